Source: an optimization exercise on an open RTL-to-GDS flow (aim: small area). Production flows keep margins and buffers that such runs may drop. Function was checked by simulation only, so behaviour that the tests miss may differ from the original. The runs stand in the order in which they began. Some may have run side by side, so a run need not build on the results above it, and the first need not be the original design. The series may have gaps, and a smaller design here may also do less where the tests do not look.

[flow/config.mk]
export PLATFORM = sky130hd
export DESIGN_NAME = hsv_rgb_pwm
export DESIGN_NICKNAME = hsv_rgb_pwm
export VERILOG_FILES = /design/flow/design.v
export SDC_FILE = /design/flow/constraint.sdc
export NUM_CORES = 4
export LEC_CHECK = 0
export CAP_MARGIN = 20
export CORE_MARGIN = 2
export CORE_UTILIZATION = 40
export SLEW_MARGIN = 20
[flow/constraint.sdc]
create_clock -name core_clock -period 70.0 [get_ports {clk}]
set_input_delay 14.0000 -clock core_clock [delete_from_list [all_inputs] [get_ports {clk}]]
set_output_delay 14.0000 -clock core_clock [all_outputs]
set_load 0.01 [all_outputs]
[flow/design.v]
`timescale 1ns / 1ps
module hsv_to_rgb(
    input [8:0] Hue,Saturation ,Value, 
    input clk, reset,
    output reg [7:0] R,G,B
        );
    integer Hi, Vmin,a, Vinc, Vdec, v;
    reg [7:0] sostR, sostG, sostB;
    reg [7:0] nR, nG, nB;                    
    always@(posedge clk) begin
        if (reset==1) begin                      
            Hi <= 0;
            Vmin <= 0;
            a <= 0;   
            Vinc <= 0;
            Vdec <= 0;
            v <= 0;   
            R <= 8'b0;
            G <= 8'b0;
            B <= 8'b0;
            sostR<=0;
            sostG<=0;
            sostB<=0;
        end
        else begin                               
             Hi = (Hue/60)%6;
             Vmin = (100-Saturation)*Value/100;
             a = (Value-Vmin)* (Hue%60)/60;
             Vinc = Vmin + a;
             Vdec = Value - a; 
             Vinc = Vinc + Vinc + Vinc/2;
             Vdec = Vdec + Vdec + Vdec/2;
             Vmin = Vmin + Vmin + Vmin/2;
             v = Value + Value + Value/2;
             sostR = R;
             sostG = G;
             sostB = B;
             nR = R;
             nG = G;
             nB = B;
             case (Hi)
                   0  : begin nR = v; nG = Vinc; nB =Vmin; end
                   1  : begin nR = Vdec; nG = v; nB =Vmin; end
                   2  : begin nR = Vmin; nG = v; nB =Vinc; end
                   3  : begin nR = Vmin; nG = Vdec; nB =v; end
                   4  : begin nR = Vinc; nG = Vmin; nB =v; end
                   5  : begin nR = v; nG = Vmin; nB =Vdec; end
                   default :  begin nR = 0; nG = 0; nB =0; end
             endcase
             if ((sostR>10)&&(nR==0)) nR = 255;
             if ((sostG>10)&&(nG==0)) nG = 255;
             if ((sostB>10)&&(nB==0)) nB = 255;
             R <= nR;
             G <= nG;
             B <= nB;
             end
        end
endmodule
`timescale 1ns / 1ps
module PWM(
    input [7:0] R,G,B,
    input clk, reset,
    output reg [2:0]rgb_led_tri_o
    );
    reg[8:0] counter;
    integer temp1,temp2,temp3;
    reg sostR,sostG,sostB;
    always@(posedge clk)
    begin
        if (reset==1) begin                          
            rgb_led_tri_o <= 0;
            temp1<=0;
            temp2<=0;
            temp3<=0;
            counter <= 0;
        end
        else begin
            if ((temp1!=R)|(temp2!=G)|(temp3!=B)) begin  
                counter = 0;
                temp1 = R;
                temp2 = G;
                temp3 = B;
            end
            if(counter<R)                              
                rgb_led_tri_o[0] <=1'b1;
            else 
                rgb_led_tri_o[0] <=1'b0;
            if(counter<G) 
                rgb_led_tri_o[1] <=1'b1;
            else 
                rgb_led_tri_o[1] <=1'b0;
            if(counter<B) 
                   rgb_led_tri_o[2] <=1'b1;
            else 
                   rgb_led_tri_o[2] <=1'b0;    
            counter<=counter+1;
        end
    end
endmodule
`timescale 1ns / 1ps
module hsv_rgb_pwm(
    input clk,
    input reset,
    input [8:0] Hue,
    input [8:0] Saturation,
    input [8:0] Value,
    output [7:0] R,
    output [7:0] G,
    output [7:0] B,
    output [2:0] rgb_led_tri_o
    );
    hsv_to_rgb hsv_to_rgb_0 (
        .Hue(Hue), .Saturation(Saturation), .Value(Value),
        .clk(clk), .reset(reset),
        .R(R), .G(G), .B(B));
    PWM PWM_0 (
        .R(R), .G(G), .B(B),
        .clk(clk), .reset(reset),
        .rgb_led_tri_o(rgb_led_tri_o));
endmodule
[flow/run.sh]
#!/bin/bash
# synth_recipe.tcl (not shown) runs the flow's synth.tcl, then flattens the netlist and writes it again
# the make line also repeats each setting of config.mk as NAME=value (left out here)
make -C /OpenROAD-flow-scripts/flow DESIGN_CONFIG=/design/flow/config.mk WORK_HOME=/design/flow/orfs CLKGATE_MAP_FILE= SYNTH_SCRIPT=/design/flow/synth_recipe.tcl finish
==> flow_metrics.py, run 1 <==
metrics = {
    "final_layout": {
        "final_cell_count_no_fill": 4885,
        "utilization": 0.4373,
        "fin_nets": 4660,
        "drive_gt1_frac": 0.04658,
        "area_growth_syn_to_layout_pct": 8.255,
        "n_antenna_cell": 0,
    },
    "cts": {
        "clkLatencyLatePin_ns": 0.32,
        "numClockSinks": 60,
        "cts_root_buffer": "clkbuf_16",
        "h-tree-depth": 3,
        "cts_tree": "yes",
        "clock_tree.buffer_depth": 2,
        "cts_hold_buffers": 0,
        "cts.reportedPaths.clkPinSlew_ns": 0.05,
        "cts-buffers-inserted": 9,
    },
    "sta": {
        "maximum_achievable_frequency_ghz": 0.01532,
        "finalClockSkew_ns": 0.006164,
        "final_setup_violations": 0,
        "fin_setup_tns_ns": 0,
        "final.min_clock_period_ns": 65.29,
        "final.setup.worst_slack_ns": 4.708,
        "drv_slew": 0,
        "tightestPinTransition_ns": 0.9951,
        "grt_setup_unrepaired": "false",
        "count_of_endpoints_failing_hold_in_the_final_timing_report": 0,
        "layout_worst_path_cycle_share": 0.9327,
        "slew-limit-headroom": 0.3366,
    },
    "flow_run": {
        "max_cap_violations": 0,
    },
    "worst_setup_path": {
        "timing.setup.critical_path_class": "input pin to flip-flop",
        "flop_to_flop_setup_slack_ns": 66.12,
        "worst_r2r_path_depth": 15,
        "timing.critical_path.slowest_cell_delay_ns": 0.57,
        "crit_required_ns": 70.26,
        "worst_r2r_endpoint": "PWM_0.rgb_led_tri_o[2]$_SDFF_PP0_",
        "critical_path_data_arrival_time_ns": 65.56,
        "endpoint_kind": "flip-flop",
        "startpoint_type": "input pin",
        "cp_slowest_cell": "fa_1",
        "worstReg2RegStart": "hsv_to_rgb_0.G[0]$_SDFF_PP0_",
        "critPathMaxFanout": 13,
    },
    "floorplanning": {
        "fp-row-count": 101,
        "full_die_area_um2": 78810,
        "die_x_um": 280.7,
        "start_util": 0.4040,
        "core_area_um2": 75820,
        "dieHeight_um": 280.7,
        "i_o_pin_cnt": 56,
    },
    "global_routing": {
        "gr-usage-all-layers": 0.2027,
        "overflow": 0,
        "first_pass_grt_wire_length_um": 131600,
        "grt_start_max_net_pins": 63,
        "vias_in_the_first_global_route": 25840,
        "grt_antenna_before_repair": 0,
    },
    "routing": {
        "finalWirelength_um": 78500,
        "drc": 0,
        "vias": 25840,
        "route.antenna.remaining_nets": 0,
        "drt_first_iter_violations": 1777,
        "detail_route.vias_per_cell": 5.290,
        "detail_route.first_pass.iterations": 6,
        "detail_route.wl_per_cell_um": 16.07,
    },
    "logic_synthesis": {
        "synth_edf_count": 0,
        "postSynth.asyncResetShare": 0,
        "post_synthesis_sequential_element_count": 60,
        "netlist.top_cell.by_area": "fa_1",
        "synth_top_area_share": 0.3255,
        "ys_top_cells_by_count": "inv_1 (765), fa_1 (498), nand2_1 (332)",
        "yosysMostFrequentCell": "inv_1",
        "synth_warnings": 2,
        "synth_seq_area_share": 0.03921,
        "synth_cell_types": 127,
        "cells_taking_the_most_area_after_synthesis": "fa_1 (33%), ha_1 (9.4%), inv_1 (9.4%), xnor2_1 (4.6%), nand2_1 (4.1%)",
        "postSynthAreaPerCell_um2": 8.125,
        "ys.flop_type": "dfxtp_1",
        "postSynthCellCount": 3770,
        "synth_area_um2": 30630,
    },
    "place": {
        "placement.io_buffers": 55,
        "detailed_place_hpwl_um": 65640,
        "gp_congestion": 0.9053,
        "dp_worst_setup_slack_ns": 2.933,
        "dp_cells": 4869,
    },
    "min_path": {
        "worst_hold_start": "PWM_0.counter[8]$_SDFF_PP0_",
        "timing.hold.worst_endpoint": "PWM_0.counter[8]$_SDFF_PP0_",
        "min_path_type": "flip-flop to flip-flop",
        "min_delay_path_depth": 2,
    },
    "status": {
        "run_status": "timing/DRC/antenna clean",
    },
}
-- cells in the final DEF, fill, tap and decap left out, drive strengths merged, types with 18 or more instances in the layout --
master and instances:
a21oi 171, a22oi 18, and3 27, inv 766, or2 27, dfxtp 60
buf 37, xor2 76, or3 32, a211oi 37, mux2i 21, xnor2 162
a31oi 23, nor2b 41, nand4 25, o211ai 32, o21a 24, nand3 93
o21bai 24, nor2 253, nor4 20, clkdlybuf4s50 54, fa 498, and2 95
nand2b 54, ha 231, conb 137, a21o 48, nand2 332, o22ai 20
o21ai 134, nor3 54
-- logic make-up (layout without fill, tap and decap cells) --
logic type                 Yosys count  in the layout  synth area share
and+or+nand+nor                   1087           1087            0.1738
buffers and inverters              871            873            0.1078
AOI/OAI and AO/OA                  742            742            0.1758
adders and majority gates          741            741            0.4238
xor gates and xnor gates           239            239           0.06952
DFF                                 60             60           0.03921
muxes                               28             28          0.009803
other                                2            137         0.0002452
-- critical path: cells and delay by family --
family	cells	cell delay, ns
mux	8	2.27
fa+ha+maj	26	10.75
simple gates	56	12.80
xor+xnor	10	2.50
buf+inv	15	1.82
compound gates	80	21.27
-- layer usage --
layer  up-vias  track usage  share of wire
li1      12480            -              -
met1     12680       0.2824           0.47
met2       603       0.3536           0.48
met3        73      0.01139          0.040
met4         0      0.02921          0.013
met5         -            0              0
-- what timing repair did --
item,4_1_cts,5_1_grt
buffers inserted,0,0
endpoints found under the hold margin,0,0
endpoints found under the setup margin,0,24
gates resized for setup,0,8
-- flip-flops by register name (all words and copies together) (netlist names) --
signal               flops
PWM_0.rgb_led_tri_o      3
PWM_0.temp3              8
PWM_0.temp1              8
hsv_to_rgb_0.R           8
hsv_to_rgb_0.G           8
hsv_to_rgb_0.B           8
PWM_0.temp2              8
PWM_0.counter            9
-- worst max path at each step --
stage / from / to / slack (ns) / cells past startpoint
6_report: Saturation[0] / hsv_to_rgb_0.B[4]$_SDFF_PP0_ / 4.71 / 195
5_1_grt: Saturation[0] / hsv_to_rgb_0.B[3]$_SDFF_PP0_ / 0.11 / 193
4_1_cts: Saturation[0] / hsv_to_rgb_0.B[4]$_SDFF_PP0_ / 3.10 / 194
3_5_place_dp: Saturation[0] / hsv_to_rgb_0.B[3]$_SDFF_PP0_ / 2.93 / 194
3_3_place_gp: Saturation[0] / hsv_to_rgb_0.B[6]$_SDFF_PP0_ / 4.01 / 195
2_1_floorplan: Saturation[0] / hsv_to_rgb_0.B[1]$_SDFF_PP0_ / 11.82 / 199
-- area by class of cell --
| cell class | instances | area (µm²) |
|---|---|---|
| Fill cell | 7639 | 42660 |
| Clock buffer | 11 | 242.7 |
| Clock inverter | 5 | 75.07 |
| Tap cell | 978 | 1224 |
| Multi-Input combinational cell | 2974 | 26730 |
| Timing Repair Buffer | 91 | 815.8 |
| Sequential cell | 60 | 1201 |
| Inverter | 766 | 2875 |
-- through the flow --
stage          hold slack [ns]  cell area [µm²]
3_3_place_gp            0.4807            32780
5_1_grt                 0.5284            33160
2_1_floorplan           0.4587            31140
6_report                0.4977            33160
4_1_cts                 0.5019            33110
3_5_place_dp            0.4902            32790
Power of run 1 is left out: the tool's default activity adds up to more than one toggle a clock period on the data nets, which glitch-free logic cannot reach.
==> run 2, diff against run 1 <==
==> flow/design.v (replaced) <==
`timescale 1ns / 1ps
module hsv_to_rgb(
    input [8:0] Hue, Saturation, Value,
    input clk, reset,
    output reg [7:0] R, G, B,
    output restart
    );
    wire [6:0] S = Saturation[6:0];
    wire [6:0] V = Value[6:0];
    reg [2:0] Hi;
    reg [5:0] f;
    always @* begin
        if      (Hue < 9'd60)  begin Hi = 3'd0; f = Hue - 9'd0;   end
        else if (Hue < 9'd120) begin Hi = 3'd1; f = Hue - 9'd60;  end
        else if (Hue < 9'd180) begin Hi = 3'd2; f = Hue - 9'd120; end
        else if (Hue < 9'd240) begin Hi = 3'd3; f = Hue - 9'd180; end
        else if (Hue < 9'd300) begin Hi = 3'd4; f = Hue - 9'd240; end
        else if (Hue < 9'd360) begin Hi = 3'd5; f = Hue - 9'd300; end
        else                   begin Hi = 3'd0; f = 6'd0;         end
    end
    wire odd = Hi[0];
    wire [5:0] fd = odd ? 6'd60 - f : f;
    wire [13:0] sv = S * V;
    wire [6:0] d = (sv + 14'd99) / 14'd100;
    wire [6:0] m = V - d;
    wire [12:0] df = d * fd + (odd ? 13'd59 : 13'd0);
    wire [6:0] t = df / 13'd60;
    wire [6:0] mid = m + t;
    reg [1:0] sr, sg, sb;
    always @* begin
        case (Hi)
            3'd0: begin sr = 2'd0; sg = 2'd2; sb = 2'd1; end
            3'd1: begin sr = 2'd2; sg = 2'd0; sb = 2'd1; end
            3'd2: begin sr = 2'd1; sg = 2'd0; sb = 2'd2; end
            3'd3: begin sr = 2'd1; sg = 2'd2; sb = 2'd0; end
            3'd4: begin sr = 2'd2; sg = 2'd1; sb = 2'd0; end
            default: begin sr = 2'd0; sg = 2'd1; sb = 2'd2; end
        endcase
    end
    function [6:0] pick(input [1:0] s, input [6:0] v0, input [6:0] v1, input [6:0] v2);
        pick = (s == 2'd0) ? v0 : (s == 2'd1) ? v1 : v2;
    endfunction
    wire [6:0] xr = pick(sr, V, m, mid);
    wire [6:0] xg = pick(sg, V, m, mid);
    wire [6:0] xb = pick(sb, V, m, mid);
    function [7:0] level(input [6:0] x, input [7:0] cur);
        level = ({x, 1'b0} + x[6:1]) | {8{x == 7'd0 && (cur[7:4] != 4'd0 || cur[3:2] == 2'b11)}};
    endfunction
    wire [7:0] nR = level(xr, R);
    wire [7:0] nG = level(xg, G);
    wire [7:0] nB = level(xb, B);
    assign restart = reset || nR != R || nG != G || nB != B;
    always @(posedge clk) begin
        if (reset) begin
            R <= 8'd0; G <= 8'd0; B <= 8'd0;
        end else begin
            R <= nR; G <= nG; B <= nB;
        end
    end
endmodule
`timescale 1ns / 1ps
module PWM(
    input [7:0] R, G, B,
    input clk, reset, restart,
    output reg [2:0] rgb_led_tri_o
    );
    reg [8:0] c;
    always @(posedge clk) begin
        if (restart) c <= 9'd0;
        else         c <= c + 9'd1;
        if (reset) rgb_led_tri_o <= 3'b000;
        else rgb_led_tri_o <= {c < B, c < G, c < R};
    end
endmodule
`timescale 1ns / 1ps
module hsv_rgb_pwm(
    input clk,
    input reset,
    input [8:0] Hue,
    input [8:0] Saturation,
    input [8:0] Value,
    output [7:0] R,
    output [7:0] G,
    output [7:0] B,
    output [2:0] rgb_led_tri_o
    );
    wire restart;
    hsv_to_rgb hsv_to_rgb_0 (
        .Hue(Hue), .Saturation(Saturation), .Value(Value),
        .clk(clk), .reset(reset),
        .R(R), .G(G), .B(B), .restart(restart));
    PWM PWM_0 (
        .R(R), .G(G), .B(B),
        .clk(clk), .reset(reset), .restart(restart),
        .rgb_led_tri_o(rgb_led_tri_o));
endmodule
--- a/flow/config.mk
+++ b/flow/config.mk
@@ -7,2 +7,3 @@
 export LEC_CHECK = 0
+export ABC_AREA = 1
 export CAP_MARGIN = 20
==> run 2 against run 1 <==
Still clean on timing, DRC and antenna. Critical path depth is 75 lower. Register-to-register slack gained 0.85 ns. Wire length decreased by 73%. Critical path type unchanged. Flip-flop and latch count fell by 24. Sequential share of layout area rose by 3.5 points. Global-route usage decreased by 1.5 points. Count of clock-buffer cells in the layout shrank 5. Die area shrank 69%. First-iteration DRC count shrank 75%. Setup slack improved by 33 ns. Largest cell class unchanged.
==> flow_metrics.py, run 2 <==
metrics = {
    "floorplanning": {
        "full_die_area_um2": 24080,
        "core_area_um2": 22570,
        "start_util": 0.4050,
        "i_o_pin_cnt": 56,
        "dieHeight_um": 155.2,
        "die_x_um": 155.2,
        "fp-row-count": 55,
    },
    "final_layout": {
        "drive_gt1_frac": 0.06344,
        "layout_commonest_cell": "nand2_1",
        "utilization": 0.4468,
        "fin_nets": 1668,
        "n_antenna_cell": 0,
        "mostFrequentLayoutCells": "nand2_1 (359), inv_1 (292), ha_1 (118), nor2_1 (95), nand3_1 (72)",
        "num-fill-cells": 2405,
        "final_design_area_no_fill_um2": 10080,
        "largest_register": "PWM_0.c",
        "area_growth_syn_to_layout_pct": 10.31,
        "largest_register_ffs": 9,
    },
    "sta": {
        "final_setup_violations": 0,
        "slew-limit-headroom": 0.3770,
        "count_of_endpoints_failing_hold_in_the_final_timing_report": 0,
        "tightestPinTransition_ns": 0.9315,
        "drv_slew": 0,
        "layout_worst_path_cycle_share": 0.4682,
        "maximum_achievable_frequency_ghz": 0.03051,
        "final.min_clock_period_ns": 32.78,
        "fin_setup_tns_ns": 0,
        "finalClockSkew_ns": 0.004631,
        "grt_setup_unrepaired": "false",
    },
    "cts": {
        "post_cts_gate_resize_count": 0,
        "h-tree-depth": 2,
        "post-cts-setup-buffers": 0,
        "clkLatencyLatePin_ns": 0.29,
        "clock_tree.buffer_depth": 2,
        "cts.reportedPaths.clkPinSlew_ns": 0.06,
        "cts-buffers-inserted": 5,
        "numClockSinks": 36,
        "cts_tree": "yes",
        "cts_root_buffer": "clkbuf_16",
        "cts_hold_buffers": 0,
    },
    "logic_synthesis": {
        "synth_compound_gate_area_share": 0.1289,
        "ys.flop_type": "dfxtp_1",
        "synth.mux.area_fraction": 0,
        "synth_xor_area_frac": 0.06419,
        "netlist.top_cell.by_area": "ha_1",
        "synth_edf_count": 0,
        "largest_family_of_logic_cells_by_synthesized_area": "simple AND/OR/NAND/NOR gates",
        "post_synthesis_sequential_element_count": 36,
        "postSynth.asyncResetShare": 0,
        "postSynthCellCount": 1424,
        "synth_simple_gate_area_share": 0.3103,
        "ys_top_cells_by_count": "nand2_1 (359), inv_1 (292), ha_1 (118)",
        "synth_area_um2": 9143,
        "yosysMostFrequentCell": "nand2_1",
        "synthAdderAreaFrac": 0.2841,
        "synth_warnings": 2,
        "postSynthAreaPerCell_um2": 6.420,
        "cells_taking_the_most_area_after_synthesis": "ha_1 (16%), nand2_1 (15%), fa_1 (12%), inv_1 (12%), dfxtp_1 (7.9%)",
        "synth_cell_types": 49,
        "synth_top_area_share": 0.1615,
        "synth_seq_area_share": 0.07883,
    },
    "worst_setup_path": {
        "worstReg2RegStart": "hsv_to_rgb_0.B[3]$_SDFF_PP0_",
        "setup.worst_path.start": "Value[4]",
        "timing.critical_path.slowest_cell_delay_ns": 0.69,
        "crit_required_ns": 70.22,
        "endpoint_kind": "flip-flop",
        "critPathMostFrequentCell": "nand2_1",
        "critPathMaxFanout": 11,
        "startpoint_type": "input pin",
        "timing.setup.critical_path_class": "input pin to flip-flop",
        "critical_path_data_arrival_time_ns": 32.99,
        "cp_slowest_cell": "clkdlybuf4s50_1",
    },
    "status": {
        "run_status": "timing/DRC/antenna clean",
    },
    "global_routing": {
        "vias_in_the_first_global_route": 8275,
        "grt_start_max_net_pins": 25,
        "grt_antenna_before_repair": 0,
        "overflow": 0,
        "first_pass_grt_wire_length_um": 38340,
        "gr-usage-all-layers": 0.1873,
    },
    "routing": {
        "detail_route.vias_per_cell": 4.893,
        "detail_route.wl_per_cell_um": 12.28,
        "route.antenna.remaining_nets": 0,
        "vias": 8567,
        "drc": 0,
        "finalWirelength_um": 21510,
        "drt_first_iter_violations": 453,
        "detail_route.first_pass.iterations": 5,
    },
    "place": {
        "placement.io_buffers": 51,
        "postPlaceCellArea_um2": 9936,
        "gp_congestion": 0.8510,
        "detailed_place_hpwl_um": 18520,
    },
    "min_path": {
        "worst_hold_start": "PWM_0.c[0]$_SDFF_PP0_",
        "min_path_type": "flip-flop to flip-flop",
    },
    "flow_run": {
        "max_cap_violations": 0,
    },
}
==> run 2: layer usage <==
metal  part of all wire  global-route usage  vias to the layer above
li1                   -                   -                     4567
met1               0.48              0.2528                     3857
met2               0.48              0.3344                      126
met3              0.025             0.01114                       17
met4              0.015             0.03320                        0
met5                  0                   0                        -
==> run 2: kinds of logic after synthesis <==
logic type | Yosys count
compound gates | 198
simple gates | 626
flops | 36
fa+ha+maj | 174
xor+xnor | 67
buf+inv | 323
==> run 2: area by class of cell <==
type | instances | area, µm² | area share
Multi-Input combinational cell | 1065 | 7199 | 0.7139
Inverter | 306 | 1149 | 0.1139
Sequential cell | 36 | 720.7 | 0.07146
Timing Repair Buffer | 51 | 510.5 | 0.05062
Tap cell | 285 | 356.6 | 0.03536
Clock buffer | 6 | 138.9 | 0.01377
Clock inverter | 2 | 10.01 | 0.0009926
==> run 2: per-stage QoR <==
step | worst slack (ns) | hold slack [ns] | instances
after floorplan | 40.22 | 0.4297 | 1424
after global placement | 36.95 | 0.4509 | 1743
after detailed placement | 36.83 | 0.4582 | 1743
after CTS | 37.10 | 0.4716 | 1751
after global routing | 35.21 | 0.5100 | 1751
final | 37.22 | 0.4655 | 1751
==> run 2: final timing paths <==
check                                        endpoint  slack (ns)  depth (start not counted)
worst max register to register  PWM_0.c[6]$_SDFF_PP0_       66.97                         15
worst max-delay path            PWM_0.c[6]$_SDFF_PP0_       37.22                        120
worst min-delay path            PWM_0.c[0]$_SDFF_PP0_        0.47                          1
worst min register to register  PWM_0.c[0]$_SDFF_PP0_        0.47                          1
==> run 2: critical path, delay by kind of cell <==
kind / cells / cell delay, ns
buf+inv: 12 / 1.37
xor+xnor: 4 / 0.80
simple gates: 80 / 8.98
compound gates: 10 / 1.64
fa+ha+maj: 14 / 6.11
Power of run 2 is left out for the same reason.
==> run 3, diff against run 2 <==
==> flow/design.v (replaced) <==
`timescale 1ns / 1ps
module hsv_to_rgb(
    input [8:0] Hue, Saturation, Value,
    input clk, reset,
    output reg [7:0] R, G, B,
    output restart
    );
    wire [6:0] S = Saturation[6:0];
    wire [6:0] V = Value[6:0];
    reg [2:0] Hi;
    reg [5:0] K;
    always @* begin
        if      (Hue < 9'd60)  begin Hi = 3'd0; K = 6'd0;  end
        else if (Hue < 9'd120) begin Hi = 3'd1; K = 6'd57; end
        else if (Hue < 9'd180) begin Hi = 3'd2; K = 6'd8;  end
        else if (Hue < 9'd240) begin Hi = 3'd3; K = 6'd49; end
        else if (Hue < 9'd300) begin Hi = 3'd4; K = 6'd16; end
        else if (Hue < 9'd360) begin Hi = 3'd5; K = 6'd41; end
        else                   begin Hi = 3'd0; K = 6'd24; end
    end
    wire odd = Hi[0];
    wire [5:0] fd = (Hue[5:0] ^ {6{odd}}) + K;
wire n0;
wire n1;
wire n2;
wire n3;
wire n4;
wire n5;
wire n6;
wire n7;
wire n8;
wire n9;
wire n10;
wire n11;
wire n12;
wire n13;
wire n14;
wire n15;
wire n16;
wire n17;
wire n18;
wire n19;
wire n20;
wire n21;
wire n22;
wire n23;
wire n24;
wire n25;
wire n26;
wire n27;
wire n28;
wire n29;
wire n30;
wire n31;
wire n32;
wire n33;
wire n34;
wire n35;
wire n36;
wire n37;
wire n38;
wire n39;
wire n40;
wire n41;
wire n42;
wire n43;
wire n44;
wire n45;
wire n46;
wire n47;
wire n48;
wire n49;
wire n50;
wire n51;
wire n52;
wire n53;
wire n54;
wire n55;
wire n56;
wire n57;
wire n58;
wire n59;
wire n60;
wire n61;
wire n62;
wire n63;
wire n64;
wire n65;
wire n66;
wire n67;
wire n68;
wire n69;
wire n70;
wire n71;
wire n72;
wire n73;
wire n74;
wire n75;
wire n76;
wire n77;
wire n78;
wire n79;
wire n80;
wire n81;
wire n82;
wire n83;
wire n84;
wire n85;
wire n86;
wire n87;
wire n88;
wire n89;
wire n90;
wire n91;
wire n92;
wire n93;
wire n94;
wire n95;
wire n96;
wire n97;
wire n98;
wire n99;
wire n100;
wire n101;
wire n102;
wire n103;
wire n104;
wire n105;
wire n106;
wire n107;
wire n108;
wire n109;
wire n110;
wire n111;
wire n112;
wire n113;
wire n114;
wire n115;
wire n116;
wire n117;
wire n118;
wire n119;
wire n120;
wire n121;
wire n122;
wire n123;
wire n124;
wire n125;
wire n126;
wire n127;
wire n128;
wire n129;
wire n130;
wire n131;
wire n132;
wire n133;
wire n134;
wire n135;
wire n136;
wire n137;
wire n138;
wire n139;
wire n140;
wire n141;
wire n142;
wire n143;
wire n144;
wire n145;
wire n146;
wire n147;
wire n148;
wire n149;
wire n150;
wire n151;
wire n152;
wire n153;
wire n154;
wire n155;
wire n156;
wire n157;
wire n158;
wire n159;
wire n160;
wire n161;
wire n162;
wire n163;
wire n164;
wire n165;
wire n166;
wire n167;
wire n168;
wire n169;
wire n170;
wire n171;
wire n172;
wire n173;
wire n174;
wire n175;
wire n176;
wire n177;
wire n178;
wire n179;
wire n180;
wire n181;
wire n182;
wire n183;
wire n184;
wire n185;
wire n186;
wire n187;
wire n188;
wire n189;
wire n190;
wire n191;
wire n192;
wire n193;
wire n194;
wire n195;
wire n196;
wire n197;
wire n198;
wire n199;
wire n200;
wire n201;
wire n202;
wire n203;
wire n204;
wire n205;
wire n206;
wire n207;
wire n208;
wire n209;
wire n210;
wire n211;
wire n212;
wire n213;
wire n214;
wire n215;
wire n216;
wire n217;
wire n218;
wire n219;
wire n220;
wire n221;
wire n222;
wire n223;
wire n224;
wire n225;
wire n226;
wire n227;
wire n228;
wire n229;
wire n230;
wire n231;
wire n232;
wire n233;
wire n234;
wire n235;
wire n236;
wire n237;
wire n238;
wire n239;
wire n240;
wire n241;
wire n242;
wire n243;
wire n244;
wire n245;
wire n246;
wire n247;
wire n248;
wire n249;
wire n250;
wire n251;
wire n252;
wire n253;
wire n254;
wire n255;
wire n256;
wire n257;
wire n258;
wire n259;
wire n260;
wire n261;
wire n262;
wire n263;
wire n264;
wire n265;
wire n266;
wire n267;
wire n268;
wire n269;
wire n270;
wire n271;
wire n272;
wire n273;
wire n274;
wire n275;
wire n276;
wire n277;
wire n278;
wire n279;
wire n280;
wire n281;
wire n282;
wire n283;
wire n284;
wire n285;
wire n286;
wire n287;
wire n288;
wire n289;
wire n290;
wire n291;
wire n292;
wire n293;
wire n294;
wire n295;
wire n296;
wire n297;
wire n298;
wire n299;
wire n300;
wire n301;
wire n302;
wire n303;
wire n304;
wire n305;
wire n306;
wire n307;
wire n308;
wire n309;
wire n310;
wire n311;
wire n312;
wire n313;
wire n314;
wire n315;
wire n316;
wire n317;
wire n318;
wire n319;
wire n320;
wire n321;
wire n322;
wire n323;
wire n324;
wire n325;
wire n326;
wire n327;
wire n328;
wire n329;
wire n330;
wire n331;
wire n332;
wire n333;
wire n334;
wire n335;
wire n336;
wire n337;
wire n338;
wire n339;
wire n340;
wire n341;
wire n342;
wire n343;
wire n344;
wire n345;
wire n346;
wire n347;
wire n348;
wire n349;
wire n350;
wire n351;
wire n352;
wire n353;
wire n354;
wire n355;
wire n356;
wire n357;
wire n358;
wire n359;
wire n360;
wire n361;
wire n362;
wire n363;
wire n364;
wire n365;
wire n366;
wire n367;
wire n368;
wire n369;
wire n370;
wire n371;
wire n372;
wire n373;
wire n374;
wire n375;
wire n376;
wire n377;
wire n378;
wire n379;
wire n380;
wire n381;
wire n382;
wire n383;
wire n384;
wire n385;
wire n386;
wire n387;
wire n388;
wire n389;
wire n390;
wire n391;
wire n392;
wire n393;
wire n394;
wire n395;
wire n396;
wire n397;
wire n398;
wire n399;
wire n400;
wire n401;
wire n402;
wire n403;
wire n404;
wire n405;
wire n406;
wire n407;
wire n408;
wire n409;
wire n410;
wire n411;
wire n412;
wire n413;
wire n414;
wire n415;
wire n416;
wire n417;
wire n418;
wire n419;
wire n420;
wire n421;
wire n422;
wire n423;
wire n424;
wire n425;
wire n426;
wire n427;
wire n428;
wire n429;
wire n430;
wire n431;
wire n432;
wire n433;
wire n434;
wire n435;
wire n436;
wire n437;
wire n438;
wire n439;
wire n440;
wire n441;
wire n442;
wire n443;
wire n444;
wire n445;
wire n446;
wire n447;
wire n448;
wire n449;
wire n450;
wire n451;
wire n452;
wire n453;
wire n454;
wire n455;
wire n456;
wire n457;
wire n458;
wire n459;
wire n460;
wire n461;
wire n462;
wire n463;
wire n464;
assign n0 = ~(S[0] & V[6]) ^ ~(S[1] & V[5]);
assign n1 = ~(~(S[0] & V[6]) | ~(S[1] & V[5]));
assign n2 = ~(S[1] & V[6]) ^ ~(S[2] & V[5]);
assign n3 = ~(~(S[1] & V[6]) | ~(S[2] & V[5]));
assign n4 = ~(S[0] & V[4]) ^ ~(S[1] & V[3]);
assign n5 = ~(~(S[0] & V[4]) | ~(S[1] & V[3]));
assign n6 = ~(S[0] & V[5]) ^ ~(S[1] & V[4]) ^ ~(S[2] & V[3]);
assign n7 = (~(S[0] & V[5]) & ~(S[1] & V[4])) | (~(S[0] & V[5]) & ~(S[2] & V[3])) | (~(S[1] & V[4]) & ~(S[2] & V[3]));
assign n8 = ~(S[3] & V[2]) ^ ~(S[4] & V[1]);
assign n9 = ~(~(S[3] & V[2]) | ~(S[4] & V[1]));
assign n10 = ~(n0);
assign n11 = n10 ^ ~(S[2] & V[4]) ^ ~(S[3] & V[3]);
assign n12 = (n10 & ~(S[2] & V[4])) | (n10 & ~(S[3] & V[3])) | (~(S[2] & V[4]) & ~(S[3] & V[3]));
assign n13 = ~(S[4] & V[2]) ^ ~(S[5] & V[1]) ^ ~(S[6] & V[0]);
assign n14 = (~(S[4] & V[2]) & ~(S[5] & V[1])) | (~(S[4] & V[2]) & ~(S[6] & V[0])) | (~(S[5] & V[1]) & ~(S[6] & V[0]));
assign n15 = ~(n2);
assign n16 = n15 ^ ~(S[3] & V[4]) ^ ~(S[4] & V[3]);
assign n17 = (n15 & ~(S[3] & V[4])) | (n15 & ~(S[4] & V[3])) | (~(S[3] & V[4]) & ~(S[4] & V[3]));
assign n18 = ~(n1);
assign n19 = ~(S[5] & V[2]) ^ ~(S[6] & V[1]) ^ n18;
assign n20 = (~(S[5] & V[2]) & ~(S[6] & V[1])) | (~(S[5] & V[2]) & n18) | (~(S[6] & V[1]) & n18);
assign n21 = ~(S[2] & V[6]) ^ ~(S[3] & V[5]) ^ ~(S[4] & V[4]);
assign n22 = (~(S[2] & V[6]) & ~(S[3] & V[5])) | (~(S[2] & V[6]) & ~(S[4] & V[4])) | (~(S[3] & V[5]) & ~(S[4] & V[4]));
assign n23 = ~(n3);
assign n24 = ~(S[5] & V[3]) ^ ~(S[6] & V[2]) ^ n23;
assign n25 = (~(S[5] & V[3]) & ~(S[6] & V[2])) | (~(S[5] & V[3]) & n23) | (~(S[6] & V[2]) & n23);
assign n26 = ~(S[3] & V[6]) ^ ~(S[4] & V[5]) ^ ~(S[5] & V[4]);
assign n27 = (~(S[3] & V[6]) & ~(S[4] & V[5])) | (~(S[3] & V[6]) & ~(S[5] & V[4])) | (~(S[4] & V[5]) & ~(S[5] & V[4]));
assign n28 = ~(S[0] & V[3]) ^ ~(S[1] & V[2]);
assign n29 = ~(~(S[0] & V[3]) | ~(S[1] & V[2]));
assign n30 = ~(n4);
assign n31 = n30 ^ ~(S[2] & V[2]) ^ ~(S[3] & V[1]);
assign n32 = (n30 & ~(S[2] & V[2])) | (n30 & ~(S[3] & V[1])) | (~(S[2] & V[2]) & ~(S[3] & V[1]));
assign n33 = ~(n8);
assign n34 = n6 ^ n33 ^ ~(S[5] & V[0]);
assign n35 = (n6 & n33) | (n6 & ~(S[5] & V[0])) | (n33 & ~(S[5] & V[0]));
assign n36 = n11 ^ n13 ^ n7;
assign n37 = (n11 & n13) | (n11 & n7) | (n13 & n7);
assign n38 = n16 ^ n19 ^ n12;
assign n39 = (n16 & n19) | (n16 & n12) | (n19 & n12);
assign n40 = n21 ^ n24 ^ n17;
assign n41 = (n21 & n24) | (n21 & n17) | (n24 & n17);
assign n42 = n26 ^ ~(S[6] & V[3]) ^ n22;
assign n43 = (n26 & ~(S[6] & V[3])) | (n26 & n22) | (~(S[6] & V[3]) & n22);
assign n44 = ~(S[4] & V[6]) ^ ~(S[5] & V[5]) ^ ~(S[6] & V[4]);
assign n45 = (~(S[4] & V[6]) & ~(S[5] & V[5])) | (~(S[4] & V[6]) & ~(S[6] & V[4])) | (~(S[5] & V[5]) & ~(S[6] & V[4]));
assign n46 = ~(S[0] & V[2]) ^ ~(S[1] & V[1]);
assign n47 = ~(~(S[0] & V[2]) | ~(S[1] & V[1]));
assign n48 = ~(n28);
assign n49 = n48 ^ ~(S[2] & V[1]) ^ ~(S[3] & V[0]);
assign n50 = (n48 & ~(S[2] & V[1])) | (n48 & ~(S[3] & V[0])) | (~(S[2] & V[1]) & ~(S[3] & V[0]));
assign n51 = ~(n29);
assign n52 = n31 ^ ~(S[4] & V[0]) ^ n51;
assign n53 = (n31 & ~(S[4] & V[0])) | (n31 & n51) | (~(S[4] & V[0]) & n51);
assign n54 = ~(n5);
assign n55 = n34 ^ n54 ^ n32;
assign n56 = (n34 & n54) | (n34 & n32) | (n54 & n32);
assign n57 = ~(n9);
assign n58 = n36 ^ n57 ^ n35;
assign n59 = (n36 & n57) | (n36 & n35) | (n57 & n35);
assign n60 = n38 ^ n14 ^ n37;
assign n61 = (n38 & n14) | (n38 & n37) | (n14 & n37);
assign n62 = n40 ^ n20 ^ n39;
assign n63 = (n40 & n20) | (n40 & n39) | (n20 & n39);
assign n64 = n42 ^ n25 ^ n41;
assign n65 = (n42 & n25) | (n42 & n41) | (n25 & n41);
assign n66 = n44 ^ n27 ^ n43;
assign n67 = (n44 & n27) | (n44 & n43) | (n27 & n43);
assign n68 = ~(S[5] & V[6]) ^ ~(S[6] & V[5]) ^ n45;
assign n69 = (~(S[5] & V[6]) & ~(S[6] & V[5])) | (~(S[5] & V[6]) & n45) | (~(S[6] & V[5]) & n45);
assign n70 = ~(S[0] & V[1]) ^ ~(S[1] & V[0]);
assign n71 = ~(~(S[0] & V[1]) | ~(S[1] & V[0]));
assign n72 = ~(~(S[2] & V[0]));
assign n73 = n46 ^ n72 ^ n71;
assign n74 = (n46 & n72) | (n46 & n71) | (n72 & n71);
assign n75 = ~(n49);
assign n76 = n75 ^ n47 ^ n74;
assign n77 = (n75 & n47) | (n75 & n74) | (n47 & n74);
assign n78 = ~(n77);
assign n79 = n52 ^ n50 ^ n78;
assign n80 = (n52 & n50) | (n52 & n78) | (n50 & n78);
assign n81 = n55 ^ n53 ^ n80;
assign n82 = (n55 & n53) | (n55 & n80) | (n53 & n80);
assign n83 = n58 ^ n56 ^ n82;
assign n84 = (n58 & n56) | (n58 & n82) | (n56 & n82);
assign n85 = n60 ^ n59 ^ n84;
assign n86 = (n60 & n59) | (n60 & n84) | (n59 & n84);
assign n87 = n62 ^ n61 ^ n86;
assign n88 = (n62 & n61) | (n62 & n86) | (n61 & n86);
assign n89 = n64 ^ n63 ^ n88;
assign n90 = (n64 & n63) | (n64 & n88) | (n63 & n88);
assign n91 = n66 ^ n65 ^ n90;
assign n92 = (n66 & n65) | (n66 & n90) | (n65 & n90);
assign n93 = n68 ^ n67 ^ n92;
assign n94 = (n68 & n67) | (n68 & n92) | (n67 & n92);
assign n95 = ~(S[6] & V[6]) ^ n69 ^ n94;
assign n96 = (~(S[6] & V[6]) & n69) | (~(S[6] & V[6]) & n94) | (n69 & n94);
assign n97 = ~(~(S[0] & V[0]));
assign n98 = n70;
assign n99 = n73;
assign n100 = n76;
assign n101 = ~(n79);
assign n102 = ~(n81);
assign n103 = ~(n83);
assign n104 = ~(n85);
assign n105 = ~(n87);
assign n106 = ~(n89);
assign n107 = ~(n91);
assign n108 = ~(n93);
assign n109 = ~(n95);
assign n110 = ~(n96);
assign n111 = n97 ^ n100;
assign n112 = n97 & n100;
assign n113 = n98 ^ n101;
assign n114 = n98 & n101;
assign n115 = n97 ^ n99 ^ n102;
assign n116 = (n97 & n99) | (n97 & n102) | (n99 & n102);
assign n117 = n107 ^ n109;
assign n118 = ~(n107 | n109);
assign n119 = n98 ^ n100 ^ n103;
assign n120 = (n98 & n100) | (n98 & n103) | (n100 & n103);
assign n121 = ~(1'b1);
assign n122 = n108 ^ n110 ^ n121;
assign n123 = (n108 & n110) | (n108 & n121) | (n110 & n121);
assign n124 = n99 ^ n101 ^ n104;
assign n125 = (n99 & n101) | (n99 & n104) | (n101 & n104);
assign n126 = n100 ^ n102 ^ n105;
assign n127 = (n100 & n102) | (n100 & n105) | (n102 & n105);
assign n128 = n111 ^ n105;
assign n129 = n111 & ~n105;
assign n130 = ~(n113);
assign n131 = n130 ^ n106 ^ n108;
assign n132 = (n130 & n106) | (n130 & n108) | (n106 & n108);
assign n133 = n115 ^ n117 ^ 1'b1;
assign n134 = (n115 & n117) | (n115 & 1'b1) | (n117 & 1'b1);
assign n135 = ~(n122);
assign n136 = n119 ^ n135 ^ n116;
assign n137 = (n119 & n135) | (n119 & n116) | (n135 & n116);
assign n138 = ~(n109);
assign n139 = n124 ^ n138 ^ n120;
assign n140 = (n124 & n138) | (n124 & n120) | (n138 & n120);
assign n141 = ~(n110);
assign n142 = n126 ^ n141 ^ 1'b1;
assign n143 = (n126 & n141) | (n126 & 1'b1) | (n141 & 1'b1);
assign n144 = n101 ^ n103 ^ n106;
assign n145 = (n101 & n103) | (n101 & n106) | (n103 & n106);
assign n146 = n102 ^ n104 ^ n107;
assign n147 = (n102 & n104) | (n102 & n107) | (n104 & n107);
assign n148 = n103 ^ n105 ^ n108;
assign n149 = (n103 & n105) | (n103 & n108) | (n105 & n108);
assign n150 = n104 ^ n106;
assign n151 = n104 & n106;
assign n152 = n105 ^ n107;
assign n153 = n105 & n107;
assign n154 = n128 ^ n107;
assign n155 = ~(n128 | n107);
assign n156 = ~(n131);
assign n157 = n156 ^ n112 ^ n129;
assign n158 = (n156 & n112) | (n156 & n129) | (n112 & n129);
assign n159 = ~(n132);
assign n160 = n133 ^ n114 ^ n159;
assign n161 = (n133 & n114) | (n133 & n159) | (n114 & n159);
assign n162 = n136 ^ n118 ^ n134;
assign n163 = (n136 & n118) | (n136 & n134) | (n118 & n134);
assign n164 = ~(n123);
assign n165 = n139 ^ n164 ^ n137;
assign n166 = (n139 & n164) | (n139 & n137) | (n164 & n137);
assign n167 = n142 ^ n125 ^ n140;
assign n168 = (n142 & n125) | (n142 & n140) | (n125 & n140);
assign n169 = n144 ^ n127 ^ n143;
assign n170 = (n144 & n127) | (n144 & n143) | (n127 & n143);
assign n171 = n146 ^ 1'b1 ^ n145;
assign n172 = (n146 & 1'b1) | (n146 & n145) | (1'b1 & n145);
assign n173 = n148 ^ 1'b1 ^ n147;
assign n174 = (n148 & 1'b1) | (n148 & n147) | (1'b1 & n147);
assign n175 = n150 ^ n109 ^ n149;
assign n176 = (n150 & n109) | (n150 & n149) | (n109 & n149);
assign n177 = n152 ^ n110 ^ n151;
assign n178 = (n152 & n110) | (n152 & n151) | (n110 & n151);
assign n179 = n106 ^ n108 ^ n153;
assign n180 = (n106 & n108) | (n106 & n153) | (n108 & n153);
assign n181 = n107 ^ n109;
assign n182 = n107 & n109;
assign n183 = n108 ^ n110;
assign n184 = n108 & n110;
assign n185 = n154 ^ 1'b1;
assign n186 = n154 & 1'b1;
assign n187 = n157 ^ n155 ^ n186;
assign n188 = (n157 & n155) | (n157 & n186) | (n155 & n186);
assign n189 = n160 ^ n158 ^ n188;
assign n190 = (n160 & n158) | (n160 & n188) | (n158 & n188);
assign n191 = n162 ^ n161 ^ n190;
assign n192 = (n162 & n161) | (n162 & n190) | (n161 & n190);
assign n193 = n165 ^ n163 ^ n192;
assign n194 = (n165 & n163) | (n165 & n192) | (n163 & n192);
assign n195 = n167 ^ n166 ^ n194;
assign n196 = (n167 & n166) | (n167 & n194) | (n166 & n194);
assign n197 = n169 ^ n168 ^ n196;
assign n198 = (n169 & n168) | (n169 & n196) | (n168 & n196);
assign n199 = n171 ^ n170 ^ n198;
assign n200 = (n171 & n170) | (n171 & n198) | (n170 & n198);
assign n201 = n173 ^ n172 ^ n200;
assign n202 = (n173 & n172) | (n173 & n200) | (n172 & n200);
assign n203 = n175 ^ n174 ^ n202;
assign n204 = (n175 & n174) | (n175 & n202) | (n174 & n202);
assign n205 = n177 ^ n176 ^ n204;
assign n206 = (n177 & n176) | (n177 & n204) | (n176 & n204);
assign n207 = n179 ^ n178 ^ n206;
assign n208 = (n179 & n178) | (n179 & n206) | (n178 & n206);
assign n209 = n181 ^ n180 ^ n208;
assign n210 = (n181 & n180) | (n181 & n208) | (n180 & n208);
assign n211 = n183 ^ n182 ^ n210;
assign n212 = (n183 & n182) | (n183 & n210) | (n182 & n210);
assign n213 = n109 ^ n184 ^ n212;
assign n214 = (n109 & n184) | (n109 & n212) | (n184 & n212);
assign n215 = n110 ^ n214;
assign n216 = n110 & n214;
assign n217 = n203;
assign n218 = n205;
assign n219 = n207;
assign n220 = n209;
assign n221 = n211;
assign n222 = n213;
assign n223 = n215;
assign n224 = V[0] ^ n217;
assign n225 = V[0] & ~n217;
assign n226 = V[1] ^ n218;
assign n227 = V[1] & ~n218;
assign n228 = V[2] ^ n219;
assign n229 = V[2] & ~n219;
assign n230 = V[3] ^ n220;
assign n231 = V[3] & ~n220;
assign n232 = V[4] ^ n221;
assign n233 = V[4] & ~n221;
assign n234 = V[5] ^ n222;
assign n235 = V[5] & ~n222;
assign n236 = V[6] ^ n223;
assign n237 = V[6] & ~n223;
assign n238 = n224 ^ 1'b1;
assign n239 = 1'b1 & ~n224;
assign n240 = ~(n226);
assign n241 = n240 ^ n225 ^ n239;
assign n242 = (n240 & n225) | (n240 & n239) | (n225 & n239);
assign n243 = ~(n228);
assign n244 = n243 ^ n227 ^ n242;
assign n245 = (n243 & n227) | (n243 & n242) | (n227 & n242);
assign n246 = ~(n230);
assign n247 = n246 ^ n229 ^ n245;
assign n248 = (n246 & n229) | (n246 & n245) | (n229 & n245);
assign n249 = ~(n232);
assign n250 = n249 ^ n231 ^ n248;
assign n251 = (n249 & n231) | (n249 & n248) | (n231 & n248);
assign n252 = ~(n234);
assign n253 = n252 ^ n233 ^ n251;
assign n254 = (n252 & n233) | (n252 & n251) | (n233 & n251);
assign n255 = ~(n236);
assign n256 = n255 ^ n235 ^ n254;
assign n257 = (n255 & n235) | (n255 & n254) | (n235 & n254);
assign n258 = ~(n238);
assign n259 = n241;
assign n260 = n244;
assign n261 = n247;
assign n262 = n250;
assign n263 = n253;
assign n264 = n256;
assign n265 = ~(n217 & fd[4]) ^ ~(n218 & fd[3]);
assign n266 = ~(~(n217 & fd[4]) | ~(n218 & fd[3]));
assign n267 = ~(n217 & fd[5]) ^ ~(n218 & fd[4]) ^ ~(n219 & fd[3]);
assign n268 = (~(n217 & fd[5]) & ~(n218 & fd[4])) | (~(n217 & fd[5]) & ~(n219 & fd[3])) | (~(n218 & fd[4]) & ~(n219 & fd[3]));
assign n269 = ~(n220 & fd[2]) ^ ~(n221 & fd[1]);
assign n270 = ~(~(n220 & fd[2]) | ~(n221 & fd[1]));
assign n271 = ~(n218 & fd[5]) ^ ~(n219 & fd[4]) ^ ~(n220 & fd[3]);
assign n272 = (~(n218 & fd[5]) & ~(n219 & fd[4])) | (~(n218 & fd[5]) & ~(n220 & fd[3])) | (~(n219 & fd[4]) & ~(n220 & fd[3]));
assign n273 = ~(n221 & fd[2]) ^ ~(n222 & fd[1]) ^ ~(n223 & fd[0]);
assign n274 = (~(n221 & fd[2]) & ~(n222 & fd[1])) | (~(n221 & fd[2]) & ~(n223 & fd[0])) | (~(n222 & fd[1]) & ~(n223 & fd[0]));
assign n275 = ~(n219 & fd[5]) ^ ~(n220 & fd[4]) ^ ~(n221 & fd[3]);
assign n276 = (~(n219 & fd[5]) & ~(n220 & fd[4])) | (~(n219 & fd[5]) & ~(n221 & fd[3])) | (~(n220 & fd[4]) & ~(n221 & fd[3]));
assign n277 = ~(n222 & fd[2]) ^ ~(n223 & fd[1]);
assign n278 = ~(~(n222 & fd[2]) | ~(n223 & fd[1]));
assign n279 = ~(n220 & fd[5]) ^ ~(n221 & fd[4]) ^ ~(n222 & fd[3]);
assign n280 = (~(n220 & fd[5]) & ~(n221 & fd[4])) | (~(n220 & fd[5]) & ~(n222 & fd[3])) | (~(n221 & fd[4]) & ~(n222 & fd[3]));
assign n281 = ~(n217 & fd[3]) ^ ~(n218 & fd[2]);
assign n282 = ~(~(n217 & fd[3]) | ~(n218 & fd[2]));
assign n283 = ~(n265);
assign n284 = n283 ^ ~(n219 & fd[2]) ^ ~(n220 & fd[1]);
assign n285 = (n283 & ~(n219 & fd[2])) | (n283 & ~(n220 & fd[1])) | (~(n219 & fd[2]) & ~(n220 & fd[1]));
assign n286 = ~(n269);
assign n287 = n267 ^ n286 ^ ~(n222 & fd[0]);
assign n288 = (n267 & n286) | (n267 & ~(n222 & fd[0])) | (n286 & ~(n222 & fd[0]));
assign n289 = n271 ^ n273 ^ n268;
assign n290 = (n271 & n273) | (n271 & n268) | (n273 & n268);
assign n291 = ~(n277);
assign n292 = n275 ^ n291 ^ n272;
assign n293 = (n275 & n291) | (n275 & n272) | (n291 & n272);
assign n294 = n279 ^ ~(n223 & fd[2]) ^ n276;
assign n295 = (n279 & ~(n223 & fd[2])) | (n279 & n276) | (~(n223 & fd[2]) & n276);
assign n296 = ~(n221 & fd[5]) ^ ~(n222 & fd[4]) ^ ~(n223 & fd[3]);
assign n297 = (~(n221 & fd[5]) & ~(n222 & fd[4])) | (~(n221 & fd[5]) & ~(n223 & fd[3])) | (~(n222 & fd[4]) & ~(n223 & fd[3]));
assign n298 = ~(n217 & fd[2]) ^ ~(n218 & fd[1]);
assign n299 = ~(~(n217 & fd[2]) | ~(n218 & fd[1]));
assign n300 = ~(n281);
assign n301 = n300 ^ ~(n219 & fd[1]) ^ ~(n220 & fd[0]);
assign n302 = (n300 & ~(n219 & fd[1])) | (n300 & ~(n220 & fd[0])) | (~(n219 & fd[1]) & ~(n220 & fd[0]));
assign n303 = ~(n282);
assign n304 = n284 ^ ~(n221 & fd[0]) ^ n303;
assign n305 = (n284 & ~(n221 & fd[0])) | (n284 & n303) | (~(n221 & fd[0]) & n303);
assign n306 = ~(n266);
assign n307 = n287 ^ n306 ^ n285;
assign n308 = (n287 & n306) | (n287 & n285) | (n306 & n285);
assign n309 = ~(n270);
assign n310 = n289 ^ n309 ^ n288;
assign n311 = (n289 & n309) | (n289 & n288) | (n309 & n288);
assign n312 = n292 ^ n274 ^ n290;
assign n313 = (n292 & n274) | (n292 & n290) | (n274 & n290);
assign n314 = ~(n278);
assign n315 = n294 ^ n314 ^ n293;
assign n316 = (n294 & n314) | (n294 & n293) | (n314 & n293);
assign n317 = n296 ^ n280 ^ n295;
assign n318 = (n296 & n280) | (n296 & n295) | (n280 & n295);
assign n319 = ~(n222 & fd[5]) ^ ~(n223 & fd[4]) ^ n297;
assign n320 = (~(n222 & fd[5]) & ~(n223 & fd[4])) | (~(n222 & fd[5]) & n297) | (~(n223 & fd[4]) & n297);
assign n321 = ~(n217 & fd[1]) ^ ~(n218 & fd[0]);
assign n322 = ~(~(n217 & fd[1]) | ~(n218 & fd[0]));
assign n323 = ~(~(n219 & fd[0]));
assign n324 = n298 ^ n323 ^ n322;
assign n325 = (n298 & n323) | (n298 & n322) | (n323 & n322);
assign n326 = ~(n301);
assign n327 = n326 ^ n299 ^ n325;
assign n328 = (n326 & n299) | (n326 & n325) | (n299 & n325);
assign n329 = ~(n328);
assign n330 = n304 ^ n302 ^ n329;
assign n331 = (n304 & n302) | (n304 & n329) | (n302 & n329);
assign n332 = n307 ^ n305 ^ n331;
assign n333 = (n307 & n305) | (n307 & n331) | (n305 & n331);
assign n334 = n310 ^ n308 ^ n333;
assign n335 = (n310 & n308) | (n310 & n333) | (n308 & n333);
assign n336 = n312 ^ n311 ^ n335;
assign n337 = (n312 & n311) | (n312 & n335) | (n311 & n335);
assign n338 = n315 ^ n313 ^ n337;
assign n339 = (n315 & n313) | (n315 & n337) | (n313 & n337);
assign n340 = n317 ^ n316 ^ n339;
assign n341 = (n317 & n316) | (n317 & n339) | (n316 & n339);
assign n342 = n319 ^ n318 ^ n341;
assign n343 = (n319 & n318) | (n319 & n341) | (n318 & n341);
assign n344 = ~(n223 & fd[5]) ^ n320 ^ n343;
assign n345 = (~(n223 & fd[5]) & n320) | (~(n223 & fd[5]) & n343) | (n320 & n343);
assign n346 = ~(~(n217 & fd[0]));
assign n347 = n321;
assign n348 = n324;
assign n349 = n327;
assign n350 = ~(n330);
assign n351 = ~(n332);
assign n352 = ~(n334);
assign n353 = ~(n336);
assign n354 = ~(n338);
assign n355 = ~(n340);
assign n356 = ~(n342);
assign n357 = ~(n344);
assign n358 = ~(n345);
assign n359 = n346 ^ n350;
assign n360 = n346 & n350;
assign n361 = n347 ^ n351;
assign n362 = n347 & n351;
assign n363 = n348 ^ n352;
assign n364 = n348 & n352;
assign n365 = n349 ^ n353;
assign n366 = n349 & n353;
assign n367 = n350 ^ n354;
assign n368 = n350 & n354;
assign n369 = n348 ^ n352;
assign n370 = n348 & n352;
assign n371 = n349 ^ n353 ^ n357;
assign n372 = (n349 & n353) | (n349 & n357) | (n353 & n357);
assign n373 = n359 ^ n354 ^ n358;
assign n374 = (n359 & n354) | (n359 & n358) | (n354 & n358);
assign n375 = n361 ^ n355 ^ odd;
assign n376 = (n361 & n355) | (n361 & odd) | (n355 & odd);
assign n377 = n363 ^ n356 ^ odd;
assign n378 = (n363 & n356) | (n363 & odd) | (n356 & odd);
assign n379 = n365 ^ n357 ^ odd;
assign n380 = (n365 & n357) | (n365 & odd) | (n357 & odd);
assign n381 = n367 ^ n358 ^ odd;
assign n382 = (n367 & n358) | (n367 & odd) | (n358 & odd);
assign n383 = n351 ^ n355 ^ odd;
assign n384 = (n351 & n355) | (n351 & odd) | (n355 & odd);
assign n385 = n369 ^ n356;
assign n386 = n369 & n356;
assign n387 = n371 ^ odd ^ n370;
assign n388 = (n371 & odd) | (n371 & n370) | (odd & n370);
assign n389 = n373 ^ 1'b1 ^ n372;
assign n390 = (n373 & 1'b1) | (n373 & n372) | (1'b1 & n372);
assign n391 = n375 ^ n360 ^ n374;
assign n392 = (n375 & n360) | (n375 & n374) | (n360 & n374);
assign n393 = n377 ^ n362 ^ n376;
assign n394 = (n377 & n362) | (n377 & n376) | (n362 & n376);
assign n395 = n379 ^ n364 ^ n378;
assign n396 = (n379 & n364) | (n379 & n378) | (n364 & n378);
assign n397 = n381 ^ n366 ^ n380;
assign n398 = (n381 & n366) | (n381 & n380) | (n366 & n380);
assign n399 = n383 ^ n368 ^ n382;
assign n400 = (n383 & n368) | (n383 & n382) | (n368 & n382);
assign n401 = n352 ^ n356 ^ n384;
assign n402 = (n352 & n356) | (n352 & n384) | (n356 & n384);
assign n403 = n353 ^ n357;
assign n404 = n353 & n357;
assign n405 = n354 ^ n358;
assign n406 = n354 & n358;
assign n407 = n385 ^ 1'b1;
assign n408 = n385 & 1'b1;
assign n409 = n387 ^ n386 ^ n408;
assign n410 = (n387 & n386) | (n387 & n408) | (n386 & n408);
assign n411 = n389 ^ n388 ^ n410;
assign n412 = (n389 & n388) | (n389 & n410) | (n388 & n410);
assign n413 = n391 ^ n390 ^ n412;
assign n414 = (n391 & n390) | (n391 & n412) | (n390 & n412);
assign n415 = n393 ^ n392 ^ n414;
assign n416 = (n393 & n392) | (n393 & n414) | (n392 & n414);
assign n417 = n395 ^ n394 ^ n416;
assign n418 = (n395 & n394) | (n395 & n416) | (n394 & n416);
assign n419 = n397 ^ n396 ^ n418;
assign n420 = (n397 & n396) | (n397 & n418) | (n396 & n418);
assign n421 = n399 ^ n398 ^ n420;
assign n422 = (n399 & n398) | (n399 & n420) | (n398 & n420);
assign n423 = n401 ^ n400 ^ n422;
assign n424 = (n401 & n400) | (n401 & n422) | (n400 & n422);
assign n425 = n403 ^ n402 ^ n424;
assign n426 = (n403 & n402) | (n403 & n424) | (n402 & n424);
assign n427 = n405 ^ n404 ^ n426;
assign n428 = (n405 & n404) | (n405 & n426) | (n404 & n426);
assign n429 = n355 ^ n406 ^ n428;
assign n430 = (n355 & n406) | (n355 & n428) | (n406 & n428);
assign n431 = n356 ^ n430;
assign n432 = n356 & n430;
assign n433 = n357 ^ n432;
assign n434 = n357 & n432;
assign n435 = n358 ^ n434;
assign n436 = n358 & n434;
assign n437 = n423;
assign n438 = n425;
assign n439 = n427;
assign n440 = n429;
assign n441 = n431;
assign n442 = n433;
assign n443 = n435;
assign n444 = n258 ^ n437;
assign n445 = n258 & n437;
assign n446 = n259 ^ n438 ^ n445;
assign n447 = (n259 & n438) | (n259 & n445) | (n438 & n445);
assign n448 = n260 ^ n439 ^ n447;
assign n449 = (n260 & n439) | (n260 & n447) | (n439 & n447);
assign n450 = n261 ^ n440 ^ n449;
assign n451 = (n261 & n440) | (n261 & n449) | (n440 & n449);
assign n452 = n262 ^ n441 ^ n451;
assign n453 = (n262 & n441) | (n262 & n451) | (n441 & n451);
assign n454 = n263 ^ n442 ^ n453;
assign n455 = (n263 & n442) | (n263 & n453) | (n442 & n453);
assign n456 = n264 ^ n443 ^ n455;
assign n457 = (n264 & n443) | (n264 & n455) | (n443 & n455);
assign n458 = n444;
assign n459 = n446;
assign n460 = n448;
assign n461 = n450;
assign n462 = n452;
assign n463 = n454;
assign n464 = n456;
    wire [6:0] dd = {n223, n222, n221, n220, n219, n218, n217};
    wire [6:0] mm = {n264, n263, n262, n261, n260, n259, n258};
    wire [6:0] md = {n464, n463, n462, n461, n460, n459, n458};
    reg [2:0] sr, sg, sb;    
    always @* begin
        case (Hi)
            3'd0: begin sr = 3'b001; sg = 3'b100; sb = 3'b010; end
            3'd1: begin sr = 3'b100; sg = 3'b001; sb = 3'b010; end
            3'd2: begin sr = 3'b010; sg = 3'b001; sb = 3'b100; end
            3'd3: begin sr = 3'b010; sg = 3'b100; sb = 3'b001; end
            3'd4: begin sr = 3'b100; sg = 3'b010; sb = 3'b001; end
            default: begin sr = 3'b001; sg = 3'b010; sb = 3'b100; end
        endcase
    end
    function [6:0] pick(input [2:0] s, input [6:0] v0, input [6:0] v1, input [6:0] v2);
        pick = ({7{s[0]}} & v0) | ({7{s[1]}} & v1) | ({7{s[2]}} & v2);
    endfunction
    wire [6:0] xr = pick(sr, V, mm, md);
    wire [6:0] xg = pick(sg, V, mm, md);
    wire [6:0] xb = pick(sb, V, mm, md);
    function [7:0] level(input [6:0] x, input [7:0] cur);
        level = ({x, 1'b0} + x[6:1]) | {8{x == 7'd0 && (cur[7:4] != 4'd0 || cur[3:2] == 2'b11)}};
    endfunction
    wire [7:0] nR = level(xr, R);
    wire [7:0] nG = level(xg, G);
    wire [7:0] nB = level(xb, B);
    assign restart = reset || nR != R || nG != G || nB != B;
    always @(posedge clk) begin
        if (reset) begin
            R <= 8'd0; G <= 8'd0; B <= 8'd0;
        end else begin
            R <= nR; G <= nG; B <= nB;
        end
    end
endmodule
`timescale 1ns / 1ps
module PWM(
    input [7:0] R, G, B,
    input clk, reset, restart,
    output reg [2:0] rgb_led_tri_o
    );
    reg [8:0] c;
    always @(posedge clk) begin
        if (restart) c <= 9'd0;
        else         c <= c + 9'd1;
        if (reset) rgb_led_tri_o <= 3'b000;
        else rgb_led_tri_o <= {c < B, c < G, c < R};
    end
endmodule
`timescale 1ns / 1ps
module hsv_rgb_pwm(
    input clk,
    input reset,
    input [8:0] Hue,
    input [8:0] Saturation,
    input [8:0] Value,
    output [7:0] R,
    output [7:0] G,
    output [7:0] B,
    output [2:0] rgb_led_tri_o
    );
    wire restart;
    hsv_to_rgb hsv_to_rgb_0 (
        .Hue(Hue), .Saturation(Saturation), .Value(Value),
        .clk(clk), .reset(reset),
        .R(R), .G(G), .B(B), .restart(restart));
    PWM PWM_0 (
        .R(R), .G(G), .B(B),
        .clk(clk), .reset(reset), .restart(restart),
        .rgb_led_tri_o(rgb_led_tri_o));
endmodule
==> run 3 against run 2 <==
Non-clock buffer count rose by 1. Count of clock-buffer cells in the layout is the same. Critical path depth fell by 36. Largest cell class unchanged. Sequential share of layout area is 0.80 points higher. Utilization is 0.44 points higher. Critical endpoint is now PWM_0.c[8]$_SDFF_PP0_.
==> flow_metrics.py, run 3 <==
metrics = {
    "final_layout": {
        "area_growth_syn_to_layout_pct": 11.59,
        "final-seq-area_um2": 720.7,
        "largest_register": "PWM_0.c",
        "multiInputGateArea_um2": 6192,
        "fin_nets": 1387,
        "n_antenna_cell": 0,
        "num-fill-cells": 2044,
        "largest_register_ffs": 9,
        "final_design_area_no_fill_um2": 9070,
        "layout_commonest_cell": "inv_1",
        "mostFrequentLayoutCells": "inv_1 (295), nand2_1 (264), fa_1 (120), ha_1 (85), nor2_1 (73)",
        "drive_gt1_frac": 0.04853,
    },
    "worst_setup_path": {
        "critPathMostFrequentCell": "fa_1",
        "critical_path_data_arrival_time_ns": 36.07,
        "worstReg2RegStart": "hsv_to_rgb_0.B[6]$_SDFF_PP0_",
        "endpoint_kind": "flip-flop",
        "worst_r2r_path_depth": 14,
        "cp_slowest_cell": "clkdlybuf4s50_1",
        "timing.critical_path.slowest_cell_delay_ns": 0.88,
        "flop_to_flop_setup_slack_ns": 67.52,
        "startpoint_type": "input pin",
        "crit_required_ns": 70.20,
        "timing.setup.critical_path_class": "input pin to flip-flop",
        "critPathMaxFanout": 11,
        "worst_r2r_endpoint": "PWM_0.c[8]$_SDFF_PP0_",
    },
    "cts": {
        "cts.reportedPaths.clkPinSlew_ns": 0.05,
        "h-tree-depth": 2,
        "clock_tree.buffer_depth": 2,
        "numClockSinks": 36,
        "cts_hold_buffers": 0,
        "cts-buffers-inserted": 5,
        "post-cts-setup-buffers": 0,
        "cts_root_buffer": "clkbuf_16",
        "post_cts_gate_resize_count": 0,
        "clkLatencyLatePin_ns": 0.28,
        "cts_tree": "yes",
    },
    "logic_synthesis": {
        "synthAdderAreaFrac": 0.4264,
        "synth.mux.area_fraction": 0,
        "synth_xor_area_frac": 0.03556,
        "postSynthCellCount": 1109,
        "synth_compound_gate_area_share": 0.06389,
        "synth_edf_count": 0,
        "netlist.top_cell.by_area": "fa_1",
        "synth_seq_area_share": 0.08867,
        "synth_top_area_share": 0.2956,
        "largest_family_of_logic_cells_by_synthesized_area": "adder cells",
        "ys.flop_type": "dfxtp_1",
        "cells_taking_the_most_area_after_synthesis": "fa_1 (30%), inv_1 (14%), ha_1 (13%), nand2_1 (12%), dfxtp_1 (8.9%)",
        "post_synthesis_sequential_element_count": 36,
        "synth_simple_gate_area_share": 0.2360,
        "postSynth.asyncResetShare": 0,
        "ys_top_cells_by_count": "inv_1 (295), nand2_1 (264), fa_1 (120)",
        "synth_area_um2": 8128,
        "yosysMostFrequentCell": "inv_1",
        "postSynthAreaPerCell_um2": 7.329,
        "synth_cell_types": 47,
        "synth_warnings": 2,
    },
    "global_routing": {
        "gr-usage-all-layers": 0.1841,
        "overflow": 0,
        "first_pass_grt_wire_length_um": 32420,
        "grt_start_max_net_pins": 29,
        "grt_antenna_before_repair": 0,
        "vias_in_the_first_global_route": 6834,
    },
    "place": {
        "postPlaceCellArea_um2": 8906,
        "placement.io_buffers": 51,
        "gp_congestion": 0.8655,
        "detailed_place_hpwl_um": 15750,
    },
    "floorplanning": {
        "core_area_um2": 20100,
        "full_die_area_um2": 21480,
        "start_util": 0.4043,
        "i_o_pin_cnt": 56,
        "die_x_um": 146.5,
        "dieHeight_um": 146.5,
        "fp-row-count": 52,
    },
    "sta": {
        "tightestPinTransition_ns": 0.7276,
        "slew-limit-headroom": 0.5115,
        "grt_setup_unrepaired": "false",
        "drv_slew": 0,
        "fin_setup_tns_ns": 0,
        "hold_slack_ns": 0.5206,
        "final.min_clock_period_ns": 35.86,
        "final_setup_violations": 0,
        "finalClockSkew_ns": 0.005229,
        "count_of_endpoints_failing_hold_in_the_final_timing_report": 0,
        "layout_worst_path_cycle_share": 0.5123,
        "maximum_achievable_frequency_ghz": 0.02788,
    },
    "min_path": {
        "timing.hold.worst_endpoint": "PWM_0.rgb_led_tri_o[0]$_SDFF_PP0_",
        "min_delay_path_depth": 1,
        "min_path_type": "flip-flop to flip-flop",
        "worst_hold_start": "PWM_0.c[8]$_SDFF_PP0_",
    },
    "routing": {
        "drt_first_iter_violations": 317,
        "drc": 0,
        "finalWirelength_um": 18470,
        "vias": 6664,
        "detail_route.vias_per_cell": 4.680,
        "detail_route.first_pass.iterations": 5,
        "route.antenna.remaining_nets": 0,
        "detail_route.wl_per_cell_um": 12.97,
    },
    "status": {
        "run_status": "timing/DRC/antenna clean",
    },
    "flow_run": {
        "max_cap_violations": 0,
    },
}
==> run 3: per-stage QoR <==
stage               cells  worst slack [ns]  utilization
finish               1424             34.14       0.4511
global route         1424             32.78       0.4511
CTS                  1424             33.98       0.4511
detailed placement   1416             33.74       0.4430
global placement     1416             33.90       0.4430
floorplan            1109             35.96            -
==> run 3: how the worst max path moves through the flow <==
stage / start / endpoint / slack (ns) / cells past startpoint
after global placement: Value[4] / PWM_0.c[2]$_SDFF_PP0_ / 33.90 / 84
after CTS: Value[3] / PWM_0.c[8]$_SDFF_PP0_ / 33.98 / 88
after floorplan: Value[4] / PWM_0.c[0]$_SDFF_PP0_ / 35.96 / 81
after detailed placement: Value[3] / PWM_0.c[8]$_SDFF_PP0_ / 33.74 / 88
after global routing: Value[4] / PWM_0.c[1]$_SDFF_PP0_ / 32.78 / 88
final: Value[3] / PWM_0.c[8]$_SDFF_PP0_ / 34.14 / 84
==> run 3: kinds of logic after synthesis <==
group / Yosys count
AND/OR/NAND/NOR: 431
adder cells (fa/ha/maj): 205
buffers and inverters: 318
XOR/XNOR: 33
AO/OA/AOI/OAI: 86
flip-flops: 36
==> run 3: layout make-up <==
cell class | instances | area share
Tap cell | 270 | 0.03725
Inverter | 303 | 0.1254
Clock buffer | 6 | 0.01421
Timing Repair Buffer | 52 | 0.05711
Sequential cell | 36 | 0.07946
Multi-Input combinational cell | 755 | 0.6827
Clock inverter | 2 | 0.003863
==> run 3: per-layer routing <==
metal  part of all wire  global-route usage  vias to the layer above
met4             0.0041             0.02330                        0
met5                  0                   0                        -
met1               0.49              0.2611                     3145
li1                   -                   -                     3388
met3              0.034             0.01219                        8
met2               0.47              0.3191                      123
==> run 3: critical path: cells and delay by family <==
kind            cells  cell delay [ns]
fa+ha+maj          39            15.92
compound gates     14             2.04
buf+inv            15             1.94
simple gates       14             1.41
xor+xnor            2             0.71
Power of run 3 is left out for the same reason.
==> run 4, diff against run 3 <==
==> flow/flow/run.sh (new file) <==
#!/bin/bash
# Own flow: the standard synthesis, then a cleanup of the adder logic
# (polar.py: full adders used inverted where that saves inverters; resynth.sh:
# the logic between adder cells and flip-flops re-mapped by ABC for area),
# then the standard layout with small port buffers.
# Each tool's output goes to a log file of its own in the work folder.
set -euo pipefail
W=$(pwd)
F=$W/flow
R=$W/orfs/results/${FLOW_PLATFORM:-sky130hd}/hsv_rgb_pwm/base
export LIB=$FLOW_HOME/platforms/sky130hd/lib/sky130_fd_sc_hd__tt_025C_1v80.lib
export CFG=$FLOW_HOME/platforms/sky130hd/config.mk
bash standard.sh synth > $W/log_synth.txt 2>&1
cp $R/1_2_yosys.v $W/netlist_standard.v
python3 $F/polar.py $W/netlist_standard.v $W/netlist_polar.v > $W/log_polar.txt 2>&1
mkdir -p $W/resynth
TMPD=$W/resynth bash $F/resynth.sh $W/netlist_polar.v $W/netlist_resynth.v $F/area.abc > $W/log_resynth.txt 2>&1
cp $W/resynth/rs.log $W/log_resynth_yosys.txt
cp $W/netlist_resynth.v $R/1_2_yosys.v
rm -f $R/1_synth.odb $R/1_synth.sdc
bash standard.sh finish "BUFFER_PORTS_ARGS=-buffer_cell sky130_fd_sc_hd__buf_1" > $W/log_layout.txt 2>&1
==> flow/flow/area.abc (new file) <==
strash
ifraig
dc2
dch -f
amap
topo
==> flow/flow/models.py (new file) <==
#!/usr/bin/env python3
"""Writes Verilog models (for techmap) of the single-output combinational cells of
a liberty file, except the ones named on the command line's keep list.
Usage: models.py lib out.v"""
import re, sys
lib = open(sys.argv[1]).read()
out = []
for cm in re.finditer(r'\n\s*cell\s*\(\s*"?([\w]+)"?\s*\)\s*\{', lib):
    name = cm.group(1)
    # find the cell's text: up to the next top-level cell
    start = cm.end()
    nxt = re.search(r'\n\s*cell\s*\(', lib[start:])
    text = lib[start: start + nxt.start()] if nxt else lib[start:]
    if re.search(r'\b(ff|latch|statetable)\s*\(', text): continue
    pins = re.findall(r'\n\s*pin\s*\(\s*"?(\w+)"?\s*\)\s*\{(.*?)\n\s{8}\}', text, re.S)
    ins, outs = [], []
    for pn, pt in pins:
        d = re.search(r'direction\s*:\s*"?(\w+)"?', pt)
        if not d: continue
        if d.group(1) == 'input': ins.append(pn)
        elif d.group(1) == 'output':
            f = re.search(r'function\s*:\s*"([^"]*)"', pt)
            outs.append((pn, f.group(1) if f else None))
    if len(outs) != 1 or outs[0][1] is None or not ins: continue
    fn = outs[0][1].replace('!', '~').replace('*', '&').replace('+', '|')
    on = outs[0][0]
    out.append(f"module {name}({', '.join(ins + [on])});\n  input {', '.join(ins)};\n  output {on};\n  assign {on} = {fn};\nendmodule\n")
open(sys.argv[2], 'w').write("\n".join(out))
sys.stderr.write(f"models: {len(out)} cells\n")
==> flow/flow/polar.py (new file) <==
#!/usr/bin/env python3
"""Inverter removal around full adders. A full adder is self-dual: inverting its
three inputs inverts both outputs. This chooses, for every fa cell, whether to
use it inverted so that the fewest inverters are needed between cells, then
rewrites the netlist (all inverters rebuilt, at most one per signal).
Usage: polar.py in.v out.v"""
import re, sys, random

src = open(sys.argv[1]).read()
m = re.search(r'^(.*?;\n)(\s*sky130_fd_sc_hd__.*)(endmodule.*)$', src, re.S)
head, body, tail = m.group(1), m.group(2), m.group(3)
# head must hold the port list and wire declarations only
cell_re = re.compile(r'\s*(sky130_fd_sc_hd__\w+)\s+(\S+)\s*\((.*?)\);', re.S)
cells = []
pos = 0
for cm in cell_re.finditer(body):
    assert body[pos:cm.start()].strip() == '', body[pos:cm.start()][:200]
    pos = cm.end()
    pins = [(p, n.strip()) for p, n in re.findall(r'\.(\w+)\(([^()]*)\)', cm.group(3))]
    cells.append([cm.group(1), cm.group(2), pins])
assert body[pos:].strip() == ''
OUTPINS = {'Y', 'X', 'SUM', 'COUT', 'Q', 'Q_N', 'HI', 'LO'}
def is_inv(t): return re.match(r'sky130_fd_sc_hd__(clk)?inv_\d+$', t) is not None
def is_glue(t):
    if re.match(r'sky130_fd_sc_hd__(fa|dfxtp|dfrtp|dfstp|dfxbp|conb)_', t): return False
    if re.match(r'sky130_fd_sc_hd__ha_', t): return HA_GLUE
    return True
HA_GLUE = __import__('os').environ.get('HA_GLUE', '1') == '1'
def is_fa(t): return re.match(r'sky130_fd_sc_hd__fa_\d+$', t) is not None

drv = {}
for i, (t, n, pins) in enumerate(cells):
    for p, net in pins:
        if p in OUTPINS: drv[net] = (i, p)
inv_of = {}  # inverter output net -> input net
for t, n, pins in cells:
    if is_inv(t):
        d = dict(pins); inv_of[d['Y']] = d['A']
def root(net):
    par = 0
    while net in inv_of:
        net = inv_of[net]; par ^= 1
    return net, par

# ports: nets named in the module header as inputs/outputs are roots / rigid loads
port_nets = set()
for mm in re.finditer(r'^\s*(input|output)\s+(\[(\d+):(\d+)\]\s*)?([\\\w.$\[\]]+)\s*;', head, re.M):
    name = mm.group(5)
    if mm.group(2):
        hi, lo = int(mm.group(3)), int(mm.group(4))
        for b in range(min(hi, lo), max(hi, lo) + 1): port_nets.add(f"{name}[{b}]")
    else:
        port_nets.add(name)
out_ports = set()
for mm in re.finditer(r'^\s*output\s+(\[(\d+):(\d+)\]\s*)?([\\\w.$\[\]]+)\s*;', head, re.M):
    name = mm.group(4)
    if mm.group(1):
        hi, lo = int(mm.group(2)), int(mm.group(3))
        for b in range(min(hi, lo), max(hi, lo) + 1): out_ports.add(f"{name}[{b}]")
    else: out_ports.add(name)

fa_idx = [i for i, c in enumerate(cells) if is_fa(c[0])]
fa_pos = {i: k for k, i in enumerate(fa_idx)}
# loads: root -> list of (cell index or None, pin, parity)
loads = {}
for i, (t, n, pins) in enumerate(cells):
    if is_inv(t): continue
    for p, net in pins:
        if p in OUTPINS: continue
        if net.startswith("1'b") or net == '': continue
        r, par = root(net)
        loads.setdefault(r, []).append((i, p, par))
for net in out_ports:
    r, par = root(net)
    if (r, par) != (net, 0):
        loads.setdefault(r, []).append((None, net, par))
# nets that are output ports driven through inverters keep their names

roots = set(loads)
for net, (i, p) in drv.items():
    if not is_inv(cells[i][0]): roots.add(net)

def fa_of_driver(r):
    d = drv.get(r)
    if d and is_fa(cells[d[0]][0]): return fa_pos[d[0]]
    return None

root_list = sorted(roots)
rinfo = []
for r in root_list:
    dfa = fa_of_driver(r)
    ls = []; soft = []
    for (i, p, par) in loads.get(r, []):
        f = fa_pos.get(i) if i is not None else None
        ls.append((f, par)); soft.append(i is not None and is_glue(cells[i][0]))
    d = drv.get(r)
    soft_drv = d is not None and is_glue(cells[d[0]][0])
    rinfo.append((dfa, ls, soft_drv, soft))
# roots touching each fa
touch = [set() for _ in fa_idx]
for k, (dfa, ls, _, _) in enumerate(rinfo):
    if dfa is not None: touch[dfa].add(k)
    for f, par in ls:
        if f is not None: touch[f].add(k)

GLUE_W = float(__import__('os').environ.get('GLUE_W', '0.25'))
def rcost(k, flip):
    dfa, ls, soft_drv, soft = rinfo[k]
    prov = flip[dfa] if dfa is not None else 0
    hard = False; softm = False
    for (f, par), sl in zip(ls, soft):
        if (par ^ (flip[f] if f is not None else 0)) != prov:
            if sl: softm = True
            else: hard = True
    if hard: return GLUE_W if soft_drv else 1.0
    return GLUE_W if softm else 0.0

def total(flip): return sum(rcost(k, flip) for k in range(len(rinfo)))

best = None
rng = random.Random(1)
for trial in range(30):
    flip = [0] * len(fa_idx) if trial == 0 else [rng.randint(0, 1) for _ in fa_idx]
    improved = True
    while improved:
        improved = False
        order = list(range(len(fa_idx))); rng.shuffle(order)
        for f in order:
            before = sum(rcost(k, flip) for k in touch[f])
            flip[f] ^= 1
            after = sum(rcost(k, flip) for k in touch[f])
            if after < before or (after == before and rng.random() < 0.3 and trial > 0):
                improved = improved or after < before
            else:
                flip[f] ^= 1
    c = total(flip)
    if best is None or c < best[0]: best = (c, flip[:])
orig_inv = sum(1 for c in cells if is_inv(c[0]))
cost0 = total([0]*len(fa_idx))
cost, flip = best
sys.stderr.write(f"polar: {len(fa_idx)} fa, inverters {orig_inv}, cost {cost0} -> {cost}, flipped {sum(flip)}\n")

# rebuild
newc = 0
def newnet():
    global newc
    newc += 1
    return f"_pol{newc}_"
# canonical nets: (r, 0) -> r ; (r, 1) -> an existing inverter output with parity 1 if any
canon = {}
for net in inv_of:
    r, par = root(net)
    if par == 1 and (r, 1) not in canon: canon[(r, 1)] = net
for net in out_ports:
    if net in inv_of:
        r, par = root(net)
        if par == 1: canon[(r, 1)] = net
def cname(r, q):
    if q == 0: return r
    if (r, 1) not in canon: canon[(r, 1)] = newnet()
    return canon[(r, 1)]
flipset = {fa_idx[f] for f in range(len(fa_idx)) if flip[f]}
out = []
used = {}
new_wires = set()
for i, (t, n, pins) in enumerate(cells):
    if is_inv(t): continue
    np_ = []
    fl = i in flipset
    for p, net in pins:
        if p in OUTPINS:
            if net == '' : np_.append((p, net)); continue
            q = 1 if fl else 0
            nn = cname(net, q)
            np_.append((p, nn)); used.setdefault(net, set()).add(q)
            new_wires.add(nn)
        elif net.startswith("1'b") or net == '':
            np_.append((p, net))
        else:
            r, par = root(net)
            q = par ^ (1 if fl else 0)
            np_.append((p, cname(r, q))); used.setdefault(r, set()).add(q)
            new_wires.add(cname(r, q))
    out.append((t, n, np_))
for net in out_ports:
    r, par = root(net)
    if (r, par) != (net, 0):
        assert cname(r, par) == net, net
        used.setdefault(r, set()).add(par)
ninv = 0
for r in root_list:
    d = drv.get(r)
    dfl = d is not None and d[0] in flipset
    prov = 1 if dfl else 0
    for q in used.get(r, set()):
        if q != prov:
            ninv += 1
            out.append(("sky130_fd_sc_hd__inv_1", f"_polinv{ninv}_", [("A", cname(r, prov)), ("Y", cname(r, q))]))
sys.stderr.write(f"polar: wrote {ninv} inverters\n")
declared = set(re.findall(r'^\s*wire\s+(?:\[\d+:\d+\]\s*)?(\S+)\s*;', head, re.M))
extra = [w for w in sorted(new_wires) if w.startswith('_pol') and w not in declared]
lines = [head.rstrip('\n')]
for w in extra: lines.append(f"  wire {w};")
for t, n, pins in out:
    lines.append(f"  {t} {n} (")
    lines.append(",\n".join(f"    .{p}({net}{' ' if net.startswith(chr(92)) else ''})" for p, net in pins))
    lines.append("  );")
lines.append(tail)
open(sys.argv[2], 'w').write("\n".join(lines))
==> flow/flow/resynth.sh (new file) <==
#!/bin/bash
# resynth.sh in.v out.v [abc script]: re-map the logic between the adder cells,
# flip-flops and tie cells with ABC for area.
set -e
HERE=$(cd $(dirname $0) && pwd)
LIB=${LIB:-/OpenROAD-flow-scripts/flow/platforms/sky130hd/lib/sky130_fd_sc_hd__tt_025C_1v80.lib}
CFG=${CFG:-/OpenROAD-flow-scripts/flow/platforms/sky130hd/config.mk}
T=${TMPD:-$(mktemp -d)}
python3 $HERE/models.py $LIB $T/models.v 2>/dev/null
if [ "${HA_GLUE:-1}" = 1 ]; then cat >> $T/models.v <<'EOM'
module sky130_fd_sc_hd__ha_1(A, B, COUT, SUM);
  input A, B;
  output COUT, SUM;
  assign SUM = A ^ B;
  assign COUT = A & B;
endmodule
EOM
fi
DU=$(for c in $(grep -o "sky130_fd_sc_hd__\(probe\w*\|lpflow\w*\)" $CFG); do echo -n "-dont_use $c "; done)
SCRIPT=${3:-$HERE/area.abc}
cat > $T/rs.ys <<EOY
read_liberty -lib $LIB
read_verilog $1
hierarchy -top hsv_rgb_pwm
techmap -map $T/models.v
techmap
opt_expr
opt_clean
abc -liberty $LIB $DU -script $SCRIPT
opt_clean -purge
hilomap -singleton -hicell sky130_fd_sc_hd__conb_1 HI -locell sky130_fd_sc_hd__conb_1 LO
insbuf -buf sky130_fd_sc_hd__buf_4 A X
splitnets
opt_clean -purge
check -assert
tee -o $T/stat.txt stat -liberty $LIB
write_verilog -noattr -nohex -nodec $2
EOY
Y=$(command -v yosys || echo $FLOW_HOME/../tools/install/yosys/bin/yosys)
$Y -q -l $T/rs.log -s $T/rs.ys > /dev/null
grep -i "chip area" $T/stat.txt
==> flow/standard.sh (new file) <==
#!/bin/bash
# synth_recipe.tcl (not shown) runs the flow's synth.tcl, then flattens the netlist and writes it again
# the make line also repeats each setting of config.mk as NAME=value (left out here)
make -C /OpenROAD-flow-scripts/flow DESIGN_CONFIG=/design/flow/config.mk WORK_HOME=/design/flow/orfs CLKGATE_MAP_FILE= SYNTH_SCRIPT=/design/flow/synth_recipe.tcl "${@:-finish}"
--- a/flow/config.mk
+++ b/flow/config.mk
@@ -11,2 +11,3 @@
 export CORE_UTILIZATION = 40
+export CTS_BUF_LIST = sky130_fd_sc_hd__clkbuf_4
 export SLEW_MARGIN = 20
removed: flow/run.sh
==> run 4 against run 3 <==
Wire length shrank 15%. Flip-flop and latch count stayed put. First-iteration DRC count increased by 38%. Synthesized area is 24% lower. Synthesized cell count fell by 29%. Count of clock-buffer cells in the layout unchanged. Final area down 26%. Still clean on timing, DRC and antenna.
==> flow_metrics.py, run 4 <==
metrics = {
    "floorplanning": {
        "full_die_area_um2": 16560,
        "fp-row-count": 45,
        "start_util": 0.4090,
        "core_area_um2": 15200,
        "i_o_pin_cnt": 56,
        "die_x_um": 128.7,
        "dieHeight_um": 128.7,
    },
    "final_layout": {
        "drive_gt1_frac": 0.01296,
        "largest_register": "PWM_0.c",
        "utilization": 0.4438,
        "fin_nets": 997,
        "mostFrequentLayoutCells": "nor2_1 (191), fa_1 (120), clkinv_1 (112), nand2_1 (71), a21oi_1 (53)",
        "final_design_area_no_fill_um2": 6746,
        "largest_register_ffs": 9,
        "num-fill-cells": 1578,
        "layout_commonest_cell": "nor2_1",
        "area_growth_syn_to_layout_pct": 8.513,
        "n_antenna_cell": 0,
    },
    "min_path": {
        "min_path_type": "flip-flop to flip-flop",
    },
    "worst_setup_path": {
        "critical_path_data_arrival_time_ns": 38.65,
        "critPathMostFrequentCell": "fa_1",
        "worst_r2r_path_depth": 18,
        "startpoint_type": "input pin",
        "worstReg2RegStart": "hsv_to_rgb_0.B[3]$_SDFF_PP0_",
        "timing.setup.critical_path_class": "input pin to flip-flop",
        "timing.critical_path.slowest_cell_delay_ns": 0.65,
        "critPathMaxFanout": 9,
        "setup.worst_path.start": "Value[3]",
        "cp_slowest_cell": "nor3_1",
        "worst_r2r_endpoint": "PWM_0.c[1]$_SDFF_PP0_",
        "timing.critical_path.to": "PWM_0.c[1]$_SDFF_PP0_",
        "flop_to_flop_setup_slack_ns": 65.77,
        "endpoint_kind": "flip-flop",
        "crit_required_ns": 70.27,
    },
    "status": {
        "run_status": "timing/DRC/antenna clean",
    },
    "routing": {
        "vias": 5669,
        "finalWirelength_um": 15780,
        "drc": 0,
        "detail_route.first_pass.iterations": 8,
        "route.antenna.remaining_nets": 0,
        "drt_first_iter_violations": 437,
        "detail_route.wl_per_cell_um": 15.22,
        "detail_route.vias_per_cell": 5.467,
    },
    "global_routing": {
        "first_pass_grt_wire_length_um": 27770,
        "grt_antenna_before_repair": 0,
        "grt_start_max_net_pins": 27,
        "overflow": 0,
        "gr-usage-all-layers": 0.2073,
        "vias_in_the_first_global_route": 5543,
    },
    "logic_synthesis": {
        "postSynthAreaPerCell_um2": 7.900,
        "synth_area_um2": 6217,
        "synth_warnings": 2,
        "postSynthCellCount": 787,
    },
    "sta": {
        "fin_setup_tns_ns": 0,
        "slew-limit-headroom": 0.3652,
        "count_of_endpoints_failing_hold_in_the_final_timing_report": 0,
        "layout_worst_path_cycle_share": 0.5483,
        "grt_setup_unrepaired": "false",
        "finalClockSkew_ns": 0.01698,
        "drv_slew": 0,
        "hold_slack_ns": 0.4299,
        "tightestPinTransition_ns": 0.9423,
        "final_setup_violations": 0,
        "final.min_clock_period_ns": 38.38,
        "maximum_achievable_frequency_ghz": 0.02606,
    },
    "cts": {
        "cts_hold_buffers": 0,
        "clkLatencyLatePin_ns": 0.36,
        "cts_root_buffer": "clkbuf_4",
        "post-cts-setup-buffers": 0,
        "cts_tree": "yes",
        "cts.reportedPaths.clkPinSlew_ns": 0.11,
        "clock_tree.buffer_depth": 2,
        "post_cts_gate_resize_count": 0,
        "cts-buffers-inserted": 5,
        "numClockSinks": 36,
        "h-tree-depth": 2,
    },
    "place": {
        "postPlaceCellArea_um2": 6666,
        "gp_congestion": 0.8383,
        "detailed_place_hpwl_um": 13560,
        "placement.io_buffers": 51,
    },
    "flow_run": {
        "max_cap_violations": 0,
    },
}
## run 4: worst min path at each step
stage / slack (ns) / startpoint / cells past startpoint / end
after floorplan: 0.40 / PWM_0.c[0]$_SDFF_PP0_ / 1 / PWM_0.c[0]$_SDFF_PP0_
after global placement: 0.41 / PWM_0.c[0]$_SDFF_PP0_ / 1 / PWM_0.c[0]$_SDFF_PP0_
after detailed placement: 0.41 / PWM_0.c[0]$_SDFF_PP0_ / 1 / PWM_0.c[0]$_SDFF_PP0_
after CTS: 0.43 / PWM_0.c[0]$_SDFF_PP0_ / 1 / PWM_0.c[0]$_SDFF_PP0_
after global routing: 0.44 / PWM_0.c[0]$_SDFF_PP0_ / 1 / PWM_0.c[0]$_SDFF_PP0_
final: 0.43 / PWM_0.c[0]$_SDFF_PP0_ / 1 / PWM_0.c[0]$_SDFF_PP0_
## run 4: stage by stage
step	instances	setup WS, ns
after floorplan	787	33.83
after global placement	1029	31.15
after global routing	1037	29.81
final	1037	31.62
after CTS	1037	31.52
after detailed placement	1029	31.13
## run 4: cell type report
class	count	area [µm²]	share of cell area
flip-flops and latches	36	720.7	0.1068
clock buffers	6	45.04	0.006677
clock inverters	2	35.03	0.005193
inverters	112	420.4	0.06231
repair buffers	54	214.0	0.03171
multi-input cells	639	5076	0.7524
well taps	188	235.2	0.03487
## run 4: worst max-delay path, delay by kind of cell
kind | cells | cell delay [ns]
AND/OR/NAND/NOR | 16 | 3.10
AO/OA/AOI/OAI | 24 | 4.56
adder cells (fa/ha/maj) | 37 | 15.76
buffers and inverters | 6 | 1.22
## run 4: metal layers
metal / routed length (µm) / part of all wire / GRT usage
met1: 8003 / 0.51 / 0.3181
met5: 0 / 0 / 0
met3: 577 / 0.037 / 0.01663
met2: 7102 / 0.45 / 0.3312
met4: 96 / 0.0061 / 0.02494
Power of run 4 is left out for the same reason.
==> run 5, diff against run 4 <==
--- a/flow/design.v
+++ b/flow/design.v
@@ -485,4 +485,2 @@
 wire n462;
-wire n463;
-wire n464;
 assign n0 = ~(S[0] & V[6]) ^ ~(S[1] & V[5]);
@@ -856,42 +854,42 @@
 assign n368 = n350 & n354;
-assign n369 = n348 ^ n352;
-assign n370 = n348 & n352;
-assign n371 = n349 ^ n353 ^ n357;
-assign n372 = (n349 & n353) | (n349 & n357) | (n353 & n357);
-assign n373 = n359 ^ n354 ^ n358;
-assign n374 = (n359 & n354) | (n359 & n358) | (n354 & n358);
-assign n375 = n361 ^ n355 ^ odd;
-assign n376 = (n361 & n355) | (n361 & odd) | (n355 & odd);
-assign n377 = n363 ^ n356 ^ odd;
-assign n378 = (n363 & n356) | (n363 & odd) | (n356 & odd);
-assign n379 = n365 ^ n357 ^ odd;
-assign n380 = (n365 & n357) | (n365 & odd) | (n357 & odd);
-assign n381 = n367 ^ n358 ^ odd;
-assign n382 = (n367 & n358) | (n367 & odd) | (n358 & odd);
-assign n383 = n351 ^ n355 ^ odd;
-assign n384 = (n351 & n355) | (n351 & odd) | (n355 & odd);
-assign n385 = n369 ^ n356;
-assign n386 = n369 & n356;
-assign n387 = n371 ^ odd ^ n370;
-assign n388 = (n371 & odd) | (n371 & n370) | (odd & n370);
-assign n389 = n373 ^ 1'b1 ^ n372;
-assign n390 = (n373 & 1'b1) | (n373 & n372) | (1'b1 & n372);
-assign n391 = n375 ^ n360 ^ n374;
-assign n392 = (n375 & n360) | (n375 & n374) | (n360 & n374);
-assign n393 = n377 ^ n362 ^ n376;
-assign n394 = (n377 & n362) | (n377 & n376) | (n362 & n376);
-assign n395 = n379 ^ n364 ^ n378;
-assign n396 = (n379 & n364) | (n379 & n378) | (n364 & n378);
-assign n397 = n381 ^ n366 ^ n380;
-assign n398 = (n381 & n366) | (n381 & n380) | (n366 & n380);
-assign n399 = n383 ^ n368 ^ n382;
-assign n400 = (n383 & n368) | (n383 & n382) | (n368 & n382);
-assign n401 = n352 ^ n356 ^ n384;
-assign n402 = (n352 & n356) | (n352 & n384) | (n356 & n384);
-assign n403 = n353 ^ n357;
-assign n404 = n353 & n357;
-assign n405 = n354 ^ n358;
-assign n406 = n354 & n358;
-assign n407 = n385 ^ 1'b1;
-assign n408 = n385 & 1'b1;
+assign n369 = n349 ^ n353;
+assign n370 = n349 & n353;
+assign n371 = n359 ^ n354 ^ n358;
+assign n372 = (n359 & n354) | (n359 & n358) | (n354 & n358);
+assign n373 = n361 ^ n355 ^ odd;
+assign n374 = (n361 & n355) | (n361 & odd) | (n355 & odd);
+assign n375 = n363 ^ n356 ^ odd;
+assign n376 = (n363 & n356) | (n363 & odd) | (n356 & odd);
+assign n377 = n365 ^ n357 ^ odd;
+assign n378 = (n365 & n357) | (n365 & odd) | (n357 & odd);
+assign n379 = n367 ^ n358 ^ odd;
+assign n380 = (n367 & n358) | (n367 & odd) | (n358 & odd);
+assign n381 = n351 ^ n355 ^ odd;
+assign n382 = (n351 & n355) | (n351 & odd) | (n355 & odd);
+assign n383 = n348 ^ n352;
+assign n384 = n348 & n352;
+assign n385 = n369 ^ n357 ^ odd;
+assign n386 = (n369 & n357) | (n369 & odd) | (n357 & odd);
+assign n387 = n371 ^ 1'b1 ^ n370;
+assign n388 = (n371 & 1'b1) | (n371 & n370) | (1'b1 & n370);
+assign n389 = n373 ^ n360 ^ n372;
+assign n390 = (n373 & n360) | (n373 & n372) | (n360 & n372);
+assign n391 = n375 ^ n362 ^ n374;
+assign n392 = (n375 & n362) | (n375 & n374) | (n362 & n374);
+assign n393 = n377 ^ n364 ^ n376;
+assign n394 = (n377 & n364) | (n377 & n376) | (n364 & n376);
+assign n395 = n379 ^ n366 ^ n378;
+assign n396 = (n379 & n366) | (n379 & n378) | (n366 & n378);
+assign n397 = n381 ^ n368 ^ n380;
+assign n398 = (n381 & n368) | (n381 & n380) | (n368 & n380);
+assign n399 = n352 ^ n356 ^ n382;
+assign n400 = (n352 & n356) | (n352 & n382) | (n356 & n382);
+assign n401 = n353 ^ n357;
+assign n402 = n353 & n357;
+assign n403 = n354 ^ n358;
+assign n404 = n354 & n358;
+assign n405 = n383 ^ n356;
+assign n406 = n383 & n356;
+assign n407 = n385 ^ n384 ^ n406;
+assign n408 = (n385 & n384) | (n385 & n406) | (n384 & n406);
 assign n409 = n387 ^ n386 ^ n408;
@@ -914,43 +912,41 @@
 assign n426 = (n403 & n402) | (n403 & n424) | (n402 & n424);
-assign n427 = n405 ^ n404 ^ n426;
-assign n428 = (n405 & n404) | (n405 & n426) | (n404 & n426);
-assign n429 = n355 ^ n406 ^ n428;
-assign n430 = (n355 & n406) | (n355 & n428) | (n406 & n428);
-assign n431 = n356 ^ n430;
-assign n432 = n356 & n430;
-assign n433 = n357 ^ n432;
-assign n434 = n357 & n432;
-assign n435 = n358 ^ n434;
-assign n436 = n358 & n434;
-assign n437 = n423;
-assign n438 = n425;
-assign n439 = n427;
-assign n440 = n429;
-assign n441 = n431;
-assign n442 = n433;
-assign n443 = n435;
-assign n444 = n258 ^ n437;
-assign n445 = n258 & n437;
-assign n446 = n259 ^ n438 ^ n445;
-assign n447 = (n259 & n438) | (n259 & n445) | (n438 & n445);
-assign n448 = n260 ^ n439 ^ n447;
-assign n449 = (n260 & n439) | (n260 & n447) | (n439 & n447);
-assign n450 = n261 ^ n440 ^ n449;
-assign n451 = (n261 & n440) | (n261 & n449) | (n440 & n449);
-assign n452 = n262 ^ n441 ^ n451;
-assign n453 = (n262 & n441) | (n262 & n451) | (n441 & n451);
-assign n454 = n263 ^ n442 ^ n453;
-assign n455 = (n263 & n442) | (n263 & n453) | (n442 & n453);
-assign n456 = n264 ^ n443 ^ n455;
-assign n457 = (n264 & n443) | (n264 & n455) | (n443 & n455);
-assign n458 = n444;
-assign n459 = n446;
-assign n460 = n448;
-assign n461 = n450;
-assign n462 = n452;
-assign n463 = n454;
-assign n464 = n456;
+assign n427 = n355 ^ n404 ^ n426;
+assign n428 = (n355 & n404) | (n355 & n426) | (n404 & n426);
+assign n429 = n356 ^ n428;
+assign n430 = n356 & n428;
+assign n431 = n357 ^ n430;
+assign n432 = n357 & n430;
+assign n433 = n358 ^ n432;
+assign n434 = n358 & n432;
+assign n435 = n421;
+assign n436 = n423;
+assign n437 = n425;
+assign n438 = n427;
+assign n439 = n429;
+assign n440 = n431;
+assign n441 = n433;
+assign n442 = n258 ^ n435;
+assign n443 = n258 & n435;
+assign n444 = n259 ^ n436 ^ n443;
+assign n445 = (n259 & n436) | (n259 & n443) | (n436 & n443);
+assign n446 = n260 ^ n437 ^ n445;
+assign n447 = (n260 & n437) | (n260 & n445) | (n437 & n445);
+assign n448 = n261 ^ n438 ^ n447;
+assign n449 = (n261 & n438) | (n261 & n447) | (n438 & n447);
+assign n450 = n262 ^ n439 ^ n449;
+assign n451 = (n262 & n439) | (n262 & n449) | (n439 & n449);
+assign n452 = n263 ^ n440 ^ n451;
+assign n453 = (n263 & n440) | (n263 & n451) | (n440 & n451);
+assign n454 = n264 ^ n441 ^ n453;
+assign n455 = (n264 & n441) | (n264 & n453) | (n441 & n453);
+assign n456 = n442;
+assign n457 = n444;
+assign n458 = n446;
+assign n459 = n448;
+assign n460 = n450;
+assign n461 = n452;
+assign n462 = n454;
     wire [6:0] dd = {n223, n222, n221, n220, n219, n218, n217};
     wire [6:0] mm = {n264, n263, n262, n261, n260, n259, n258};
-    wire [6:0] md = {n464, n463, n462, n461, n460, n459, n458};
+    wire [6:0] md = {n462, n461, n460, n459, n458, n457, n456};
     reg [2:0] sr, sg, sb;    
--- a/flow/flow/run.sh
+++ b/flow/flow/run.sh
@@ -20,2 +20,4 @@
 rm -f $R/1_synth.odb $R/1_synth.sdc
-bash standard.sh finish "BUFFER_PORTS_ARGS=-buffer_cell sky130_fd_sc_hd__buf_1" > $W/log_layout.txt 2>&1
+bash standard.sh finish "BUFFER_PORTS_ARGS=-buffer_cell sky130_fd_sc_hd__buf_1" \
+  "CTS_ARGS=-sink_clustering_enable -repair_clock_nets -buf_list sky130_fd_sc_hd__clkbuf_8 -dont_use_dummy_load" \
+  > $W/log_layout.txt 2>&1
--- a/flow/flow/polar.py
+++ b/flow/flow/polar.py
@@ -105,3 +105,3 @@
 
-GLUE_W = float(__import__('os').environ.get('GLUE_W', '0.25'))
+GLUE_W = float(__import__('os').environ.get('GLUE_W', '0.1'))
 def rcost(k, flip):
--- a/flow/config.mk
+++ b/flow/config.mk
@@ -10,4 +10,3 @@
 export CORE_MARGIN = 2
-export CORE_UTILIZATION = 40
-export CTS_BUF_LIST = sky130_fd_sc_hd__clkbuf_4
+export CORE_UTILIZATION = 50
 export SLEW_MARGIN = 20
==> run 5 against run 4 <==
Register-to-register slack worse by 0.35 ns. Flip-flop and latch count did not move. Synthesized area shrank 0.99%. Synthesized cell count decreased by 0.13%. Global-route usage grew 5.6 points. Die area is 20% lower. Count of clock-buffer cells in the layout decreased by 1. First-iteration DRC count decreased by 4.8%. Non-clock buffer count is the same. Highest routed layer unchanged.
==> flow_metrics.py, run 5 <==
metrics = {
    "sta": {
        "finalClockSkew_ns": 0.01925,
        "grt_setup_unrepaired": "false",
        "count_of_endpoints_failing_hold_in_the_final_timing_report": 0,
        "slew-limit-headroom": 0.3482,
        "fin_setup_tns_ns": 0,
        "layout_worst_path_cycle_share": 0.5534,
        "final.min_clock_period_ns": 38.74,
        "maximum_achievable_frequency_ghz": 0.02581,
        "drv_slew": 0,
        "tightestPinTransition_ns": 0.9675,
        "final_setup_violations": 0,
    },
    "cts": {
        "numClockSinks": 36,
        "post_cts_gate_resize_count": 0,
        "clock_tree.buffer_depth": 2,
        "cts-buffers-inserted": 5,
        "h-tree-depth": 2,
        "cts_tree": "yes",
        "cts.reportedPaths.clkPinSlew_ns": 0.07,
        "cts_hold_buffers": 0,
        "cts_root_buffer": "clkbuf_8",
        "post-cts-setup-buffers": 0,
        "clkLatencyLatePin_ns": 0.30,
    },
    "status": {
        "run_status": "timing/DRC/antenna clean",
    },
    "worst_setup_path": {
        "worst_r2r_path_depth": 18,
        "crit_required_ns": 70.20,
        "critPathMaxFanout": 9,
        "critical_path_data_arrival_time_ns": 38.94,
        "worstReg2RegStart": "hsv_to_rgb_0.B[4]$_SDFF_PP0_",
        "critPathMostFrequentCell": "fa_1",
        "worst_r2r_endpoint": "PWM_0.c[7]$_SDFF_PP0_",
        "flop_to_flop_setup_slack_ns": 65.42,
        "cp_bufs_invs": 4,
        "timing.setup.critical_path_class": "input pin to flip-flop",
        "endpoint_kind": "flip-flop",
        "cp_slowest_cell": "fa_1",
        "timing.critical_path.slowest_cell_delay_ns": 0.57,
        "cpLargestDelayFamily": "adder cells",
        "startpoint_type": "input pin",
    },
    "final_layout": {
        "n_antenna_cell": 0,
        "area_growth_syn_to_layout_pct": 7.683,
        "multiInputGateArea_um2": 5036,
        "num-fill-cells": 1230,
        "largest_register_ffs": 9,
        "final_design_area_no_fill_um2": 6629,
        "largest_register": "PWM_0.c",
        "mostFrequentLayoutCells": "nor2_1 (220), fa_1 (118), clkinv_1 (108), nand2_1 (54), a21oi_1 (52)",
        "fin_nets": 994,
        "layout_commonest_cell": "nor2_1",
        "final-seq-area_um2": 720.7,
        "drive_gt1_frac": 0.01065,
    },
    "routing": {
        "detail_route.wl_per_cell_um": 16.81,
        "detail_route.first_pass.iterations": 7,
        "finalWirelength_um": 16680,
        "drc": 0,
        "vias": 5783,
        "route.antenna.remaining_nets": 0,
        "detail_route.vias_per_cell": 5.830,
        "drt_first_iter_violations": 416,
    },
    "logic_synthesis": {
        "postSynthAreaPerCell_um2": 7.832,
        "postSynthCellCount": 786,
        "synth_area_um2": 6156,
        "synth_warnings": 2,
    },
    "place": {
        "gp_congestion": 0.9060,
        "postPlaceCellArea_um2": 6554,
        "placement.io_buffers": 51,
        "detailed_place_hpwl_um": 14260,
    },
    "min_path": {
        "min_path_type": "flip-flop to flip-flop",
        "worst_hold_start": "PWM_0.c[0]$_SDFF_PP0_",
        "min_delay_path_depth": 1,
        "timing.hold.worst_endpoint": "PWM_0.c[0]$_SDFF_PP0_",
    },
    "global_routing": {
        "gr-usage-all-layers": 0.2632,
        "grt_antenna_before_repair": 0,
        "overflow": 0,
        "first_pass_grt_wire_length_um": 27580,
        "vias_in_the_first_global_route": 5702,
        "grt_start_max_net_pins": 29,
    },
    "floorplanning": {
        "i_o_pin_cnt": 56,
        "fp-row-count": 40,
        "die_x_um": 115.0,
        "full_die_area_um2": 13220,
        "start_util": 0.5125,
        "dieHeight_um": 115.0,
        "core_area_um2": 12010,
    },
    "flow_run": {
        "max_cap_violations": 0,
    },
}
==> run 5: cell types whose count changed in the layout (fill, tap and decap cells not counted), sizes merged, moves of 3 or more <==
cell     delta
a22oi       +9
or2        -12
nor2b       -3
a211oi      -6
o21ai       +6
o221ai      -3
nor3        -4
a2111oi     +4
clkinv      -5
a221oi      -3
nor2       +29
a31oi       +3
a222oi      -5
nand2      -17
==> run 5: worst max-delay path by stage <==
stage / end / cells after the start / from
3_3_place_gp: PWM_0.c[7]$_SDFF_PP0_ / 70 / Value[1]
3_5_place_dp: PWM_0.c[5]$_SDFF_PP0_ / 70 / Value[1]
5_1_grt: PWM_0.c[5]$_SDFF_PP0_ / 75 / Value[1]
2_1_floorplan: PWM_0.c[1]$_SDFF_PP0_ / 69 / Saturation[0]
4_1_cts: PWM_0.c[7]$_SDFF_PP0_ / 70 / Value[1]
6_report: PWM_0.c[7]$_SDFF_PP0_ / 70 / Value[1]
==> run 5: metal layers <==
metal | global-route usage | share of wire
met1 | 0.3392 | 0.43
met2 | 0.4867 | 0.52
met3 | 0.01845 | 0.039
met4 | 0.05622 | 0.011
met5 | 0 | 0
==> run 5: through the flow <==
stage	util	hold WS (ns)	cells	setup slack, ns
after floorplan	-	0.4006	786	33.29
after global placement	0.5456	0.4114	987	30.81
after detailed placement	0.5456	0.4277	987	30.54
after CTS	0.5514	0.4438	992	30.81
after global routing	0.5519	0.4692	992	29.90
final	0.5519	0.4346	992	31.26
==> run 5: layout make-up <==
| cell class | instances | share of cell area |
|---|---|---|
| multi-input combinational | 642 | 0.7597 |
| clock buffer | 5 | 0.01038 |
| timing repair buffer | 54 | 0.03228 |
| inverter | 108 | 0.06116 |
| tap | 147 | 0.02775 |
| sequential | 36 | 0.1087 |
Power of run 5 is left out for the same reason.
==> run 6, diff against run 5 <==
--- a/flow/flow/run.sh
+++ b/flow/flow/run.sh
@@ -21,3 +21,3 @@
 bash standard.sh finish "BUFFER_PORTS_ARGS=-buffer_cell sky130_fd_sc_hd__buf_1" \
-  "CTS_ARGS=-sink_clustering_enable -repair_clock_nets -buf_list sky130_fd_sc_hd__clkbuf_8 -dont_use_dummy_load" \
+  "CTS_ARGS=-sink_clustering_enable -sink_clustering_size 40 -sink_clustering_max_diameter 400 -repair_clock_nets -buf_list sky130_fd_sc_hd__clkbuf_16 -dont_use_dummy_load" \
   > $W/log_layout.txt 2>&1
--- a/flow/config.mk
+++ b/flow/config.mk
@@ -10,3 +10,3 @@
 export CORE_MARGIN = 2
-export CORE_UTILIZATION = 50
+export CORE_UTILIZATION = 60
 export SLEW_MARGIN = 20
==> run 6 against run 5 <==
Still clean on timing, DRC and antenna. Setup slack improved by 0.14 ns. Final area rose by 0.70%. Critical path depth rose by 3. Die area fell by 16%. Via count rose by 2.5%. Highest routed layer unchanged.
==> flow_metrics.py, run 6 <==
metrics = {
    "global_routing": {
        "gr-usage-all-layers": 0.3053,
        "overflow": 0,
        "vias_in_the_first_global_route": 5810,
        "grt_antenna_before_repair": 0,
        "global_route.usage.met3": 0.05195,
        "grt_start_max_net_pins": 29,
        "first_pass_grt_wire_length_um": 27580,
        "gr-max-usage-layer": "met2",
        "grt.met2_usage": 0.5147,
        "met1_usage": 0.4145,
    },
    "sta": {
        "final_setup_violations": 0,
        "hold_slack_ns": 0.4310,
        "final.min_clock_period_ns": 38.60,
        "count_of_endpoints_failing_hold_in_the_final_timing_report": 0,
        "finalClockSkew_ns": 0.01322,
        "fin_setup_tns_ns": 0,
        "tightestPinTransition_ns": 0.8785,
        "grt_setup_unrepaired": "false",
        "maximum_achievable_frequency_ghz": 0.02590,
        "drv_slew": 0,
        "layout_worst_path_cycle_share": 0.5515,
        "slew-limit-headroom": 0.4143,
    },
    "logic_synthesis": {
        "postSynthCellCount": 786,
        "synth_area_um2": 6156,
        "postSynthAreaPerCell_um2": 7.832,
        "synth_warnings": 2,
    },
    "floorplanning": {
        "full_die_area_um2": 11090,
        "i_o_pin_cnt": 56,
        "fp-row-count": 36,
        "die_x_um": 105.3,
        "core_area_um2": 9864,
        "start_util": 0.6240,
        "dieHeight_um": 105.3,
    },
    "worst_setup_path": {
        "cp_slowest_cell": "fa_1",
        "worst_r2r_endpoint": "PWM_0.c[2]$_SDFF_PP0_",
        "endpoint_kind": "flip-flop",
        "critical_path_data_arrival_time_ns": 38.79,
        "timing.setup.critical_path_class": "input pin to flip-flop",
        "critPathMaxFanout": 9,
        "critPathMostFrequentCell": "fa_1",
        "crit_required_ns": 70.18,
        "timing.critical_path.slowest_cell_delay_ns": 0.68,
        "worstReg2RegStart": "hsv_to_rgb_0.B[6]$_SDFF_PP0_",
        "flop_to_flop_setup_slack_ns": 65.53,
        "worst_r2r_path_depth": 18,
        "startpoint_type": "input pin",
    },
    "final_layout": {
        "drive_gt1_frac": 0.01182,
        "multiInputGateArea_um2": 5036,
        "final_cell_count_no_fill": 979,
        "fin_nets": 995,
        "final-seq-area_um2": 720.7,
        "largest_register_ffs": 9,
        "layout_commonest_cell": "nor2_1",
        "num-fill-cells": 852,
        "largest_register": "PWM_0.c",
        "mostFrequentLayoutCells": "nor2_1 (220), fa_1 (118), clkinv_1 (108), nand2_1 (54), a21oi_1 (52)",
        "utilization": 0.6767,
        "area_growth_syn_to_layout_pct": 8.435,
        "n_antenna_cell": 0,
    },
    "cts": {
        "post-cts-setup-buffers": 0,
        "cts.reportedPaths.clkPinSlew_ns": 0.06,
        "numClockSinks": 36,
        "cts_tree": "yes",
        "clkLatencyLatePin_ns": 0.28,
        "cts_hold_buffers": 0,
        "clock_tree.buffer_depth": 2,
        "cts-buffers-inserted": 5,
        "post_cts_gate_resize_count": 0,
        "cts_root_buffer": "clkbuf_16",
        "h-tree-depth": 2,
    },
    "routing": {
        "route.antenna.remaining_nets": 0,
        "drt_first_iter_violations": 565,
        "finalWirelength_um": 16190,
        "drc": 0,
        "detail_route.wl_per_cell_um": 16.54,
        "detail_route.vias_per_cell": 6.057,
        "detail_route.first_pass.iterations": 8,
        "vias": 5930,
    },
    "status": {
        "run_status": "timing/DRC/antenna clean",
    },
    "place": {
        "detailed_place_hpwl_um": 13760,
        "dp_cells": 974,
        "gp_congestion": 0.9302,
        "placement.io_buffers": 51,
    },
    "flow_run": {
        "max_cap_violations": 0,
    },
    "min_path": {
        "min_delay_path_depth": 1,
        "min_path_type": "flip-flop to flip-flop",
        "timing.hold.worst_endpoint": "PWM_0.c[0]$_SDFF_PP0_",
        "worst_hold_start": "PWM_0.c[0]$_SDFF_PP0_",
    },
}
==> run 6: metal layers <==
metal / vias to the layer above / part of all wire
li1: 2818 / -
met1: 2802 / 0.41
met2: 272 / 0.48
met3: 38 / 0.085
met4: 0 / 0.022
met5: - / 0
==> run 6: worst max path at each step <==
| stage | slack (ns) | end | from |
|---|---|---|---|
| final | 31.40 | PWM_0.c[2]$_SDFF_PP0_ | Value[1] |
| after global routing | 30.03 | PWM_0.c[5]$_SDFF_PP0_ | Value[1] |
| after CTS | 31.19 | PWM_0.c[2]$_SDFF_PP0_ | Value[1] |
| after detailed placement | 30.95 | PWM_0.c[2]$_SDFF_PP0_ | Value[1] |
| after global placement | 31.19 | PWM_0.c[2]$_SDFF_PP0_ | Value[1] |
| after floorplan | 33.29 | PWM_0.c[1]$_SDFF_PP0_ | Saturation[0] |
==> run 6: critical path, delay by kind of cell <==
kind                     cells  cell delay (ns)
adder cells (fa/ha/maj)     36            16.01
AO/OA/AOI/OAI               19             4.11
AND/OR/NAND/NOR             12             3.21
buffers and inverters        6             1.47
==> run 6: layout make-up <==
class | count | share of cell area
Inverter | 108 | 0.06073
Sequential cell | 36 | 0.1080
Multi-Input combinational cell | 642 | 0.7545
Tap cell | 133 | 0.02493
Timing Repair Buffer | 55 | 0.03318
Clock buffer | 5 | 0.01874
==> run 6: through the flow <==
stage | instance area, µm² | setup slack (ns)
6_report | 6675 | 31.40
5_1_grt | 6675 | 30.03
4_1_cts | 6669 | 31.19
3_5_place_dp | 6544 | 30.95
3_3_place_gp | 6544 | 31.19
2_1_floorplan | 6156 | 33.29
Power of run 6 is left out for the same reason.
==> run 7, diff against run 6 <==
--- a/flow/design.v
+++ b/flow/design.v
@@ -968,14 +968,21 @@
     wire [6:0] xb = pick(sb, V, mm, md);
-    function [7:0] level(input [6:0] x, input [7:0] cur);
-        level = ({x, 1'b0} + x[6:1]) | {8{x == 7'd0 && (cur[7:4] != 4'd0 || cur[3:2] == 2'b11)}};
+    reg [6:0] yr, yg, yb;
+    function [7:0] k(input [6:0] y);
+        k = {y, 1'b0} + y[6:1];
     endfunction
-    wire [7:0] nR = level(xr, R);
-    wire [7:0] nG = level(xg, G);
-    wire [7:0] nB = level(xb, B);
-    assign restart = reset || nR != R || nG != G || nB != B;
+    always @* begin
+        R = k(yr); G = k(yg); B = k(yb);
+    end
+    function [6:0] code(input [6:0] x, input [6:0] cur);
+        code = (x == 7'd0 && cur >= 7'd5) ? 7'd102 : x;
+    endfunction
+    wire [6:0] nr = code(xr, yr);
+    wire [6:0] ng = code(xg, yg);
+    wire [6:0] nb = code(xb, yb);
+    assign restart = reset || nr != yr || ng != yg || nb != yb;
     always @(posedge clk) begin
         if (reset) begin
-            R <= 8'd0; G <= 8'd0; B <= 8'd0;
+            yr <= 7'd0; yg <= 7'd0; yb <= 7'd0;
         end else begin
-            R <= nR; G <= nG; B <= nB;
+            yr <= nr; yg <= ng; yb <= nb;
         end
==> flow/flow/run.sh (replaced) <==
#!/bin/bash
# Own flow: the standard synthesis, then a cleanup of the adder logic
# (polar.py: full adders used inverted where that saves inverters; resynth.sh:
# the logic between adder cells and flip-flops re-mapped by ABC for area;
# best.sh tries a few settings of both and keeps the smallest netlist),
# then the standard layout with small port buffers and a plain clock tree.
# Each tool's output goes to a log file of its own in the work folder.
set -euo pipefail
W=$(pwd)
F=$W/flow
R=$W/orfs/results/${FLOW_PLATFORM:-sky130hd}/hsv_rgb_pwm/base
export LIB=$FLOW_HOME/platforms/sky130hd/lib/sky130_fd_sc_hd__tt_025C_1v80.lib
export CFG=$FLOW_HOME/platforms/sky130hd/config.mk
bash standard.sh synth > $W/log_synth.txt 2>&1
cp $R/1_2_yosys.v $W/netlist_standard.v
NJ=${NUM_CORES:-4} bash $F/best.sh $W/netlist_standard.v $W/netlist_resynth.v $W/resynth > $W/log_resynth.txt 2>&1
cp $W/netlist_resynth.v $R/1_2_yosys.v
rm -f $R/1_synth.odb $R/1_synth.sdc
bash standard.sh finish "BUFFER_PORTS_ARGS=-buffer_cell sky130_fd_sc_hd__buf_1" \
  "CTS_ARGS=-sink_clustering_enable -repair_clock_nets -buf_list sky130_fd_sc_hd__clkbuf_8 -dont_use_dummy_load" \
  > $W/log_layout.txt 2>&1
==> flow/flow/area2.abc (new file) <==
strash
ifraig
dc2
dch -f
amap
strash
dch -f
amap
topo
==> flow/flow/best.sh (new file) <==
#!/bin/bash
# best.sh in.v out.v workdir: try several inverter choices (polar.py) and ABC
# scripts (resynth.sh) in parallel and keep the smallest netlist.
HERE=$(cd $(dirname $0) && pwd)
IN=$1; OUT=$2; WD=$3
mkdir -p $WD
i=0
for gw in 0.05 0.1 0.25 0.5; do
  for sc in ${SCRIPTS:-area area2 deep}; do
    i=$((i+1)); D=$WD/t$i; mkdir -p $D
    (
      GLUE_W=$gw python3 $HERE/polar.py $IN $D/pol.v > $D/polar.log 2>&1 &&
      TMPD=$D bash $HERE/resynth.sh $D/pol.v $D/rs.v $HERE/$sc.abc > $D/area.txt 2>&1
      echo "GLUE_W=$gw script=$sc" >> $D/area.txt
    ) &
    if (( i % ${NJ:-4} == 0 )); then wait; fi
  done
done
wait
best=""; bestA=1e18
for D in $WD/t*; do
  a=$(grep -o "Chip area for module.*: [0-9.]*" $D/area.txt 2>/dev/null | awk '{print $NF}')
  [ -n "$a" ] || continue
  echo "$D $a $(tail -1 $D/area.txt)"
  if awk "BEGIN{exit !($a < $bestA)}"; then bestA=$a; best=$D; fi
done
echo "best: $best $bestA"
cp $best/rs.v $OUT
==> flow/flow/deep.abc (new file) <==
strash
ifraig
&get -n
&deepsyn -T 60
&put
dch -f
amap
topo
--- a/flow/flow/polar.py
+++ b/flow/flow/polar.py
@@ -144,2 +144,4 @@
 newc = 0
+TAG = "pol"
+while f"_{TAG}" in src: TAG += "x"
 def newnet():
@@ -147,3 +149,3 @@
     newc += 1
-    return f"_pol{newc}_"
+    return f"_{TAG}{newc}_"
 # canonical nets: (r, 0) -> r ; (r, 1) -> an existing inverter output with parity 1 if any
@@ -197,6 +199,6 @@
             ninv += 1
-            out.append(("sky130_fd_sc_hd__inv_1", f"_polinv{ninv}_", [("A", cname(r, prov)), ("Y", cname(r, q))]))
+            out.append(("sky130_fd_sc_hd__inv_1", f"_{TAG}inv{ninv}_", [("A", cname(r, prov)), ("Y", cname(r, q))]))
 sys.stderr.write(f"polar: wrote {ninv} inverters\n")
 declared = set(re.findall(r'^\s*wire\s+(?:\[\d+:\d+\]\s*)?(\S+)\s*;', head, re.M))
-extra = [w for w in sorted(new_wires) if w.startswith('_pol') and w not in declared]
+extra = [w for w in sorted(new_wires) if w.startswith('_' + TAG) and w not in declared]
 lines = [head.rstrip('\n')]
--- a/flow/config.mk
+++ b/flow/config.mk
@@ -10,3 +10,3 @@
 export CORE_MARGIN = 2
-export CORE_UTILIZATION = 60
+export CORE_UTILIZATION = 50
 export SLEW_MARGIN = 20
==> run 7 against run 6 <==
Final cell count shrank 0.82%. Sequential share of layout area shrank 0.61 points. Count of clock-buffer cells in the layout did not move. Largest cell class unchanged. Non-clock buffer count shrank 1. Wire length decreased by 0.61%.
==> flow_metrics.py, run 7 <==
metrics = {
    "floorplanning": {
        "full_die_area_um2": 12980,
        "start_util": 0.5072,
        "i_o_pin_cnt": 56,
        "die_x_um": 113.9,
        "fp-row-count": 40,
        "dieHeight_um": 113.9,
        "core_area_um2": 11910,
    },
    "sta": {
        "final.min_clock_period_ns": 37.12,
        "tightestPinTransition_ns": 1.068,
        "slew-limit-headroom": 0.2877,
        "final_setup_violations": 0,
        "grt_setup_unrepaired": "false",
        "final.setup.worst_slack_ns": 32.88,
        "fin_setup_tns_ns": 0,
        "layout_worst_path_cycle_share": 0.5303,
        "maximum_achievable_frequency_ghz": 0.02694,
        "finalClockSkew_ns": 0.009638,
        "drv_slew": 0,
        "count_of_endpoints_failing_hold_in_the_final_timing_report": 0,
    },
    "worst_setup_path": {
        "endpoint_kind": "flip-flop",
        "startpoint_type": "input pin",
        "crit_required_ns": 70.21,
        "worst_r2r_path_depth": 13,
        "critical_path_data_arrival_time_ns": 37.33,
        "critPathMaxFanout": 9,
        "critPathMostFrequentCell": "fa_1",
        "timing.setup.critical_path_class": "input pin to flip-flop",
        "cp_slowest_cell": "fa_1",
        "timing.critical_path.slowest_cell_delay_ns": 0.71,
    },
    "routing": {
        "drc": 0,
        "detail_route.vias_per_cell": 5.926,
        "detail_route.first_pass.iterations": 10,
        "detail_route.wl_per_cell_um": 16.57,
        "route.antenna.remaining_nets": 0,
        "drt_first_iter_violations": 412,
        "finalWirelength_um": 16090,
        "vias": 5754,
    },
    "final_layout": {
        "fin_nets": 973,
        "mostFrequentLayoutCells": "nor2_1 (198), fa_1 (118), clkinv_1 (105), nand2_1 (74), a21oi_1 (54)",
        "largest_register": "PWM_0.c",
        "area_growth_syn_to_layout_pct": 7.351,
        "largest_register_ffs": 9,
        "layout_commonest_cell": "nor2_1",
        "final_design_area_no_fill_um2": 6486,
        "n_antenna_cell": 0,
        "drive_gt1_frac": 0.009709,
        "num-fill-cells": 1175,
    },
    "place": {
        "detailed_place_hpwl_um": 13620,
        "postPlaceCellArea_um2": 6417,
        "gp_congestion": 0.9005,
        "placement.io_buffers": 51,
        "dp_worst_setup_slack_ns": 32.28,
    },
    "global_routing": {
        "grt_antenna_before_repair": 0,
        "vias_in_the_first_global_route": 5814,
        "overflow": 0,
        "gr-usage-all-layers": 0.2676,
        "first_pass_grt_wire_length_um": 27780,
        "grt_start_max_net_pins": 26,
    },
    "cts": {
        "cts.reportedPaths.clkPinSlew_ns": 0.07,
        "cts_hold_buffers": 0,
        "cts_root_buffer": "clkbuf_8",
        "cts_tree": "yes",
        "cts-buffers-inserted": 5,
        "clkLatencyLatePin_ns": 0.30,
        "h-tree-depth": 2,
        "post_cts_gate_resize_count": 0,
        "numClockSinks": 33,
        "clock_tree.buffer_depth": 2,
        "post-cts-setup-buffers": 0,
    },
    "min_path": {
        "min_delay_path_depth": 1,
        "min_path_type": "flip-flop to flip-flop",
    },
    "flow_run": {
        "max_cap_violations": 0,
    },
    "logic_synthesis": {
        "synth_area_um2": 6042,
        "postSynthAreaPerCell_um2": 7.867,
        "synth_warnings": 2,
        "postSynthCellCount": 768,
    },
    "status": {
        "run_status": "timing/DRC/antenna clean",
    },
}
[run 7: stage by stage]
stage | instances | utilization | hold WS [ns]
floorplan | 768 | - | 0.4469
CTS | 971 | 0.5445 | 0.5005
global placement | 966 | 0.5388 | 0.4768
detailed placement | 966 | 0.5388 | 0.4869
finish | 971 | 0.5445 | 0.5009
global route | 971 | 0.5445 | 0.5442
[run 7: worst paths after layout]
kind	slack (ns)	start	end
worst min-delay path	0.50	PWM_0.c[0]$_SDFF_PP0_	PWM_0.c[0]$_SDFF_PP0_
worst min register to register	0.50	PWM_0.c[0]$_SDFF_PP0_	PWM_0.c[0]$_SDFF_PP0_
worst max register to register	66.19	hsv_to_rgb_0.yb[1]$_SDFF_PP0_	PWM_0.c[2]$_SDFF_PP0_
worst max-delay path	32.88	Value[6]	PWM_0.c[2]$_SDFF_PP0_
[run 7: worst max-delay path: cells and delay by family]
kind	cells	cell delay, ns
AO/OA/AOI/OAI	22	4.67
adder cells (fa/ha/maj)	34	14.58
buffers and inverters	8	1.60
AND/OR/NAND/NOR	13	2.46
[run 7: layout make-up]
class | count | area, µm² | share of cell area
clock buffer | 5 | 68.82 | 0.01061
inverter | 105 | 394.1 | 0.06076
multi-input combinational | 627 | 4965 | 0.7654
sequential | 33 | 660.6 | 0.1019
tap | 147 | 183.9 | 0.02836
timing repair buffer | 54 | 214.0 | 0.03299
[run 7: layer usage]
layer  GRT usage  wire length [µm]  vias to the layer above  share of wire
li1            -                 -                     2771              -
met3     0.01753               674                       29          0.042
met1      0.3463              6711                     2774           0.42
met2      0.4806              8306                      180           0.52
met5           0                 0                        -              0
met4     0.08537               399                        0          0.025
Power of run 7 is left out for the same reason.
==> run 8, diff against run 7 <==
==> flow/design.v (replaced) <==
`timescale 1ns / 1ps
module hsv_to_rgb(
    input [8:0] Hue, Saturation, Value,
    input clk, reset,
    output reg [7:0] R, G, B,
    output restart
    );
    reg [6:0] yr, yg, yb;    
    wire [6:0] S = Saturation[6:0];
    wire [6:0] V = Value[6:0];
    reg [2:0] Hi;
    reg [5:0] K;
    always @* begin
        if      (Hue < 9'd60)  begin Hi = 3'd0; K = 6'd0;  end
        else if (Hue < 9'd120) begin Hi = 3'd1; K = 6'd57; end
        else if (Hue < 9'd180) begin Hi = 3'd2; K = 6'd8;  end
        else if (Hue < 9'd240) begin Hi = 3'd3; K = 6'd49; end
        else if (Hue < 9'd300) begin Hi = 3'd4; K = 6'd16; end
        else if (Hue < 9'd360) begin Hi = 3'd5; K = 6'd41; end
        else                   begin Hi = 3'd0; K = 6'd24; end
    end
    wire odd = Hi[0];
    wire [5:0] fd = (Hue[5:0] ^ {6{odd}}) + K;
wire n0;
wire n1;
wire n2;
wire n3;
wire n4;
wire n5;
wire n6;
wire n7;
wire n8;
wire n9;
wire n10;
wire n11;
wire n12;
wire n13;
wire n14;
wire n15;
wire n16;
wire n17;
wire n18;
wire n19;
wire n20;
wire n21;
wire n22;
wire n23;
wire n24;
wire n25;
wire n26;
wire n27;
wire n28;
wire n29;
wire n30;
wire n31;
wire n32;
wire n33;
wire n34;
wire n35;
wire n36;
wire n37;
wire n38;
wire n39;
wire n40;
wire n41;
wire n42;
wire n43;
wire n44;
wire n45;
wire n46;
wire n47;
wire n48;
wire n49;
wire n50;
wire n51;
wire n52;
wire n53;
wire n54;
wire n55;
wire n56;
wire n57;
wire n58;
wire n59;
wire n60;
wire n61;
wire n62;
wire n63;
wire n64;
wire n65;
wire n66;
wire n67;
wire n68;
wire n69;
wire n70;
wire n71;
wire n72;
wire n73;
wire n74;
wire n75;
wire n76;
wire n77;
wire n78;
wire n79;
wire n80;
wire n81;
wire n82;
wire n83;
wire n84;
wire n85;
wire n86;
wire n87;
wire n88;
wire n89;
wire n90;
wire n91;
wire n92;
wire n93;
wire n94;
wire n95;
wire n96;
wire n97;
wire n98;
wire n99;
wire n100;
wire n101;
wire n102;
wire n103;
wire n104;
wire n105;
wire n106;
wire n107;
wire n108;
wire n109;
wire n110;
wire n111;
wire n112;
wire n113;
wire n114;
wire n115;
wire n116;
wire n117;
wire n118;
wire n119;
wire n120;
wire n121;
wire n122;
wire n123;
wire n124;
wire n125;
wire n126;
wire n127;
wire n128;
wire n129;
wire n130;
wire n131;
wire n132;
wire n133;
wire n134;
wire n135;
wire n136;
wire n137;
wire n138;
wire n139;
wire n140;
wire n141;
wire n142;
wire n143;
wire n144;
wire n145;
wire n146;
wire n147;
wire n148;
wire n149;
wire n150;
wire n151;
wire n152;
wire n153;
wire n154;
wire n155;
wire n156;
wire n157;
wire n158;
wire n159;
wire n160;
wire n161;
wire n162;
wire n163;
wire n164;
wire n165;
wire n166;
wire n167;
wire n168;
wire n169;
wire n170;
wire n171;
wire n172;
wire n173;
wire n174;
wire n175;
wire n176;
wire n177;
wire n178;
wire n179;
wire n180;
wire n181;
wire n182;
wire n183;
wire n184;
wire n185;
wire n186;
wire n187;
wire n188;
wire n189;
wire n190;
wire n191;
wire n192;
wire n193;
wire n194;
wire n195;
wire n196;
wire n197;
wire n198;
wire n199;
wire n200;
wire n201;
wire n202;
wire n203;
wire n204;
wire n205;
wire n206;
wire n207;
wire n208;
wire n209;
wire n210;
wire n211;
wire n212;
wire n213;
wire n214;
wire n215;
wire n216;
wire n217;
wire n218;
wire n219;
wire n220;
wire n221;
wire n222;
wire n223;
wire n224;
wire n225;
wire n226;
wire n227;
wire n228;
wire n229;
wire n230;
wire n231;
wire n232;
wire n233;
wire n234;
wire n235;
wire n236;
wire n237;
wire n238;
wire n239;
wire n240;
wire n241;
wire n242;
wire n243;
wire n244;
wire n245;
wire n246;
wire n247;
wire n248;
wire n249;
wire n250;
wire n251;
wire n252;
wire n253;
wire n254;
wire n255;
wire n256;
wire n257;
wire n258;
wire n259;
wire n260;
wire n261;
wire n262;
wire n263;
wire n264;
wire n265;
wire n266;
wire n267;
wire n268;
wire n269;
wire n270;
wire n271;
wire n272;
wire n273;
wire n274;
wire n275;
wire n276;
wire n277;
wire n278;
wire n279;
wire n280;
wire n281;
wire n282;
wire n283;
wire n284;
wire n285;
wire n286;
wire n287;
wire n288;
wire n289;
wire n290;
wire n291;
wire n292;
wire n293;
wire n294;
wire n295;
wire n296;
wire n297;
wire n298;
wire n299;
wire n300;
wire n301;
wire n302;
wire n303;
wire n304;
wire n305;
wire n306;
wire n307;
wire n308;
wire n309;
wire n310;
wire n311;
wire n312;
wire n313;
wire n314;
wire n315;
wire n316;
wire n317;
wire n318;
wire n319;
wire n320;
wire n321;
wire n322;
wire n323;
wire n324;
wire n325;
wire n326;
wire n327;
wire n328;
wire n329;
wire n330;
wire n331;
wire n332;
wire n333;
wire n334;
wire n335;
wire n336;
wire n337;
wire n338;
wire n339;
wire n340;
wire n341;
wire n342;
wire n343;
wire n344;
wire n345;
wire n346;
wire n347;
wire n348;
wire n349;
wire n350;
wire n351;
wire n352;
wire n353;
wire n354;
wire n355;
wire n356;
wire n357;
wire n358;
wire n359;
wire n360;
wire n361;
wire n362;
wire n363;
wire n364;
wire n365;
wire n366;
wire n367;
wire n368;
wire n369;
wire n370;
wire n371;
wire n372;
wire n373;
wire n374;
wire n375;
wire n376;
wire n377;
wire n378;
wire n379;
wire n380;
wire n381;
wire n382;
wire n383;
wire n384;
wire n385;
wire n386;
wire n387;
wire n388;
wire n389;
wire n390;
wire n391;
wire n392;
wire n393;
wire n394;
wire n395;
wire n396;
wire n397;
wire n398;
wire n399;
wire n400;
wire n401;
wire n402;
wire n403;
wire n404;
wire n405;
wire n406;
wire n407;
wire n408;
wire n409;
wire n410;
wire n411;
wire n412;
wire n413;
wire n414;
wire n415;
wire n416;
wire n417;
wire n418;
wire n419;
wire n420;
wire n421;
wire n422;
wire n423;
wire n424;
wire n425;
wire n426;
wire n427;
wire n428;
wire n429;
wire n430;
wire n431;
wire n432;
wire n433;
wire n434;
wire n435;
wire n436;
wire n437;
wire n438;
wire n439;
wire n440;
wire n441;
wire n442;
wire n443;
wire n444;
wire n445;
wire n446;
wire n447;
wire n448;
wire n449;
wire n450;
wire n451;
wire n452;
wire n453;
wire n454;
wire n455;
wire n456;
wire n457;
wire n458;
wire n459;
wire n460;
wire n461;
wire n462;
wire n463;
wire n464;
wire n465;
wire n466;
wire n467;
wire n468;
wire n469;
wire n470;
wire n471;
wire n472;
wire n473;
wire n474;
wire n475;
wire n476;
wire n477;
wire n478;
wire n479;
wire n480;
wire n481;
wire n482;
wire n483;
assign n0 = ~(S[0] & V[1]) ^ ~(S[1] & V[0]);
assign n1 = ~(~(S[0] & V[1]) | ~(S[1] & V[0]));
assign n2 = ~(S[0] & V[2]) ^ ~(S[1] & V[1]) ^ ~(S[2] & V[0]);
assign n3 = (~(S[0] & V[2]) & ~(S[1] & V[1])) | (~(S[0] & V[2]) & ~(S[2] & V[0])) | (~(S[1] & V[1]) & ~(S[2] & V[0]));
assign n4 = n1 ^ n2;
assign n5 = n1 & ~n2;
assign n6 = ~(S[0] & V[3]) ^ ~(S[1] & V[2]) ^ ~(S[2] & V[1]);
assign n7 = (~(S[0] & V[3]) & ~(S[1] & V[2])) | (~(S[0] & V[3]) & ~(S[2] & V[1])) | (~(S[1] & V[2]) & ~(S[2] & V[1]));
assign n8 = ~(n5);
assign n9 = ~(S[3] & V[0]) ^ n3 ^ n8;
assign n10 = (~(S[3] & V[0]) & n3) | (~(S[3] & V[0]) & n8) | (n3 & n8);
assign n11 = n6 ^ n9;
assign n12 = ~(n6 | n9);
assign n13 = ~(S[0] & V[4]) ^ ~(S[1] & V[3]) ^ ~(S[2] & V[2]);
assign n14 = (~(S[0] & V[4]) & ~(S[1] & V[3])) | (~(S[0] & V[4]) & ~(S[2] & V[2])) | (~(S[1] & V[3]) & ~(S[2] & V[2]));
assign n15 = ~(S[3] & V[1]) ^ ~(S[4] & V[0]) ^ n7;
assign n16 = (~(S[3] & V[1]) & ~(S[4] & V[0])) | (~(S[3] & V[1]) & n7) | (~(S[4] & V[0]) & n7);
assign n17 = ~(n12);
assign n18 = n10 ^ n17 ^ n13;
assign n19 = (n10 & n17) | (n10 & n13) | (n17 & n13);
assign n20 = n15 ^ n18;
assign n21 = ~(n15 | n18);
assign n22 = ~(S[0] & V[5]) ^ ~(S[1] & V[4]) ^ ~(S[2] & V[3]);
assign n23 = (~(S[0] & V[5]) & ~(S[1] & V[4])) | (~(S[0] & V[5]) & ~(S[2] & V[3])) | (~(S[1] & V[4]) & ~(S[2] & V[3]));
assign n24 = ~(S[3] & V[2]) ^ ~(S[4] & V[1]) ^ ~(S[5] & V[0]);
assign n25 = (~(S[3] & V[2]) & ~(S[4] & V[1])) | (~(S[3] & V[2]) & ~(S[5] & V[0])) | (~(S[4] & V[1]) & ~(S[5] & V[0]));
assign n26 = n14 ^ n16 ^ n19;
assign n27 = (n14 & n16) | (n14 & n19) | (n16 & n19);
assign n28 = ~(n21);
assign n29 = n28 ^ n22 ^ n24;
assign n30 = (n28 & n22) | (n28 & n24) | (n22 & n24);
assign n31 = n26 ^ n29;
assign n32 = ~(n26 | n29);
assign n33 = ~(S[0] & V[6]) ^ ~(S[1] & V[5]) ^ ~(S[2] & V[4]);
assign n34 = (~(S[0] & V[6]) & ~(S[1] & V[5])) | (~(S[0] & V[6]) & ~(S[2] & V[4])) | (~(S[1] & V[5]) & ~(S[2] & V[4]));
assign n35 = ~(S[3] & V[3]) ^ ~(S[4] & V[2]) ^ ~(S[5] & V[1]);
assign n36 = (~(S[3] & V[3]) & ~(S[4] & V[2])) | (~(S[3] & V[3]) & ~(S[5] & V[1])) | (~(S[4] & V[2]) & ~(S[5] & V[1]));
assign n37 = ~(S[6] & V[0]) ^ n23 ^ n25;
assign n38 = (~(S[6] & V[0]) & n23) | (~(S[6] & V[0]) & n25) | (n23 & n25);
assign n39 = ~(n32);
assign n40 = n27 ^ n30 ^ n39;
assign n41 = (n27 & n30) | (n27 & n39) | (n30 & n39);
assign n42 = n33 ^ n35 ^ n37;
assign n43 = (n33 & n35) | (n33 & n37) | (n35 & n37);
assign n44 = n40 ^ n42;
assign n45 = ~(n40 | n42);
assign n46 = ~(S[1] & V[6]) ^ ~(S[2] & V[5]) ^ ~(S[3] & V[4]);
assign n47 = (~(S[1] & V[6]) & ~(S[2] & V[5])) | (~(S[1] & V[6]) & ~(S[3] & V[4])) | (~(S[2] & V[5]) & ~(S[3] & V[4]));
assign n48 = ~(S[4] & V[3]) ^ ~(S[5] & V[2]) ^ ~(S[6] & V[1]);
assign n49 = (~(S[4] & V[3]) & ~(S[5] & V[2])) | (~(S[4] & V[3]) & ~(S[6] & V[1])) | (~(S[5] & V[2]) & ~(S[6] & V[1]));
assign n50 = n34 ^ n36 ^ n38;
assign n51 = (n34 & n36) | (n34 & n38) | (n36 & n38);
assign n52 = ~(n45);
assign n53 = n41 ^ n43 ^ n52;
assign n54 = (n41 & n43) | (n41 & n52) | (n43 & n52);
assign n55 = n46 ^ n48 ^ n50;
assign n56 = (n46 & n48) | (n46 & n50) | (n48 & n50);
assign n57 = n53 ^ n55;
assign n58 = ~(n53 | n55);
assign n59 = ~(S[2] & V[6]) ^ ~(S[3] & V[5]) ^ ~(S[4] & V[4]);
assign n60 = (~(S[2] & V[6]) & ~(S[3] & V[5])) | (~(S[2] & V[6]) & ~(S[4] & V[4])) | (~(S[3] & V[5]) & ~(S[4] & V[4]));
assign n61 = ~(S[5] & V[3]) ^ ~(S[6] & V[2]) ^ n47;
assign n62 = (~(S[5] & V[3]) & ~(S[6] & V[2])) | (~(S[5] & V[3]) & n47) | (~(S[6] & V[2]) & n47);
assign n63 = n49 ^ n51 ^ n54;
assign n64 = (n49 & n51) | (n49 & n54) | (n51 & n54);
assign n65 = ~(n58);
assign n66 = n56 ^ n65 ^ n59;
assign n67 = (n56 & n65) | (n56 & n59) | (n65 & n59);
assign n68 = n61 ^ n63 ^ n66;
assign n69 = (n61 & n63) | (n61 & n66) | (n63 & n66);
assign n70 = ~(S[3] & V[6]) ^ ~(S[4] & V[5]) ^ ~(S[5] & V[4]);
assign n71 = (~(S[3] & V[6]) & ~(S[4] & V[5])) | (~(S[3] & V[6]) & ~(S[5] & V[4])) | (~(S[4] & V[5]) & ~(S[5] & V[4]));
assign n72 = ~(S[6] & V[3]) ^ n60 ^ n62;
assign n73 = (~(S[6] & V[3]) & n60) | (~(S[6] & V[3]) & n62) | (n60 & n62);
assign n74 = n64 ^ n67 ^ n69;
assign n75 = (n64 & n67) | (n64 & n69) | (n67 & n69);
assign n76 = n70 ^ n72 ^ n74;
assign n77 = (n70 & n72) | (n70 & n74) | (n72 & n74);
assign n78 = ~(S[4] & V[6]) ^ ~(S[5] & V[5]) ^ ~(S[6] & V[4]);
assign n79 = (~(S[4] & V[6]) & ~(S[5] & V[5])) | (~(S[4] & V[6]) & ~(S[6] & V[4])) | (~(S[5] & V[5]) & ~(S[6] & V[4]));
assign n80 = n71 ^ n73 ^ n75;
assign n81 = (n71 & n73) | (n71 & n75) | (n73 & n75);
assign n82 = n77 ^ n78 ^ n80;
assign n83 = (n77 & n78) | (n77 & n80) | (n78 & n80);
assign n84 = ~(S[5] & V[6]) ^ ~(S[6] & V[5]) ^ n79;
assign n85 = (~(S[5] & V[6]) & ~(S[6] & V[5])) | (~(S[5] & V[6]) & n79) | (~(S[6] & V[5]) & n79);
assign n86 = n81 ^ n83 ^ n84;
assign n87 = (n81 & n83) | (n81 & n84) | (n83 & n84);
assign n88 = ~(S[6] & V[6]) ^ n85 ^ n87;
assign n89 = (~(S[6] & V[6]) & n85) | (~(S[6] & V[6]) & n87) | (n85 & n87);
assign n90 = ~(~(S[0] & V[0]));
assign n91 = n0;
assign n92 = ~(n4);
assign n93 = n11;
assign n94 = n20;
assign n95 = n31;
assign n96 = n44;
assign n97 = n57;
assign n98 = ~(n68);
assign n99 = ~(n76);
assign n100 = ~(n82);
assign n101 = ~(n86);
assign n102 = ~(n88);
assign n103 = ~(n89);
assign n104 = ~(n98);
assign n105 = n90 ^ n93 ^ n104;
assign n106 = (n90 & n93) | (n90 & n104) | (n93 & n104);
assign n107 = ~(n100);
assign n108 = n107 ^ n105 ^ 1'b1;
assign n109 = (n107 & n105) | (n107 & 1'b1) | (n105 & 1'b1);
assign n110 = ~(n99);
assign n111 = n91 ^ n94 ^ n110;
assign n112 = (n91 & n94) | (n91 & n110) | (n94 & n110);
assign n113 = ~(n101);
assign n114 = n113 ^ n106 ^ n109;
assign n115 = (n113 & n106) | (n113 & n109) | (n106 & n109);
assign n116 = n111 ^ n114;
assign n117 = n111 & n114;
assign n118 = n90 ^ n92 ^ n95;
assign n119 = (n90 & n92) | (n90 & n95) | (n92 & n95);
assign n120 = ~(n112);
assign n121 = n100 ^ n102 ^ n120;
assign n122 = (n100 & n102) | (n100 & n120) | (n102 & n120);
assign n123 = n115 ^ n117 ^ n118;
assign n124 = (n115 & n117) | (n115 & n118) | (n117 & n118);
assign n125 = ~(n121);
assign n126 = n125 ^ n123 ^ 1'b1;
assign n127 = (n125 & n123) | (n125 & 1'b1) | (n123 & 1'b1);
assign n128 = ~(n101);
assign n129 = n93 ^ n96 ^ n128;
assign n130 = (n93 & n96) | (n93 & n128) | (n96 & n128);
assign n131 = ~(n119);
assign n132 = n103 ^ n131 ^ n122;
assign n133 = (n103 & n131) | (n103 & n122) | (n131 & n122);
assign n134 = ~(n91);
assign n135 = n124 ^ n127 ^ n134;
assign n136 = (n124 & n127) | (n124 & n134) | (n127 & n134);
assign n137 = ~(n132);
assign n138 = n129 ^ n137 ^ n135;
assign n139 = (n129 & n137) | (n129 & n135) | (n137 & n135);
assign n140 = n92 ^ n94 ^ n97;
assign n141 = (n92 & n94) | (n92 & n97) | (n94 & n97);
assign n142 = ~(n102);
assign n143 = n142 ^ n91 ^ n130;
assign n144 = (n142 & n91) | (n142 & n130) | (n91 & n130);
assign n145 = ~(n133);
assign n146 = n145 ^ n136 ^ n139;
assign n147 = (n145 & n136) | (n145 & n139) | (n136 & n139);
assign n148 = n140 ^ n143 ^ n146;
assign n149 = (n140 & n143) | (n140 & n146) | (n143 & n146);
assign n150 = n93 ^ n95 ^ n98;
assign n151 = (n93 & n95) | (n93 & n98) | (n95 & n98);
assign n152 = ~(n103);
assign n153 = n152 ^ n141 ^ n144;
assign n154 = (n152 & n141) | (n152 & n144) | (n141 & n144);
assign n155 = n147 ^ n149 ^ n150;
assign n156 = (n147 & n149) | (n147 & n150) | (n149 & n150);
assign n157 = n153 ^ n155 ^ 1'b1;
assign n158 = (n153 & n155) | (n153 & 1'b1) | (n155 & 1'b1);
assign n159 = n94 ^ n96 ^ n99;
assign n160 = (n94 & n96) | (n94 & n99) | (n96 & n99);
assign n161 = n151 ^ n154 ^ n156;
assign n162 = (n151 & n154) | (n151 & n156) | (n154 & n156);
assign n163 = n158 ^ n159 ^ n161;
assign n164 = (n158 & n159) | (n158 & n161) | (n159 & n161);
assign n165 = n95 ^ n97 ^ n100;
assign n166 = (n95 & n97) | (n95 & n100) | (n97 & n100);
assign n167 = n160 ^ n162 ^ n164;
assign n168 = (n160 & n162) | (n160 & n164) | (n162 & n164);
assign n169 = n165 ^ n167 ^ 1'b1;
assign n170 = (n165 & n167) | (n165 & 1'b1) | (n167 & 1'b1);
assign n171 = n96 ^ n98 ^ n101;
assign n172 = (n96 & n98) | (n96 & n101) | (n98 & n101);
assign n173 = n166 ^ n168 ^ n170;
assign n174 = (n166 & n168) | (n166 & n170) | (n168 & n170);
assign n175 = n171 ^ n173 ^ 1'b1;
assign n176 = (n171 & n173) | (n171 & 1'b1) | (n173 & 1'b1);
assign n177 = n97 ^ n99 ^ n102;
assign n178 = (n97 & n99) | (n97 & n102) | (n99 & n102);
assign n179 = n172 ^ n174 ^ n176;
assign n180 = (n172 & n174) | (n172 & n176) | (n174 & n176);
assign n181 = n177 ^ n179;
assign n182 = n177 & n179;
assign n183 = n98 ^ n100 ^ n103;
assign n184 = (n98 & n100) | (n98 & n103) | (n100 & n103);
assign n185 = n178 ^ n180 ^ n182;
assign n186 = (n178 & n180) | (n178 & n182) | (n180 & n182);
assign n187 = n183 ^ n185;
assign n188 = n183 & n185;
assign n189 = n99 ^ n101 ^ n184;
assign n190 = (n99 & n101) | (n99 & n184) | (n101 & n184);
assign n191 = n186 ^ n188 ^ n189;
assign n192 = (n186 & n188) | (n186 & n189) | (n188 & n189);
assign n193 = n100 ^ n102 ^ n190;
assign n194 = (n100 & n102) | (n100 & n190) | (n102 & n190);
assign n195 = n192 ^ n193;
assign n196 = n192 & n193;
assign n197 = n101 ^ n103 ^ n194;
assign n198 = (n101 & n103) | (n101 & n194) | (n103 & n194);
assign n199 = n196 ^ n197;
assign n200 = n196 & n197;
assign n201 = n102 ^ n198 ^ n200;
assign n202 = (n102 & n198) | (n102 & n200) | (n198 & n200);
assign n203 = n103 ^ n202;
assign n204 = n103 & n202;
assign n205 = n181;
assign n206 = n187;
assign n207 = n191;
assign n208 = n195;
assign n209 = n199;
assign n210 = n201;
assign n211 = n203;
assign n212 = ~(n205);
assign n213 = V[0] ^ n212 ^ 1'b1;
assign n214 = (V[0] & n212) | (V[0] & 1'b1) | (n212 & 1'b1);
assign n215 = ~(n206);
assign n216 = V[1] ^ n215 ^ n214;
assign n217 = (V[1] & n215) | (V[1] & n214) | (n215 & n214);
assign n218 = ~(n207);
assign n219 = V[2] ^ n218 ^ n217;
assign n220 = (V[2] & n218) | (V[2] & n217) | (n218 & n217);
assign n221 = ~(n208);
assign n222 = V[3] ^ n221 ^ n220;
assign n223 = (V[3] & n221) | (V[3] & n220) | (n221 & n220);
assign n224 = ~(n209);
assign n225 = V[4] ^ n224 ^ n223;
assign n226 = (V[4] & n224) | (V[4] & n223) | (n224 & n223);
assign n227 = ~(n210);
assign n228 = V[5] ^ n227 ^ n226;
assign n229 = (V[5] & n227) | (V[5] & n226) | (n227 & n226);
assign n230 = ~(n211);
assign n231 = V[6] ^ n230 ^ n229;
assign n232 = (V[6] & n230) | (V[6] & n229) | (n230 & n229);
assign n233 = n213;
assign n234 = n216;
assign n235 = n219;
assign n236 = n222;
assign n237 = n225;
assign n238 = n228;
assign n239 = n231;
assign n240 = ~(n205 & fd[1]) ^ ~(n206 & fd[0]);
assign n241 = ~(~(n205 & fd[1]) | ~(n206 & fd[0]));
assign n242 = ~(n205 & fd[2]) ^ ~(n206 & fd[1]) ^ ~(n207 & fd[0]);
assign n243 = (~(n205 & fd[2]) & ~(n206 & fd[1])) | (~(n205 & fd[2]) & ~(n207 & fd[0])) | (~(n206 & fd[1]) & ~(n207 & fd[0]));
assign n244 = n241 ^ n242;
assign n245 = n241 & ~n242;
assign n246 = ~(n205 & fd[3]) ^ ~(n206 & fd[2]) ^ ~(n207 & fd[1]);
assign n247 = (~(n205 & fd[3]) & ~(n206 & fd[2])) | (~(n205 & fd[3]) & ~(n207 & fd[1])) | (~(n206 & fd[2]) & ~(n207 & fd[1]));
assign n248 = ~(n245);
assign n249 = ~(n208 & fd[0]) ^ n243 ^ n248;
assign n250 = (~(n208 & fd[0]) & n243) | (~(n208 & fd[0]) & n248) | (n243 & n248);
assign n251 = n246 ^ n249;
assign n252 = ~(n246 | n249);
assign n253 = ~(n205 & fd[4]) ^ ~(n206 & fd[3]) ^ ~(n207 & fd[2]);
assign n254 = (~(n205 & fd[4]) & ~(n206 & fd[3])) | (~(n205 & fd[4]) & ~(n207 & fd[2])) | (~(n206 & fd[3]) & ~(n207 & fd[2]));
assign n255 = ~(n208 & fd[1]) ^ ~(n209 & fd[0]) ^ n247;
assign n256 = (~(n208 & fd[1]) & ~(n209 & fd[0])) | (~(n208 & fd[1]) & n247) | (~(n209 & fd[0]) & n247);
assign n257 = ~(n252);
assign n258 = n250 ^ n257 ^ n253;
assign n259 = (n250 & n257) | (n250 & n253) | (n257 & n253);
assign n260 = n255 ^ n258;
assign n261 = ~(n255 | n258);
assign n262 = ~(n205 & fd[5]) ^ ~(n206 & fd[4]) ^ ~(n207 & fd[3]);
assign n263 = (~(n205 & fd[5]) & ~(n206 & fd[4])) | (~(n205 & fd[5]) & ~(n207 & fd[3])) | (~(n206 & fd[4]) & ~(n207 & fd[3]));
assign n264 = ~(n208 & fd[2]) ^ ~(n209 & fd[1]) ^ ~(n210 & fd[0]);
assign n265 = (~(n208 & fd[2]) & ~(n209 & fd[1])) | (~(n208 & fd[2]) & ~(n210 & fd[0])) | (~(n209 & fd[1]) & ~(n210 & fd[0]));
assign n266 = n254 ^ n256 ^ n259;
assign n267 = (n254 & n256) | (n254 & n259) | (n256 & n259);
assign n268 = ~(n261);
assign n269 = n268 ^ n262 ^ n264;
assign n270 = (n268 & n262) | (n268 & n264) | (n262 & n264);
assign n271 = n266 ^ n269;
assign n272 = ~(n266 | n269);
assign n273 = ~(n206 & fd[5]) ^ ~(n207 & fd[4]) ^ ~(n208 & fd[3]);
assign n274 = (~(n206 & fd[5]) & ~(n207 & fd[4])) | (~(n206 & fd[5]) & ~(n208 & fd[3])) | (~(n207 & fd[4]) & ~(n208 & fd[3]));
assign n275 = ~(n209 & fd[2]) ^ ~(n210 & fd[1]) ^ ~(n211 & fd[0]);
assign n276 = (~(n209 & fd[2]) & ~(n210 & fd[1])) | (~(n209 & fd[2]) & ~(n211 & fd[0])) | (~(n210 & fd[1]) & ~(n211 & fd[0]));
assign n277 = n263 ^ n265 ^ n267;
assign n278 = (n263 & n265) | (n263 & n267) | (n265 & n267);
assign n279 = ~(n272);
assign n280 = n270 ^ n279 ^ n273;
assign n281 = (n270 & n279) | (n270 & n273) | (n279 & n273);
assign n282 = n275 ^ n277 ^ n280;
assign n283 = (n275 & n277) | (n275 & n280) | (n277 & n280);
assign n284 = ~(n207 & fd[5]) ^ ~(n208 & fd[4]) ^ ~(n209 & fd[3]);
assign n285 = (~(n207 & fd[5]) & ~(n208 & fd[4])) | (~(n207 & fd[5]) & ~(n209 & fd[3])) | (~(n208 & fd[4]) & ~(n209 & fd[3]));
assign n286 = ~(n210 & fd[2]) ^ ~(n211 & fd[1]) ^ n274;
assign n287 = (~(n210 & fd[2]) & ~(n211 & fd[1])) | (~(n210 & fd[2]) & n274) | (~(n211 & fd[1]) & n274);
assign n288 = n276 ^ n278 ^ n281;
assign n289 = (n276 & n278) | (n276 & n281) | (n278 & n281);
assign n290 = n283 ^ n284 ^ n286;
assign n291 = (n283 & n284) | (n283 & n286) | (n284 & n286);
assign n292 = n288 ^ n290;
assign n293 = ~(n288 | n290);
assign n294 = ~(n208 & fd[5]) ^ ~(n209 & fd[4]) ^ ~(n210 & fd[3]);
assign n295 = (~(n208 & fd[5]) & ~(n209 & fd[4])) | (~(n208 & fd[5]) & ~(n210 & fd[3])) | (~(n209 & fd[4]) & ~(n210 & fd[3]));
assign n296 = ~(n211 & fd[2]) ^ n285 ^ n287;
assign n297 = (~(n211 & fd[2]) & n285) | (~(n211 & fd[2]) & n287) | (n285 & n287);
assign n298 = ~(n293);
assign n299 = n289 ^ n291 ^ n298;
assign n300 = (n289 & n291) | (n289 & n298) | (n291 & n298);
assign n301 = n294 ^ n296 ^ n299;
assign n302 = (n294 & n296) | (n294 & n299) | (n296 & n299);
assign n303 = ~(n209 & fd[5]) ^ ~(n210 & fd[4]) ^ ~(n211 & fd[3]);
assign n304 = (~(n209 & fd[5]) & ~(n210 & fd[4])) | (~(n209 & fd[5]) & ~(n211 & fd[3])) | (~(n210 & fd[4]) & ~(n211 & fd[3]));
assign n305 = n295 ^ n297 ^ n300;
assign n306 = (n295 & n297) | (n295 & n300) | (n297 & n300);
assign n307 = n302 ^ n303 ^ n305;
assign n308 = (n302 & n303) | (n302 & n305) | (n303 & n305);
assign n309 = ~(n210 & fd[5]) ^ ~(n211 & fd[4]) ^ n304;
assign n310 = (~(n210 & fd[5]) & ~(n211 & fd[4])) | (~(n210 & fd[5]) & n304) | (~(n211 & fd[4]) & n304);
assign n311 = n306 ^ n308 ^ n309;
assign n312 = (n306 & n308) | (n306 & n309) | (n308 & n309);
assign n313 = ~(n211 & fd[5]) ^ n310 ^ n312;
assign n314 = (~(n211 & fd[5]) & n310) | (~(n211 & fd[5]) & n312) | (n310 & n312);
assign n315 = ~(~(n205 & fd[0]));
assign n316 = n240;
assign n317 = ~(n244);
assign n318 = n251;
assign n319 = n260;
assign n320 = n271;
assign n321 = ~(n282);
assign n322 = n292;
assign n323 = ~(n301);
assign n324 = ~(n307);
assign n325 = ~(n311);
assign n326 = ~(n313);
assign n327 = ~(n314);
assign n328 = n317 ^ n321 ^ n325;
assign n329 = (n317 & n321) | (n317 & n325) | (n321 & n325);
assign n330 = n318 ^ n322 ^ n326;
assign n331 = (n318 & n322) | (n318 & n326) | (n322 & n326);
assign n332 = odd ^ n329 ^ n330;
assign n333 = (odd & n329) | (odd & n330) | (n329 & n330);
assign n334 = n315 ^ n319 ^ n323;
assign n335 = (n315 & n319) | (n315 & n323) | (n319 & n323);
assign n336 = n327 ^ n331 ^ n333;
assign n337 = (n327 & n331) | (n327 & n333) | (n331 & n333);
assign n338 = n334 ^ n336 ^ 1'b1;
assign n339 = (n334 & n336) | (n334 & 1'b1) | (n336 & 1'b1);
assign n340 = n316 ^ n320 ^ n324;
assign n341 = (n316 & n320) | (n316 & n324) | (n320 & n324);
assign n342 = odd ^ n335 ^ n337;
assign n343 = (odd & n335) | (odd & n337) | (n335 & n337);
assign n344 = n339 ^ n340 ^ n342;
assign n345 = (n339 & n340) | (n339 & n342) | (n340 & n342);
assign n346 = n317 ^ n321 ^ n325;
assign n347 = (n317 & n321) | (n317 & n325) | (n321 & n325);
assign n348 = odd ^ n341 ^ n343;
assign n349 = (odd & n341) | (odd & n343) | (n341 & n343);
assign n350 = n345 ^ n346 ^ n348;
assign n351 = (n345 & n346) | (n345 & n348) | (n346 & n348);
assign n352 = n318 ^ n322 ^ n326;
assign n353 = (n318 & n322) | (n318 & n326) | (n322 & n326);
assign n354 = odd ^ n347 ^ n349;
assign n355 = (odd & n347) | (odd & n349) | (n347 & n349);
assign n356 = n351 ^ n352 ^ n354;
assign n357 = (n351 & n352) | (n351 & n354) | (n352 & n354);
assign n358 = n319 ^ n323 ^ n327;
assign n359 = (n319 & n323) | (n319 & n327) | (n323 & n327);
assign n360 = odd ^ n353 ^ n355;
assign n361 = (odd & n353) | (odd & n355) | (n353 & n355);
assign n362 = n357 ^ n358 ^ n360;
assign n363 = (n357 & n358) | (n357 & n360) | (n358 & n360);
assign n364 = n320 ^ n324 ^ odd;
assign n365 = (n320 & n324) | (n320 & odd) | (n324 & odd);
assign n366 = n359 ^ n361 ^ n363;
assign n367 = (n359 & n361) | (n359 & n363) | (n361 & n363);
assign n368 = n364 ^ n366;
assign n369 = n364 & n366;
assign n370 = n321 ^ n325 ^ n365;
assign n371 = (n321 & n325) | (n321 & n365) | (n325 & n365);
assign n372 = n367 ^ n369 ^ n370;
assign n373 = (n367 & n369) | (n367 & n370) | (n369 & n370);
assign n374 = n322 ^ n326 ^ n371;
assign n375 = (n322 & n326) | (n322 & n371) | (n326 & n371);
assign n376 = n373 ^ n374;
assign n377 = n373 & n374;
assign n378 = n323 ^ n327 ^ n375;
assign n379 = (n323 & n327) | (n323 & n375) | (n327 & n375);
assign n380 = n377 ^ n378;
assign n381 = n377 & n378;
assign n382 = n324 ^ n379 ^ n381;
assign n383 = (n324 & n379) | (n324 & n381) | (n379 & n381);
assign n384 = n325 ^ n383;
assign n385 = n325 & n383;
assign n386 = n326 ^ n385;
assign n387 = n326 & n385;
assign n388 = n327 ^ n387;
assign n389 = n327 & n387;
assign n390 = n372;
assign n391 = n376;
assign n392 = n380;
assign n393 = n382;
assign n394 = n384;
assign n395 = n386;
assign n396 = n388;
assign n397 = n233 ^ n390;
assign n398 = n233 & n390;
assign n399 = n234 ^ n391 ^ n398;
assign n400 = (n234 & n391) | (n234 & n398) | (n391 & n398);
assign n401 = n235 ^ n392 ^ n400;
assign n402 = (n235 & n392) | (n235 & n400) | (n392 & n400);
assign n403 = n236 ^ n393 ^ n402;
assign n404 = (n236 & n393) | (n236 & n402) | (n393 & n402);
assign n405 = n237 ^ n394 ^ n404;
assign n406 = (n237 & n394) | (n237 & n404) | (n394 & n404);
assign n407 = n238 ^ n395 ^ n406;
assign n408 = (n238 & n395) | (n238 & n406) | (n395 & n406);
assign n409 = n239 ^ n396 ^ n408;
assign n410 = (n239 & n396) | (n239 & n408) | (n396 & n408);
assign n411 = n397;
assign n412 = n399;
assign n413 = n401;
assign n414 = n403;
assign n415 = n405;
assign n416 = n407;
assign n417 = n409;
assign n418 = yr[0] ^ yr[2];
assign n419 = yr[0] & yr[2];
assign n420 = yr[1] ^ yr[3] ^ n419;
assign n421 = (yr[1] & yr[3]) | (yr[1] & n419) | (yr[3] & n419);
assign n422 = yr[2] ^ yr[4] ^ n421;
assign n423 = (yr[2] & yr[4]) | (yr[2] & n421) | (yr[4] & n421);
assign n424 = yr[3] ^ yr[5] ^ n423;
assign n425 = (yr[3] & yr[5]) | (yr[3] & n423) | (yr[5] & n423);
assign n426 = yr[4] ^ yr[6] ^ n425;
assign n427 = (yr[4] & yr[6]) | (yr[4] & n425) | (yr[6] & n425);
assign n428 = yr[5] ^ n427;
assign n429 = yr[5] & n427;
assign n430 = yr[6] ^ n429;
assign n431 = yr[6] & n429;
assign n432 = yr[1];
assign n433 = n418;
assign n434 = n420;
assign n435 = n422;
assign n436 = n424;
assign n437 = n426;
assign n438 = n428;
assign n439 = n430;
assign n440 = yg[0] ^ yg[2];
assign n441 = yg[0] & yg[2];
assign n442 = yg[1] ^ yg[3] ^ n441;
assign n443 = (yg[1] & yg[3]) | (yg[1] & n441) | (yg[3] & n441);
assign n444 = yg[2] ^ yg[4] ^ n443;
assign n445 = (yg[2] & yg[4]) | (yg[2] & n443) | (yg[4] & n443);
assign n446 = yg[3] ^ yg[5] ^ n445;
assign n447 = (yg[3] & yg[5]) | (yg[3] & n445) | (yg[5] & n445);
assign n448 = yg[4] ^ yg[6] ^ n447;
assign n449 = (yg[4] & yg[6]) | (yg[4] & n447) | (yg[6] & n447);
assign n450 = yg[5] ^ n449;
assign n451 = yg[5] & n449;
assign n452 = yg[6] ^ n451;
assign n453 = yg[6] & n451;
assign n454 = yg[1];
assign n455 = n440;
assign n456 = n442;
assign n457 = n444;
assign n458 = n446;
assign n459 = n448;
assign n460 = n450;
assign n461 = n452;
assign n462 = yb[0] ^ yb[2];
assign n463 = yb[0] & yb[2];
assign n464 = yb[1] ^ yb[3] ^ n463;
assign n465 = (yb[1] & yb[3]) | (yb[1] & n463) | (yb[3] & n463);
assign n466 = yb[2] ^ yb[4] ^ n465;
assign n467 = (yb[2] & yb[4]) | (yb[2] & n465) | (yb[4] & n465);
assign n468 = yb[3] ^ yb[5] ^ n467;
assign n469 = (yb[3] & yb[5]) | (yb[3] & n467) | (yb[5] & n467);
assign n470 = yb[4] ^ yb[6] ^ n469;
assign n471 = (yb[4] & yb[6]) | (yb[4] & n469) | (yb[6] & n469);
assign n472 = yb[5] ^ n471;
assign n473 = yb[5] & n471;
assign n474 = yb[6] ^ n473;
assign n475 = yb[6] & n473;
assign n476 = yb[1];
assign n477 = n462;
assign n478 = n464;
assign n479 = n466;
assign n480 = n468;
assign n481 = n470;
assign n482 = n472;
assign n483 = n474;
    wire [6:0] dd = {n211, n210, n209, n208, n207, n206, n205};
    wire [6:0] mm = {n239, n238, n237, n236, n235, n234, n233};
    wire [6:0] md = {n417, n416, n415, n414, n413, n412, n411};
    reg [2:0] sr, sg, sb;    
    always @* begin
        case (Hi)
            3'd0: begin sr = 3'b001; sg = 3'b100; sb = 3'b010; end
            3'd1: begin sr = 3'b100; sg = 3'b001; sb = 3'b010; end
            3'd2: begin sr = 3'b010; sg = 3'b001; sb = 3'b100; end
            3'd3: begin sr = 3'b010; sg = 3'b100; sb = 3'b001; end
            3'd4: begin sr = 3'b100; sg = 3'b010; sb = 3'b001; end
            default: begin sr = 3'b001; sg = 3'b010; sb = 3'b100; end
        endcase
    end
    function [6:0] pick(input [2:0] s, input [6:0] v0, input [6:0] v1, input [6:0] v2);
        pick = ({7{s[0]}} & v0) | ({7{s[1]}} & v1) | ({7{s[2]}} & v2);
    endfunction
    wire [6:0] xr = pick(sr, V, mm, md);
    wire [6:0] xg = pick(sg, V, mm, md);
    wire [6:0] xb = pick(sb, V, mm, md);
    always @* begin
        R = {n439, n438, n437, n436, n435, n434, n433, n432};
        G = {n461, n460, n459, n458, n457, n456, n455, n454};
        B = {n483, n482, n481, n480, n479, n478, n477, n476};
    end
    function [6:0] code(input [6:0] x, input [6:0] cur);
        code = (x == 7'd0 && cur >= 7'd5) ? 7'd102 : x;
    endfunction
    wire [6:0] nr = code(xr, yr);
    wire [6:0] ng = code(xg, yg);
    wire [6:0] nb = code(xb, yb);
    assign restart = reset || nr != yr || ng != yg || nb != yb;
    always @(posedge clk) begin
        if (reset) begin
            yr <= 7'd0; yg <= 7'd0; yb <= 7'd0;
        end else begin
            yr <= nr; yg <= ng; yb <= nb;
        end
    end
endmodule
`timescale 1ns / 1ps
module PWM(
    input [7:0] R, G, B,
    input clk, reset, restart,
    output reg [2:0] rgb_led_tri_o
    );
    reg [8:0] c;
    always @(posedge clk) begin
        if (restart) c <= 9'd0;
        else         c <= c + 9'd1;
        if (reset) rgb_led_tri_o <= 3'b000;
        else rgb_led_tri_o <= {c < B, c < G, c < R};
    end
endmodule
`timescale 1ns / 1ps
module hsv_rgb_pwm(
    input clk,
    input reset,
    input [8:0] Hue,
    input [8:0] Saturation,
    input [8:0] Value,
    output [7:0] R,
    output [7:0] G,
    output [7:0] B,
    output [2:0] rgb_led_tri_o
    );
    wire restart;
    hsv_to_rgb hsv_to_rgb_0 (
        .Hue(Hue), .Saturation(Saturation), .Value(Value),
        .clk(clk), .reset(reset),
        .R(R), .G(G), .B(B), .restart(restart));
    PWM PWM_0 (
        .R(R), .G(G), .B(B),
        .clk(clk), .reset(reset), .restart(restart),
        .rgb_led_tri_o(rgb_led_tri_o));
endmodule
--- a/flow/flow/resynth.sh
+++ b/flow/flow/resynth.sh
@@ -31,3 +31,3 @@
 hilomap -singleton -hicell sky130_fd_sc_hd__conb_1 HI -locell sky130_fd_sc_hd__conb_1 LO
-insbuf -buf sky130_fd_sc_hd__buf_4 A X
+insbuf -buf sky130_fd_sc_hd__buf_1 A X
 splitnets
==> run 8 against run 7 <==
Non-clock buffer count rose by 1. Critical path type unchanged. Final cell count down 11%. Count of clock-buffer cells in the layout unchanged. Fmax fell by 18%. Global-route usage down 2.8 points. Still clean on timing, DRC and antenna.
==> flow_metrics.py, run 8 <==
metrics = {
    "sta": {
        "final_setup_violations": 0,
        "finalClockSkew_ns": 0.01308,
        "count_of_endpoints_failing_hold_in_the_final_timing_report": 0,
        "fin_setup_tns_ns": 0,
        "layout_worst_path_cycle_share": 0.6478,
        "drv_slew": 0,
        "final.min_clock_period_ns": 45.35,
        "slew-limit-headroom": 0.4823,
        "grt_setup_unrepaired": "false",
        "maximum_achievable_frequency_ghz": 0.02205,
        "tightestPinTransition_ns": 0.7685,
    },
    "routing": {
        "detail_route.first_pass.iterations": 8,
        "route.antenna.remaining_nets": 0,
        "drt_first_iter_violations": 393,
        "vias": 4994,
        "drc": 0,
        "finalWirelength_um": 13840,
        "detail_route.wl_per_cell_um": 16.07,
        "detail_route.vias_per_cell": 5.800,
    },
    "logic_synthesis": {
        "synth_area_um2": 5811,
        "postSynthCellCount": 682,
        "synth_warnings": 2,
        "postSynthAreaPerCell_um2": 8.520,
    },
    "global_routing": {
        "grt_antenna_before_repair": 0,
        "overflow": 0,
        "gr-usage-all-layers": 0.2397,
        "vias_in_the_first_global_route": 5061,
        "first_pass_grt_wire_length_um": 24300,
        "grt_start_max_net_pins": 24,
    },
    "place": {
        "postPlaceCellArea_um2": 6121,
        "detailed_place_hpwl_um": 11810,
        "gp_congestion": 0.8654,
        "placement.io_buffers": 51,
    },
    "cts": {
        "cts_root_buffer": "clkbuf_8",
        "post_cts_gate_resize_count": 0,
        "cts-buffers-inserted": 5,
        "post-cts-setup-buffers": 0,
        "h-tree-depth": 2,
        "clkLatencyLatePin_ns": 0.29,
        "numClockSinks": 33,
        "cts_hold_buffers": 0,
        "cts_tree": "yes",
        "clock_tree.buffer_depth": 2,
        "cts.reportedPaths.clkPinSlew_ns": 0.06,
    },
    "worst_setup_path": {
        "worst_r2r_endpoint": "PWM_0.c[7]$_SDFF_PP0_",
        "setup.worst_path.start": "Value[2]",
        "cp_slowest_cell": "fa_1",
        "worst_r2r_path_depth": 11,
        "critPathMostFrequentCell": "fa_1",
        "crit_required_ns": 70.19,
        "critPathMaxFanout": 11,
        "worstReg2RegStart": "hsv_to_rgb_0.yb[4]$_SDFF_PP0_",
        "timing.setup.critical_path_class": "input pin to flip-flop",
        "flop_to_flop_setup_slack_ns": 66.03,
        "endpoint_kind": "flip-flop",
        "startpoint_type": "input pin",
        "timing.critical_path.slowest_cell_delay_ns": 0.61,
        "critical_path_data_arrival_time_ns": 45.53,
        "timing.critical_path.to": "PWM_0.c[7]$_SDFF_PP0_",
    },
    "floorplanning": {
        "fp-row-count": 39,
        "start_util": 0.5111,
        "i_o_pin_cnt": 56,
        "full_die_area_um2": 12500,
        "dieHeight_um": 111.8,
        "core_area_um2": 11370,
        "die_x_um": 111.8,
    },
    "final_layout": {
        "num-fill-cells": 1085,
        "fin_nets": 881,
        "area_growth_syn_to_layout_pct": 6.525,
        "n_antenna_cell": 0,
        "largest_register_ffs": 9,
        "layout_commonest_cell": "nor2_1",
        "largest_register": "PWM_0.c",
        "mostFrequentLayoutCells": "nor2_1 (148), fa_1 (132), nand2_1 (83), clkinv_1 (76), buf_1 (51)",
        "drive_gt1_frac": 0.01253,
        "final_design_area_no_fill_um2": 6190,
    },
    "min_path": {
        "min_path_type": "flip-flop to flip-flop",
        "min_delay_path_depth": 1,
    },
    "flow_run": {
        "max_cap_violations": 0,
    },
    "status": {
        "run_status": "timing/DRC/antenna clean",
    },
}
[run 8: critical path: cells and delay by family]
kind	cells	cell delay (ns)
AOI/OAI and AO/OA	14	3.26
buffers and inverters	13	1.35
and+or+nand+nor	32	4.65
adders and majority gates	48	22.25
[run 8: worst min-delay path by stage]
stage | slack [ns] | startpoint | endpoint
3_5_place_dp | 0.46 | PWM_0.c[8]$_SDFF_PP0_ | PWM_0.c[8]$_SDFF_PP0_
6_report | 0.46 | PWM_0.c[8]$_SDFF_PP0_ | PWM_0.c[8]$_SDFF_PP0_
3_3_place_gp | 0.45 | PWM_0.c[8]$_SDFF_PP0_ | PWM_0.c[8]$_SDFF_PP0_
5_1_grt | 0.51 | PWM_0.c[8]$_SDFF_PP0_ | PWM_0.c[8]$_SDFF_PP0_
2_1_floorplan | 0.42 | PWM_0.c[0]$_SDFF_PP0_ | PWM_0.c[0]$_SDFF_PP0_
4_1_cts | 0.47 | PWM_0.c[8]$_SDFF_PP0_ | PWM_0.c[8]$_SDFF_PP0_
[run 8: final cells by class]
type / instances / area (µm²) / share of cell area
tap: 143 / 178.9 / 0.02891
sequential: 33 / 660.6 / 0.1067
multi-input combinational: 549 / 4775 / 0.7714
timing repair buffer: 55 / 221.5 / 0.03578
inverter: 76 / 285.3 / 0.04609
clock buffer: 5 / 68.82 / 0.01112
[run 8: per-layer routing]
metal,vias up,global-route usage,wire length [µm]
li1,2369,-,-
met1,2418,0.3063,5780
met2,166,0.4238,6943
met3,41,0.02831,656
met4,0,0.08230,459
met5,-,0,0
[run 8: per-stage QoR]
stage,util,cells,hold WS [ns],setup slack (ns)
after global routing,0.5444,861,0.5116,22.97
after floorplan,-,682,0.4175,27.54
final,0.5444,861,0.4642,24.65
after CTS,0.5444,861,0.4721,24.52
after global placement,0.5384,856,0.4491,24.89
after detailed placement,0.5384,856,0.4599,24.25
Power of run 8 is left out for the same reason.
==> run 9, diff against run 8 <==
--- a/flow/flow/polar.py
+++ b/flow/flow/polar.py
@@ -25,3 +25,3 @@
     if re.match(r'sky130_fd_sc_hd__(fa|dfxtp|dfrtp|dfstp|dfxbp|conb)_', t): return False
-    if re.match(r'sky130_fd_sc_hd__ha_', t): return HA_GLUE
+    if re.match(r'sky130_fd_sc_hd__ha_', t): return HA_GLUE and not HA_FLIP
     return True
@@ -61,3 +61,7 @@
 
-fa_idx = [i for i, c in enumerate(cells) if is_fa(c[0])]
+HA_FLIP = __import__('os').environ.get('HA_FLIP', '0') == '1'
+HA_W = float(__import__('os').environ.get('HA_W', '1'))
+def is_ha(t): return re.match(r'sky130_fd_sc_hd__ha_\d+$', t) is not None
+fa_idx = [i for i, c in enumerate(cells) if is_fa(c[0]) or (HA_FLIP and is_ha(c[0]))]
+base = [1 if is_ha(cells[i][0]) else 0 for i in fa_idx]
 fa_pos = {i: k for k, i in enumerate(fa_idx)}
@@ -84,3 +88,3 @@
     d = drv.get(r)
-    if d and is_fa(cells[d[0]][0]): return fa_pos[d[0]]
+    if d and d[0] in fa_pos: return fa_pos[d[0]]
     return None
@@ -108,4 +112,4 @@
     dfa, ls, soft_drv, soft = rinfo[k]
-    prov = flip[dfa] if dfa is not None else 0
-    hard = False; softm = False
+    prov = (flip[dfa] ^ base[dfa]) if dfa is not None else 0
+    hard = 0.0; softm = False
     for (f, par), sl in zip(ls, soft):
@@ -113,4 +117,6 @@
             if sl: softm = True
-            else: hard = True
-    if hard: return GLUE_W if soft_drv else 1.0
+            else: hard = max(hard, HA_W if (f is not None and base[f]) else 1.0)
+    if soft_drv and dfa is None and hard: return GLUE_W
+    if dfa is not None and base[dfa] and hard: hard = min(hard, HA_W)
+    if hard: return hard
     return GLUE_W if softm else 0.0
@@ -163,3 +169,4 @@
     return canon[(r, 1)]
-flipset = {fa_idx[f] for f in range(len(fa_idx)) if flip[f]}
+flipset = {fa_idx[f] for f in range(len(fa_idx)) if flip[f] and not base[f]}
+haflip = {fa_idx[f] for f in range(len(fa_idx)) if flip[f] and base[f]}
 out = []
@@ -170,3 +177,3 @@
     np_ = []
-    fl = i in flipset
+    fl = i in flipset or i in haflip
     for p, net in pins:
@@ -174,3 +181,3 @@
             if net == '' : np_.append((p, net)); continue
-            q = 1 if fl else 0
+            q = 1 if (fl and i not in haflip) else 0
             nn = cname(net, q)
@@ -185,2 +192,8 @@
             new_wires.add(cname(r, q))
+    if i in haflip:
+        # half adder on complemented inputs: sum = xor, carry = nor
+        d_ = dict(np_)
+        out.append(("sky130_fd_sc_hd__xor2_1", n + "_s", [("A", d_['A']), ("B", d_['B']), ("X", d_['SUM'])]))
+        out.append(("sky130_fd_sc_hd__nor2_1", n + "_c", [("A", d_['A']), ("B", d_['B']), ("Y", d_['COUT'])]))
+        continue
     out.append((t, n, np_))
--- a/flow/config.mk
+++ b/flow/config.mk
@@ -11,2 +11,3 @@
 export CORE_UTILIZATION = 50
+export GPL_TIMING_DRIVEN = 0
 export SLEW_MARGIN = 20
==> run 9 against run 8 <==
Sequential share of layout area is 0.10 points lower. Still clean on timing, DRC and antenna. Critical endpoint is now PWM_0.c[8]$_SDFF_PP0_. Setup slack better by 0.25 ns. Wire length is 0.27% higher.
==> flow_metrics.py, run 9 <==
metrics = {
    "global_routing": {
        "overflow": 0,
        "first_pass_grt_wire_length_um": 23810,
        "grt_antenna_before_repair": 0,
        "gr-usage-all-layers": 0.2362,
        "vias_in_the_first_global_route": 4994,
        "grt_start_max_net_pins": 24,
    },
    "cts": {
        "post-cts-setup-buffers": 0,
        "cts.reportedPaths.clkPinSlew_ns": 0.07,
        "cts-buffers-inserted": 5,
        "post_cts_gate_resize_count": 0,
        "cts_tree": "yes",
        "clkLatencyLatePin_ns": 0.29,
        "cts_root_buffer": "clkbuf_8",
        "h-tree-depth": 2,
        "clock_tree.buffer_depth": 2,
        "numClockSinks": 33,
        "cts_hold_buffers": 0,
    },
    "place": {
        "gp_congestion": 0.9148,
        "dp_cells": 876,
        "detailed_place_hpwl_um": 11780,
        "placement.io_buffers": 51,
    },
    "sta": {
        "count_of_endpoints_failing_hold_in_the_final_timing_report": 0,
        "final_setup_violations": 0,
        "finalClockSkew_ns": 0.01158,
        "fin_setup_tns_ns": 0,
        "maximum_achievable_frequency_ghz": 0.02218,
        "layout_worst_path_cycle_share": 0.6442,
        "drv_slew": 0,
        "grt_setup_unrepaired": "false",
        "final.min_clock_period_ns": 45.09,
        "tightestPinTransition_ns": 0.9737,
        "hold_slack_ns": 0.4810,
        "slew-limit-headroom": 0.3509,
    },
    "final_layout": {
        "largest_register": "PWM_0.c",
        "final_cell_count_no_fill": 881,
        "area_growth_syn_to_layout_pct": 7.558,
        "layout_commonest_cell": "nor2_1",
        "mostFrequentLayoutCells": "nor2_1 (148), fa_1 (132), nand2_1 (83), clkinv_1 (76), buf_1 (75)",
        "fin_nets": 901,
        "num-fill-cells": 1134,
        "drive_gt1_frac": 0.006775,
        "n_antenna_cell": 0,
        "largest_register_ffs": 9,
    },
    "floorplanning": {
        "start_util": 0.5111,
        "core_area_um2": 11370,
        "fp-row-count": 39,
        "dieHeight_um": 111.8,
        "full_die_area_um2": 12500,
        "i_o_pin_cnt": 56,
        "die_x_um": 111.8,
    },
    "worst_setup_path": {
        "flop_to_flop_setup_slack_ns": 66.01,
        "endpoint_kind": "flip-flop",
        "timing.setup.critical_path_class": "input pin to flip-flop",
        "worstReg2RegStart": "hsv_to_rgb_0.yb[4]$_SDFF_PP0_",
        "startpoint_type": "input pin",
        "timing.critical_path.slowest_cell_delay_ns": 0.70,
        "crit_required_ns": 70.19,
        "worst_r2r_path_depth": 11,
        "worst_r2r_endpoint": "PWM_0.c[8]$_SDFF_PP0_",
        "cp_slowest_cell": "fa_1",
        "critPathMostFrequentCell": "fa_1",
        "critical_path_data_arrival_time_ns": 45.29,
        "critPathMaxFanout": 11,
    },
    "routing": {
        "detail_route.first_pass.iterations": 7,
        "detail_route.vias_per_cell": 5.579,
        "detail_route.wl_per_cell_um": 15.75,
        "drc": 0,
        "vias": 4915,
        "route.antenna.remaining_nets": 0,
        "finalWirelength_um": 13880,
        "drt_first_iter_violations": 345,
    },
    "min_path": {
        "worst_hold_start": "PWM_0.c[8]$_SDFF_PP0_",
        "min_delay_path_depth": 1,
        "min_path_type": "flip-flop to flip-flop",
        "timing.hold.worst_endpoint": "PWM_0.c[8]$_SDFF_PP0_",
    },
    "logic_synthesis": {
        "synth_warnings": 2,
        "postSynthCellCount": 682,
        "synth_area_um2": 5811,
        "postSynthAreaPerCell_um2": 8.520,
    },
    "status": {
        "run_status": "timing/DRC/antenna clean",
    },
    "flow_run": {
        "max_cap_violations": 0,
    },
}
-- run 9: final cells by class --
class / instances / area (µm²) / area share
multi-input combinational: 549 / 4775 / 0.7640
tap: 143 / 178.9 / 0.02863
clock buffer: 5 / 68.82 / 0.01101
buffer: 24 / 90.09 / 0.01441
inverter: 76 / 285.3 / 0.04565
sequential: 33 / 660.6 / 0.1057
timing repair buffer: 51 / 191.4 / 0.03063
-- run 9: worst max-delay path by stage --
| stage | slack (ns) | to | start |
|---|---|---|---|
| final | 24.91 | PWM_0.c[8]$_SDFF_PP0_ | Value[2] |
| after global routing | 22.79 | PWM_0.c[3]$_SDFF_PP0_ | Value[2] |
| after CTS | 24.54 | PWM_0.c[3]$_SDFF_PP0_ | Value[2] |
| after detailed placement | 24.31 | PWM_0.c[3]$_SDFF_PP0_ | Value[2] |
| after global placement | 24.58 | PWM_0.c[7]$_SDFF_PP0_ | Value[2] |
| after floorplan | 27.54 | PWM_0.c[1]$_SDFF_PP0_ | Saturation[0] |
-- run 9: layer usage --
layer  vias up  global-route usage  part of all wire
met5         -                   0                 0
met3        31             0.02722             0.046
met1      2359              0.2975              0.42
li1       2386                   -                 -
met2       139              0.4218              0.50
met4         0             0.08313             0.034
-- run 9: critical path: cells and delay by family --
kind                       cells  cell delay, ns
and+or+nand+nor               32            4.63
AOI/OAI and AO/OA             14            3.16
buffers and inverters         13            1.37
adders and majority gates     48           22.10
-- run 9: per-stage QoR --
stage	area [µm²]	setup slack, ns	util
2_1_floorplan	5811	27.54	-
3_3_place_gp	6181	24.58	0.5436
3_5_place_dp	6181	24.31	0.5436
4_1_cts	6250	24.54	0.5497
5_1_grt	6250	22.79	0.5497
6_report	6250	24.91	0.5497
Power of run 9 is left out for the same reason.
==> run 10, diff against run 9 <==
==> flow/flow/best.sh (replaced) <==
#!/bin/bash
# best.sh in.v out.v workdir: try several inverter choices (polar.py: weight of
# the logic between cells, search seed) and ABC scripts (resynth.sh) in
# parallel and keep the smallest netlist.
HERE=$(cd $(dirname $0) && pwd)
IN=$1; OUT=$2; WD=$3
mkdir -p $WD
i=0
for seed in ${SEEDS:-1 2 3}; do
 for gw in ${GWS:-0.1 0.25 0.5}; do
  for sc in ${SCRIPTS:-area area2 deep}; do
    i=$((i+1)); D=$WD/t$i; mkdir -p $D
    (
      POLAR_SEED=$seed GLUE_W=$gw python3 $HERE/polar.py $IN $D/pol.v > $D/polar.log 2>&1 &&
      TMPD=$D bash $HERE/resynth.sh $D/pol.v $D/rs.v $HERE/$sc.abc > $D/area.txt 2>&1
      echo "POLAR_SEED=$seed GLUE_W=$gw script=$sc" >> $D/area.txt
    ) &
    if (( i % ${NJ:-4} == 0 )); then wait; fi
  done
 done
done
wait
best=""; bestA=1e18
for D in $WD/t*; do
  a=$(grep -o "Chip area for module.*: [0-9.]*" $D/area.txt 2>/dev/null | awk '{print $NF}')
  [ -n "$a" ] || continue
  echo "$D $a $(tail -1 $D/area.txt)"
  if awk "BEGIN{exit !($a < $bestA)}"; then bestA=$a; best=$D; fi
done
echo "best: $best $bestA"
cp $best/rs.v $OUT
--- a/flow/flow/polar.py
+++ b/flow/flow/polar.py
@@ -126,3 +126,3 @@
 best = None
-rng = random.Random(1)
+rng = random.Random(int(__import__('os').environ.get('POLAR_SEED', '1')))
 for trial in range(30):
--- a/flow/flow/resynth.sh
+++ b/flow/flow/resynth.sh
@@ -2,3 +2,4 @@
 # resynth.sh in.v out.v [abc script]: re-map the logic between the adder cells,
-# flip-flops and tie cells with ABC for area.
+# flip-flops and tie cells with ABC for area. The generated adder wires
+# (hsv_to_rgb_0.n*) lose their names so that output ports need no buffers.
 set -e
@@ -31,2 +32,4 @@
 hilomap -singleton -hicell sky130_fd_sc_hd__conb_1 HI -locell sky130_fd_sc_hd__conb_1 LO
+rename -hide w:hsv_to_rgb_0.n*
+opt_clean -purge
 insbuf -buf sky130_fd_sc_hd__buf_1 A X
==> run 10 against run 9 <==
Still clean on timing, DRC and antenna. Register-to-register slack improved by 0.04 ns. Count of clock-buffer cells in the layout is the same. Via count decreased by 0.14%. Synthesized cell count decreased by 3.5%. Critical path depth shrank 1. Worst hold slack got worse by 0.033 ns. First-iteration DRC count up 28%. Flip-flop and latch count unchanged. Clock skew fell by 0.0063 ns. Wire length is 1.1% higher. Critical path type unchanged. Critical endpoint is now PWM_0.c[6]$_SDFF_PP0_. Highest routed layer unchanged.
==> flow_metrics.py, run 10 <==
metrics = {
    "status": {
        "run_status": "timing/DRC/antenna clean",
    },
    "worst_setup_path": {
        "timing.critical_path.slowest_cell_delay_ns": 0.65,
        "cp_slowest_cell": "o21ai_1",
        "cp_bufs_invs": 13,
        "endpoint_kind": "flip-flop",
        "timing.setup.critical_path_class": "input pin to flip-flop",
        "worstReg2RegStart": "hsv_to_rgb_0.yb[4]$_SDFF_PP0_",
        "worst_r2r_endpoint": "PWM_0.c[6]$_SDFF_PP0_",
        "worst_r2r_path_depth": 11,
        "crit_required_ns": 70.19,
        "critical_path_data_arrival_time_ns": 45.40,
        "flop_to_flop_setup_slack_ns": 66.05,
        "critPathMaxFanout": 11,
        "startpoint_type": "input pin",
        "critPathMostFrequentCell": "fa_1",
        "cpLargestDelayFamily": "adder cells",
    },
    "floorplanning": {
        "fp-row-count": 39,
        "start_util": 0.5075,
        "die_x_um": 111.0,
        "core_area_um2": 11270,
        "dieHeight_um": 111.0,
        "i_o_pin_cnt": 56,
        "full_die_area_um2": 12310,
    },
    "final_layout": {
        "layout_commonest_cell": "nor2_1",
        "final-seq-area_um2": 660.6,
        "n_antenna_cell": 0,
        "drive_gt1_frac": 0.007003,
        "largest_register_ffs": 9,
        "mostFrequentLayoutCells": "nor2_1 (148), fa_1 (132), nand2_1 (83), clkinv_1 (76), buf_1 (51)",
        "num-fill-cells": 1105,
        "largest_register": "PWM_0.c",
        "multiInputGateArea_um2": 4775,
        "fin_nets": 877,
        "area_growth_syn_to_layout_pct": 7.677,
    },
    "cts": {
        "cts_tree": "yes",
        "cts.reportedPaths.clkPinSlew_ns": 0.06,
        "h-tree-depth": 2,
        "post-cts-setup-buffers": 0,
        "clkLatencyLatePin_ns": 0.28,
        "post_cts_gate_resize_count": 0,
        "cts-buffers-inserted": 5,
        "cts_root_buffer": "clkbuf_8",
        "cts_hold_buffers": 0,
        "clock_tree.buffer_depth": 2,
        "numClockSinks": 33,
    },
    "logic_synthesis": {
        "postSynthAreaPerCell_um2": 8.694,
        "synth_warnings": 2,
        "postSynthCellCount": 658,
        "synth_area_um2": 5720,
    },
    "global_routing": {
        "met1_usage": 0.3099,
        "global_route.usage.met3": 0.01859,
        "grt_start_max_net_pins": 24,
        "vias_in_the_first_global_route": 4979,
        "grt_antenna_before_repair": 0,
        "gr-usage-all-layers": 0.2405,
        "first_pass_grt_wire_length_um": 23830,
        "gr-max-usage-layer": "met2",
        "overflow": 0,
        "grt.met2_usage": 0.4237,
    },
    "sta": {
        "maximum_achievable_frequency_ghz": 0.02212,
        "grt_setup_unrepaired": "false",
        "final.min_clock_period_ns": 45.21,
        "slew-limit-headroom": 0.3084,
        "tightestPinTransition_ns": 1.026,
        "drv_slew": 0,
        "fin_setup_tns_ns": 0,
        "final_setup_violations": 0,
        "finalClockSkew_ns": 0.005262,
        "count_of_endpoints_failing_hold_in_the_final_timing_report": 0,
        "layout_worst_path_cycle_share": 0.6459,
    },
    "place": {
        "placement.io_buffers": 51,
        "gp_congestion": 0.9193,
        "detailed_place_hpwl_um": 11980,
    },
    "min_path": {
        "min_path_type": "flip-flop to flip-flop",
        "timing.hold.worst_endpoint": "PWM_0.c[0]$_SDFF_PP0_",
        "worst_hold_start": "PWM_0.c[0]$_SDFF_PP0_",
        "min_delay_path_depth": 1,
    },
    "routing": {
        "detail_route.wl_per_cell_um": 16.37,
        "vias": 4908,
        "finalWirelength_um": 14030,
        "route.antenna.remaining_nets": 0,
        "drc": 0,
        "detail_route.vias_per_cell": 5.727,
        "drt_first_iter_violations": 441,
        "detail_route.first_pass.iterations": 6,
    },
    "flow_run": {
        "max_cap_violations": 0,
    },
}
run 10: worst max-delay path by stage:
stage | startpoint | to | slack (ns) | cells past startpoint
2_1_floorplan | Saturation[0] | PWM_0.c[1]$_SDFF_PP0_ | 27.54 | 105
3_3_place_gp | Value[2] | PWM_0.c[2]$_SDFF_PP0_ | 24.53 | 106
3_5_place_dp | Value[2] | PWM_0.c[6]$_SDFF_PP0_ | 24.01 | 106
4_1_cts | Value[2] | PWM_0.c[6]$_SDFF_PP0_ | 24.33 | 106
5_1_grt | Value[2] | PWM_0.c[6]$_SDFF_PP0_ | 23.06 | 105
6_report | Value[2] | PWM_0.c[6]$_SDFF_PP0_ | 24.79 | 106
run 10: layout make-up:
type / instances / share of cell area
multi-input cells: 549 / 0.7751
flip-flops and latches: 33 / 0.1073
inverters: 76 / 0.04631
repair buffers: 51 / 0.03108
well taps: 143 / 0.02905
clock buffers: 5 / 0.01117
run 10: stage by stage:
stage	hold slack (ns)	worst slack, ns	cells	cell area, µm²	utilization
3_3_place_gp	0.4301	24.53	852	6091	0.5403
4_1_cts	0.4540	24.33	857	6160	0.5465
5_1_grt	0.4699	23.06	857	6160	0.5465
6_report	0.4476	24.79	857	6160	0.5465
2_1_floorplan	0.4175	27.54	658	5720	-
3_5_place_dp	0.4395	24.01	852	6091	0.5403
run 10: layer usage:
| layer | share of wire | vias up |
|---|---|---|
| li1 | - | 2343 |
| met1 | 0.42 | 2373 |
| met2 | 0.51 | 160 |
| met3 | 0.046 | 32 |
| met4 | 0.031 | 0 |
| met5 | 0 | - |
run 10: worst register-to-register path: stages (launching register included):
cell       delay (ns)
dfxtp_1          0.36
or4_1            0.58
o2111ai_1        0.20
nor2_1           0.10
nor2b_1          0.22
nor2_1           0.06
or4b_1           0.45
a2111oi_0        0.50
nand4_1          0.14
a2111oi_0        0.39
nand4_1          0.52
a211oi_1         0.34
Power of run 10 is left out for the same reason.
==> run 11, diff against run 10 <==
--- a/flow/flow/run.sh
+++ b/flow/flow/run.sh
@@ -19,3 +19,3 @@
 bash standard.sh finish "BUFFER_PORTS_ARGS=-buffer_cell sky130_fd_sc_hd__buf_1" \
-  "CTS_ARGS=-sink_clustering_enable -repair_clock_nets -buf_list sky130_fd_sc_hd__clkbuf_8 -dont_use_dummy_load" \
+  "CTS_ARGS=-sink_clustering_enable -repair_clock_nets -buf_list sky130_fd_sc_hd__clkbuf_4 -dont_use_dummy_load" \
   > $W/log_layout.txt 2>&1
==> run 11 against run 10 <==
Global-route usage decreased by 0.059 points. Final cell count unchanged. Via count increased by 0.35%. Die area unchanged. Wire length decreased by 0.19%. Worst hold slack improved by 0.0065 ns. Clock skew increased by 0.0058 ns. Synthesized area unchanged. Flip-flop and latch count unchanged.
==> flow_metrics.py, run 11 <==
metrics = {
    "floorplanning": {
        "full_die_area_um2": 12310,
        "dieHeight_um": 111.0,
        "fp-row-count": 39,
        "start_util": 0.5075,
        "i_o_pin_cnt": 56,
        "core_area_um2": 11270,
        "die_x_um": 111.0,
    },
    "final_layout": {
        "largest_register": "PWM_0.c",
        "layout_commonest_cell": "nor2_1",
        "fin_nets": 877,
        "num-fill-cells": 1110,
        "area_growth_syn_to_layout_pct": 7.130,
        "n_antenna_cell": 0,
        "final_cell_count_no_fill": 857,
        "largest_register_ffs": 9,
        "mostFrequentLayoutCells": "nor2_1 (148), fa_1 (132), nand2_1 (83), clkinv_1 (76), buf_1 (51)",
        "drive_gt1_frac": 0.007003,
    },
    "sta": {
        "maximum_achievable_frequency_ghz": 0.02217,
        "final_setup_violations": 0,
        "count_of_endpoints_failing_hold_in_the_final_timing_report": 0,
        "final.min_clock_period_ns": 45.11,
        "finalClockSkew_ns": 0.01107,
        "final.setup.worst_slack_ns": 24.89,
        "drv_slew": 0,
        "layout_worst_path_cycle_share": 0.6444,
        "grt_setup_unrepaired": "false",
        "tightestPinTransition_ns": 1.026,
        "fin_setup_tns_ns": 0,
        "slew-limit-headroom": 0.3084,
    },
    "global_routing": {
        "grt_start_max_net_pins": 24,
        "vias_in_the_first_global_route": 4968,
        "gr-usage-all-layers": 0.2399,
        "grt_antenna_before_repair": 0,
        "overflow": 0,
        "first_pass_grt_wire_length_um": 23850,
    },
    "place": {
        "gp_congestion": 0.9193,
        "detailed_place_hpwl_um": 11980,
        "dp_cells": 852,
        "placement.io_buffers": 51,
        "dp_worst_setup_slack_ns": 24.01,
    },
    "worst_setup_path": {
        "worst_r2r_endpoint": "PWM_0.c[6]$_SDFF_PP0_",
        "flop_to_flop_setup_slack_ns": 66.08,
        "crit_required_ns": 70.25,
        "critPathMaxFanout": 11,
        "timing.setup.critical_path_class": "input pin to flip-flop",
        "endpoint_kind": "flip-flop",
        "cp_slowest_cell": "o21ai_1",
        "critical_path_data_arrival_time_ns": 45.36,
        "worstReg2RegStart": "hsv_to_rgb_0.yb[4]$_SDFF_PP0_",
        "startpoint_type": "input pin",
        "timing.critical_path.to": "PWM_0.c[6]$_SDFF_PP0_",
        "timing.critical_path.slowest_cell_delay_ns": 0.65,
        "critPathMostFrequentCell": "fa_1",
        "setup.worst_path.start": "Value[2]",
        "worst_r2r_path_depth": 11,
    },
    "cts": {
        "cts.reportedPaths.clkPinSlew_ns": 0.09,
        "h-tree-depth": 2,
        "cts_hold_buffers": 0,
        "post-cts-setup-buffers": 0,
        "post_cts_gate_resize_count": 0,
        "cts-buffers-inserted": 5,
        "clkLatencyLatePin_ns": 0.34,
        "numClockSinks": 33,
        "cts_tree": "yes",
        "clock_tree.buffer_depth": 2,
        "cts_root_buffer": "clkbuf_4",
    },
    "routing": {
        "vias": 4925,
        "route.antenna.remaining_nets": 0,
        "drc": 0,
        "detail_route.vias_per_cell": 5.747,
        "detail_route.first_pass.iterations": 5,
        "drt_first_iter_violations": 387,
        "finalWirelength_um": 14010,
        "detail_route.wl_per_cell_um": 16.34,
    },
    "logic_synthesis": {
        "postSynthAreaPerCell_um2": 8.694,
        "postSynthCellCount": 658,
        "synth_warnings": 2,
        "synth_area_um2": 5720,
    },
    "flow_run": {
        "max_cap_violations": 0,
    },
    "min_path": {
        "min_path_type": "flip-flop to flip-flop",
    },
    "status": {
        "run_status": "timing/DRC/antenna clean",
    },
}
run 11: critical path: cells and delay by family:
kind | cells | cell delay, ns
buf+inv | 13 | 1.38
compound gates | 15 | 3.63
simple gates | 31 | 4.67
fa+ha+maj | 47 | 21.62
run 11: area by class of cell:
type / count / area (µm²) / area share
Inverter: 76 / 285.3 / 0.04655
Tap cell: 143 / 178.9 / 0.02920
Sequential cell: 33 / 660.6 / 0.1078
Clock buffer: 5 / 37.54 / 0.006125
Timing Repair Buffer: 51 / 191.4 / 0.03124
Multi-Input combinational cell: 549 / 4775 / 0.7791
run 11: worst min-delay path by stage:
stage | slack, ns | from | depth (start not counted) | end
final | 0.45 | PWM_0.c[0]$_SDFF_PP0_ | 1 | PWM_0.c[0]$_SDFF_PP0_
after global routing | 0.48 | PWM_0.c[0]$_SDFF_PP0_ | 1 | PWM_0.c[0]$_SDFF_PP0_
after CTS | 0.46 | PWM_0.c[0]$_SDFF_PP0_ | 1 | PWM_0.c[0]$_SDFF_PP0_
after detailed placement | 0.44 | PWM_0.c[0]$_SDFF_PP0_ | 1 | PWM_0.c[0]$_SDFF_PP0_
after global placement | 0.43 | PWM_0.c[0]$_SDFF_PP0_ | 1 | PWM_0.c[0]$_SDFF_PP0_
after floorplan | 0.42 | PWM_0.c[0]$_SDFF_PP0_ | 1 | PWM_0.c[0]$_SDFF_PP0_
run 11: metrics by stage:
| step | hold WS, ns | utilization | instance area [µm²] |
|---|---|---|---|
| 4_1_cts | 0.4618 | 0.5437 | 6128 |
| 3_5_place_dp | 0.4395 | 0.5403 | 6091 |
| 5_1_grt | 0.4794 | 0.5437 | 6128 |
| 6_report | 0.4541 | 0.5437 | 6128 |
| 3_3_place_gp | 0.4301 | 0.5403 | 6091 |
| 2_1_floorplan | 0.4175 | - | 5720 |
run 11: metal layers:
layer	GRT usage	vias up	wire, µm
li1	-	2347	-
met1	0.3103	2387	5816
met2	0.4229	165	7144
met3	0.01695	26	674
met4	0.09417	0	371
met5	0	-	0
Power of run 11 is left out for the same reason.
==> run 12, diff against run 11 <==
--- a/flow/flow/run.sh
+++ b/flow/flow/run.sh
@@ -5,3 +5,4 @@
 # best.sh tries a few settings of both and keeps the smallest netlist),
-# then the standard layout with small port buffers and a plain clock tree.
+# then the standard layout with small port buffers and a plain clock tree
+# of clkbuf_4 cells (no dummy loads).
 # Each tool's output goes to a log file of its own in the work folder.
==> run 12 against run 11 <==
Wire length stayed put. Final area did not move. Utilization is the same. Final cell count unchanged. Worst hold slack is the same. Setup slack stayed put. Non-clock buffer count is the same. Critical path type unchanged. Critical endpoint unchanged.
==> flow_metrics.py, run 12 <==
metrics = {
    "status": {
        "run_status": "timing/DRC/antenna clean",
    },
    "flow_run": {
        "max_cap_violations": 0,
    },
    "worst_setup_path": {
        "endpoint_kind": "flip-flop",
        "timing.critical_path.slowest_cell_delay_ns": 0.65,
        "critPathMaxFanout": 11,
        "startpoint_type": "input pin",
        "flop_to_flop_setup_slack_ns": 66.08,
        "worst_r2r_path_depth": 11,
        "critical_path_data_arrival_time_ns": 45.36,
        "critPathMostFrequentCell": "fa_1",
        "timing.setup.critical_path_class": "input pin to flip-flop",
        "worst_r2r_endpoint": "PWM_0.c[6]$_SDFF_PP0_",
        "cp_slowest_cell": "o21ai_1",
        "crit_required_ns": 70.25,
        "worstReg2RegStart": "hsv_to_rgb_0.yb[4]$_SDFF_PP0_",
    },
    "sta": {
        "fin_setup_tns_ns": 0,
        "final.min_clock_period_ns": 45.11,
        "drv_slew": 0,
        "finalClockSkew_ns": 0.01107,
        "slew-limit-headroom": 0.3084,
        "final_setup_violations": 0,
        "layout_worst_path_cycle_share": 0.6444,
        "maximum_achievable_frequency_ghz": 0.02217,
        "grt_setup_unrepaired": "false",
        "tightestPinTransition_ns": 1.026,
        "count_of_endpoints_failing_hold_in_the_final_timing_report": 0,
    },
    "floorplanning": {
        "fp-row-count": 39,
        "core_area_um2": 11270,
        "start_util": 0.5075,
        "full_die_area_um2": 12310,
        "die_x_um": 111.0,
        "i_o_pin_cnt": 56,
        "dieHeight_um": 111.0,
    },
    "min_path": {
        "min_delay_path_depth": 1,
        "worst_hold_start": "PWM_0.c[0]$_SDFF_PP0_",
        "timing.hold.worst_endpoint": "PWM_0.c[0]$_SDFF_PP0_",
        "min_path_type": "flip-flop to flip-flop",
    },
    "cts": {
        "post_cts_gate_resize_count": 0,
        "numClockSinks": 33,
        "cts_tree": "yes",
        "h-tree-depth": 2,
        "cts-buffers-inserted": 5,
        "clkLatencyLatePin_ns": 0.34,
        "clock_tree.buffer_depth": 2,
        "post-cts-setup-buffers": 0,
        "cts_root_buffer": "clkbuf_4",
        "cts_hold_buffers": 0,
        "cts.reportedPaths.clkPinSlew_ns": 0.09,
    },
    "logic_synthesis": {
        "postSynthAreaPerCell_um2": 8.694,
        "synth_warnings": 2,
        "synth_area_um2": 5720,
        "postSynthCellCount": 658,
    },
    "final_layout": {
        "mostFrequentLayoutCells": "nor2_1 (148), fa_1 (132), nand2_1 (83), clkinv_1 (76), buf_1 (51)",
        "fin_nets": 877,
        "area_growth_syn_to_layout_pct": 7.130,
        "layout_commonest_cell": "nor2_1",
        "largest_register": "PWM_0.c",
        "drive_gt1_frac": 0.007003,
        "n_antenna_cell": 0,
        "largest_register_ffs": 9,
    },
    "routing": {
        "vias": 4925,
        "finalWirelength_um": 14010,
        "drt_first_iter_violations": 387,
        "drc": 0,
        "detail_route.first_pass.iterations": 5,
        "detail_route.vias_per_cell": 5.747,
        "detail_route.wl_per_cell_um": 16.34,
        "route.antenna.remaining_nets": 0,
    },
    "place": {
        "placement.io_buffers": 51,
        "detailed_place_hpwl_um": 11980,
        "gp_congestion": 0.9193,
    },
    "global_routing": {
        "grt_antenna_before_repair": 0,
        "first_pass_grt_wire_length_um": 23850,
        "vias_in_the_first_global_route": 4968,
        "grt_start_max_net_pins": 24,
        "gr-usage-all-layers": 0.2399,
        "overflow": 0,
    },
}
==> run 12: layout make-up <==
class                      count  area, µm²
clock buffer                   5      37.54
fill                        1110       5144
multi-input combinational    549       4775
timing repair buffer          51      191.4
sequential                    33      660.6
tap                          143      178.9
inverter                      76      285.3
==> run 12: worst max-delay path, delay by kind of cell <==
kind	cells	cell delay [ns]
compound gates	15	3.63
buf+inv	13	1.38
fa+ha+maj	47	21.62
simple gates	31	4.67
==> run 12: layer usage <==
| layer | part of all wire | up-vias | track usage |
|---|---|---|---|
| met5 | 0 | - | 0 |
| met4 | 0.026 | 0 | 0.09417 |
| met1 | 0.42 | 2387 | 0.3103 |
| met2 | 0.51 | 165 | 0.4229 |
| met3 | 0.048 | 26 | 0.01695 |
| li1 | - | 2347 | - |
==> run 12: worst max-delay path by stage <==
stage / start / to / slack [ns] / depth (start not counted)
2_1_floorplan: Saturation[0] / PWM_0.c[1]$_SDFF_PP0_ / 27.54 / 105
3_3_place_gp: Value[2] / PWM_0.c[2]$_SDFF_PP0_ / 24.53 / 106
3_5_place_dp: Value[2] / PWM_0.c[6]$_SDFF_PP0_ / 24.01 / 106
6_report: Value[2] / PWM_0.c[6]$_SDFF_PP0_ / 24.89 / 106
4_1_cts: Value[2] / PWM_0.c[6]$_SDFF_PP0_ / 24.39 / 106
5_1_grt: Value[2] / PWM_0.c[6]$_SDFF_PP0_ / 23.12 / 105
==> run 12: stage by stage <==
stage	utilization	hold slack, ns	cell area (µm²)	cells	setup WS, ns
floorplan	-	0.4175	5720	658	27.54
CTS	0.5437	0.4618	6128	857	24.39
global route	0.5437	0.4794	6128	857	23.12
detailed placement	0.5403	0.4395	6091	852	24.01
finish	0.5437	0.4541	6128	857	24.89
global placement	0.5403	0.4301	6091	852	24.53
Power of run 12 is left out for the same reason.

separate check: timing with driven ports:
How much do the figures lean on ideal ports? The routed layouts below were timed once more, with nothing changed but the port constraints.
Step 1, drivers: a clkbuf_16 drives clk and a buf_2 each remaining input, both assumed.
Step 2 times the ports against the registers' clock, not the clock port: input delays grow and output delays shrink by t, the midpoint of the rising clock arrivals with the driver on.
a / b / c = no drivers / after step 1 / after step 2; a / b = the first two.
run | t (ns) | setup WS [ns] | hold WS [ns] | worst slew at a driven data input, ns | pins driven straight from the clock port
run 1 | 0.350 | 4.708 / 4.716 / 4.366 | 0.498 / 0.498 / 0.498 | 0.10 | 1
run 2 | 0.317 | 37.224 / 37.232 / 36.915 | 0.465 / 0.465 / 0.465 | 0.03 | 1
run 3 | 0.309 | 34.136 / 34.145 / 33.835 | 0.521 / 0.521 / 0.521 | 0.04 | 1
run 4 | 0.370 | 31.620 / 31.620 / 31.250 | 0.430 / 0.430 / 0.430 | 0.07 | 1
run 5 | 0.323 | 31.262 / 31.268 / 30.945 | 0.435 / 0.435 / 0.435 | 0.03 | 1
run 6 | 0.298 | 31.397 / 31.397 / 31.098 | 0.431 / 0.431 / 0.431 | 0.03 | 1
run 7 | 0.321 | 32.879 / 32.883 / 32.562 | 0.501 / 0.501 / 0.501 | 0.03 | 1
run 8 | 0.311 | 24.655 / 24.655 / 24.343 | 0.464 / 0.464 / 0.464 | 0.03 | 1
run 9 | 0.311 | 24.908 / 24.911 / 24.600 | 0.481 / 0.481 / 0.481 | 0.03 | 1
run 10 | 0.312 | 24.785 / 24.789 / 24.476 | 0.448 / 0.448 / 0.448 | 0.03 | 1
run 11 | 0.359 | 24.889 / 24.887 / 24.528 | 0.454 / 0.454 / 0.454 | 0.03 | 1
run 12 | 0.359 | 24.889 / 24.887 / 24.528 | 0.454 / 0.454 / 0.454 | 0.03 | 1
After both steps every run listed still meets setup and hold. For run 4, which loses most, drivers alone change the setup slack by 0.000 ns; drivers and shift together by -0.370 ns.
